From an optimization exercise on the open Yosys and OpenROAD flow, aimed at small area; shortcuts taken in it are not production practice. Where RTL was checked, it was by simulation tests only, not by an equivalence proof against the original. The runs stand in the order in which they began. Some may have run side by side, so a run need not build on the results above it, and the first need not be the original design. The series may have gaps, and a smaller design here may also do less where the tests do not look. Only the layout flow was run in runs 3, 9 and 15 to 17; the RTL was not checked for function there. The flow treats the clock pin as an ideal source, which a real chip does not have. Power figures rest on the tool's default switching activity, not on a simulated workload.

**config.mk**
```make
export PLATFORM = sky130hd
export DESIGN_NAME = uart_top
export DESIGN_NICKNAME = uart_top
export VERILOG_FILES = /design/flow/design.v
export SDC_FILE = /design/flow/constraint.sdc
export NUM_CORES = 4
export LEC_CHECK = 0
export CAP_MARGIN = 20
export CORE_MARGIN = 2
export CORE_UTILIZATION = 40
export SLEW_MARGIN = 20
```
**constraint.sdc**
```tcl
create_clock -name core_clock -period 20.0 [get_ports {clk}]
set_input_delay 4.0000 -clock core_clock [delete_from_list [all_inputs] [get_ports {clk}]]
set_output_delay 4.0000 -clock core_clock [all_outputs]
set_load 0.01 [all_outputs]
```
**design.v**
```verilog
`timescale 1ns / 1ps
module fifo_sync #(
    parameter DATA_WIDTH = 8,
    parameter DEPTH = 8,
    parameter ADDR_WIDTH = 3
)(
    input  clk,
    input  rst,
    input  wr_en,
    input  rd_en,
    input  [DATA_WIDTH-1:0] data_in,
    output reg [DATA_WIDTH-1:0] data_out,
    output full,
    output empty
);
reg [DATA_WIDTH-1:0] mem [0:DEPTH-1];
reg [ADDR_WIDTH-1:0] wr_ptr;
reg [ADDR_WIDTH-1:0] rd_ptr;
reg [ADDR_WIDTH:0]   count;
assign empty = (count == 0);
assign full  = (count == DEPTH);
wire do_wr = wr_en && !full;
wire do_rd = rd_en && !empty;
always @(posedge clk) begin
    if (rst) begin
        wr_ptr <= 0;
        rd_ptr <= 0;
        count  <= 0;
    end
    else begin
        if (do_wr) begin
            mem[wr_ptr] <= data_in;
            wr_ptr <= wr_ptr + 1;
        end
        if (do_rd) begin
            data_out <= mem[rd_ptr];
            rd_ptr <= rd_ptr + 1;
        end
        if (do_wr && !do_rd)
            count <= count + 1;
        else if (do_rd && !do_wr)
            count <= count - 1;
    end
end
endmodule
`timescale 1ns / 1ps
module uart_baud_gen
 # (parameter integer  clk_freq  = 50000000,
    parameter integer  baud_rate = 9600 ) 
(
input clk , rst,
output reg baud_tick 
    );
    localparam integer baud_div = clk_freq / baud_rate;
     reg [$clog2(baud_div)-1:0] baud_cnt;
always @(posedge clk)begin
if(rst)
begin 
baud_tick <= 1'b0 ;
baud_cnt <= 1'b0;
end
else
begin
if(baud_cnt == baud_div -1)
begin
baud_cnt <= 1'b0;
baud_tick <= 1'b1;
end
else
begin
baud_cnt <= baud_cnt + 1;
baud_tick <= 1'b0;
 end
 end  
  end
endmodule
`timescale 1ns / 1ps
module uart_tx (
    input  wire clk,
    input  wire rst,
    input  wire baud_tick,
    input  wire tx_start,
    input  wire [7:0] tx_data,
    output reg  tx,
    output reg  tx_busy
);
    localparam [1:0]
        IDLE  = 2'b00,
        START = 2'b01,
        DATA  = 2'b10,
        STOP  = 2'b11;
    reg [1:0] state;
    reg [7:0] shift_reg;
    reg [2:0] bit_cnt;
    always @(posedge clk) begin
        if (rst) begin
            state     <= IDLE;
            tx        <= 1'b1;
            tx_busy  <= 1'b0;
            bit_cnt  <= 3'd0;
            shift_reg<= 8'd0;
        end else begin
            case (state)
                IDLE: begin
                    tx <= 1'b1;
                    tx_busy <= 1'b0;
                    if (tx_start) begin
                        bit_cnt   <= 3'd0;
                        state     <= START;
                        tx_busy   <= 1'b1;
                    end
                end
                START: begin
                    tx <= 1'b0;
                    shift_reg <= tx_data;
                    if (baud_tick)
                        state <= DATA;
                end
                DATA: begin
                    tx <= shift_reg[0];
                    if (baud_tick) begin
                        shift_reg <= shift_reg >> 1;
                        bit_cnt   <= bit_cnt + 1;
                        if (bit_cnt == 3'd7)
                            state <= STOP;
                    end
                end
                STOP: begin
                    tx <= 1'b1;
                    if (baud_tick) begin
                        state    <= IDLE;
                        tx_busy  <= 1'b0;
                    end
                end
            endcase
        end
    end
endmodule
`timescale 1ns / 1ps
module uart_rx (
    input  wire clk,
    input  wire rst,
    input  wire baud_tick,
    input  wire rx,
    output reg  [7:0] rx_data,
    output reg  rx_done
);
    localparam [1:0]
        IDLE  = 2'b00,
        START = 2'b01,
        DATA  = 2'b10,
        STOP  = 2'b11;
    reg [1:0] state;
    reg [7:0] shift_reg;
    reg [2:0] bit_cnt;
    reg       rx_prev;
    always @(posedge clk) begin
        if (rst) begin
            state     <= IDLE;
            shift_reg <= 8'd0;
            bit_cnt   <= 3'd0;
            rx_data   <= 8'd0;
            rx_done   <= 1'b0;
            rx_prev   <= 1'b1;   
        end else begin
            rx_done <= 1'b0;
            rx_prev <= rx;
            case (state)
                IDLE: begin
                    bit_cnt <= 3'd0;
                    if (rx_prev == 1'b1 && rx == 1'b0) begin
                        state <= START;
                    end
                end
                START: begin
                    if (baud_tick) begin
                        if (rx == 1'b0) begin
                            state <= DATA;
                        end else begin
                            state <= IDLE;
                        end
                    end
                end
                DATA: begin
                    if (baud_tick) begin
                        shift_reg <= {rx, shift_reg[7:1]};
                        bit_cnt   <= bit_cnt + 1'b1;
                        if (bit_cnt == 3'd7) begin
                            state <= STOP;
                        end
                    end
                end
                STOP: begin
                    if (baud_tick) begin
                        if (rx == 1'b1) begin
                            rx_data <= shift_reg;
                            rx_done <= 1'b1;   
                        end
                        state <= IDLE;
                    end
                end
            endcase
        end
    end
endmodule
`timescale 1ns / 1ps
module uart_top (
    input  clk,
    input  rst,
    input  rx,
    output tx,
    input  tx_wr_en,
    input  [7:0] tx_wr_data,
    input  rx_rd_en,
    output [7:0] rx_rd_data,
    output tx_full,
    output rx_empty
);
wire baud_tick;
wire tx_busy;
wire tx_start;
wire [7:0] tx_data;
wire rx_done;
wire [7:0] rx_data;
wire tx_fifo_empty;
wire rx_fifo_full;
uart_baud_gen baud_gen (
    .clk(clk),
    .rst(rst),
    .baud_tick(baud_tick)
);
uart_tx tx_inst (
    .clk(clk),
    .rst(rst),
    .baud_tick(baud_tick),
    .tx_start(tx_start),
    .tx_data(tx_data),
    .tx(tx),
    .tx_busy(tx_busy)
);
uart_rx rx_inst (
    .clk(clk),
    .rst(rst),
    .baud_tick(baud_tick),
    .rx(rx),
    .rx_data(rx_data),
    .rx_done(rx_done)
);
fifo_sync tx_fifo (
    .clk(clk),
    .rst(rst),
    .wr_en(tx_wr_en),
    .rd_en(tx_start),
    .data_in(tx_wr_data),
    .data_out(tx_data),
    .full(tx_full),
    .empty(tx_fifo_empty)
);
fifo_sync rx_fifo (
    .clk(clk),
    .rst(rst),
    .wr_en(rx_done),
    .rd_en(rx_rd_en),
    .data_in(rx_data),
    .data_out(rx_rd_data),
    .full(rx_fifo_full),
    .empty(rx_empty)
);
assign tx_start = !tx_busy && !tx_fifo_empty && baud_tick;
endmodule
```
**run.sh**
```bash
#!/bin/bash
# synth_recipe.tcl (not shown) runs the flow's synth.tcl, then flattens the netlist and writes it again
# the make line also repeats each setting of config.mk as NAME=value (left out here)
make -C /OpenROAD-flow-scripts/flow DESIGN_CONFIG=/design/flow/config.mk WORK_HOME=/design/flow/orfs CLKGATE_MAP_FILE= SYNTH_SCRIPT=/design/flow/synth_recipe.tcl finish
```
==> results of run 1 <==
## cells by family (layout without fill, tap and decap cells)
logic type | count (synthesis) | after routing | synth area share (%)
compound gates | 62 | 62 | 5.10
mux | 61 | 61 | 11.9
fa+ha+maj | 21 | 21 | 3.20
flops | 216 | 216 | 66.3
simple gates | 173 | 173 | 9.16
buf+inv | 41 | 88 | 2.07
xor+xnor | 22 | 22 | 2.22
## report_power, final
part / internal (mW) / switching [mW]
combinational: 0.0637 / 0.0634
clock: 0.241 / 0.164
sequential: 0.495 / 0.0199
## cells in the mapped netlist, types with 3 or more instances
library cell	count	area [µm²]
nor3_1	10	50.1
nand4_1	5	31.3
nor4b_1	3	26.3
buf_2	5	25.0
mux4_2	32	721
ha_1	19	238
nand2b_1	3	18.8
buf_1	6	22.5
a211oi_1	9	67.6
dfxtp_1	72	1440
o21ai_0	6	30.0
mux2i_1	10	100
nor2b_1	5	31.3
xor2_1	12	105
nor4_1	3	18.8
a21oi_1	29	145
or3_1	3	18.8
nor2_1	67	251
nand3_1	21	105
inv_1	14	52.6
xnor2_1	10	87.6
mux2_2	19	214
edfxtp_1	144	4320
buf_4	5	37.5
clkbuf_1	10	37.5
nand2_1	43	161
a22o_1	4	35.0
## tightest hold or removal path, stage by stage (launching register included)
cell	delay [ns]
dfxtp_1	0.31
nand2_1	0.05
a21oi_1	0.05
## worst max path at each step
stage,from,endpoint,slack [ns]
2_1_floorplan,rst,rx_fifo.mem[4][0]$_DFFE_PP_,14.38
3_3_place_gp,rst,tx_fifo.mem[1][0]$_DFFE_PP_,13.66
3_5_place_dp,tx_wr_en,tx_fifo.mem[0][6]$_DFFE_PP_,13.57
4_1_cts,tx_fifo.count[0]$_SDFFE_PP0P_,tx_full,13.73
5_1_grt,tx_fifo.count[0]$_SDFFE_PP0P_,tx_full,13.66
6_report,tx_fifo.count[0]$_SDFFE_PP0P_,tx_full,13.77
## metrics by stage
stage	total power [mW]	hold WS (ns)	setup WS, ns
global placement	0.646	0.445	13.66
floorplan	0.615	0.432	14.38
global route	1.10	0.489	13.66
detailed placement	0.652	0.448	13.57
finish	1.05	0.452	13.77
CTS	1.06	0.456	13.73
## cell type report
class	count	area [µm²]
Clock buffer	31	648
Clock inverter	13	91.3
Fill cell	1786	11200
Inverter	14	52.6
Multi-Input combinational cell	339	2760
Sequential cell	216	5770
Tap cell	275	344
Timing Repair Buffer	30	278
## per-layer routing
| layer | global-route usage [%] | vias up | share of wire, % |
|---|---|---|---|
| li1 | - | 2294 | - |
| met1 | 19.2 | 2393 | 46 |
| met2 | 24.0 | 83 | 49 |
| met3 | 2.23 | 24 | 3.4 |
| met4 | 3.74 | 0 | 1.5 |
| met5 | 0 | - | 0 |
==> results.txt, run 1 <==
* CTS Buf Count at 24
* CTS clock-pin slew for the worst setup and hold paths at 0.06 ns
* Worst Max-Slew Pin Slew at 0.969 ns
* Largest net degree at the start of global routing at 66
* CTS tree: built
* Tmin final at 6.23 ns
* Run status: complete, no violations
* Max H-tree Level at 1
* Critical path depth at 3
* Worst vdd ir at 65.2 µV
* Cell Area, Placed at 0.00919 mm²
* Post-synth EDFFs at 144
* Global-route wire length before repair at 25700 µm
* Cells on worst reg2reg path at 10
* Antenna Cells at 0
* Async SR Flop Fraction at 0%
* Hold Crit Class: flop to flop
* Routed wire length at 15500 µm
* YS warnings at 4
* Final setup fails at 0
* Num rows at 53
* Grt total ovfl at 0
* Most common flop cell mapped by yosys: edfxtp_1
* Largest regs: rx_fifo.mem: 64 flops, tx_fifo.mem: 64 flops, baud_gen.baud_cnt: 13 flops
* Pwr/cell area at 105 mW/mm²
* CP Cell Sequence: or4b_1 -> inv_1 -> clkdlybuf4s50_1
* Pins Over Slew Limit at 0
* Hold EP: rx_inst.shift_reg[0]$_SDFFE_PP0P_
* IO Count at 24
* Area Growth Syn to Fin at 14.4%
* Synthesized net count at 630
* Total track usage at 14.2%
* RSZ-0062 raised after global routing: no
* Most frequent cells in the layout: 144 x edfxtp_1, 72 x dfxtp_1, 67 x nor2_1, 43 x nand2_1, 32 x mux4_2
* Starting Density at 41.1%
* Initial antenna violation count at 0
* Post-CTS setup buffer count at 0
* R2R Path End: rx_fifo.count[3]$_SDFFE_PP0P_
* Cells after Synth at 596
* Quantity of gates resized following cts at 0
* WP buf/inv at 2
* Seq cells post-synth at 216
* Arrival time worst endpoint at 2.23 ns
* Peak Freq at 0.161 GHz
* Final period utilization at 31.1%
* Min-delay src: rx_inst.shift_reg[0]$_SDFFE_PP0P_
* Clock sinks at 216
* DRC violations left at 0
* PortBufs at 23
* WHS Path Cells at 2
* Final ANT Viol Nets at 0
* Final Cell Area at 0.00994 mm²
* Worst setup EP type: primary output
* Delay-heaviest family, CP: simple AND/OR/NAND/NOR gates
* Max Clock Skew at 0.0121 ns
* FF-to-FF setup slack at 17.07 ns
* Number of global-route vias before repair at 4938
* Die area at 0.0229 mm²
* Gpl congestion at 0.769
* Yosys cell types at 47
* Clk root buf: clkbuf_16
* Register area share after synthesis at 66.3%
* Hold buffers post-CTS at 0
* Crit-path max cell delay at 0.69 ns
* Relative slew margins at 35.2%
* Setup TNS at 0 ns
* Leak at 3.37 nW
* Crit-path max FO at 5
* Synthesized area at 0.00869 mm²
* WS Path Type: flop to primary output
* Drt initial violations at 366
* Avg Cell Area, Syn at 14.6 µm²
* Vias/cell at 5.22
* WL/cell at 16.9 µm
* Layout Utilization at 47.0%
* Die height at 151 µm
* CP Launch Type: flop
* Post-DP HPWL at 10100 µm
* Worst skew pair latency at 0.50 ns
* Most frequent standard cell in the layout excluding fill and tap cells: edfxtp_1
* Fin nets at 659
* Placed insts at 874
* Final Non-Filler Cells at 918
* First-pass detailed-route iteration total at 5
* Die Wd at 151 µm
* Vias at 4794
* Slowest cell on the critical path: or4b_1
* Hold Fails Final Rpt at 0
* Worst reg2reg startpoint: rx_fifo.count[3]$_SDFFE_PP0P_
* CTS max path bufs at 3
* Share of cells above drive strength 1 at 15.9%
* WP data required at 16.00 ns
* Max-Cap Viols at 0
* Core footprint at 0.0212 mm²
==> run 2: changes to the inputs <==
==> design.v (replaced) <==
`timescale 1ns / 1ps
module fifo_sync (
    input  clk,
    input  rst,
    input  wr_en,
    input  rd_en,
    input  [7:0] data_in,
    output [7:0] data_out,
    output full,
    output empty
);
reg [7:0] mem [0:7];
reg [2:0] wr_ptr;
reg [2:0] rd_ptr;
reg       last_wr;     
wire same = (wr_ptr == rd_ptr);
assign full  = same &  last_wr;
assign empty = same & ~last_wr;
assign data_out = mem[rd_ptr];
wire do_wr = wr_en & ~full;
wire do_rd = rd_en & ~empty;
always @(posedge clk) begin
    if (do_wr)
        mem[wr_ptr] <= data_in;
end
always @(posedge clk) begin
    if (rst) begin
        wr_ptr  <= 3'd0;
        rd_ptr  <= 3'd0;
        last_wr <= 1'b0;
    end else begin
        if (do_wr)
            wr_ptr <= wr_ptr + 3'd1;
        if (do_rd)
            rd_ptr <= rd_ptr + 3'd1;
        last_wr <= do_wr | (last_wr & ~do_rd);
    end
end
endmodule
`timescale 1ns / 1ps
module uart_baud_gen (
    input  clk,
    input  rst,
    output baud_tick
);
reg [2:0] c8;
reg [1:0] c3;
reg [2:0] c7;
reg [4:0] c31;
always @(posedge clk) begin
    if (rst) begin
        c8  <= 3'd0;
        c3  <= 2'd3;
        c7  <= 3'b001;
        c31 <= 5'b00001;
    end else begin
        c8  <= c8 + 3'd1;
        c3  <= {~c3[1] & c3[0], ~(c3[1] ^ c3[0])};    
        c7  <= {c7[1:0], c7[2] ^ c7[1]};
        c31 <= {c31[3:0], c31[4] ^ c31[2]};
    end
end
assign baud_tick = (c8 == 3'd0) && (c3 == 2'd0) && (c7 == 3'b001) && (c31 == 5'b00001);
endmodule
`timescale 1ns / 1ps
module uart_tx (
    input  wire clk,
    input  wire rst,
    input  wire baud_tick,
    input  wire fifo_empty,
    input  wire [7:0] fifo_data,
    output wire tx_start,
    output reg  tx
);
reg [3:0] state;
reg [7:0] data;
wire idle = (state == 4'd0);
assign tx_start = idle & ~fifo_empty & baud_tick;
always @(posedge clk) begin
    if (idle)
        data <= fifo_data;
end
always @(posedge clk) begin
    if (rst) begin
        state <= 4'd0;
        tx    <= 1'b1;
    end else begin
        tx <= state[3] ? data[state[2:0]] : (state != 4'd1);
        if (idle) begin
            if (tx_start)
                state <= 4'd1;
        end else if (baud_tick) begin
            case (state)
                4'd1:    state <= 4'd8;
                4'd15:   state <= 4'd2;
                4'd2:    state <= 4'd0;
                default: state <= state + 4'd1;
            endcase
        end
    end
end
endmodule
`timescale 1ns / 1ps
module uart_rx (
    input  wire clk,
    input  wire rst,
    input  wire baud_tick,
    input  wire rx,
    output reg  [7:0] rx_data,
    output wire rx_done
);
reg [3:0] state;
reg       rx_prev;
assign rx_done = (state == 4'd3) & rx_prev;
always @(posedge clk) begin
    if (state[3] & baud_tick)
        rx_data <= {rx, rx_data[7:1]};
end
always @(posedge clk) begin
    if (rst) begin
        state   <= 4'd0;
        rx_prev <= 1'b1;
    end else begin
        rx_prev <= rx;
        case (state)
            4'd0, 4'd3: state <= (rx_prev & ~rx) ? 4'd1 : 4'd0;
            4'd1:  if (baud_tick) state <= rx ? 4'd0 : 4'd8;
            4'd2:  if (baud_tick) state <= 4'd3;
            4'd15: if (baud_tick) state <= 4'd2;
            default: if (baud_tick) state <= state + 4'd1;
        endcase
    end
end
endmodule
`timescale 1ns / 1ps
module uart_top (
    input  clk,
    input  rst,
    input  rx,
    output tx,
    input  tx_wr_en,
    input  [7:0] tx_wr_data,
    input  rx_rd_en,
    output reg [7:0] rx_rd_data,
    output tx_full,
    output rx_empty
);
wire baud_tick;
wire tx_start;
wire tx_fifo_empty;
wire [7:0] tx_head;
wire rx_done;
wire [7:0] rx_data;
wire [7:0] rx_head;
wire rx_fifo_full;
uart_baud_gen baud_gen (
    .clk(clk),
    .rst(rst),
    .baud_tick(baud_tick)
);
uart_tx tx_inst (
    .clk(clk),
    .rst(rst),
    .baud_tick(baud_tick),
    .fifo_empty(tx_fifo_empty),
    .fifo_data(tx_head),
    .tx_start(tx_start),
    .tx(tx)
);
uart_rx rx_inst (
    .clk(clk),
    .rst(rst),
    .baud_tick(baud_tick),
    .rx(rx),
    .rx_data(rx_data),
    .rx_done(rx_done)
);
fifo_sync tx_fifo (
    .clk(clk),
    .rst(rst),
    .wr_en(tx_wr_en),
    .rd_en(tx_start),
    .data_in(tx_wr_data),
    .data_out(tx_head),
    .full(tx_full),
    .empty(tx_fifo_empty)
);
fifo_sync rx_fifo (
    .clk(clk),
    .rst(rst),
    .wr_en(rx_done),
    .rd_en(rx_rd_en),
    .data_in(rx_data),
    .data_out(rx_head),
    .full(rx_fifo_full),
    .empty(rx_empty)
);
always @(posedge clk) begin
    if (rx_rd_en & ~rx_empty)
        rx_rd_data <= rx_head;
end
endmodule
==> run 2 against run 1 <==
  * Sequential cell count shrank 27
  * Worst hold slack lost 0.0039 ns
  * Clock power shrank 14%
  * Power shrank 17%
  * Still clean on timing, DRC and antenna
  * Largest cell class unchanged
  * Critical path depth is the same
  * Core utilization shrank 0.33 points
  * Non-clock buffer count shrank 3
==> results.txt, run 2 <==
* Routed wire length at 13400 µm
* Psw at 0.203 mW
* Fin nets at 506
* WP data required at 16.00 ns
* Die Wd at 142 µm
* Cells after Synth at 451
* Antenna Cells at 0
* Largest net degree at the start of global routing at 39
* Post-CTS setup buffer count at 0
* Setup TNS at 0 ns
* First-pass detailed-route iteration total at 4
* Dpl ws at 13.68 ns
* Worst hold slack at 0.448 ns
* Pins Over Slew Limit at 0
* CTS Buf Count at 17
* Post-synth top area share at 59.7%
* Total track usage at 14.2%
* Sw Share at 23.4%
* Leak at 2.90 nW
* Max-Cap Viols at 0
* Clk root buf: clkbuf_16
* Worst vdd ir at 56.0 µV
* Logic gate share of total power at 8.6%
* Biggest area consumer among synthesized cells: edfxtp_1
* Total power at 0.866 mW
* Largest regs: rx_fifo.mem: 64 flops, tx_fifo.mem: 64 flops
* Most frequent cells in the layout: 152 x edfxtp_1, 37 x dfxtp_1, 35 x nor2_1, 34 x mux4_2, 23 x clkdlybuf4s50_1
* Avg Cell Area, Syn at 16.9 µm²
* Number of global-route vias before repair at 3868
* Post-DP HPWL at 8730 µm
* Vias/cell at 5.30
* Register area share after synthesis at 69.4%
* Tmin final at 6.70 ns
* Fillers at 1535
* Final period utilization at 33.5%
* Drt initial violations at 262
* CP Launch Type: flop
* Clock sinks at 189
* Final ANT Viol Nets at 0
* Layout Utilization at 46.6%
* Peak Freq at 0.149 GHz
* Seq pwr share at 51.4%
* Clk pwr share at 40.1%
* Most common cell in the netlist: edfxtp_1
* Internal at 0.663 mW
* Final setup fails at 0
* Most frequent standard cell in the layout excluding fill and tap cells: edfxtp_1
* Arrival time worst endpoint at 2.70 ns
* YS warnings at 5
* Worst skew pair latency at 0.43 ns
* Die height at 142 µm
* Most common library cells after synthesis: 152 x edfxtp_1, 37 x dfxtp_1, 35 x nor2_1
* Post-synth EDFFs at 152
* Hold Crit Class: flop to flop
* CTS clock-pin slew for the worst setup and hold paths at 0.07 ns
* Seq cells post-synth at 189
* CTS tree: built
* Run status: complete, no violations
* WL/cell at 18.5 µm
* Gpl congestion at 0.800
* Top cells by area, synth: edfxtp_1 60%, mux4_2 10%, dfxtp_1 9.7%
* Synthesized area at 0.00764 mm²
* Initial antenna violation count at 0
* Pwr/cell area at 99.3 mW/mm²
* Area Growth Syn to Fin at 14.2%
* Max H-tree Level at 4
* Global-route wire length before repair at 21400 µm
* Final Worst Setup Slack at 13.30 ns
* RSZ-0062 raised after global routing: no
* Max Clock Skew at 0.0173 ns
* WS Path Type: flop to primary output
* Quantity of gates resized following cts at 0
* Share of cells above drive strength 1 at 20.6%
* Worst Max-Slew Pin Slew at 0.928 ns
* CTS max path bufs at 2
* Synthesized net count at 480
* Die area at 0.0202 mm²
* Worst setup EP type: primary output
* Grt total ovfl at 0
* Crit-path max FO at 19
* Hold buffers post-CTS at 0
* Yosys cell types at 60
* PortBufs at 23
* DRC violations left at 0
* Starting Density at 40.9%
* Num rows at 50
* Most common flop cell mapped by yosys: edfxtp_1
* Vias at 3838
* Hold Fails Final Rpt at 0
* Async SR Flop Fraction at 0%
* Core footprint at 0.0187 mm²
* Relative slew margins at 37.9%
* IO Count at 24
[run 2: changes by cell type in the layout (fill, tap and decap cells not counted), moves of 6 or more]
cell	delta
nand2b_1	+6
clkbuf_1	-6
clkbuf_16	-8
dfxtp_1	-35
nand2_1	-31
nand3_1	-18
a211oi_1	-8
edfxtp_1	+8
xnor2_1	-6
a21oi_1	-13
nor2_1	-32
mux2i_1	-6
[run 2: critical path, cell delays in order (launching register included)]
cell and delay [ns]:
dfxtp_1 0.90, xor2_1 0.27, nor4_1 0.48, clkdlybuf4s50_1 0.62
[run 2: final cells by class]
cell class                 instances  area (µm²)  area share [%]
timing repair buffer              27         260            2.98
multi-input combinational        226        2180            25.0
inverter                          16        60.1           0.688
sequential                       189        5310            60.8
tap                              234         293            3.36
clock buffer                      17         425            4.88
clock inverter                    15         198            2.27
[run 2: path summary, 6_finish.rpt]
check        slack, ns  depth (start not counted)                          end                            from
max              13.30                          3                     rx_empty  rx_fifo.rd_ptr[1]$_SDFFE_PP0P_
min               0.45                          1    baud_gen.c8[0]$_SDFF_PP0_       baud_gen.c8[0]$_SDFF_PP0_
min reg2reg       0.45                          1    baud_gen.c8[0]$_SDFF_PP0_       baud_gen.c8[0]$_SDFF_PP0_
max reg2reg      17.12                          4  tx_fifo.mem[0][0]$_DFFE_PP_  tx_fifo.rd_ptr[1]$_SDFFE_PP0P_
[run 2: cells by family (layout without fill, tap and decap cells)]
family	Yosys count	after routing	synth area share [%]
flip-flops	189	189	69.4
AND/OR/NAND/NOR	99	99	7.24
multiplexers	54	54	12.9
AO/OA/AOI/OAI	46	46	4.44
buffers and inverters	36	75	2.13
adder cells (fa/ha/maj)	16	16	2.62
XOR/XNOR	11	11	1.26
[run 2: layer usage]
layer  up-vias  part of all wire, %  track usage, %  wire length, µm
met4         0                  1.1            5.37              141
met1      1934                   47            20.3             6350
met2        95                   46            21.5             6210
met3         9                  5.1            2.96              677
li1       1800                    -               -                -
met5         -                    0               0                0
[run 2: metrics by stage]
| step | instances | instance area, µm² |
|---|---|---|
| 2_1_floorplan | 451 | 7640 |
| 3_3_place_gp | 692 | 8100 |
| 3_5_place_dp | 692 | 8100 |
| 4_1_cts | 724 | 8720 |
| 5_1_grt | 724 | 8730 |
| 6_report | 724 | 8730 |
[run 2: power groups by stage]
stage	registers, mW	clock network, mW	logic (mW)
after CTS	0.445	0.352	0.0747
after detailed placement	0.454	0	0.0743
after global placement	0.453	0	0.0722
after floorplan	0.451	0	0.0548
final	0.445	0.347	0.0741
after global routing	0.447	0.369	0.0828
==> run 3: changes to the inputs <==
--- a/design.v
+++ b/design.v
@@ -11,29 +11,31 @@
 );
 reg [7:0] mem [0:7];
-reg [2:0] wr_ptr;
-reg [2:0] rd_ptr;
-reg       last_wr;     
-wire same = (wr_ptr == rd_ptr);
-assign full  = same &  last_wr;
-assign empty = same & ~last_wr;
-assign data_out = mem[rd_ptr];
+reg [3:0] count;
+assign full  = count[3];
+assign empty = (count == 4'd0);
+wire [7:0] m0 = count[0] ? mem[0] : mem[7];
+wire [7:0] m1 = count[0] ? mem[2] : mem[1];
+wire [7:0] m2 = count[0] ? mem[4] : mem[3];
+wire [7:0] m3 = count[0] ? mem[6] : mem[5];
+wire [7:0] n0 = count[1] ? m1 : m0;
+wire [7:0] n1 = count[1] ? m3 : m2;
+assign data_out = count[2] ? n1 : n0;
 wire do_wr = wr_en & ~full;
 wire do_rd = rd_en & ~empty;
-always @(posedge clk) begin
-    if (do_wr)
-        mem[wr_ptr] <= data_in;
-end
-always @(posedge clk) begin
-    if (rst) begin
-        wr_ptr  <= 3'd0;
-        rd_ptr  <= 3'd0;
-        last_wr <= 1'b0;
-    end else begin
-        if (do_wr)
-            wr_ptr <= wr_ptr + 3'd1;
-        if (do_rd)
-            rd_ptr <= rd_ptr + 3'd1;
-        last_wr <= do_wr | (last_wr & ~do_rd);
-    end
+integer i;
+always @(posedge clk) begin
+    if (do_wr) begin
+        mem[0] <= data_in;
+        for (i = 1; i < 8; i = i + 1)
+            mem[i] <= mem[i-1];
+    end
+end
+always @(posedge clk) begin
+    if (rst)
+        count <= 4'd0;
+    else if (do_wr & ~do_rd)
+        count <= count + 4'd1;
+    else if (do_rd & ~do_wr)
+        count <= count - 4'd1;
 end
 endmodule
@@ -55,5 +57,5 @@
         c31 <= 5'b00001;
     end else begin
-        c8  <= c8 + 3'd1;
+        c8  <= {c8[1:0], c8[2] ^ (c8[1] | ~c8[0])};    
         c3  <= {~c3[1] & c3[0], ~(c3[1] ^ c3[0])};    
         c7  <= {c7[1:0], c7[2] ^ c7[1]};
@@ -79,5 +81,6 @@
 always @(posedge clk) begin
     if (idle)
-        data <= fifo_data;
+        data <= {fifo_data[5], fifo_data[6], fifo_data[3], fifo_data[7],
+                 fifo_data[4], fifo_data[2], fifo_data[1], fifo_data[0]};
 end
 always @(posedge clk) begin
@@ -92,8 +95,8 @@
         end else if (baud_tick) begin
             case (state)
-                4'd1:    state <= 4'd8;
-                4'd15:   state <= 4'd2;
+                4'd1:    state <= 4'b1000;
+                4'b1100: state <= 4'd2;
                 4'd2:    state <= 4'd0;
-                default: state <= state + 4'd1;
+                default: state <= {1'b1, state[1:0], state[2] ^ (state[1] | ~state[0])};
             endcase
         end
@@ -127,6 +130,6 @@
             4'd1:  if (baud_tick) state <= rx ? 4'd0 : 4'd8;
             4'd2:  if (baud_tick) state <= 4'd3;
-            4'd15: if (baud_tick) state <= 4'd2;
-            default: if (baud_tick) state <= state + 4'd1;
+            4'b1100: if (baud_tick) state <= 4'd2;
+            default: if (baud_tick) state <= {1'b1, state[1:0], state[2] ^ (state[1] | ~state[0])};
         endcase
     end
==> flow/run.sh (new file) <==
#!/bin/bash
# Standard layout, with the smallest buffer on each port.
set -euo pipefail
cd "$(dirname "$0")/.."
export BUFFER_PORTS_ARGS="-buffer_cell sky130_fd_sc_hd__buf_1"
bash standard.sh > standard.log 2>&1
==> standard.sh (new file) <==
#!/bin/bash
# synth_recipe.tcl (not shown) runs the flow's synth.tcl, then flattens the netlist and writes it again
# the make line also repeats each setting of config.mk as NAME=value (left out here)
make -C /OpenROAD-flow-scripts/flow DESIGN_CONFIG=/design/flow/config.mk WORK_HOME=/design/flow/orfs CLKGATE_MAP_FILE= SYNTH_SCRIPT=/design/flow/synth_recipe.tcl "${@:-finish}"
removed: run.sh
==> run 3 against run 2 <==
  * Area after synthesis fell by 5.6%
  * Final cell count fell by 9.8%
  * Core utilization fell by 1.4 points
  * Combinational power rose by 110%
  * Synthesized cell count fell by 16%
  * Worst setup slack improved by 1.0 ns
  * Clock-buffer cell count rose by 1
  * Critical endpoint unchanged
  * Clock power fell by about 10%
  * Register-to-register slack got worse by 0.55 ns
  * Highest routed layer unchanged
==> results.txt, run 3 <==
* Die height at 138 µm
* Final setup fails at 0
* Clk pwr share at 31.6%
* Largest net degree at the start of global routing at 66
* Slowest cell on the critical path: dfxtp_1
* PortBufs at 23
* Peak Freq at 0.176 GHz
* Cells after Synth at 381
* Worst vdd ir at 62.6 µV
* Most common cell in the netlist: edfxtp_1
* RSZ-0062 raised after global routing: no
* Share of cells above drive strength 1 at 15.6%
* WL/cell at 16.9 µm
* CP Cell Sequence: nor4_1 -> buf_1
* Crit-path max FO at 20
* Max-Cap Viols at 0
* IO Count at 24
* Starting Density at 40.4%
* Psw at 0.248 mW
* DRC violations left at 0
* Gpl congestion at 0.726
* Top cells by area, synth: edfxtp_1 63%, mux4_1 11%, dfxtp_1 8.6%
* Arrival time worst endpoint at 1.69 ns
* XOR/XNOR share of the synthesized area at 1.09%
* Delay-heaviest family, CP: flip-flops
* CP Launch Type: flop
* Max Clock Skew at 0.00868 ns
* Seq pwr share at 52.6%
* Seq cells post-synth at 183
* Core footprint at 0.0178 mm²
* Grt total ovfl at 0
* Total track usage at 12.2%
* Internal at 0.737 mW
* Drt initial violations at 217
* Hold buffers post-CTS at 0
* Worst setup EP type: primary output
* Synthesized net count at 404
* Routed wire length at 11000 µm
* Final ANT Viol Nets at 0
* Adder-cell area share of the yosys netlist at 1.94%
* Post-DP HPWL at 6510 µm
* Yosys cell types at 45
* Initial antenna violation count at 0
* Area Growth Syn to Fin at 11.9%
* Avg Cell Area, Syn at 18.9 µm²
* Synthesized area at 0.00722 mm²
* WP data required at 16.00 ns
* Fillers at 1519
* Clock sinks at 183
* Most common library cells after synthesis: 152 x edfxtp_1, 31 x dfxtp_1, 29 x mux4_1
* Synth Area in Simple Gates at 4.65%
* Synth Area in Compound Gates at 3.05%
* CTS max path bufs at 2
* Num rows at 49
* Most frequent cells in the layout: 152 x edfxtp_1, 30 x dfxtp_1, 29 x mux4_1, 23 x buf_1
* CTS Buf Count at 17
* Crit-path max cell delay at 0.62 ns
* Die area at 0.0191 mm²
* CTS tree: built
* Setup TNS at 0 ns
* Final period utilization at 28.4%
* Largest regs: rx_fifo.mem: 64 flops, tx_fifo.mem: 64 flops
* Tmin final at 5.69 ns
* Register area share after synthesis at 71.9%
* Relative slew margins at 37.2%
* YS warnings at 6
* Sw Share at 25.2%
* Global-route wire length before repair at 18300 µm
* Main combinational cell family by area after synthesis: multiplexers
* Worst Max-Slew Pin Slew at 0.940 ns
* Post-synth EDFFs at 152
* Most frequent standard cell in the layout excluding fill and tap cells: edfxtp_1
* Pins Over Slew Limit at 0
* Vias/cell at 5.26
* Leak at 2.68 nW
* WS Path Type: flop to primary output
* Clk root buf: clkbuf_16
* Worst skew pair latency at 0.42 ns
* Biggest area consumer among synthesized cells: edfxtp_1
* Post-synth top area share at 63.3%
* Pwr/cell area at 122 mW/mm²
* Die Wd at 138 µm
* WP buf/inv at 1
* Run status: complete, no violations
* First-pass detailed-route iteration total at 4
* Most common flop cell mapped by yosys: edfxtp_1
* Mux cell area share after synthesis at 15.2%
* Number of global-route vias before repair at 3460
* Max H-tree Level at 4
* Antenna Cells at 0
* Vias at 3432
* Total power at 0.985 mW
* Fin nets at 434
* Quantity of gates resized following cts at 0
* CTS clock-pin slew for the worst setup and hold paths at 0.06 ns
* Async SR Flop Fraction at 0%
* Hold Crit Class: flop to flop
* Hold Fails Final Rpt at 0
* Logic gate share of total power at 15.8%
* Post-CTS setup buffer count at 0
## run 3: changes by cell type in the layout (fill, tap and decap cells not counted), sizes merged, moves of 3 or more
cell,change
nor2,-18
clkinvlp,+4
dfxtp,-6
ha,-8
clkdlybuf4s50,-23
xnor2,+3
inv,-10
nor2b,+3
nor3,-6
buf,+24
nand2b,-6
xor2,-5
## run 3: kinds of logic after synthesis
group / after synthesis
adders and majority gates: 10
DFF: 183
xor gates and xnor gates: 9
muxes: 54
buffers and inverters: 28
and+or+nand+nor: 63
AOI/OAI and AO/OA: 34
## run 3: worst paths after layout
check                                                endpoint  slack (ns)                          start  cells past startpoint
worst max-delay path                                 rx_empty       14.31  rx_fifo.count[1]$_SDFFE_PP0P_                      2
worst min-delay path              rx_fifo.mem[0][0]$_DFFE_PP_        0.42   rx_inst.rx_data[0]$_DFFE_PP_                      0
worst max register to register  rx_fifo.count[3]$_SDFFE_PP0P_       16.57  rx_inst.state[2]$_SDFFE_PP0P_                     12
worst min register to register    rx_fifo.mem[0][0]$_DFFE_PP_        0.42   rx_inst.rx_data[0]$_DFFE_PP_                      0
## run 3: cell type report
class / instances / area [µm²] / share of cell area (%)
multi-input combinational: 170 / 1880 / 23.3
clock buffer: 18 / 429 / 5.31
tap: 229 / 287 / 3.55
timing repair buffer: 28 / 124 / 1.53
inverter: 11 / 41.3 / 0.511
sequential: 183 / 5190 / 64.2
clock inverter: 14 / 126 / 1.56
## run 3: power groups by stage
stage / combinational [mW] / clock, mW / sequential [mW]
final: 0.156 / 0.312 / 0.518
after global routing: 0.171 / 0.337 / 0.526
after CTS: 0.159 / 0.321 / 0.520
after detailed placement: 0.157 / 0 / 0.527
after global placement: 0.153 / 0 / 0.524
after floorplan: 0.144 / 0 / 0.502
## run 3: metal layers
layer | part of all wire, % | global-route usage (%) | routed length, µm
met2 | 48 | 18.6 | 5320
met1 | 47 | 16.5 | 5130
met3 | 3.4 | 3.53 | 379
met5 | 0 | 0 | 0
met4 | 1.6 | 5.42 | 176
## run 3: metrics by stage
step	util (%)	hold WS (ns)	setup slack [ns]	cells	instance area [µm²]
2_1_floorplan	-	0.400	11.32	381	7220
3_3_place_gp	42.1	0.402	14.34	621	7520
3_5_place_dp	42.1	0.407	14.24	621	7520
4_1_cts	45.3	0.417	14.26	653	8080
5_1_grt	45.3	0.428	14.21	653	8080
6_report	45.3	0.418	14.31	653	8080
==> run 4: changes to the inputs <==
--- a/design.v
+++ b/design.v
@@ -14,11 +14,12 @@
 assign full  = count[3];
 assign empty = (count == 4'd0);
-wire [7:0] m0 = count[0] ? mem[0] : mem[7];
-wire [7:0] m1 = count[0] ? mem[2] : mem[1];
-wire [7:0] m2 = count[0] ? mem[4] : mem[3];
-wire [7:0] m3 = count[0] ? mem[6] : mem[5];
-wire [7:0] n0 = count[1] ? m1 : m0;
-wire [7:0] n1 = count[1] ? m3 : m2;
-assign data_out = count[2] ? n1 : n0;
+reg [7:0] head;
+integer j;
+always @* begin
+    head = 8'd0;
+    for (j = 0; j < 8; j = j + 1)
+        head = head | ({8{count[2:0] == ((j + 1) % 8)}} & mem[j]);
+end
+assign data_out = head;
 wire do_wr = wr_en & ~full;
 wire do_rd = rd_en & ~empty;
==> flow/run.sh (replaced) <==
#!/bin/bash
# The standard layout with three changes:
#  - synthesis maps logic with an area-oriented ABC script (abc_area.script)
#    instead of ORFS's speed script; everything else in synthesis is the standard flow's
#  - each port gets the smallest buffer, sky130_fd_sc_hd__buf_1
#  - clock tree synthesis uses small clock buffers and no dummy loads
set -euo pipefail
W="$(cd "$(dirname "$0")/.." && pwd)"
cd "$W"
{
  echo "proc abc {args} {"
  echo "  set i [lsearch \$args -script]"
  echo "  if {\$i >= 0} { lset args [expr {\$i + 1}] $W/flow/abc_area.script }"
  echo "  yosys abc {*}\$args"
  echo "}"
  cat synth_recipe.tcl
} > flow_synth.tcl
sed "s#SYNTH_SCRIPT=[^ ]*#SYNTH_SCRIPT=$W/flow_synth.tcl#" standard.sh > flow_standard.sh
grep -q "SYNTH_SCRIPT=$W/flow_synth.tcl" flow_standard.sh
export BUFFER_PORTS_ARGS="-buffer_cell sky130_fd_sc_hd__buf_1"
export CTS_ARGS="-sink_clustering_enable -repair_clock_nets -dont_use_dummy_load -buf_list sky130_fd_sc_hd__clkbuf_8 -sink_clustering_size 12"
bash flow_standard.sh > flow_standard.log 2>&1
==> flow/abc_area.script (new file) <==
strash
&get -n
&st
&dch
&nf -a
&put
==> run 4 against run 3 <==
  * Global-route usage grew 0.36 points
  * Area after synthesis is 6.7% lower
  * Via count is 6.2% higher
  * Die area down 6.5%
  * Final cell count up 3.1%
  * Worst setup slack got worse by 0.32 ns
  * Still clean on timing, DRC and antenna
  * Power shrank 13%
  * Routed wire length down 3.7%
  * Critical path depth rose by 8
  * Sequential cell count unchanged
  * First-iteration DRC count up 88%
==> results.txt, run 4 <==
* PortBufs at 23
* Final ANT Viol Nets at 0
* RSZ-0062 raised after global routing: no
* CTS max path bufs at 2
* Number of global-route vias before repair at 3543
* Largest net degree at the start of global routing at 66
* Yosys cell types at 41
* Most frequent standard cell in the layout excluding fill and tap cells: edfxtp_1
* Most common cell in the netlist: edfxtp_1
* Register area share after synthesis at 77.0%
* Top cells by area, synth: edfxtp_1 68%, dfxtp_1 9.2%, a222oi_1 3.1%
* Dpl ws at 13.50 ns
* Quantity of gates resized following cts at 0
* FF-to-FF setup slack at 16.84 ns
* WL/cell at 15.7 µm
* Most frequent CP cell: ha_1
* Vias/cell at 5.41
* Final Cell Area at 0.00738 mm²
* Hold buffers post-CTS at 0
* Largest regs: rx_fifo.mem: 64 flops, tx_fifo.mem: 64 flops
* Crit-path max FO at 65
* Starting Density at 40.7%
* Multi-input logic area at 0.00153 mm²
* Setup TNS at 0 ns
* WS Path Type: primary input to flop
* Post-DP HPWL at 6630 µm
* Cells after Synth at 409
* Share of cells above drive strength 1 at 5.96%
* Pins Over Slew Limit at 0
* R2R Path End: tx_fifo.count[3]$_SDFFE_PP0P_
* Slowest cell on the critical path: buf_4
* Tmin final at 6.01 ns
* Hold Crit Class: flop to flop
* CTS clock-pin slew for the worst setup and hold paths at 0.08 ns
* Seq cells post-synth at 183
* Total track usage at 12.6%
* Die Wd at 134 µm
* Vias at 3644
* Crit-path max cell delay at 0.61 ns
* IO Count at 24
* WP buf/inv at 3
* Antenna Cells at 0
* Area Growth Syn to Fin at 9.67%
* Synthesized area at 0.00673 mm²
* Pwr/cell area at 117 mW/mm²
* Register area at 0.00518 mm²
* Async SR Flop Fraction at 0%
* YS warnings at 6
* Critical path depth at 10
* Post-CTS setup buffer count at 0
* Most common library cells after synthesis: 152 x edfxtp_1, 31 x dfxtp_1, 29 x nand2_1
* Max H-tree Level at 4
* Layout Utilization at 44.7%
* Worst skew pair latency at 0.45 ns
* WP data required at 20.36 ns
* Core footprint at 0.0165 mm²
* Global-route wire length before repair at 17700 µm
* DRC violations left at 0
* CP Cell Sequence: buf_1 -> nor2b_4 -> buf_4 -> ha_1 -> clkinv_1 -> ha_1 -> a21oi_1 -> a31oi_1 -> and3_1 -> nor3_1
* Worst reg2reg startpoint: tx_fifo.count[0]$_SDFFE_PP0P_
* Worst Max-Slew Pin Slew at 1.05 ns
* First-pass detailed-route iteration total at 6
* Initial antenna violation count at 0
* Total power at 0.861 mW
* Worst vdd ir at 58.8 µV
* Fin nets at 478
* Cells on worst reg2reg path at 10
* Synthesized net count at 432
* Run status: complete, no violations
* Peak Freq at 0.166 GHz
* Relative slew margins at 29.7%
* Delay-heaviest family, CP: buffers and inverters
* Clk root buf: clkbuf_8
* CTS tree: built
* Most frequent cells in the layout: 152 x edfxtp_1, 31 x dfxtp_1, 29 x nand2_1, 23 x buf_1, 21 x a222oi_1
* CTS Buf Count at 17
* Gpl congestion at 0.740
* Post-synth EDFFs at 152
* Most common flop cell mapped by yosys: edfxtp_1
* Final period utilization at 30.0%
* Drt initial violations at 408
* Max Clock Skew at 0.0285 ns
* Post-synth top area share at 67.8%
* Avg Cell Area, Syn at 16.5 µm²
* Die height at 134 µm
* Grt total ovfl at 0
* Die area at 0.0179 mm²
* Critical Path Start: tx_wr_en
* Fillers at 1444
* Final Worst Setup Slack at 13.99 ns
* Final setup fails at 0
* CP Launch Type: primary input
* Arrival time worst endpoint at 6.37 ns
* Num rows at 47
* Leak at 2.39 nW
* Worst Setup EP: tx_fifo.count[3]$_SDFFE_PP0P_
* Max-Cap Viols at 0
* Hold Fails Final Rpt at 0
* Cell Area, Placed at 0.00714 mm²
* Routed wire length at 10600 µm
* Worst setup EP type: flop
* Clock sinks at 183
* Biggest area consumer among synthesized cells: edfxtp_1
-- run 4: cell types whose count changed in the layout (fill, tap and decap cells not counted), moves of 15 or more --
cell	before	now
a222oi_1	0	21
mux2_2	16	0
nand2_1	12	29
clkbuf_8	0	17
mux4_1	29	0
clkbuf_16	17	0
nand3_1	4	19
-- run 4: worst min path at each step --
stage,start,to,depth (start not counted)
3_5_place_dp,rx_inst.rx_data[0]$_DFFE_PP_,rx_fifo.mem[0][0]$_DFFE_PP_,0
2_1_floorplan,rx_inst.rx_data[0]$_DFFE_PP_,rx_fifo.mem[0][0]$_DFFE_PP_,0
5_1_grt,tx_fifo.mem[6][0]$_DFFE_PP_,tx_fifo.mem[7][0]$_DFFE_PP_,0
6_report,rx_inst.rx_data[0]$_DFFE_PP_,rx_fifo.mem[0][0]$_DFFE_PP_,0
4_1_cts,rx_inst.rx_data[0]$_DFFE_PP_,rx_fifo.mem[0][0]$_DFFE_PP_,0
3_3_place_gp,rx_inst.rx_data[0]$_DFFE_PP_,rx_fifo.mem[0][0]$_DFFE_PP_,0
-- run 4: metal layers --
metal / vias to the layer above / global-route usage [%] / wire [µm]
met5: - / 0 / 0
met4: 0 / 4.43 / 156
met3: 14 / 3.88 / 490
met2: 85 / 19.4 / 4950
met1: 1809 / 16.9 / 5000
li1: 1736 / - / -
-- run 4: logic make-up (layout without fill, tap and decap cells) --
| logic type | Yosys count | count (layout) | synth area share, % |
|---|---|---|---|
| multiplexers | 5 | 5 | 1.12 |
| flip-flops | 183 | 183 | 77.0 |
| AND/OR/NAND/NOR | 118 | 118 | 9.16 |
| XOR/XNOR | 7 | 7 | 0.911 |
| adder cells (fa/ha/maj) | 10 | 10 | 2.08 |
| buffers and inverters | 10 | 54 | 0.558 |
| AO/OA/AOI/OAI | 76 | 76 | 9.15 |
-- run 4: metrics by stage --
stage / instances / hold slack, ns
2_1_floorplan: 409 / 0.400
3_3_place_gp: 656 / 0.409
3_5_place_dp: 656 / 0.412
4_1_cts: 673 / 0.431
5_1_grt: 673 / 0.446
6_report: 673 / 0.432
-- run 4: worst reg2reg max path: stages, from the launching register on --
cell      delay, ns
dfxtp_1        0.44
nor3_1         0.90
nand2b_1       0.17
nand3_1        0.15
ha_1           0.22
clkinv_1       0.17
ha_1           0.38
a21oi_1        0.21
a31oi_1        0.15
and3_1         0.19
nor3_1         0.11
-- run 4: cell type report --
type                       instances  area share (%)
sequential                       183            70.2
multi-input combinational        216            20.8
tap                              220            3.73
clock buffer                      17            3.17
timing repair buffer              27            1.58
inverter                          10           0.508
-- run 4: report_power, final --
group	switching [mW]	internal (mW)
Sequential	0.0337	0.481
Combinational	0.0942	0.0691
Clock	0.107	0.0752
==> run 5: changes to the inputs <==
==> flow/run.sh (replaced) <==
#!/bin/bash
# The standard layout (standard.sh) with these changes:
#  - synthesis maps logic with an area-oriented ABC script (abc_area.script)
#    in place of ORFS's speed script; the rest of synthesis is the standard flow's own
#    script, so registers keep their names and cell types
#  - each port gets the smallest buffer, sky130_fd_sc_hd__buf_1
#  - clock tree synthesis uses clkbuf_8 and no dummy loads; after it,
#    clk_resize.tcl swaps each clock buffer for clkbuf_2 or clkbuf_4 where
#    the estimated slew at its loads stays under CLK_SLEW_LIMIT_PS
# Each step's output goes to a log of its own in this folder.
set -euo pipefail
W="$(cd "$(dirname "$0")/.." && pwd)"
cd "$W"
{
  echo "proc abc {args} {"
  echo "  set i [lsearch \$args -script]"
  echo "  if {\$i >= 0} { lset args [expr {\$i + 1}] $W/flow/abc_area.script }"
  echo "  yosys abc {*}\$args"
  echo "}"
  cat synth_recipe.tcl
} > flow_synth.tcl
sed "s#SYNTH_SCRIPT=[^ ]*#SYNTH_SCRIPT=$W/flow_synth.tcl#" standard.sh > flow_standard.sh
grep -q "SYNTH_SCRIPT=$W/flow_synth.tcl" flow_standard.sh
export BUFFER_PORTS_ARGS="-buffer_cell sky130_fd_sc_hd__buf_1"
export CTS_ARGS="-sink_clustering_enable -repair_clock_nets -dont_use_dummy_load -buf_list sky130_fd_sc_hd__clkbuf_8"
bash flow_standard.sh cts > flow_1_to_cts.log 2>&1
CLK_RESULTS="$W/orfs/results/$FLOW_PLATFORM/uart_top/base" CLK_SLEW_LIMIT_PS=115 \
  openroad -no_init -exit flow/clk_resize.tcl > flow_clk_resize.log 2>&1
bash flow_standard.sh > flow_2_to_finish.log 2>&1
==> flow/abc_area.script (replaced) <==
strash
dc2
dch -f
amap -F 50 -A 100
==> flow/clk_resize.tcl (new file) <==
# Downsize each clock buffer that drives flip-flops to the smallest clock
# buffer whose estimated slew at its loads stays under a limit.
set P $::env(FLOW_HOME)/platforms/sky130hd
set R $::env(CLK_RESULTS)
read_liberty $P/lib/sky130_fd_sc_hd__tt_025C_1v80.lib
read_db $R/4_cts.odb
read_sdc $R/4_cts.sdc
source $P/setRC.tcl
estimate_parasitics -placement
set limit $::env(CLK_SLEW_LIMIT_PS)
proc load_slew {inst} {
  set worst 0
  foreach pin [get_pins -of_objects [get_nets -of_objects [get_pins $inst/X]]] {
    if {[get_property $pin direction] ne "input"} continue
    foreach a {max min} { foreach e {rise fall} {
      set s [get_property $pin slew_${a}_${e}]
      if {[string is double -strict $s]} { set worst [expr {max($worst, [sta::time_ui_sta $s] * 1e12)}] }
    } }
  }
  return $worst
}
foreach inst [get_cells -quiet clkbuf_*] {
  set name [get_name $inst]
  set orig [get_property $inst ref_name]
  puts "$name $orig start [format %.1f [load_slew $name]]"
  foreach cand {sky130_fd_sc_hd__clkbuf_2 sky130_fd_sc_hd__clkbuf_4} {
    if {$cand eq $orig} break
    replace_cell $inst $cand
    estimate_parasitics -placement
    set s [load_slew $name]
    if {$s <= $limit} { puts "  -> $cand [format %.1f $s]"; set orig $cand; break }
    replace_cell $inst $orig
    estimate_parasitics -placement
  }
}
detailed_placement
check_placement
write_db $R/4_cts.odb
==> run 5 against run 4 <==
  * Critical path type unchanged
  * Core utilization up 0.13 points
  * Synthesized cell count up 2.2%
  * Power down 5.9%
  * Global-route usage up 1.6 points
  * Die area down 1.1%
  * Routed wire length up 12%
  * Non-clock buffer count up 10
==> results.txt, run 5 <==
* Run status: complete, no violations
* First-pass detailed-route iteration total at 5
* Relative slew margins at 47.4%
* Avg Cell Area, Syn at 15.9 µm²
* Arrival time worst endpoint at 6.47 ns
* Leak at 2.34 nW
* Most frequent cells in the layout: 152 x edfxtp_1, 39 x clkinv_1, 31 x dfxtp_1, 30 x nor2_1, 29 x a222oi_1
* WS Path Type: primary input to flop
* Final Worst Setup Slack at 13.86 ns
* Routed wire length at 11900 µm
* Cells after Synth at 418
* Global-route wire length before repair at 19400 µm
* CTS max path bufs at 2
* Final setup fails at 0
* Vias at 3824
* Worst vdd ir at 53.1 µV
* Slowest cell on the critical path: buf_4
* Synthesized net count at 441
* Clk root buf: clkbuf_8
* Worst setup EP type: flop
* Core footprint at 0.0164 mm²
* Post-synth top area share at 68.6%
* RSZ-0062 raised after global routing: no
* Most frequent standard cell in the layout excluding fill and tap cells: edfxtp_1
* Post-CTS setup buffer count at 0
* Post-DP HPWL at 7500 µm
* CP Launch Type: primary input
* Max-Cap Viols at 0
* Hold Crit Class: flop to flop
* Hold Fails Final Rpt at 0
* Synthesized area at 0.00665 mm²
* WHS Path Cells at 0
* Post-synth EDFFs at 152
* Worst skew pair latency at 0.44 ns
* Die height at 133 µm
* Die Wd at 133 µm
* IO Count at 24
* Max H-tree Level at 4
* Setup TNS at 0 ns
* Vias/cell at 5.53
* Worst hold slack at 0.421 ns
* Cell Area, Placed at 0.00716 mm²
* DRC violations left at 0
* Quantity of gates resized following cts at 0
* CTS clock-pin slew for the worst setup and hold paths at 0.10 ns
* Total power at 0.810 mW
* WP data required at 20.33 ns
* Fillers at 1432
* Layout Utilization at 44.8%
* Starting Density at 40.6%
* Final ANT Viol Nets at 0
* Share of cells above drive strength 1 at 8.26%
* CP Cell Sequence: buf_1 -> nor2b_4 -> buf_4 -> ha_1 -> clkinv_1 -> ha_1 -> a21o_1 -> a21oi_1 -> nor2_1 -> a211oi_1 -> nor2_1 -> a211oi_1
* Cells on worst reg2reg path at 13
* Grt total ovfl at 0
* Biggest area consumer among synthesized cells: edfxtp_1
* CTS tree: built
* Gpl congestion at 0.849
* Peak Freq at 0.163 GHz
* Final period utilization at 30.7%
* Seq cells post-synth at 183
* Most common cell in the netlist: edfxtp_1
* Placed insts at 675
* Tmin final at 6.14 ns
* CTS Buf Count at 17
* Async SR Flop Fraction at 0%
* Register area share after synthesis at 77.9%
* Crit-path max cell delay at 0.60 ns
* Worst Max-Slew Pin Slew at 0.789 ns
* Number of global-route vias before repair at 3755
* Antenna Cells at 0
* Drt initial violations at 558
* Max Clock Skew at 0.0332 ns
* Largest net degree at the start of global routing at 66
* YS warnings at 6
* PortBufs at 23
* Initial antenna violation count at 0
* Fin nets at 497
* Pins Over Slew Limit at 0
* Dpl ws at 13.40 ns
* Num rows at 47
* Largest regs: rx_fifo.mem: 64 flops, tx_fifo.mem: 64 flops
* WL/cell at 17.1 µm
* Hold buffers post-CTS at 0
* Crit-path max FO at 65
* Final Non-Filler Cells at 692
* Final Cell Area at 0.00735 mm²
* Yosys cell types at 33
* Die area at 0.0177 mm²
* Top cells by area, synth: edfxtp_1 69%, dfxtp_1 9.3%, a222oi_1 4.4%
* Area Growth Syn to Fin at 10.5%
* Pwr/cell area at 110 mW/mm²
* Most common library cells after synthesis: 152 x edfxtp_1, 39 x clkinv_1, 31 x dfxtp_1
* Most common flop cell mapped by yosys: edfxtp_1
* Clock sinks at 183
* Total track usage at 14.2%
==> run 5: cell type report <==
class | count | area (µm²) | share of cell area (%)
Sequential cell | 183 | 5180 | 70.5
Multi-Input combinational cell | 196 | 1370 | 18.6
Tap cell | 220 | 275 | 3.74
Clock buffer | 17 | 190 | 2.59
Timing Repair Buffer | 37 | 189 | 2.57
Inverter | 39 | 146 | 1.99
==> run 5: worst paths after layout <==
kind / to / start / slack [ns]
hold / removal: tx_fifo.mem[7][0]$_DFFE_PP_ / tx_fifo.mem[6][0]$_DFFE_PP_ / 0.42
setup reg to reg: rx_fifo.count[3]$_SDFFE_PP0P_ / rx_inst.state[1]$_SDFFE_PP0P_ / 16.54
hold reg to reg: tx_fifo.mem[7][0]$_DFFE_PP_ / tx_fifo.mem[6][0]$_DFFE_PP_ / 0.42
setup / recovery: tx_fifo.count[3]$_SDFFE_PP0P_ / tx_wr_en / 13.86
==> run 5: kinds of logic (layout without fill, tap and decap cells) <==
group	Yosys count	in the layout	share of synthesized area, %
compound gates	92	92	11.2
buf+inv	39	93	2.20
flops	183	183	77.9
fa+ha+maj	10	10	2.11
simple gates	94	94	6.60
==> run 5: per-layer routing <==
layer / track usage [%] / part of all wire (%) / vias to the layer above
li1: - / - / 1792
met1: 19.2 / 44 / 1865
met2: 22.1 / 48 / 155
met3: 3.95 / 7.1 / 12
met4: 5.26 / 1.4 / 0
met5: 0 / 0 / -
==> run 5: where the power goes <==
part | internal (mW) | total (mW) | switching [mW]
logic | 0.0520 | 0.142 | 0.0895
clock network | 0.0608 | 0.165 | 0.104
registers | 0.475 | 0.503 | 0.0281
total | 0.588 | 0.810 | 0.222
==> run 5: worst max-delay path: cells and delay by family <==
| family | cells | cell delay [ns] |
|---|---|---|
| compound gates | 4 | 0.75 |
| fa+ha+maj | 2 | 0.64 |
| buf+inv | 3 | 0.82 |
| simple gates | 3 | 0.27 |
==> run 6: changes to the inputs <==
--- a/config.mk
+++ b/config.mk
@@ -9,3 +9,4 @@
 export CORE_MARGIN = 2
 export CORE_UTILIZATION = 40
+export GPL_TIMING_DRIVEN = 0
 export SLEW_MARGIN = 20
==> run 6 against run 5 <==
  * Still clean
  * Synthesized cell count did not move
  * Worst setup slack improved by 0.12 ns
  * Power barely moved
  * Clock power barely moved
  * Final cell count fell by 0.58%
  * First-iteration DRC count fell by 28%
  * Cell area rose by 0.66%
  * Non-clock buffer count fell by 4
  * Routed wire length rose by 1.7%
  * Critical path type is now flop to primary output
  * Largest power group unchanged
  * Highest routed layer unchanged
==> results.txt, run 6 <==
* Layout Utilization at 45.1%
* Leak at 2.34 nW
* CTS clock-pin slew for the worst setup and hold paths at 0.09 ns
* Largest net degree at the start of global routing at 32
* PortBufs at 23
* CP Cell Sequence: nor3_2 -> clkinv_1 -> nor2_1 -> buf_1
* Setup TNS at 0 ns
* Num rows at 47
* Pwr/cell area at 109 mW/mm²
* Post-synth top area share at 68.6%
* Largest regs: rx_fifo.mem: 64 flops, tx_fifo.mem: 64 flops
* Met2 Wirelength at 5870 µm
* Core footprint at 0.0164 mm²
* Clk root buf: clkbuf_8
* Main combinational cell family by area after synthesis: compound AO/OA/AOI/OAI gates
* Final period utilization at 30.1%
* Worst hold slack at 0.414 ns
* Crit-path max cell delay at 0.71 ns
* Cells on worst reg2reg path at 12
* Hold Crit Class: flop to flop
* Worst Setup EP: rx_empty
* Worst skew pair latency at 0.44 ns
* WP data required at 16.00 ns
* Clock sinks at 183
* Number of global-route vias before repair at 3794
* Antenna Cells at 0
* Final setup fails at 0
* Most frequent standard cell in the layout excluding fill and tap cells: edfxtp_1
* FF-to-FF setup slack at 16.68 ns
* Register area share after synthesis at 77.9%
* Most frequent cells in the layout: 152 x edfxtp_1, 39 x clkinv_1, 31 x dfxtp_1, 30 x nor2_1, 29 x a222oi_1
* Most common library cells after synthesis: 152 x edfxtp_1, 39 x clkinv_1, 31 x dfxtp_1
* Relative slew margins at 30.6%
* Synth Area in Compound Gates at 11.2%
* Gpl congestion at 0.851
* R2R Path End: rx_fifo.count[3]$_SDFFE_PP0P_
* Most common cell in the netlist: edfxtp_1
* Post-DP HPWL at 7770 µm
* Async SR Flop Fraction at 0%
* Yosys cell types at 33
* YS warnings at 6
* Die height at 133 µm
* Most common flop cell mapped by yosys: edfxtp_1
* Initial antenna violation count at 0
* Critical Path Start: rx_fifo.count[0]$_SDFFE_PP0P_
* Final ANT Viol Nets at 0
* Starting Density at 40.6%
* Pins Over Slew Limit at 0
* Avg Cell Area, Syn at 15.9 µm²
* Total track usage at 14.6%
* WL/cell at 17.5 µm
* Synthesized net count at 441
* DRT met1 WL at 5280 µm
* Vias at 3814
* Share of cells above drive strength 1 at 9.83%
* Post-synth EDFFs at 152
* Top cells by area, synth: edfxtp_1 69%, dfxtp_1 9.3%, a222oi_1 4.4%
* Biggest area consumer among synthesized cells: edfxtp_1
* Peak Freq at 0.166 GHz
* Tmin final at 6.02 ns
* Fin nets at 493
* IO Count at 24
* Max-Cap Viols at 0
* DRC violations left at 0
* Worst Max-Slew Pin Slew at 1.04 ns
* Adder-cell area share of the yosys netlist at 2.11%
* Hold buffers post-CTS at 0
* Die Wd at 133 µm
* Run status: complete, no violations
* Die area at 0.0177 mm²
* WS Path Type: flop to primary output
* CP Launch Type: flop
* Drt initial violations at 399
* Crit-path max FO at 9
* Cells after Synth at 418
* Seq cells post-synth at 183
* CTS Buf Count at 17
* CTS tree: built
* Synthesized area at 0.00665 mm²
* Mux cell area share after synthesis at 0%
* Hold Fails Final Rpt at 0
* CTS max path bufs at 2
* Routed wire length at 12100 µm
* Worst reg2reg startpoint: rx_fifo.count[0]$_SDFFE_PP0P_
* Max Used Layer: met4
* Slowest cell on the critical path: nor3_2
* Grt total ovfl at 0
* Area Growth Syn to Fin at 11.2%
* Min-delay src: baud_gen.c31[1]$_SDFF_PP0_
* Arrival time worst endpoint at 2.02 ns
* Quantity of gates resized following cts at 0
* Max Clock Skew at 0.0359 ns
* Routed wl met3 at 758 µm
* Worst setup EP type: primary output
* Post-CTS setup buffer count at 0
* First-pass detailed-route iteration total at 6
* RSZ-0062 raised after global routing: no
* Synth Area in Simple Gates at 6.60%
* Worst vdd ir at 58.1 µV
* XOR/XNOR share of the synthesized area at 0%
* Global-route wire length before repair at 20000 µm
* Max H-tree Level at 4
* Vias/cell at 5.54
## run 6: cell count changes in the layout (fill, tap and decap cells not counted), sizes merged
| cell | previous run | this run |
|---|---|---|
| buf | 37 | 33 |
## run 6: cells by family after synthesis
kind of cell | after synthesis
simple gates | 94
compound gates | 92
fa+ha+maj | 10
buf+inv | 39
flops | 183
## run 6: final cells by class
cell class                 count  area (µm²)
fill                        1414        9010
tap                          220         275
clock buffer                  17         184
multi-input combinational    196        1420
sequential                   183        5180
timing repair buffer          33         188
inverter                      39         146
## run 6: metal layers
metal,vias up,GRT usage (%)
met1,1890,19.7
li1,1779,-
met4,0,4.06
met5,-,0
met2,132,23.3
met3,13,4.29
## run 6: critical path, delay by kind of cell, from the launching register on
family / cells / cell delay (ns)
buffers and inverters: 2 / 0.35
and+or+nand+nor: 2 / 0.83
DFF: 1 / 0.43
## run 6: worst min path at each step
stage,end,cells past startpoint
after global routing,baud_gen.c7[1]$_SDFF_PP0_,2
final,baud_gen.c31[2]$_SDFF_PP0_,2
after global placement,rx_fifo.mem[0][0]$_DFFE_PP_,0
after floorplan,baud_gen.c7[1]$_SDFF_PP0_,2
after CTS,rx_fifo.mem[7][0]$_DFFE_PP_,0
after detailed placement,rx_fifo.mem[0][0]$_DFFE_PP_,0
## run 6: per-stage QoR
| step | setup WS (ns) | area [µm²] | power (mW) | instances |
|---|---|---|---|---|
| floorplan | 11.25 | 6650 | 0.599 | 418 |
| global placement | 10.13 | 7020 | 0.641 | 661 |
| detailed placement | 13.94 | 7210 | 0.654 | 671 |
| CTS | 13.93 | 7440 | 0.836 | 688 |
| global route | 13.83 | 7400 | 0.854 | 688 |
| finish | 13.98 | 7400 | 0.809 | 688 |
## run 6: where the power goes
part / total, mW / leakage (nW) / internal (mW) / switching (mW)
logic: 0.142 / 0.556 / 0.0515 / 0.0900
clock network: 0.164 / 0.102 / 0.0587 / 0.105
registers: 0.503 / 1.68 / 0.474 / 0.0290
==> run 7: changes to the inputs <==
--- a/config.mk
+++ b/config.mk
@@ -6,7 +6,7 @@
 export NUM_CORES = 4
 export LEC_CHECK = 0
-export CAP_MARGIN = 20
+export CAP_MARGIN = 5
 export CORE_MARGIN = 2
 export CORE_UTILIZATION = 40
 export GPL_TIMING_DRIVEN = 0
-export SLEW_MARGIN = 20
+export SLEW_MARGIN = 5
==> run 7 against run 6 <==
  * Highest routed layer unchanged
  * Critical path type is now primary input to flop
  * Routed wire length down 1.3%
  * Power down 0.38%
  * Critical path depth up 7
  * Sequential share of layout area up 0.67 points
  * Largest power group unchanged
  * First-iteration DRC count down 11%
  * Maximum frequency down 1.5%
==> results.txt, run 7 <==
* Tmin final at 6.12 ns
* Most common flop cell mapped by yosys: edfxtp_1
* Number of global-route vias before repair at 3803
* Fillers at 1441
* Clock sinks at 183
* Async SR Flop Fraction at 0%
* Grt total ovfl at 0
* Leak at 2.32 nW
* Pins Over Slew Limit at 0
* Final period utilization at 30.6%
* YS warnings at 6
* Starting Density at 40.6%
* Max H-tree Level at 4
* Worst vdd ir at 66.0 µV
* Seq cells post-synth at 183
* Top cells by area, synth: edfxtp_1 69%, dfxtp_1 9.3%, a222oi_1 4.4%
* Die height at 133 µm
* Num rows at 47
* Total power at 0.806 mW
* Share of cells above drive strength 1 at 6.42%
* Worst hold slack at 0.423 ns
* Max-Cap Viols at 0
* Routed wire length at 11900 µm
* Internal at 0.585 mW
* Psw at 0.221 mW
* RSZ-0062 raised after global routing: no
* DRC violations left at 0
* CTS clock-pin slew for the worst setup and hold paths at 0.09 ns
* Logic gate share of total power at 17.2%
* Worst setup EP type: flop
* Most common cell in the netlist: edfxtp_1
* WL/cell at 17.3 µm
* Post-CTS setup buffer count at 0
* Gpl congestion at 0.851
* Setup TNS at 0 ns
* Hold buffers post-CTS at 0
* Final setup fails at 0
* Drt initial violations at 356
* PortBufs at 23
* Most frequent standard cell in the layout excluding fill and tap cells: edfxtp_1
* Register area share after synthesis at 77.9%
* Avg Cell Area, Syn at 15.9 µm²
* Post-DP HPWL at 7720 µm
* Yosys cell types at 33
* WP data required at 20.33 ns
* Die Wd at 133 µm
* Peak Freq at 0.163 GHz
* Worst Max-Slew Pin Slew at 1.32 ns
* Arrival time worst endpoint at 6.45 ns
* Hold Fails Final Rpt at 0
* Final ANT Viol Nets at 0
* Global-route wire length before repair at 19900 µm
* Pwr/cell area at 110 mW/mm²
* Run status: complete, no violations
* WS Path Type: primary input to flop
* Clk root buf: clkbuf_8
* CP Launch Type: primary input
* CTS max path bufs at 2
* Biggest area consumer among synthesized cells: edfxtp_1
* Fin nets at 492
* Most frequent cells in the layout: 152 x edfxtp_1, 39 x clkinv_1, 31 x dfxtp_1, 30 x nor2_1, 29 x a222oi_1
* Most common library cells after synthesis: 152 x edfxtp_1, 39 x clkinv_1, 31 x dfxtp_1
* Largest regs: rx_fifo.mem: 64 flops, tx_fifo.mem: 64 flops
* Total track usage at 14.6%
* Synthesized area at 0.00665 mm²
* Hold Crit Class: flop to flop
* Synthesized net count at 441
* Vias at 3825
* Sw Share at 27.4%
* Quantity of gates resized following cts at 0
* Initial antenna violation count at 0
* Crit-path max FO at 29
* Cells after Synth at 418
* Die area at 0.0177 mm²
* IO Count at 24
* Antenna Cells at 0
* Core footprint at 0.0164 mm²
* CTS tree: built
* Final Worst Setup Slack at 13.88 ns
* Dpl ws at 13.40 ns
* Worst skew pair latency at 0.44 ns
* Post-synth EDFFs at 152
* First-pass detailed-route iteration total at 8
* Vias/cell at 5.57
* Seq pwr share at 62.3%
* Clk pwr share at 20.5%
* Relative slew margins at 11.2%
* Area Growth Syn to Fin at 10.2%
* CTS Buf Count at 17
* Post-synth top area share at 68.6%
* Largest net degree at the start of global routing at 38
* Max Clock Skew at 0.0299 ns
[run 7: cell counts after synthesis]
Identical to the previous run, type by type.
[run 7: metal layers]
layer  vias up  GRT usage (%)  part of all wire (%)
met5         -              0                     0
met2       157           22.4                    47
met3        18           3.68                   6.3
li1       1776              -                     -
met1      1874           19.8                    45
met4         0           6.27                   1.8
[run 7: stage by stage]
stage | instance area [µm²] | utilization (%) | cells
2_1_floorplan | 6650 | - | 418
3_3_place_gp | 7020 | 42.8 | 661
3_5_place_dp | 7140 | 43.5 | 670
4_1_cts | 7370 | 44.9 | 687
5_1_grt | 7330 | 44.7 | 687
6_report | 7330 | 44.7 | 687
[run 7: cell type report]
class                           instances  area (µm²)  share of cell area [%]
Multi-Input combinational cell        196        1350                    18.4
Tap cell                              220         275                    3.76
Inverter                               39         146                    2.00
Clock buffer                           17         190                    2.59
Timing Repair Buffer                   32         186                    2.54
Sequential cell                       183        5180                    70.7
[run 7: worst paths after layout]
| kind | cells after the start | slack, ns | to | startpoint |
|---|---|---|---|---|
| worst min register to register | 0 | 0.42 | rx_fifo.mem[0][0]$_DFFE_PP_ | rx_inst.rx_data[0]$_DFFE_PP_ |
| worst min-delay path | 0 | 0.42 | rx_fifo.mem[0][0]$_DFFE_PP_ | rx_inst.rx_data[0]$_DFFE_PP_ |
| worst max register to register | 12 | 16.66 | rx_fifo.count[3]$_SDFFE_PP0P_ | rx_fifo.count[0]$_SDFFE_PP0P_ |
| worst max-delay path | 11 | 13.88 | tx_fifo.count[3]$_SDFFE_PP0P_ | tx_wr_en |
[run 7: critical path, cell delays in order]
cell      delay (ns)
buf_1           0.07
nor2b_4         0.68
ha_1            0.34
clkinv_1        0.15
ha_1            0.31
a21o_1          0.17
a21oi_1         0.18
nor2_1          0.06
a211oi_1        0.25
nor2_1          0.07
a211oi_1        0.17
[run 7: power by group through the flow]
stage	Clock [mW]	Combinational [mW]	Sequential [mW]
detailed placement	0	0.140	0.510
global route	0.187	0.157	0.508
CTS	0.189	0.140	0.502
finish	0.165	0.139	0.502
global placement	0	0.130	0.511
floorplan	0	0.0897	0.509
[run 7: cells by family after synthesis]
| kind of cell | share of synthesized area (%) |
|---|---|
| fa+ha+maj | 2.11 |
| flops | 77.9 |
| buf+inv | 2.20 |
| simple gates | 6.60 |
| compound gates | 11.2 |
==> run 8: changes to the inputs <==
--- a/flow/run.sh
+++ b/flow/run.sh
@@ -23,5 +23,5 @@
 grep -q "SYNTH_SCRIPT=$W/flow_synth.tcl" flow_standard.sh
 export BUFFER_PORTS_ARGS="-buffer_cell sky130_fd_sc_hd__buf_1"
-export CTS_ARGS="-sink_clustering_enable -repair_clock_nets -dont_use_dummy_load -buf_list sky130_fd_sc_hd__clkbuf_8"
+export CTS_ARGS="-sink_clustering_enable -repair_clock_nets -dont_use_dummy_load -buf_list sky130_fd_sc_hd__clkbuf_16"
 bash flow_standard.sh cts > flow_1_to_cts.log 2>&1
 CLK_RESULTS="$W/orfs/results/$FLOW_PLATFORM/uart_top/base" CLK_SLEW_LIMIT_PS=115 \
==> run 8 against run 7 <==
  * Highest routed layer unchanged
  * Core utilization grew 0.69 points
  * Sequential cell count unchanged
  * Global-route usage fell by 0.051 points
  * Clock skew increased by 0.021 ns
  * Cell area is 1.5% higher
  * Clock-buffer cell count unchanged
  * Final cell count is the same
  * Combinational power hardly changed
  * Die area did not move
==> results.txt, run 8 <==
* Final period utilization at 30.8%
* Avg Cell Area, Syn at 15.9 µm²
* Adder-cell area share of the yosys netlist at 2.11%
* Total power at 0.856 mW
* Starting Density at 40.6%
* Hold buffers post-CTS at 0
* Max-Cap Viols at 0
* Die height at 133 µm
* Setup TNS at 0 ns
* Crit-path max cell delay at 0.68 ns
* Post-DP HPWL at 7720 µm
* Die area at 0.0177 mm²
* Register area share after synthesis at 77.9%
* Synthesized net count at 441
* XOR/XNOR share of the synthesized area at 0%
* Most common library cells after synthesis: 152 x edfxtp_1, 39 x clkinv_1, 31 x dfxtp_1
* Delay-heaviest family, CP: simple AND/OR/NAND/NOR gates
* Crit-path max FO at 29
* Area Growth Syn to Fin at 11.8%
* Worst Setup EP: tx_fifo.count[3]$_SDFFE_PP0P_
* Largest regs: rx_fifo.mem: 64 flops, tx_fifo.mem: 64 flops
* Number of global-route vias before repair at 3813
* Max Clock Skew at 0.0506 ns
* Core footprint at 0.0164 mm²
* Final Non-Filler Cells at 687
* Clk root buf: clkbuf_16
* Worst reg2reg startpoint: rx_fifo.count[0]$_SDFFE_PP0P_
* WP data required at 20.29 ns
* Top cells by area, synth: edfxtp_1 69%, dfxtp_1 9.3%, a222oi_1 4.4%
* Antenna Cells at 0
* Fin nets at 492
* Internal at 0.629 mW
* Synthesized area at 0.00665 mm²
* Worst Max-Slew Pin Slew at 1.32 ns
* Cells after Synth at 418
* WL/cell at 17.4 µm
* WS Path Type: primary input to flop
* CTS max path bufs at 2
* Yosys cell types at 33
* Synth Area in Compound Gates at 11.2%
* Psw at 0.227 mW
* Drt initial violations at 384
* Most frequent standard cell in the layout excluding fill and tap cells: edfxtp_1
* Mux cell area share after synthesis at 0%
* Most common flop cell mapped by yosys: edfxtp_1
* Most frequent cells in the layout: 152 x edfxtp_1, 39 x clkinv_1, 31 x dfxtp_1, 30 x nor2_1, 29 x a222oi_1
* Cells on worst reg2reg path at 12
* Final setup fails at 0
* Synth Area in Simple Gates at 6.60%
* CTS tree: built
* CTS clock-pin slew for the worst setup and hold paths at 0.11 ns
* Seq cells post-synth at 183
* Critical Path Start: tx_wr_en
* DRC violations left at 0
* Pwr/cell area at 115 mW/mm²
* Worst setup EP type: flop
* Hold Fails Final Rpt at 0
* First-pass detailed-route iteration total at 8
* Biggest area consumer among synthesized cells: edfxtp_1
* Worst skew pair latency at 0.42 ns
* Quantity of gates resized following cts at 0
* Critical path depth at 11
* Async SR Flop Fraction at 0%
* Grt total ovfl at 0
* CP Launch Type: primary input
* Pins Over Slew Limit at 0
* Global-route wire length before repair at 19900 µm
* Arrival time worst endpoint at 6.45 ns
* Largest net degree at the start of global routing at 38
* Tmin final at 6.16 ns
* Placed insts at 670
* Logic gate share of total power at 16.3%
* Post-synth EDFFs at 152
* Fillers at 1413
* Routed wire length at 12000 µm
* Main combinational cell family by area after synthesis: compound AO/OA/AOI/OAI gates
* Peak Freq at 0.162 GHz
* Gpl congestion at 0.851
* IO Count at 24
* Total track usage at 14.5%
* Clk pwr share at 25.0%
* Leak at 2.38 nW
* CTS Buf Count at 17
* FF-to-FF setup slack at 16.66 ns
* Worst vdd ir at 73.6 µV
* Clock sinks at 183
* CP Cell Sequence: buf_1 -> nor2b_4 -> ha_1 -> clkinv_1 -> ha_1 -> a21o_1 -> a21oi_1 -> nor2_1 -> a211oi_1 -> nor2_1 -> a211oi_1
* Run status: complete, no violations
* Final ANT Viol Nets at 0
* Die Wd at 133 µm
* Relative slew margins at 11.1%
* R2R Path End: rx_fifo.count[3]$_SDFFE_PP0P_
* Max H-tree Level at 4
* Most common cell in the netlist: edfxtp_1
* Worst hold slack at 0.401 ns
* YS warnings at 6
* Num rows at 47
* Vias at 3830
* Slowest cell on the critical path: nor2b_4
* Vias/cell at 5.57
* Hold Crit Class: flop to flop
* Seq pwr share at 58.7%
* Initial antenna violation count at 0
* Sw Share at 26.5%
* Share of cells above drive strength 1 at 6.42%
* WP buf/inv at 2
* Post-CTS setup buffer count at 0
* RSZ-0062 raised after global routing: no
* PortBufs at 23
* Post-synth top area share at 68.6%
[run 8: worst register-to-register path: stages (launching register included)]
cell      delay, ns
dfxtp_1        0.42
nor3_2         0.72
clkinv_1       0.19
o21ai_0        0.31
ha_1           0.26
clkinv_1       0.15
ha_1           0.32
a21o_1         0.18
a21oi_1        0.19
nor2_1         0.06
a211oi_1       0.24
nor2_1         0.07
a211oi_1       0.16
[run 8: kinds of logic after synthesis]
group	after synthesis
buffers and inverters	39
AOI/OAI and AO/OA	92
DFF	183
and+or+nand+nor	94
adders and majority gates	10
[run 8: area by class of cell]
cell class	count	area, µm²	share of cell area (%)
clock buffer	17	303	4.07
multi-input combinational	196	1350	18.1
inverter	39	146	1.97
tap	220	275	3.70
sequential	183	5180	69.7
timing repair buffer	32	186	2.51
[run 8: through the flow]
step                util [%]  area, µm²  setup WS, ns
detailed placement      43.5       7140         13.40
global route            45.4       7440         13.57
global placement        42.8       7020         10.13
CTS                     46.1       7560         13.86
floorplan                  -       6650         11.25
finish                  45.4       7440         13.84
[run 8: how the worst min path moves through the flow]
stage | startpoint | end | slack [ns] | depth (start not counted)
final | rx_fifo.mem[0][0]$_DFFE_PP_ | rx_fifo.mem[1][0]$_DFFE_PP_ | 0.40 | 0
after global routing | rx_fifo.mem[0][0]$_DFFE_PP_ | rx_fifo.mem[1][0]$_DFFE_PP_ | 0.41 | 0
after CTS | rx_inst.rx_data[0]$_DFFE_PP_ | rx_fifo.mem[0][0]$_DFFE_PP_ | 0.42 | 0
after detailed placement | rx_inst.rx_data[0]$_DFFE_PP_ | rx_fifo.mem[0][0]$_DFFE_PP_ | 0.40 | 0
after global placement | rx_inst.rx_data[0]$_DFFE_PP_ | rx_fifo.mem[0][0]$_DFFE_PP_ | 0.41 | 0
after floorplan | baud_gen.c7[0]$_SDFF_PP1_ | baud_gen.c7[1]$_SDFF_PP0_ | 0.40 | 2
[run 8: power by group through the flow]
stage / clock network [mW] / registers (mW) / logic, mW
floorplan: 0 / 0.509 / 0.0897
global placement: 0 / 0.511 / 0.130
detailed placement: 0 / 0.510 / 0.140
CTS: 0.272 / 0.503 / 0.140
global route: 0.237 / 0.508 / 0.157
finish: 0.214 / 0.502 / 0.139
[run 8: layer usage]
| metal | track usage (%) | up-vias | part of all wire (%) |
|---|---|---|---|
| li1 | - | 1778 | - |
| met1 | 19.6 | 1894 | 44 |
| met2 | 22.6 | 140 | 48 |
| met3 | 4.71 | 18 | 6.6 |
| met4 | 4.36 | 0 | 1.2 |
| met5 | 0 | - | 0 |
==> run 9: changes to the inputs <==
--- a/design.v
+++ b/design.v
@@ -24,9 +24,14 @@
 wire do_wr = wr_en & ~full;
 wire do_rd = rd_en & ~empty;
+wire do_wr_hi = do_wr & count[2];
 integer i;
 always @(posedge clk) begin
     if (do_wr) begin
         mem[0] <= data_in;
-        for (i = 1; i < 8; i = i + 1)
+        for (i = 1; i < 4; i = i + 1)
+            mem[i] <= mem[i-1];
+    end
+    if (do_wr_hi) begin
+        for (i = 4; i < 8; i = i + 1)
             mem[i] <= mem[i-1];
     end
--- a/flow/run.sh
+++ b/flow/run.sh
@@ -6,5 +6,5 @@
 #  - each port gets the smallest buffer, sky130_fd_sc_hd__buf_1
 #  - clock tree synthesis uses clkbuf_8 and no dummy loads; after it,
-#    clk_resize.tcl swaps each clock buffer for clkbuf_2 or clkbuf_4 where
+#    clk_resize.tcl swaps each clock buffer for a smaller clock buffer where
 #    the estimated slew at its loads stays under CLK_SLEW_LIMIT_PS
 # Each step's output goes to a log of its own in this folder.
@@ -23,7 +23,7 @@
 grep -q "SYNTH_SCRIPT=$W/flow_synth.tcl" flow_standard.sh
 export BUFFER_PORTS_ARGS="-buffer_cell sky130_fd_sc_hd__buf_1"
-export CTS_ARGS="-sink_clustering_enable -repair_clock_nets -dont_use_dummy_load -buf_list sky130_fd_sc_hd__clkbuf_16"
+export CTS_ARGS="-sink_clustering_enable -repair_clock_nets -dont_use_dummy_load -buf_list sky130_fd_sc_hd__clkbuf_8"
 bash flow_standard.sh cts > flow_1_to_cts.log 2>&1
-CLK_RESULTS="$W/orfs/results/$FLOW_PLATFORM/uart_top/base" CLK_SLEW_LIMIT_PS=115 \
+CLK_RESULTS="$W/orfs/results/$FLOW_PLATFORM/uart_top/base" CLK_SLEW_LIMIT_PS=122 \
   openroad -no_init -exit flow/clk_resize.tcl > flow_clk_resize.log 2>&1
 bash flow_standard.sh > flow_2_to_finish.log 2>&1
==> flow/clk_resize.tcl (replaced) <==
# Downsize each clock buffer to the smallest clock buffer whose estimated
# slew at its loads stays under CLK_SLEW_LIMIT_PS (placement parasitics).
# Only buffers whose slew already meets the limit are touched, so the root
# buffer, which drives the other buffers, keeps its size. At the end the
# slew at every flip-flop clock pin is checked, and all changes are undone
# if any is over the limit.
set P $::env(FLOW_HOME)/platforms/sky130hd
set R $::env(CLK_RESULTS)
read_liberty $P/lib/sky130_fd_sc_hd__tt_025C_1v80.lib
read_db $R/4_cts.odb
read_sdc $R/4_cts.sdc
source $P/setRC.tcl
estimate_parasitics -placement
set limit $::env(CLK_SLEW_LIMIT_PS)
proc pin_slew {pin} {
  set worst 0
  foreach a {max min} { foreach e {rise fall} {
    set s [get_property $pin slew_${a}_${e}]
    if {[string is double -strict $s]} { set worst [expr {max($worst, [sta::time_ui_sta $s] * 1e12)}] }
  } }
  return $worst
}
proc load_slew {inst} {
  set worst 0
  foreach pin [get_pins -of_objects [get_nets -of_objects [get_pins $inst/X]]] {
    if {[get_property $pin direction] ne "input"} continue
    set worst [expr {max($worst, [pin_slew $pin])}]
  }
  return $worst
}
proc clock_pin_slew {} {
  set worst 0
  foreach pin [all_registers -clock_pins -edge_triggered] { set worst [expr {max($worst, [pin_slew $pin])}] }
  return $worst
}
set sizes {sky130_fd_sc_hd__clkbuf_1 sky130_fd_sc_hd__clkbuf_2 sky130_fd_sc_hd__clkbuf_4 sky130_fd_sc_hd__clkbuf_8 sky130_fd_sc_hd__clkbuf_16}
set changed {}
puts "clock pin slew before: [format %.1f [clock_pin_slew]] ps"
foreach inst [get_cells -quiet clkbuf_*] {
  set name [get_name $inst]
  set orig [get_property $inst ref_name]
  set s0 [load_slew $name]
  puts "$name $orig [format %.1f $s0]"
  if {$s0 > $limit} continue
  foreach cand $sizes {
    if {$cand eq $orig} break
    replace_cell $inst $cand
    estimate_parasitics -placement
    set s [load_slew $name]
    if {$s <= $limit} { puts "  -> $cand [format %.1f $s]"; lappend changed [list $inst $orig]; break }
    replace_cell $inst $orig
    estimate_parasitics -placement
  }
}
set after [clock_pin_slew]
puts "clock pin slew after: [format %.1f $after] ps"
if {$after > $limit} {
  puts "over the limit: undoing all changes"
  foreach c [lreverse $changed] { replace_cell [lindex $c 0] [lindex $c 1] }
  estimate_parasitics -placement
  puts "clock pin slew restored: [format %.1f [clock_pin_slew]] ps"
}
detailed_placement
check_placement
write_db $R/4_cts.odb
==> run 9 against run 8 <==
  * Still clean on timing, DRC and antenna
  * Die area increased by 0.64%
  * Critical path depth decreased by 7
  * Non-clock buffer count increased by 1
  * Via count increased by 2.9%
  * First-iteration DRC count increased by 36%
  * Synthesized cell count increased by 2.4%
  * Routed wire length increased by 4.5%
  * Critical endpoint is now rx_empty
  * Largest power group unchanged
  * Highest routed layer unchanged
==> results.txt, run 9 <==
* Most frequent cells in the layout: 152 x edfxtp_1, 36 x clkinv_1, 31 x dfxtp_1, 30 x nor2_1, 27 x a222oi_1
* Crit-path max FO at 9
* Peak Freq at 0.155 GHz
* Die Wd at 133 µm
* Pins Over Slew Limit at 0
* Core footprint at 0.0165 mm²
* WL/cell at 17.9 µm
* Drt initial violations at 521
* Seq cells post-synth at 183
* First-pass detailed-route iteration total at 5
* Setup TNS at 0 ns
* Die height at 133 µm
* Dpl ws at 13.98 ns
* CTS Buf Count at 17
* Cell Area, Placed at 0.00719 mm²
* Starting Density at 40.7%
* Relative slew margins at 13.6%
* Async SR Flop Fraction at 0%
* Post-synth EDFFs at 152
* Layout Utilization at 44.7%
* Yosys cell types at 35
* Register area share after synthesis at 77.4%
* Total power at 0.794 mW
* DRC violations left at 0
* Clk root buf: clkbuf_8
* CTS tree: built
* Post-synth top area share at 68.1%
* Post-DP HPWL at 8000 µm
* Synthesized net count at 451
* Gpl congestion at 0.804
* Largest regs: rx_fifo.mem: 64 flops, tx_fifo.mem: 64 flops
* Max Clock Skew at 0.0351 ns
* Vias at 3940
* Share of cells above drive strength 1 at 6.49%
* Most common library cells after synthesis: 152 x edfxtp_1, 36 x clkinv_1, 31 x dfxtp_1, 31 x nor2_1, 27 x a222oi_1
* Vias/cell at 5.64
* Biggest area consumer among synthesized cells: edfxtp_1
* Largest net degree at the start of global routing at 33
* Synthesized area at 0.00670 mm²
* Num rows at 47
* Worst hold slack at 0.427 ns
* Die area at 0.0178 mm²
* Arrival time worst endpoint at 2.44 ns
* Post-CTS setup buffer count at 0
* CTS clock-pin slew for the worst setup and hold paths at 0.11 ns
* Tmin final at 6.44 ns
* Max H-tree Level at 4
* IO Count at 24
* Antenna Cells at 0
* Most common flop cell mapped by yosys: edfxtp_1
* PortBufs at 23
* Final ANT Viol Nets at 0
* Worst vdd ir at 59.8 µV
* Run status: complete, no violations
* Final Worst Setup Slack at 13.56 ns
* Avg Cell Area, Syn at 15.6 µm²
* Worst setup EP type: primary output
* Clock sinks at 183
* Most frequent standard cell in the layout excluding fill and tap cells: edfxtp_1
* CTS max path bufs at 2
* YS warnings at 6
* Final Non-Filler Cells at 698
* Area Growth Syn to Fin at 9.99%
* Top cells by area, synth: edfxtp_1 68%, dfxtp_1 9.3%, a222oi_1 4.0%
* Fin nets at 503
* Final period utilization at 32.2%
* Number of global-route vias before repair at 3868
* Worst Max-Slew Pin Slew at 1.29 ns
* WS Path Type: flop to primary output
* Worst skew pair latency at 0.44 ns
* RSZ-0062 raised after global routing: no
* WP data required at 16.00 ns
* Max-Cap Viols at 0
* Final setup fails at 0
* Hold Crit Class: flop to flop
* Hold Fails Final Rpt at 0
* Initial antenna violation count at 0
* Leak at 2.33 nW
* Quantity of gates resized following cts at 0
* Placed insts at 681
* Global-route wire length before repair at 20200 µm
* Hold buffers post-CTS at 0
* Routed wire length at 12500 µm
* CP Launch Type: flop
* Pwr/cell area at 108 mW/mm²
* Cells after Synth at 428
* Grt total ovfl at 0
* Final Cell Area at 0.00737 mm²
* Most common cell in the netlist: edfxtp_1
* Total track usage at 14.8%
==> run 9: cell count changes after synthesis, moves of 3 or more <==
cell and delta:
clkinv_1 -3, nand2_1 +6, nand4_1 +6, nor3_1 +5, nand3_1 -4
==> run 9: final cells by class <==
cell class / instances / area [µm²]
Tap cell: 220 / 275
Sequential cell: 183 / 5180
Fill cell: 1489 / 9100
Multi-Input combinational cell: 209 / 1400
Clock buffer: 17 / 181
Timing Repair Buffer: 33 / 189
Inverter: 36 / 135
==> run 9: path summary, 6_finish.rpt <==
check                                                   start                            end  slack (ns)  cells after the start
worst max register to register  rx_fifo.count[0]$_SDFFE_PP0P_  rx_fifo.count[3]$_SDFFE_PP0P_       16.29                     12
worst min register to register    tx_fifo.mem[2][0]$_DFFE_PP_    tx_fifo.mem[3][0]$_DFFE_PP_        0.43                      0
worst min-delay path              tx_fifo.mem[2][0]$_DFFE_PP_    tx_fifo.mem[3][0]$_DFFE_PP_        0.43                      0
worst max-delay path            rx_fifo.count[0]$_SDFFE_PP0P_                       rx_empty       13.56                      4
==> run 9: critical path, cell delays in order, from the launching register on <==
cell	delay (ns)
dfxtp_1	0.42
nor3_1	1.06
clkinv_1	0.22
nor2_1	0.14
buf_1	0.16
==> run 9: metal layers <==
metal | vias to the layer above | global-route usage, % | wire [µm]
met1 | 1956 | 19.7 | 5520
li1 | 1829 | - | -
met5 | - | 0 | 0
met2 | 139 | 23.7 | 6060
met4 | 0 | 6.03 | 195
met3 | 16 | 3.54 | 738
==> run 9: report_power, final <==
part / leakage (nW) / switching (mW) / internal (mW) / total [mW]
clock: 0.101 / 0.105 / 0.0578 / 0.163
combinational: 0.559 / 0.0930 / 0.0529 / 0.146
sequential: 1.67 / 0.0253 / 0.460 / 0.486
total: 2.33 / 0.223 / 0.571 / 0.794
==> run 9: logic make-up after synthesis <==
logic type | share of synthesized area [%]
and+or+nand+nor | 7.83
DFF | 77.4
buffers and inverters | 2.02
AOI/OAI and AO/OA | 10.6
adders and majority gates | 2.09
==> run 10: changes to the inputs <==
--- a/design.v
+++ b/design.v
@@ -24,14 +24,9 @@
 wire do_wr = wr_en & ~full;
 wire do_rd = rd_en & ~empty;
-wire do_wr_hi = do_wr & count[2];
 integer i;
 always @(posedge clk) begin
     if (do_wr) begin
         mem[0] <= data_in;
-        for (i = 1; i < 4; i = i + 1)
-            mem[i] <= mem[i-1];
-    end
-    if (do_wr_hi) begin
-        for (i = 4; i < 8; i = i + 1)
+        for (i = 1; i < 8; i = i + 1)
             mem[i] <= mem[i-1];
     end
==> run 10 against run 9 <==
  * Still clean on timing, DRC and antenna
  * Routed wire length decreased by 4.7%
  * First-iteration DRC count decreased by 31%
  * Power increased by 0.55%
  * Cell area decreased by 0.76%
  * Die area decreased by 0.64%
  * Final cell count decreased by 1.6%
  * Worst setup slack improved by 0.31 ns
  * Combinational power decreased by 5%
  * Synthesized cell count decreased by 2.3%
  * Largest cell class unchanged
==> results.txt, run 10 <==
* FF-to-FF setup slack at 16.67 ns
* CTS clock-pin slew for the worst setup and hold paths at 0.09 ns
* Worst vdd ir at 60.1 µV
* YS warnings at 6
* Min-delay src: rx_inst.rx_data[0]$_DFFE_PP_
* Global-route wire length before repair at 19900 µm
* Max-Cap Viols at 0
* Register area share after synthesis at 77.9%
* Die Wd at 133 µm
* Final period utilization at 30.6%
* Hold buffers post-CTS at 0
* Final setup fails at 0
* Die height at 133 µm
* Most common library cells after synthesis: 152 x edfxtp_1, 39 x clkinv_1, 31 x dfxtp_1
* CTS tree: built
* Worst Setup EP: tx_fifo.count[3]$_SDFFE_PP0P_
* CP Launch Type: primary input
* Seq cells post-synth at 183
* PortBufs at 23
* WS Path Type: primary input to flop
* Clk root buf: clkbuf_8
* Die area at 0.0177 mm²
* Avg Cell Area, Syn at 15.9 µm²
* Pwr/cell area at 109 mW/mm²
* Routed wire length at 11900 µm
* Largest net degree at the start of global routing at 38
* Max H-tree Level at 4
* Biggest area consumer among synthesized cells: edfxtp_1
* Most common flop cell mapped by yosys: edfxtp_1
* Arrival time worst endpoint at 6.45 ns
* WP data required at 20.32 ns
* Final Non-Filler Cells at 687
* Post-DP HPWL at 7720 µm
* Number of global-route vias before repair at 3809
* Largest regs: rx_fifo.mem: 64 flops, tx_fifo.mem: 64 flops
* Area Growth Syn to Fin at 9.87%
* Pins Over Slew Limit at 0
* DRC violations left at 0
* Worst skew pair latency at 0.44 ns
* Quantity of gates resized following cts at 0
* Final ANT Viol Nets at 0
* Fin nets at 492
* Antenna Cells at 0
* Final Worst Setup Slack at 13.87 ns
* Synthesized net count at 441
* Placed insts at 670
* Worst setup EP type: flop
* Clock sinks at 183
* IO Count at 24
* CTS max path bufs at 2
* Vias at 3779
* Hold Crit Class: flop to flop
* Post-CTS setup buffer count at 0
* Initial antenna violation count at 0
* Synthesized area at 0.00665 mm²
* Num rows at 47
* Post-synth top area share at 68.6%
* Starting Density at 40.6%
* Cells after Synth at 418
* CTS Buf Count at 17
* Worst hold slack at 0.423 ns
* Total track usage at 14.6%
* Dpl ws at 13.40 ns
* Core footprint at 0.0164 mm²
* Peak Freq at 0.163 GHz
* Most frequent standard cell in the layout excluding fill and tap cells: edfxtp_1
* Worst reg2reg startpoint: rx_fifo.count[0]$_SDFFE_PP0P_
* Critical Path Start: tx_wr_en
* Tmin final at 6.13 ns
* Hold Fails Final Rpt at 0
* RSZ-0062 raised after global routing: no
* Vias/cell at 5.50
* First-pass detailed-route iteration total at 7
* Run status: complete, no violations
* Crit-path max FO at 29
* Gpl congestion at 0.851
* Top cells by area, synth: edfxtp_1 69%, dfxtp_1 9.3%, a222oi_1 4.4%
* WL/cell at 17.4 µm
* Relative slew margins at 11.2%
* Async SR Flop Fraction at 0%
* Max Clock Skew at 0.0312 ns
* Share of cells above drive strength 1 at 6.42%
* Worst Max-Slew Pin Slew at 1.32 ns
* Total power at 0.799 mW
* Grt total ovfl at 0
* Leak at 2.32 nW
* Most frequent cells in the layout: 152 x edfxtp_1, 39 x clkinv_1, 31 x dfxtp_1, 30 x nor2_1, 29 x a222oi_1
* Drt initial violations at 361
* Cells on worst reg2reg path at 12
* Post-synth EDFFs at 152
* Setup TNS at 0 ns
* Yosys cell types at 33
* Fillers at 1445
* R2R Path End: rx_fifo.count[3]$_SDFFE_PP0P_
* Most common cell in the netlist: edfxtp_1
## run 10: cell count changes after synthesis, moves of 3 or more
cell	change
nand2_1	-6
nand4_1	-6
nor3_1	-5
nand3_1	+4
clkinv_1	+3
## run 10: worst max-delay path, cell delays in order
cell and delay (ns):
buf_1 0.07, nor2b_4 0.68, ha_1 0.34, clkinv_1 0.15, ha_1 0.31, a21o_1 0.17
a21oi_1 0.18, nor2_1 0.06, a211oi_1 0.25, nor2_1 0.07, a211oi_1 0.17
## run 10: where the power goes
| group | total (mW) | internal, mW | switching, mW |
|---|---|---|---|
| sequential | 0.502 | 0.474 | 0.0274 |
| combinational | 0.138 | 0.0501 | 0.0884 |
| clock | 0.158 | 0.0546 | 0.104 |
## run 10: per-layer routing
metal / track usage [%] / vias up / wire length [µm]
met2: 22.4 / 137 / 5640
li1: - / 1775 / -
met4: 6.27 / 0 / 211
met3: 3.68 / 18 / 756
met5: 0 / - / 0
met1: 19.8 / 1849 / 5320
## run 10: worst min path at each step
| stage | endpoint | slack (ns) | depth (start not counted) |
|---|---|---|---|
| after floorplan | baud_gen.c7[1]$_SDFF_PP0_ | 0.40 | 2 |
| after global placement | rx_fifo.mem[0][0]$_DFFE_PP_ | 0.41 | 0 |
| after detailed placement | rx_fifo.mem[0][0]$_DFFE_PP_ | 0.40 | 0 |
| after CTS | tx_fifo.mem[2][6]$_DFFE_PP_ | 0.43 | 0 |
| after global routing | baud_gen.c7[1]$_SDFF_PP0_ | 0.44 | 2 |
| final | rx_fifo.mem[0][0]$_DFFE_PP_ | 0.42 | 0 |
## run 10: cell families (layout without fill, tap and decap cells)
| kind of cell | after synthesis | count (layout) | synth area share, % |
|---|---|---|---|
| DFF | 183 | 183 | 77.9 |
| and+or+nand+nor | 94 | 94 | 6.60 |
| adders and majority gates | 10 | 10 | 2.11 |
| buffers and inverters | 39 | 88 | 2.20 |
| AOI/OAI and AO/OA | 92 | 92 | 11.2 |
## run 10: stage by stage
stage                     utilization (%)  area, µm²
final                                44.6       7310
after global routing                 44.6       7310
after CTS                            44.9       7370
after detailed placement             43.5       7140
after global placement               42.8       7020
after floorplan                         -       6650
## run 10: final cells by class
cell class	instances	area [µm²]	area share [%]
timing repair buffer	32	186	2.55
sequential	183	5180	70.9
tap	220	275	3.77
multi-input combinational	196	1350	18.4
inverter	39	146	2.00
clock buffer	17	171	2.34
==> run 11: changes to the inputs <==
--- a/config.mk
+++ b/config.mk
@@ -8,5 +8,6 @@
 export CAP_MARGIN = 5
 export CORE_MARGIN = 2
-export CORE_UTILIZATION = 40
+export CORE_UTILIZATION = 55
 export GPL_TIMING_DRIVEN = 0
+export PLACE_DENSITY = 0.75
 export SLEW_MARGIN = 5
==> run 11 against run 10 <==
  * Still clean
  * Register-to-register slack about the same
  * Clock power about the same
  * Cell area down 1.7%
==> results.txt, run 11 <==
* Number of global-route vias before repair at 3728
* Starting Density at 55.9%
* XOR/XNOR share of the synthesized area at 0%
* Worst skew pair latency at 0.45 ns
* Setup TNS at 0 ns
* CTS tree: built
* Arrival time worst endpoint at 6.48 ns
* RSZ-0062 raised after global routing: no
* Worst reg2reg startpoint: rx_fifo.count[0]$_SDFFE_PP0P_
* DRC violations left at 0
* Run status: complete, no violations
* Main combinational cell family by area after synthesis: compound AO/OA/AOI/OAI gates
* Fillers at 876
* Hold Crit Class: flop to flop
* Post-synth EDFFs at 152
* Synthesized area at 0.00665 mm²
* Initial antenna violation count at 0
* Synth Area in Compound Gates at 11.2%
* Grt total ovfl at 0
* Quantity of gates resized following cts at 0
* YS warnings at 6
* Post-DP HPWL at 7510 µm
* Share of cells above drive strength 1 at 6.22%
* CTS clock-pin slew for the worst setup and hold paths at 0.11 ns
* PortBufs at 23
* IO Count at 24
* Hold Fails Final Rpt at 0
* Area Growth Syn to Fin at 8.05%
* Hold EP: baud_gen.c7[1]$_SDFF_PP0_
* CTS Buf Count at 17
* Final setup fails at 0
* CP Launch Type: primary input
* Total power at 0.797 mW
* Worst Max-Slew Pin Slew at 1.32 ns
* Vias/cell at 6.32
* Biggest area consumer among synthesized cells: edfxtp_1
* Die area at 0.0130 mm²
* Synth Area in Simple Gates at 6.60%
* Worst hold slack at 0.419 ns
* Final Cell Area at 0.00719 mm²
* Min-delay src: baud_gen.c7[0]$_SDFF_PP1_
* Num rows at 40
* Drt initial violations at 576
* CTS max path bufs at 2
* Most common cell in the netlist: edfxtp_1
* Hold buffers post-CTS at 0
* WS Path Type: primary input to flop
* Max-Cap Viols at 0
* Critical Path Start: tx_wr_en
* Worst vdd ir at 51.7 µV
* Largest net degree at the start of global routing at 37
* Total track usage at 19.3%
* Register area at 0.00518 mm²
* Die height at 114 µm
* Most common library cells after synthesis: 152 x edfxtp_1, 39 x clkinv_1, 31 x dfxtp_1
* Gpl congestion at 0.796
* WHS Path Cells at 2
* Most frequent standard cell in the layout excluding fill and tap cells: edfxtp_1
* Vias at 3873
* Seq cells post-synth at 183
* Avg Cell Area, Syn at 15.9 µm²
* Cells after Synth at 418
* Yosys cell types at 33
* Largest regs: rx_fifo.mem: 64 flops, tx_fifo.mem: 64 flops
* Tmin final at 6.12 ns
* Antenna Cells at 0
* Max Clock Skew at 0.0366 ns
* WP data required at 20.36 ns
* Register area share after synthesis at 77.9%
* Global-route wire length before repair at 18800 µm
* Synthesized net count at 441
* Pins Over Slew Limit at 0
* WL/cell at 19.0 µm
* R2R Path End: rx_fifo.count[3]$_SDFFE_PP0P_
* Routed wire length at 11600 µm
* Max H-tree Level at 4
* Cell Area, Placed at 0.00702 mm²
* Die Wd at 114 µm
* Mux cell area share after synthesis at 0%
* Most frequent cells in the layout: 152 x edfxtp_1, 39 x clkinv_1, 31 x dfxtp_1, 30 x nor2_1, 29 x a222oi_1
* Post-CTS setup buffer count at 0
* Clk root buf: clkbuf_8
* Leak at 2.31 nW
* Worst setup EP type: flop
* Async SR Flop Fraction at 0%
* Peak Freq at 0.163 GHz
* Fin nets at 491
* Core footprint at 0.0119 mm²
* Relative slew margins at 11.4%
* Cells on worst reg2reg path at 12
* Clock sinks at 183
* Final period utilization at 30.6%
* Top cells by area, synth: edfxtp_1 69%, dfxtp_1 9.3%, a222oi_1 4.4%
* Final ANT Viol Nets at 0
* Crit-path max FO at 30
* Pwr/cell area at 111 mW/mm²
* FF-to-FF setup slack at 16.66 ns
* Adder-cell area share of the yosys netlist at 2.11%
* Most common flop cell mapped by yosys: edfxtp_1
* Multi-input logic area at 0.00135 mm²
* Post-synth top area share at 68.6%
* First-pass detailed-route iteration total at 6
[run 11: worst max-delay path: stages]
cell and delay (ns):
buf_1 0.07, nor2b_4 0.67, ha_1 0.35, clkinv_1 0.16, ha_1 0.32, a21o_1 0.18
a21oi_1 0.18, nor2_1 0.06, a211oi_1 0.26, nor2_1 0.07, a211oi_1 0.15
[run 11: kinds of logic after synthesis]
group,after synthesis
AO/OA/AOI/OAI,92
AND/OR/NAND/NOR,94
adder cells (fa/ha/maj),10
flip-flops,183
buffers and inverters,39
[run 11: final cells by class]
| cell class | instances | share of cell area, % |
|---|---|---|
| flip-flops and latches | 183 | 72.1 |
| multi-input cells | 196 | 18.7 |
| well taps | 147 | 2.56 |
| clock buffers | 17 | 2.30 |
| repair buffers | 31 | 2.26 |
| inverters | 39 | 2.04 |
[run 11: worst max-delay path by stage]
stage	to
final	tx_fifo.count[3]$_SDFFE_PP0P_
after global routing	tx_fifo.count[3]$_SDFFE_PP0P_
after CTS	tx_fifo.count[3]$_SDFFE_PP0P_
after detailed placement	tx_fifo.count[3]$_SDFFE_PP0P_
after global placement	tx_fifo.count[3]$_SDFFE_PP0P_
after floorplan	tx_fifo.count[3]$_SDFFE_PP0P_
[run 11: power breakdown]
group | total [mW] | switching [mW] | leakage [nW] | internal [mW]
logic | 0.138 | 0.0885 | 0.528 | 0.0497
clock network | 0.156 | 0.103 | 0.0937 | 0.0524
registers | 0.503 | 0.0283 | 1.68 | 0.475
total | 0.797 | 0.220 | 2.31 | 0.577
[run 11: per-stage QoR]
step	cells	setup slack (ns)	utilization, %
2_1_floorplan	418	11.25	-
3_3_place_gp	588	10.23	58.1
3_5_place_dp	595	13.38	58.9
4_1_cts	612	13.87	60.9
5_1_grt	613	13.65	60.4
6_report	613	13.88	60.4
[run 11: layer usage]
| layer | vias up | global-route usage, % | routed length, µm | share of wire (%) |
|---|---|---|---|---|
| met4 | 0 | 9.67 | 250 | 2.1 |
| met5 | - | 0 | 0 | 0 |
| li1 | 1794 | - | - | - |
| met3 | 25 | 5.26 | 935 | 8.0 |
| met2 | 186 | 28.6 | 5430 | 47 |
| met1 | 1868 | 26.5 | 5030 | 43 |
==> run 12: changes to the inputs <==
--- a/flow/run.sh
+++ b/flow/run.sh
@@ -5,4 +5,6 @@
 #    script, so registers keep their names and cell types
 #  - each port gets the smallest buffer, sky130_fd_sc_hd__buf_1
+#  - after global placement, prebuffer.tcl gives each net with 20 or more
+#    loads one buffer at the centre of its loads, before repair_design
 #  - clock tree synthesis uses clkbuf_8 and no dummy loads; after it,
 #    clk_resize.tcl swaps each clock buffer for a smaller clock buffer where
@@ -24,6 +26,9 @@
 export BUFFER_PORTS_ARGS="-buffer_cell sky130_fd_sc_hd__buf_1"
 export CTS_ARGS="-sink_clustering_enable -repair_clock_nets -dont_use_dummy_load -buf_list sky130_fd_sc_hd__clkbuf_8"
-bash flow_standard.sh cts > flow_1_to_cts.log 2>&1
-CLK_RESULTS="$W/orfs/results/$FLOW_PLATFORM/uart_top/base" CLK_SLEW_LIMIT_PS=122 \
+R="$W/orfs/results/$FLOW_PLATFORM/uart_top/base"
+bash flow_standard.sh "$R/3_3_place_gp.odb" > flow_1_to_global_place.log 2>&1
+PB_RESULTS="$R" PB_MIN_FANOUT=20 openroad -no_init -exit flow/prebuffer.tcl > flow_prebuffer.log 2>&1
+bash flow_standard.sh cts > flow_2_to_cts.log 2>&1
+CLK_RESULTS="$R" CLK_SLEW_LIMIT_PS=112 \
   openroad -no_init -exit flow/clk_resize.tcl > flow_clk_resize.log 2>&1
-bash flow_standard.sh > flow_2_to_finish.log 2>&1
+bash flow_standard.sh > flow_3_to_finish.log 2>&1
==> flow/prebuffer.tcl (new file) <==
# Give each high-fanout signal net one buffer, placed at the centre of its
# loads, before the resizer's repair_design runs; repair_design otherwise
# builds chains of large buffers on these nets. Clock nets are left alone.
set P $::env(FLOW_HOME)/platforms/sky130hd
set R $::env(PB_RESULTS)
read_liberty $P/lib/sky130_fd_sc_hd__tt_025C_1v80.lib
read_db $R/3_3_place_gp.odb
read_sdc $R/2_floorplan.sdc
source $P/setRC.tcl
set block [ord::get_db_block]
set n 0
foreach net [$block getNets] {
  if {[$net getSigType] ne "SIGNAL"} continue
  set name [$net getName]
  if {[string match "*clk*" $name]} continue
  set loads {}
  set driver ""
  foreach it [$net getITerms] {
    if {[$it isOutputSignal]} { set driver $it } elseif {[$it isInputSignal]} { lappend loads $it }
  }
  if {$driver eq "" || [llength $loads] < $::env(PB_MIN_FANOUT)} continue
  set sx 0; set sy 0
  foreach it $loads {
    set inst [$it getInst]
    set b [$inst getBBox]
    set sx [expr {$sx + ([$b xMin] + [$b xMax]) / 2.0}]
    set sy [expr {$sy + ([$b yMin] + [$b yMax]) / 2.0}]
  }
  set dbu [$block getDbUnitsPerMicron]
  set x [expr {$sx / [llength $loads] / $dbu}]
  set y [expr {$sy / [llength $loads] / $dbu}]
  set cell [expr {[llength $loads] > 40 ? "sky130_fd_sc_hd__buf_4" : "sky130_fd_sc_hd__buf_2"}]
  puts "net $name: [llength $loads] loads, $cell at ([format %.1f $x], [format %.1f $y])"
  insert_buffer -buffer_cell $cell -net $name -location [list $x $y] -buffer_name prebuf_$n -net_name prebuf_net_$n
  incr n
}
puts "inserted $n buffers"
write_db $R/3_3_place_gp.odb
==> run 12 against run 11 <==
  * Core utilization is 0.24 points lower
  * Combinational power about the same
  * Register-to-register slack lost 0.42 ns
  * Clock skew about the same
  * Die area did not move
  * Routed wire length grew 2.2%
  * Sequential power about the same
  * Area after synthesis unchanged
  * Highest routed layer unchanged
==> results.txt, run 12 <==
* CP Launch Type: primary input
* Run status: complete, no violations
* DRC violations left at 0
* Cells on worst reg2reg path at 13
* Max Clock Skew at 0.0362 ns
* Core footprint at 0.0119 mm²
* Biggest area consumer among synthesized cells: edfxtp_1
* Die area at 0.0130 mm²
* Fin nets at 488
* Worst hold slack at 0.387 ns
* WP buf/inv at 3
* Largest net degree at the start of global routing at 66
* Final ANT Viol Nets at 0
* Seq cells post-synth at 183
* Global-route wire length before repair at 19000 µm
* Setup TNS at 0 ns
* Slowest cell on the critical path: buf_4
* CTS Buf Count at 17
* RSZ-0062 raised after global routing: no
* Hold buffers post-CTS at 0
* Grt total ovfl at 0
* Synthesized area at 0.00665 mm²
* Area Growth Syn to Fin at 7.62%
* Placed insts at 592
* Vias/cell at 6.37
* Fillers at 859
* Number of global-route vias before repair at 3779
* Die Wd at 114 µm
* Crit-path max FO at 65
* Crit-path max cell delay at 0.69 ns
* Register area share after synthesis at 77.9%
* Pins Over Slew Limit at 0
* Cells after Synth at 418
* Max-Cap Viols at 0
* Worst Max-Slew Pin Slew at 1.28 ns
* Critical path depth at 12
* Most common cell in the netlist: edfxtp_1
* FF-to-FF setup slack at 16.24 ns
* Avg Cell Area, Syn at 15.9 µm²
* Yosys cell types at 33
* Arrival time worst endpoint at 6.77 ns
* Most common flop cell mapped by yosys: edfxtp_1
* Delay-heaviest family, CP: buffers and inverters
* Starting Density at 55.9%
* Synthesized net count at 441
* Hold Crit Class: flop to flop
* Final setup fails at 0
* Relative slew margins at 13.9%
* Routed wire length at 11900 µm
* Post-CTS setup buffer count at 0
* Clk root buf: clkbuf_8
* IO Count at 24
* Top cells by area, synth: edfxtp_1 69%, dfxtp_1 9.3%, a222oi_1 4.4%
* Worst setup EP type: flop
* Drt initial violations at 611
* Max H-tree Level at 4
* Most frequent standard cell in the layout excluding fill and tap cells: edfxtp_1
* Critical Path Start: tx_wr_en
* Tmin final at 6.44 ns
* Leak at 2.29 nW
* Final Non-Filler Cells at 610
* Hold Fails Final Rpt at 0
* WL/cell at 19.5 µm
* Most common library cells after synthesis: 152 x edfxtp_1, 39 x clkinv_1, 31 x dfxtp_1
* Post-synth top area share at 68.6%
* Die height at 114 µm
* CTS clock-pin slew for the worst setup and hold paths at 0.10 ns
* Initial antenna violation count at 0
* Share of cells above drive strength 1 at 5.18%
* PortBufs at 23
* Largest regs: rx_fifo.mem: 64 flops, tx_fifo.mem: 64 flops
* WP data required at 20.33 ns
* Pwr/cell area at 112 mW/mm²
* Worst skew pair latency at 0.44 ns
* CTS max path bufs at 2
* Worst vdd ir at 63.3 µV
* Vias at 3883
* Register area at 0.00518 mm²
* Clock sinks at 183
* Post-synth EDFFs at 152
* YS warnings at 6
* Worst reg2reg startpoint: rx_inst.state[1]$_SDFFE_PP0P_
* CTS tree: built
* Final period utilization at 32.2%
* Min-delay src: baud_gen.c7[0]$_SDFF_PP1_
* Quantity of gates resized following cts at 0
* Most frequent cells in the layout: 152 x edfxtp_1, 39 x clkinv_1, 31 x dfxtp_1, 30 x nor2_1, 29 x a222oi_1
* Total track usage at 19.3%
* WHS Path Cells at 2
* First-pass detailed-route iteration total at 6
* WS Path Type: primary input to flop
* Multi-input logic area at 0.00133 mm²
* Post-DP HPWL at 7350 µm
* Num rows at 40
* Peak Freq at 0.155 GHz
* Antenna Cells at 0
* CP Cell Sequence: buf_1 -> nor2b_1 -> buf_4 -> ha_1 -> clkinv_1 -> ha_1 -> a21o_1 -> a21oi_1 -> nor2_1 -> a211oi_1 -> nor2_1 -> a211oi_1
* Gpl congestion at 0.796
* Async SR Flop Fraction at 0%
## run 12: worst reg2reg max path, stage by stage, from the launching register on
cell      delay [ns]
dfxtp_1         0.43
clkinv_1        0.15
or3_1           0.38
nor3_1          0.25
buf_4           0.70
ha_1            0.37
clkinv_1        0.16
ha_1            0.33
a21o_1          0.17
a21oi_1         0.18
nor2_1          0.06
a211oi_1        0.25
nor2_1          0.07
a211oi_1        0.15
## run 12: cells by family after synthesis
group	share of synthesized area [%]
and+or+nand+nor	6.60
DFF	77.9
buffers and inverters	2.20
AOI/OAI and AO/OA	11.2
adders and majority gates	2.11
## run 12: per-layer routing
metal  global-route usage, %  vias up  wire (µm)
li1                        -     1774          -
met1                    26.1     1892       5020
met2                    29.8      196       5710
met3                    5.26       21        975
met4                    8.05        0        190
met5                       0        -          0
## run 12: power by group
part / total [mW] / switching [mW] / internal, mW
registers: 0.503 / 0.0280 / 0.475
clock network: 0.166 / 0.105 / 0.0608
logic: 0.136 / 0.0877 / 0.0480
## run 12: cell type report
type | count | share of cell area, %
repair buffers | 28 | 1.69
clock buffers | 17 | 2.66
multi-input cells | 196 | 18.6
well taps | 147 | 2.57
inverters | 39 | 2.04
flip-flops and latches | 183 | 72.4
## run 12: final timing paths
kind | end
worst max-delay path | tx_fifo.count[3]$_SDFFE_PP0P_
worst min-delay path | baud_gen.c7[1]$_SDFF_PP0_
worst max register to register | rx_fifo.count[3]$_SDFFE_PP0P_
worst min register to register | baud_gen.c7[1]$_SDFF_PP0_
## run 12: metrics by stage
stage               utilization (%)  cell area, µm²  total power, mW  setup WS (ns)
floorplan                         -            6650            0.599          11.25
global placement               58.1            6920            0.637          10.23
detailed placement             58.5            6960            0.644          13.16
CTS                            60.4            7200            0.824          13.61
global route                   60.1            7160            0.843          13.29
finish                         60.1            7160            0.804          13.56
==> run 13: changes to the inputs <==
--- a/flow/run.sh
+++ b/flow/run.sh
@@ -30,5 +30,5 @@
 PB_RESULTS="$R" PB_MIN_FANOUT=20 openroad -no_init -exit flow/prebuffer.tcl > flow_prebuffer.log 2>&1
 bash flow_standard.sh cts > flow_2_to_cts.log 2>&1
-CLK_RESULTS="$R" CLK_SLEW_LIMIT_PS=112 \
+CLK_RESULTS="$R" CLK_SLEW_LIMIT_PS=118 \
   openroad -no_init -exit flow/clk_resize.tcl > flow_clk_resize.log 2>&1
 bash flow_standard.sh > flow_3_to_finish.log 2>&1
--- a/config.mk
+++ b/config.mk
@@ -8,6 +8,5 @@
 export CAP_MARGIN = 5
 export CORE_MARGIN = 2
-export CORE_UTILIZATION = 55
+export CORE_UTILIZATION = 40
 export GPL_TIMING_DRIVEN = 0
-export PLACE_DENSITY = 0.75
 export SLEW_MARGIN = 5
==> run 13 against run 12 <==
  * Cell area is 1.3% higher
  * Clock skew decreased by 0.0069 ns
  * Maximum frequency rose by 1.7%
  * Critical path type unchanged
  * Sequential cell count unchanged
  * Largest power group unchanged
  * Non-clock buffer count grew 1
  * Synthesized cell count is the same
  * Power down 0.33%
  * Area after synthesis did not move
  * Sequential share of layout area shrank 0.92 points
  * Sequential power hardly changed
  * Worst hold slack improved by 0.040 ns
  * Die area grew 36%
==> results.txt, run 13 <==
* Initial antenna violation count at 0
* Logic gate share of total power at 16.9%
* CTS max path bufs at 2
* Async SR Flop Fraction at 0%
* Num rows at 47
* Crit-path max FO at 65
* Max Clock Skew at 0.0293 ns
* Max-Cap Viols at 0
* WP data required at 20.35 ns
* DRC violations left at 0
* Final setup fails at 0
* Final period utilization at 31.6%
* WL/cell at 17.6 µm
* PortBufs at 23
* Hold Fails Final Rpt at 0
* Most frequent cells in the layout: 152 x edfxtp_1, 39 x clkinv_1, 31 x dfxtp_1, 30 x nor2_1, 29 x a222oi_1
* Max H-tree Level at 4
* IO Count at 24
* Seq pwr share at 62.6%
* Final ANT Viol Nets at 0
* Vias at 3753
* Tmin final at 6.33 ns
* Biggest area consumer among synthesized cells: edfxtp_1
* Layout Utilization at 44.2%
* Arrival time worst endpoint at 6.68 ns
* Most frequent standard cell in the layout excluding fill and tap cells: edfxtp_1
* Routed wire length at 12000 µm
* Worst skew pair latency at 0.44 ns
* Worst Max-Slew Pin Slew at 1.30 ns
* WS Path Type: primary input to flop
* Synthesized area at 0.00665 mm²
* Antenna Cells at 0
* Register area share after synthesis at 77.9%
* Pins Over Slew Limit at 0
* Clk root buf: clkbuf_8
* Clock sinks at 183
* Placed insts at 666
* Die area at 0.0177 mm²
* Core footprint at 0.0164 mm²
* CTS Buf Count at 17
* Share of cells above drive strength 1 at 5.60%
* Sw Share at 27.5%
* Number of global-route vias before repair at 3692
* Avg Cell Area, Syn at 15.9 µm²
* Hold buffers post-CTS at 0
* Dpl ws at 13.15 ns
* Cell Area, Placed at 0.00706 mm²
* Fin nets at 489
* Peak Freq at 0.158 GHz
* DRT met1 WL at 5480 µm
* Drt initial violations at 502
* Global-route wire length before repair at 19700 µm
* Total track usage at 14.4%
* Yosys cell types at 33
* Leak at 2.29 nW
* Worst vdd ir at 51.0 µV
* Relative slew margins at 12.4%
* Total power at 0.802 mW
* Max Used Layer: met4
* Die Wd at 133 µm
* Pwr/cell area at 111 mW/mm²
* Most common cell in the netlist: edfxtp_1
* Final Worst Setup Slack at 13.67 ns
* Grt total ovfl at 0
* Most common library cells after synthesis: 152 x edfxtp_1, 39 x clkinv_1, 31 x dfxtp_1
* RSZ-0062 raised after global routing: no
* First-pass detailed-route iteration total at 5
* Most common flop cell mapped by yosys: edfxtp_1
* Largest net degree at the start of global routing at 66
* Vias/cell at 5.49
* Hold Crit Class: flop to flop
* Gpl congestion at 0.851
* Synthesized net count at 441
* Quantity of gates resized following cts at 0
* Post-DP HPWL at 7440 µm
* Starting Density at 40.6%
* Seq cells post-synth at 183
* Worst hold slack at 0.428 ns
* Post-CTS setup buffer count at 0
* Psw at 0.220 mW
* Cells after Synth at 418
* Post-synth top area share at 68.6%
* Internal at 0.581 mW
* YS warnings at 6
* Met2 Wirelength at 5620 µm
* Final Cell Area at 0.00725 mm²
* Top cells by area, synth: edfxtp_1 69%, dfxtp_1 9.3%, a222oi_1 4.4%
* Final Non-Filler Cells at 684
* CTS tree: built
* CTS clock-pin slew for the worst setup and hold paths at 0.10 ns
* Worst setup EP type: flop
* Post-synth EDFFs at 152
* Area Growth Syn to Fin at 9.01%
* Setup TNS at 0 ns
* Routed wl met3 at 746 µm
* Largest regs: rx_fifo.mem: 64 flops, tx_fifo.mem: 64 flops
* Run status: complete, no violations
* Clk pwr share at 20.5%
* Die height at 133 µm
* CP Launch Type: primary input
==> run 13: cell count changes in the layout (fill, tap and decap cells not counted), sizes merged <==
| cell | before | now |
|---|---|---|
| clkbuf | 18 | 17 |
| buf | 27 | 29 |
==> run 13: final timing paths <==
path / startpoint / end / slack, ns / cells past startpoint
hold reg to reg: rx_inst.rx_data[0]$_DFFE_PP_ / rx_fifo.mem[0][0]$_DFFE_PP_ / 0.43 / 0
hold / removal: rx_inst.rx_data[0]$_DFFE_PP_ / rx_fifo.mem[0][0]$_DFFE_PP_ / 0.43 / 0
setup reg to reg: rx_inst.state[1]$_SDFFE_PP0P_ / rx_fifo.count[3]$_SDFFE_PP0P_ / 16.33 / 13
setup / recovery: tx_wr_en / tx_fifo.count[3]$_SDFFE_PP0P_ / 13.67 / 12
==> run 13: cell type report <==
cell class	instances	area, µm²
sequential	183	5180
inverter	39	146
fill	1466	9150
tap	220	275
timing repair buffer	29	124
clock buffer	17	184
multi-input combinational	196	1340
==> run 13: routing by layer <==
metal	global-route usage [%]	vias up
met2	21.8	138
met3	4.02	16
met5	0	-
li1	-	1768
met4	5.79	0
met1	19.8	1831
==> run 13: power groups by stage <==
stage                     logic [mW]  registers (mW)  clock network (mW)
final                          0.135           0.502               0.164
after CTS                      0.136           0.502               0.190
after global routing           0.153           0.509               0.185
after detailed placement       0.135           0.511                   0
after floorplan               0.0897           0.509                   0
after global placement         0.130           0.511                   0
==> run 13: critical path, cell delays in order <==
cell and delay (ns):
buf_1 0.06, nor2b_1 0.22, buf_4 0.66, ha_1 0.34
clkinv_1 0.15, ha_1 0.32, a21o_1 0.17, a21oi_1 0.18
nor2_1 0.06, a211oi_1 0.25, nor2_1 0.07, a211oi_1 0.17
==> run 13: cell families after synthesis <==
| group | Yosys count | share of synthesized area (%) |
|---|---|---|
| flops | 183 | 77.9 |
| simple gates | 94 | 6.60 |
| compound gates | 92 | 11.2 |
| buf+inv | 39 | 2.20 |
| fa+ha+maj | 10 | 2.11 |
==> run 14: changes to the inputs <==
--- a/flow/run.sh
+++ b/flow/run.sh
@@ -25,5 +25,5 @@
 grep -q "SYNTH_SCRIPT=$W/flow_synth.tcl" flow_standard.sh
 export BUFFER_PORTS_ARGS="-buffer_cell sky130_fd_sc_hd__buf_1"
-export CTS_ARGS="-sink_clustering_enable -repair_clock_nets -dont_use_dummy_load -buf_list sky130_fd_sc_hd__clkbuf_8"
+export CTS_ARGS="-sink_clustering_enable -repair_clock_nets -dont_use_dummy_load -buf_list sky130_fd_sc_hd__clkbuf_8 -sink_clustering_levels 1 -sink_clustering_size 24 -sink_clustering_max_diameter 100"
 R="$W/orfs/results/$FLOW_PLATFORM/uart_top/base"
 bash flow_standard.sh "$R/3_3_place_gp.odb" > flow_1_to_global_place.log 2>&1
==> run 14 against run 13 <==
  * Still clean on timing, DRC and antenna
  * Maximum frequency stayed put
  * Sequential power about the same
  * Core utilization is the same
  * Worst setup slack unchanged
  * Highest routed layer unchanged
==> results.txt, run 14 <==
* Run status: complete, no violations
* WP data required at 20.35 ns
* Area Growth Syn to Fin at 9.01%
* Synthesized net count at 441
* Most common library cells after synthesis: 152 x edfxtp_1, 39 x clkinv_1, 31 x dfxtp_1
* Post-synth EDFFs at 152
* Final setup fails at 0
* YS warnings at 6
* Global-route wire length before repair at 19700 µm
* CTS tree: built
* Post-CTS setup buffer count at 0
* Seq cells post-synth at 183
* Max H-tree Level at 4
* Most common flop cell mapped by yosys: edfxtp_1
* Vias at 3753
* Die area at 0.0177 mm²
* Leak at 2.29 nW
* Routed wire length at 12000 µm
* Clock sinks at 183
* Core footprint at 0.0164 mm²
* CTS Buf Count at 17
* Final period utilization at 31.6%
* Register area share after synthesis at 77.9%
* Initial antenna violation count at 0
* Largest regs: rx_fifo.mem: 64 flops, tx_fifo.mem: 64 flops
* Quantity of gates resized following cts at 0
* Worst hold slack at 0.428 ns
* PortBufs at 23
* Fin nets at 489
* Hold Crit Class: flop to flop
* WL/cell at 17.6 µm
* Worst Max-Slew Pin Slew at 1.30 ns
* Biggest area consumer among synthesized cells: edfxtp_1
* First-pass detailed-route iteration total at 5
* Share of cells above drive strength 1 at 5.60%
* Relative slew margins at 12.4%
* Yosys cell types at 33
* Max Clock Skew at 0.0293 ns
* Dpl ws at 13.15 ns
* Final Worst Setup Slack at 13.67 ns
* Most common cell in the netlist: edfxtp_1
* IO Count at 24
* Setup TNS at 0 ns
* Hold Fails Final Rpt at 0
* Pins Over Slew Limit at 0
* Peak Freq at 0.158 GHz
* Worst vdd ir at 51.0 µV
* RSZ-0062 raised after global routing: no
* Die height at 133 µm
* Post-synth top area share at 68.6%
* Die Wd at 133 µm
* WS Path Type: primary input to flop
* DRC violations left at 0
* Vias/cell at 5.49
* CTS max path bufs at 2
* CTS clock-pin slew for the worst setup and hold paths at 0.10 ns
* Synthesized area at 0.00665 mm²
* Final ANT Viol Nets at 0
* Gpl congestion at 0.851
* Pwr/cell area at 111 mW/mm²
* Antenna Cells at 0
* Worst setup EP type: flop
* Number of global-route vias before repair at 3692
* Grt total ovfl at 0
* Arrival time worst endpoint at 6.68 ns
* Clk root buf: clkbuf_8
* Worst skew pair latency at 0.44 ns
* Crit-path max FO at 65
* FF-to-FF setup slack at 16.33 ns
* CP Launch Type: primary input
* Hold buffers post-CTS at 0
* Largest net degree at the start of global routing at 66
* Most frequent standard cell in the layout excluding fill and tap cells: edfxtp_1
* Avg Cell Area, Syn at 15.9 µm²
* Async SR Flop Fraction at 0%
* Max-Cap Viols at 0
* Drt initial violations at 502
* Top cells by area, synth: edfxtp_1 69%, dfxtp_1 9.3%, a222oi_1 4.4%
* Total track usage at 14.4%
* Most frequent cells in the layout: 152 x edfxtp_1, 39 x clkinv_1, 31 x dfxtp_1, 30 x nor2_1, 29 x a222oi_1
* Num rows at 47
* Cells after Synth at 418
* Post-DP HPWL at 7440 µm
* Starting Density at 40.6%
* Tmin final at 6.33 ns
[run 14: cell counts after synthesis]
Identical to the previous run, type by type.
[run 14: layout make-up]
type | instances | area, µm²
Fill cell | 1466 | 9150
Tap cell | 220 | 275
Clock buffer | 17 | 184
Inverter | 39 | 146
Multi-Input combinational cell | 196 | 1340
Sequential cell | 183 | 5180
Timing Repair Buffer | 29 | 124
[run 14: final timing paths]
check,from,end,cells past startpoint
min reg2reg,rx_inst.rx_data[0]$_DFFE_PP_,rx_fifo.mem[0][0]$_DFFE_PP_,0
max,tx_wr_en,tx_fifo.count[3]$_SDFFE_PP0P_,12
min,rx_inst.rx_data[0]$_DFFE_PP_,rx_fifo.mem[0][0]$_DFFE_PP_,0
max reg2reg,rx_inst.state[1]$_SDFFE_PP0P_,rx_fifo.count[3]$_SDFFE_PP0P_,13
[run 14: critical path: stages]
cell,delay [ns]
buf_1,0.06
nor2b_1,0.22
buf_4,0.66
ha_1,0.34
clkinv_1,0.15
ha_1,0.32
a21o_1,0.17
a21oi_1,0.18
nor2_1,0.06
a211oi_1,0.25
nor2_1,0.07
a211oi_1,0.17
[run 14: cells by family (layout without fill, tap and decap cells)]
logic type,after synthesis,in the layout,share of synthesized area (%)
flip-flops,183,183,77.9
AND/OR/NAND/NOR,94,94,6.60
buffers and inverters,39,85,2.20
AO/OA/AOI/OAI,92,92,11.2
adder cells (fa/ha/maj),10,10,2.11
[run 14: metal layers]
layer  GRT usage (%)  part of all wire, %
met5               0                    0
met4            5.79                  1.4
met3            4.02                  6.2
met2            21.8                   47
met1            19.8                   46
[run 14: metrics by stage]
step                area [µm²]  instances  power [mW]  utilization [%]
detailed placement        7060        666       0.646             43.0
finish                    7250        684       0.802             44.2
global placement          7020        661       0.641             42.8
CTS                       7290        683       0.829             44.5
floorplan                 6650        418       0.599                -
global route              7250        684       0.847             44.2
[run 14: report_power, final]
part,total [mW],switching [mW],internal (mW)
clock,0.164,0.105,0.0587
sequential,0.502,0.0270,0.475
combinational,0.135,0.0879,0.0476
==> run 15: changes to the inputs <==
--- a/design.v
+++ b/design.v
@@ -45,5 +45,6 @@
     input  clk,
     input  rst,
-    output baud_tick
+    output baud_tick,
+    output baud_tick_d      
 );
 reg [2:0] c8;
@@ -65,4 +66,5 @@
 end
 assign baud_tick = (c8 == 3'd0) && (c3 == 2'd0) && (c7 == 3'b001) && (c31 == 5'b00001);
+assign baud_tick_d = (c8 == 3'b001) && (c3 == 2'd1) && (c7 == 3'b010) && (c31 == 5'b00010);
 endmodule
 `timescale 1ns / 1ps
@@ -71,8 +73,9 @@
     input  wire rst,
     input  wire baud_tick,
+    input  wire baud_tick_d,
     input  wire fifo_empty,
     input  wire [7:0] fifo_data,
     output wire tx_start,
-    output reg  tx
+    output wire tx
 );
 reg [3:0] state;
@@ -80,4 +83,5 @@
 wire idle = (state == 4'd0);
 assign tx_start = idle & ~fifo_empty & baud_tick;
+assign tx = state[3] ? data[state[2:0]] : (state != 4'd3);
 always @(posedge clk) begin
     if (idle)
@@ -88,18 +92,13 @@
     if (rst) begin
         state <= 4'd0;
-        tx    <= 1'b1;
     end else begin
-        tx <= state[3] ? data[state[2:0]] : (state != 4'd1);
-        if (idle) begin
-            if (tx_start)
-                state <= 4'd1;
-        end else if (baud_tick) begin
-            case (state)
-                4'd1:    state <= 4'b1000;
-                4'b1100: state <= 4'd2;
-                4'd2:    state <= 4'd0;
-                default: state <= {1'b1, state[1:0], state[2] ^ (state[1] | ~state[0])};
-            endcase
-        end
+        case (state)
+            4'd0:    if (tx_start) state <= 4'd1;
+            4'd1:    state <= 4'd3;
+            4'd3:    if (baud_tick_d) state <= 4'b1000;
+            4'b1100: if (baud_tick_d) state <= 4'd2;
+            4'd2:    if (baud_tick_d) state <= 4'd0;
+            default: if (baud_tick_d) state <= {1'b1, state[1:0], state[2] ^ (state[1] | ~state[0])};
+        endcase
     end
 end
@@ -115,6 +114,5 @@
 );
 reg [3:0] state;
-reg       rx_prev;
-assign rx_done = (state == 4'd3) & rx_prev;
+assign rx_done = (state == 4'd3);
 always @(posedge clk) begin
     if (state[3] & baud_tick)
@@ -123,12 +121,11 @@
 always @(posedge clk) begin
     if (rst) begin
-        state   <= 4'd0;
-        rx_prev <= 1'b1;
+        state <= 4'd0;
     end else begin
-        rx_prev <= rx;
         case (state)
-            4'd0, 4'd3: state <= (rx_prev & ~rx) ? 4'd1 : 4'd0;
+            4'd0, 4'd3: state <= rx ? 4'd0 : 4'd1;
+            4'd4, 4'd5: state <= rx ? 4'd0 : 4'd4;
             4'd1:  if (baud_tick) state <= rx ? 4'd0 : 4'd8;
-            4'd2:  if (baud_tick) state <= 4'd3;
+            4'd2:  if (baud_tick) state <= rx ? 4'd3 : 4'd5;
             4'b1100: if (baud_tick) state <= 4'd2;
             default: if (baud_tick) state <= {1'b1, state[1:0], state[2] ^ (state[1] | ~state[0])};
@@ -151,4 +148,5 @@
 );
 wire baud_tick;
+wire baud_tick_d;
 wire tx_start;
 wire tx_fifo_empty;
@@ -161,5 +159,6 @@
     .clk(clk),
     .rst(rst),
-    .baud_tick(baud_tick)
+    .baud_tick(baud_tick),
+    .baud_tick_d(baud_tick_d)
 );
 uart_tx tx_inst (
@@ -167,4 +166,5 @@
     .rst(rst),
     .baud_tick(baud_tick),
+    .baud_tick_d(baud_tick_d),
     .fifo_empty(tx_fifo_empty),
     .fifo_data(tx_head),
--- a/flow/run.sh
+++ b/flow/run.sh
@@ -25,5 +25,5 @@
 grep -q "SYNTH_SCRIPT=$W/flow_synth.tcl" flow_standard.sh
 export BUFFER_PORTS_ARGS="-buffer_cell sky130_fd_sc_hd__buf_1"
-export CTS_ARGS="-sink_clustering_enable -repair_clock_nets -dont_use_dummy_load -buf_list sky130_fd_sc_hd__clkbuf_8 -sink_clustering_levels 1 -sink_clustering_size 24 -sink_clustering_max_diameter 100"
+export CTS_ARGS="-sink_clustering_enable -repair_clock_nets -dont_use_dummy_load -buf_list sky130_fd_sc_hd__clkbuf_8"
 R="$W/orfs/results/$FLOW_PLATFORM/uart_top/base"
 bash flow_standard.sh "$R/3_3_place_gp.odb" > flow_1_to_global_place.log 2>&1
==> run 15 against run 14 <==
  * Sequential cell count down 2
  * Highest routed layer unchanged
  * Critical path depth down 8
  * Clock-buffer cell count unchanged
  * Area after synthesis up 0.43%
  * Still clean on timing, DRC and antenna
  * Critical path type is now flop to primary output
  * Global-route usage down 0.35 points
  * Clock skew up 0.0078 ns
  * Via count up 5.1%
==> results.txt, run 15 <==
* Fillers at 1477
* Placed insts at 677
* Hold Crit Class: flop to flop
* CP Launch Type: flop
* WL/cell at 17.6 µm
* Post-DP HPWL at 7550 µm
* CTS Buf Count at 17
* IO Count at 24
* PortBufs at 23
* Leak at 2.28 nW
* Register area share after synthesis at 77.0%
* Num rows at 47
* Core footprint at 0.0165 mm²
* Die Wd at 133 µm
* Share of cells above drive strength 1 at 4.43%
* Largest net degree at the start of global routing at 66
* Post-CTS setup buffer count at 0
* Min-delay src: tx_fifo.mem[2][2]$_DFFE_PP_
* Largest regs: rx_fifo.mem: 64 flops, tx_fifo.mem: 64 flops
* Clock sinks at 181
* Initial antenna violation count at 0
* Clk root buf: clkbuf_8
* Peak Freq at 0.156 GHz
* Biggest area consumer among synthesized cells: edfxtp_1
* Register area at 0.00514 mm²
* DRC violations left at 0
* Gpl congestion at 0.878
* CTS clock-pin slew for the worst setup and hold paths at 0.12 ns
* Final period utilization at 32.0%
* Pwr/cell area at 117 mW/mm²
* Routed wire length at 12200 µm
* Most common flop cell mapped by yosys: edfxtp_1
* Async SR Flop Fraction at 0%
* Quantity of gates resized following cts at 0
* Die height at 133 µm
* Post-synth EDFFs at 152
* YS warnings at 6
* Pins Over Slew Limit at 0
* Antenna Cells at 0
* Yosys cell types at 29
* Worst setup EP type: primary output
* Final ANT Viol Nets at 0
* Synthesized net count at 455
* CTS tree: built
* Setup TNS at 0 ns
* Worst skew pair latency at 0.44 ns
* Final setup fails at 0
* Crit-path max FO at 9
* Most common cell in the netlist: edfxtp_1
* Total track usage at 14.1%
* WP data required at 16.00 ns
* Seq cells post-synth at 181
* Number of global-route vias before repair at 3574
* Run status: complete, no violations
* Cells after Synth at 431
* Hold Fails Final Rpt at 0
* Starting Density at 40.6%
* Vias at 3945
* Grt total ovfl at 0
* Worst Max-Slew Pin Slew at 1.36 ns
* Global-route wire length before repair at 19200 µm
* Max H-tree Level at 4
* Fin nets at 500
* Relative slew margins at 8.50%
* Top cells by area, synth: edfxtp_1 68%, dfxtp_1 8.7%, a222oi_1 3.7%
* Critical Path Start: rx_fifo.count[0]$_SDFFE_PP0P_
* Arrival time worst endpoint at 2.40 ns
* Area Growth Syn to Fin at 8.63%
* Max-Cap Viols at 0
* Avg Cell Area, Syn at 15.5 µm²
* Vias/cell at 5.68
* RSZ-0062 raised after global routing: no
* WS Path Type: flop to primary output
* Post-synth top area share at 68.3%
* Hold buffers post-CTS at 0
* Max Clock Skew at 0.0371 ns
* Worst vdd ir at 51.5 µV
* Multi-input logic area at 0.00139 mm²
* CTS max path bufs at 2
* Final Non-Filler Cells at 694
* Most common library cells after synthesis: 152 x edfxtp_1, 41 x clkinv_1, 34 x nor2_1
* First-pass detailed-route iteration total at 7
* Worst reg2reg startpoint: rx_inst.state[3]$_SDFFE_PP0P_
* Drt initial violations at 460
* Most frequent cells in the layout: 152 x edfxtp_1, 41 x clkinv_1, 34 x nor2_1, 29 x dfxtp_1, 28 x a22oi_1
* Die area at 0.0178 mm²
* Most frequent standard cell in the layout excluding fill and tap cells: edfxtp_1
* Tmin final at 6.40 ns
* Synthesized area at 0.00668 mm²
==> run 15: cell count changes after synthesis, moves of 3 or more <==
| cell | delta |
|---|---|
| nand4_1 | +9 |
| nand3_1 | -7 |
| a222oi_1 | -4 |
| a22oi_1 | +7 |
| nand2_1 | +5 |
| o31ai_1 | +3 |
| nor2_1 | +4 |
==> run 15: logic make-up (layout without fill, tap and decap cells) <==
family / count (synthesis) / count (layout) / share of synthesized area (%)
simple gates: 102 / 102 / 7.08
fa+ha+maj: 11 / 11 / 2.28
buf+inv: 41 / 84 / 2.30
flops: 181 / 181 / 77.0
compound gates: 96 / 96 / 11.3
==> run 15: layer usage <==
metal / wire [µm] / global-route usage (%) / part of all wire, %
met2: 5560 / 20.7 / 46
met1: 5770 / 20.1 / 47
met4: 195 / 5.73 / 1.6
met3: 691 / 3.50 / 5.7
met5: 0 / 0 / 0
==> run 15: report_power, final <==
group / total [mW] / internal, mW / switching, mW
Sequential: 0.513 / 0.481 / 0.0323
Combinational: 0.169 / 0.0565 / 0.113
Clock: 0.168 / 0.0609 / 0.107
Total: 0.851 / 0.599 / 0.252
==> run 15: cell type report <==
| class | instances | share of cell area (%) |
|---|---|---|
| multi-input combinational | 209 | 19.1 |
| timing repair buffer | 26 | 1.47 |
| inverter | 41 | 2.12 |
| tap | 220 | 3.79 |
| clock buffer | 17 | 2.62 |
| sequential | 181 | 70.9 |
==> run 15: stage by stage <==
stage | util (%) | power [mW] | cell area (µm²) | hold WS [ns] | worst slack [ns]
after floorplan | - | 0.637 | 6680 | 0.400 | 10.82
after global placement | 42.8 | 0.685 | 7040 | 0.409 | 8.60
after detailed placement | 42.9 | 0.689 | 7060 | 0.405 | 13.16
after CTS | 44.3 | 0.873 | 7300 | 0.423 | 13.56
after global routing | 44.1 | 0.897 | 7260 | 0.419 | 13.32
final | 44.1 | 0.851 | 7260 | 0.415 | 13.60
==> run 15: final timing paths <==
path / end / slack [ns] / cells past startpoint
max: rx_empty / 13.60 / 4
min: tx_fifo.mem[3][2]$_DFFE_PP_ / 0.42 / 0
max reg2reg: rx_fifo.count[3]$_SDFFE_PP0P_ / 16.36 / 13
min reg2reg: tx_fifo.mem[3][2]$_DFFE_PP_ / 0.42 / 0
==> run 15: worst max-delay path: stages (launching register included) <==
cell      delay (ns)
dfxtp_1         0.41
nor3_1          1.03
clkinv_1        0.24
nor2_1          0.14
buf_1           0.16
==> run 16: changes to the inputs <==
--- a/design.v
+++ b/design.v
@@ -45,6 +45,5 @@
     input  clk,
     input  rst,
-    output baud_tick,
-    output baud_tick_d      
+    output baud_tick
 );
 reg [2:0] c8;
@@ -66,5 +65,4 @@
 end
 assign baud_tick = (c8 == 3'd0) && (c3 == 2'd0) && (c7 == 3'b001) && (c31 == 5'b00001);
-assign baud_tick_d = (c8 == 3'b001) && (c3 == 2'd1) && (c7 == 3'b010) && (c31 == 5'b00010);
 endmodule
 `timescale 1ns / 1ps
@@ -73,9 +71,8 @@
     input  wire rst,
     input  wire baud_tick,
-    input  wire baud_tick_d,
     input  wire fifo_empty,
     input  wire [7:0] fifo_data,
     output wire tx_start,
-    output wire tx
+    output reg  tx
 );
 reg [3:0] state;
@@ -83,5 +80,4 @@
 wire idle = (state == 4'd0);
 assign tx_start = idle & ~fifo_empty & baud_tick;
-assign tx = state[3] ? data[state[2:0]] : (state != 4'd3);
 always @(posedge clk) begin
     if (idle)
@@ -92,13 +88,18 @@
     if (rst) begin
         state <= 4'd0;
+        tx    <= 1'b1;
     end else begin
-        case (state)
-            4'd0:    if (tx_start) state <= 4'd1;
-            4'd1:    state <= 4'd3;
-            4'd3:    if (baud_tick_d) state <= 4'b1000;
-            4'b1100: if (baud_tick_d) state <= 4'd2;
-            4'd2:    if (baud_tick_d) state <= 4'd0;
-            default: if (baud_tick_d) state <= {1'b1, state[1:0], state[2] ^ (state[1] | ~state[0])};
-        endcase
+        tx <= state[3] ? data[state[2:0]] : (state != 4'd1);
+        if (idle) begin
+            if (tx_start)
+                state <= 4'd1;
+        end else if (baud_tick) begin
+            case (state)
+                4'd1:    state <= 4'b1000;
+                4'b1100: state <= 4'd2;
+                4'd2:    state <= 4'd0;
+                default: state <= {1'b1, state[1:0], state[2] ^ (state[1] | ~state[0])};
+            endcase
+        end
     end
 end
@@ -148,5 +149,4 @@
 );
 wire baud_tick;
-wire baud_tick_d;
 wire tx_start;
 wire tx_fifo_empty;
@@ -159,12 +159,10 @@
     .clk(clk),
     .rst(rst),
+    .baud_tick(baud_tick)
+);
+uart_tx tx_inst (
+    .clk(clk),
+    .rst(rst),
     .baud_tick(baud_tick),
-    .baud_tick_d(baud_tick_d)
-);
-uart_tx tx_inst (
-    .clk(clk),
-    .rst(rst),
-    .baud_tick(baud_tick),
-    .baud_tick_d(baud_tick_d),
     .fifo_empty(tx_fifo_empty),
     .fifo_data(tx_head),
==> run 16 against run 15 <==
  * Still clean
  * Sequential share of layout area grew 0.21 points
  * Final cell count decreased by 0.43%
  * Sequential power fell by 2%
  * Via count shrank 3.2%
  * Core utilization barely moved
  * Critical endpoint is now tx_fifo.count[3]$_SDFFE_PP0P_
  * Largest cell class unchanged
  * Highest routed layer unchanged
==> results.txt, run 16 <==
* Share of cells above drive strength 1 at 5.10%
* Worst vdd ir at 53.8 µV
* CP Cell Sequence: buf_1 -> nor2b_1 -> buf_4 -> ha_1 -> clkinv_1 -> ha_1 -> a21o_1 -> a21oi_1 -> nor2_1 -> a211oi_1 -> nor2_1 -> a211oi_1
* Worst setup EP type: flop
* WS Path Type: primary input to flop
* Hold Fails Final Rpt at 0
* Seq cells post-synth at 182
* Routed wire length at 11900 µm
* Synthesized area at 0.00667 mm²
* Most frequent cells in the layout: 152 x edfxtp_1, 37 x clkinv_1, 33 x nor2_1, 30 x dfxtp_1
* WL/cell at 17.2 µm
* Biggest area consumer among synthesized cells: edfxtp_1
* Internal at 0.589 mW
* Multi-input logic area at 0.00138 mm²
* CTS Buf Count at 17
* Area Growth Syn to Fin at 8.97%
* Drt initial violations at 481
* Starting Density at 40.5%
* Gpl congestion at 0.800
* Dpl ws at 13.20 ns
* Relative slew margins at 13.3%
* Arrival time worst endpoint at 6.74 ns
* Worst reg2reg startpoint: rx_inst.state[3]$_SDFFE_PP0P_
* Max Clock Skew at 0.0300 ns
* Core footprint at 0.0165 mm²
* Post-synth EDFFs at 152
* Fillers at 1490
* Hold buffers post-CTS at 0
* Most frequent standard cell in the layout excluding fill and tap cells: edfxtp_1
* Largest net degree at the start of global routing at 66
* Yosys cell types at 31
* Logic gate share of total power at 19.0%
* Total track usage at 14.2%
* Final period utilization at 32.0%
* Grt total ovfl at 0
* Cells after Synth at 426
* Run status: complete, no violations
* Peak Freq at 0.156 GHz
* Register area at 0.00516 mm²
* Min-delay src: rx_inst.rx_data[0]$_DFFE_PP_
* WP buf/inv at 3
* Crit-path max FO at 65
* Fin nets at 496
* WP data required at 20.34 ns
* Quantity of gates resized following cts at 0
* Final ANT Viol Nets at 0
* Sw Share at 28.4%
* Post-synth top area share at 68.5%
* CTS tree: built
* Tmin final at 6.40 ns
* CP Launch Type: primary input
* Avg Cell Area, Syn at 15.7 µm²
* YS warnings at 6
* PortBufs at 23
* Max H-tree Level at 4
* Final Worst Setup Slack at 13.60 ns
* Psw at 0.234 mW
* Initial antenna violation count at 0
* Register area share after synthesis at 77.5%
* First-pass detailed-route iteration total at 5
* Most common library cells after synthesis: 152 x edfxtp_1, 37 x clkinv_1, 33 x nor2_1
* Worst skew pair latency at 0.44 ns
* Clk root buf: clkbuf_8
* Setup TNS at 0 ns
* Hold Crit Class: flop to flop
* Clock sinks at 182
* Slowest cell on the critical path: buf_4
* Async SR Flop Fraction at 0%
* Synthesized net count at 449
* Vias/cell at 5.53
* Top cells by area, synth: edfxtp_1 68%, dfxtp_1 9.0%, a222oi_1 3.6%
* Seq pwr share at 60.9%
* Vias at 3818
* Largest regs: rx_fifo.mem: 64 flops, tx_fifo.mem: 64 flops
* Final setup fails at 0
* IO Count at 24
* DRC violations left at 0
* Die Wd at 133 µm
* Delay-heaviest family, CP: buffers and inverters
* Worst hold slack at 0.431 ns
* Number of global-route vias before repair at 3695
* RSZ-0062 raised after global routing: no
* Most common cell in the netlist: edfxtp_1
* Post-CTS setup buffer count at 0
* CTS clock-pin slew for the worst setup and hold paths at 0.08 ns
* Num rows at 47
* Max-Cap Viols at 0
* Clk pwr share at 20.0%
* Die area at 0.0177 mm²
* Global-route wire length before repair at 19600 µm
* Die height at 133 µm
* Post-DP HPWL at 7350 µm
* Most common flop cell mapped by yosys: edfxtp_1
* Crit-path max cell delay at 0.68 ns
* Antenna Cells at 0
* CTS max path bufs at 2
* Leak at 2.30 nW
* Pwr/cell area at 113 mW/mm²
* Worst Max-Slew Pin Slew at 1.29 ns
* Pins Over Slew Limit at 0
* Critical Path Start: tx_wr_en
[run 16: changes by cell type in the layout (fill, tap and decap cells not counted), sizes merged, moves of 2 or more]
cell    before  now
clkinv      41   37
a22oi       28   24
a211oi       7    5
a221oi       3    5
o221a        0    3
nand4       18   16
nand2       20   23
[run 16: power groups by stage]
| stage | clock network, mW | logic (mW) | registers, mW |
|---|---|---|---|
| final | 0.165 | 0.157 | 0.501 |
| after global routing | 0.186 | 0.178 | 0.508 |
| after CTS | 0.189 | 0.156 | 0.501 |
| after detailed placement | 0 | 0.156 | 0.510 |
| after global placement | 0 | 0.150 | 0.512 |
| after floorplan | 0 | 0.108 | 0.508 |
[run 16: logic make-up (layout without fill, tap and decap cells)]
group	count (synthesis)	after routing	synth area share [%]
simple gates	106	106	7.43
flops	182	182	77.5
buf+inv	37	82	2.08
compound gates	91	91	10.9
fa+ha+maj	10	10	2.10
[run 16: cell type report]
cell class	count	share of cell area (%)
Clock buffer	17	2.62
Inverter	37	1.91
Multi-Input combinational cell	207	18.9
Sequential cell	182	71.1
Tap cell	220	3.79
Timing Repair Buffer	28	1.67
[run 16: final timing paths]
check	endpoint	slack [ns]	depth (start not counted)
max	tx_fifo.count[3]$_SDFFE_PP0P_	13.60	12
min reg2reg	rx_fifo.mem[0][0]$_DFFE_PP_	0.43	0
max reg2reg	rx_fifo.count[3]$_SDFFE_PP0P_	16.34	13
min	rx_fifo.mem[0][0]$_DFFE_PP_	0.43	0
[run 16: routing by layer]
| layer | vias to the layer above | GRT usage [%] | part of all wire [%] |
|---|---|---|---|
| li1 | 1800 | - | - |
| met1 | 1887 | 19.6 | 46 |
| met2 | 119 | 21.9 | 47 |
| met3 | 12 | 4.03 | 5.8 |
| met4 | 0 | 4.91 | 1.2 |
| met5 | - | 0 | 0 |
[run 16: through the flow]
stage | utilization [%] | cells | instance area [µm²] | power [mW]
after floorplan | - | 426 | 6670 | 0.616
after global placement | 42.7 | 669 | 7030 | 0.663
after detailed placement | 42.9 | 673 | 7060 | 0.665
after CTS | 44.3 | 690 | 7300 | 0.847
after global routing | 44.1 | 691 | 7270 | 0.872
final | 44.1 | 691 | 7270 | 0.823
==> run 17: changes to the inputs <==
--- a/design.v
+++ b/design.v
@@ -45,5 +45,6 @@
     input  clk,
     input  rst,
-    output baud_tick
+    output baud_tick,
+    output baud_tick_d      
 );
 reg [2:0] c8;
@@ -65,4 +66,5 @@
 end
 assign baud_tick = (c8 == 3'd0) && (c3 == 2'd0) && (c7 == 3'b001) && (c31 == 5'b00001);
+assign baud_tick_d = (c8 == 3'b001) && (c3 == 2'd1) && (c7 == 3'b010) && (c31 == 5'b00010);
 endmodule
 `timescale 1ns / 1ps
@@ -71,8 +73,9 @@
     input  wire rst,
     input  wire baud_tick,
+    input  wire baud_tick_d,
     input  wire fifo_empty,
     input  wire [7:0] fifo_data,
     output wire tx_start,
-    output reg  tx
+    output wire tx
 );
 reg [3:0] state;
@@ -80,4 +83,5 @@
 wire idle = (state == 4'd0);
 assign tx_start = idle & ~fifo_empty & baud_tick;
+assign tx = state[3] ? data[state[2:0]] : (state != 4'd3);
 always @(posedge clk) begin
     if (idle)
@@ -88,18 +92,13 @@
     if (rst) begin
         state <= 4'd0;
-        tx    <= 1'b1;
     end else begin
-        tx <= state[3] ? data[state[2:0]] : (state != 4'd1);
-        if (idle) begin
-            if (tx_start)
-                state <= 4'd1;
-        end else if (baud_tick) begin
-            case (state)
-                4'd1:    state <= 4'b1000;
-                4'b1100: state <= 4'd2;
-                4'd2:    state <= 4'd0;
-                default: state <= {1'b1, state[1:0], state[2] ^ (state[1] | ~state[0])};
-            endcase
-        end
+        case (state)
+            4'd0:    if (tx_start) state <= 4'd1;
+            4'd1:    state <= 4'd3;
+            4'd3:    if (baud_tick_d) state <= 4'b1000;
+            4'b1100: if (baud_tick_d) state <= 4'd2;
+            4'd2:    if (baud_tick_d) state <= 4'd0;
+            default: if (baud_tick_d) state <= {1'b1, state[1:0], state[2] ^ (state[1] | ~state[0])};
+        endcase
     end
 end
@@ -115,5 +114,6 @@
 );
 reg [3:0] state;
-assign rx_done = (state == 4'd3);
+reg       rx_prev;
+assign rx_done = (state == 4'd3) & rx_prev;
 always @(posedge clk) begin
     if (state[3] & baud_tick)
@@ -122,11 +122,12 @@
 always @(posedge clk) begin
     if (rst) begin
-        state <= 4'd0;
+        state   <= 4'd0;
+        rx_prev <= 1'b1;
     end else begin
+        rx_prev <= rx;
         case (state)
-            4'd0, 4'd3: state <= rx ? 4'd0 : 4'd1;
-            4'd4, 4'd5: state <= rx ? 4'd0 : 4'd4;
+            4'd0, 4'd3: state <= (rx_prev & ~rx) ? 4'd1 : 4'd0;
             4'd1:  if (baud_tick) state <= rx ? 4'd0 : 4'd8;
-            4'd2:  if (baud_tick) state <= rx ? 4'd3 : 4'd5;
+            4'd2:  if (baud_tick) state <= 4'd3;
             4'b1100: if (baud_tick) state <= 4'd2;
             default: if (baud_tick) state <= {1'b1, state[1:0], state[2] ^ (state[1] | ~state[0])};
@@ -149,4 +150,5 @@
 );
 wire baud_tick;
+wire baud_tick_d;
 wire tx_start;
 wire tx_fifo_empty;
@@ -159,5 +161,6 @@
     .clk(clk),
     .rst(rst),
-    .baud_tick(baud_tick)
+    .baud_tick(baud_tick),
+    .baud_tick_d(baud_tick_d)
 );
 uart_tx tx_inst (
@@ -165,4 +168,5 @@
     .rst(rst),
     .baud_tick(baud_tick),
+    .baud_tick_d(baud_tick_d),
     .fifo_empty(tx_fifo_empty),
     .fifo_data(tx_head),
==> run 17 against run 16 <==
  * Final cell count grew 0.72%
  * Clock skew grew 0.0056 ns
  * Register-to-register slack gained 0.05 ns
  * Clock power is essentially flat
  * Global-route usage grew 0.11 points
  * Worst setup slack gained 0.19 ns
  * Critical endpoint unchanged
  * First-iteration DRC count shrank 7.7%
  * Core utilization is essentially flat
  * Cell area is essentially flat
  * Power grew 2.7%
  * Via count grew 0.47%
==> results.txt, run 17 <==
* Run status: complete, no violations
* Most frequent cells in the layout: 152 x edfxtp_1, 41 x clkinv_1, 34 x nor2_1, 30 x dfxtp_1, 27 x a222oi_1
* Internal at 0.597 mW
* Final ANT Viol Nets at 0
* Seq cells post-synth at 182
* Initial antenna violation count at 0
* Logic gate share of total power at 20.0%
* Worst setup EP type: flop
* CP Cell Sequence: buf_1 -> nor2b_1 -> buf_4 -> ha_1 -> clkinv_1 -> ha_1 -> a21o_1 -> a21oi_1 -> nor2_1 -> a211oi_1 -> nor2_1 -> a211oi_1
* Area Growth Syn to Fin at 8.85%
* Max H-tree Level at 4
* Avg Cell Area, Syn at 15.5 µm²
* Hold EP: baud_gen.c31[2]$_SDFF_PP0_
* Vias/cell at 5.51
* CTS max path bufs at 2
* R2R Path End: rx_fifo.count[3]$_SDFFE_PP0P_
* Die area at 0.0177 mm²
* Share of cells above drive strength 1 at 5.25%
* CP Launch Type: primary input
* Cells after Synth at 430
* Hold Fails Final Rpt at 0
* Most common flop cell mapped by yosys: edfxtp_1
* Max Clock Skew at 0.0356 ns
* Hold Crit Class: flop to flop
* Tmin final at 6.20 ns
* WL/cell at 17.1 µm
* Pins Over Slew Limit at 0
* Most common cell in the netlist: edfxtp_1
* Die Wd at 133 µm
* Sw Share at 29.4%
* IO Count at 24
* Hold buffers post-CTS at 0
* Post-synth top area share at 68.4%
* Synthesized net count at 454
* Gpl congestion at 0.822
* WHS Path Cells at 2
* Psw at 0.248 mW
* Layout Utilization at 44.1%
* Fillers at 1492
* Max-Cap Viols at 0
* Worst Max-Slew Pin Slew at 1.30 ns
* Drt initial violations at 444
* YS warnings at 6
* Quantity of gates resized following cts at 0
* Antenna Cells at 0
* Clk root buf: clkbuf_8
* Most frequent standard cell in the layout excluding fill and tap cells: edfxtp_1
* Grt total ovfl at 0
* Largest net degree at the start of global routing at 66
* Cells on worst reg2reg path at 13
* CTS tree: built
* Final period utilization at 31.0%
* CTS Buf Count at 17
* Worst skew pair latency at 0.46 ns
* Min-delay src: baud_gen.c31[1]$_SDFF_PP0_
* Number of global-route vias before repair at 3739
* Worst reg2reg startpoint: rx_inst.state[3]$_SDFFE_PP0P_
* Crit-path max cell delay at 0.64 ns
* Post-CTS setup buffer count at 0
* Async SR Flop Fraction at 0%
* Arrival time worst endpoint at 6.57 ns
* Yosys cell types at 29
* Post-synth EDFFs at 152
* Worst vdd ir at 45.1 µV
* Vias at 3836
* Clock sinks at 182
* WP data required at 20.37 ns
* Crit-path max FO at 65
* Most common library cells after synthesis: 152 x edfxtp_1, 41 x clkinv_1, 34 x nor2_1
* Num rows at 47
* PortBufs at 23
* Relative slew margins at 12.8%
* Leak at 2.29 nW
* Total track usage at 14.3%
* Core footprint at 0.0165 mm²
* Final setup fails at 0
* Pwr/cell area at 116 mW/mm²
* Die height at 133 µm
* Biggest area consumer among synthesized cells: edfxtp_1
* Fin nets at 502
* Starting Density at 40.5%
* WS Path Type: primary input to flop
* Register area share after synthesis at 77.4%
* CTS clock-pin slew for the worst setup and hold paths at 0.11 ns
* Top cells by area, synth: edfxtp_1 68%, dfxtp_1 9.0%, a222oi_1 4.1%
* Setup TNS at 0 ns
* Synthesized area at 0.00667 mm²
* Critical Path Start: tx_wr_en
* Routed wire length at 11900 µm
* Largest regs: rx_fifo.mem: 64 flops, tx_fifo.mem: 64 flops
* Seq pwr share at 60.4%
* FF-to-FF setup slack at 16.39 ns
* DRC violations left at 0
* RSZ-0062 raised after global routing: no
* Slowest cell on the critical path: buf_4
* Peak Freq at 0.161 GHz
* Post-DP HPWL at 7520 µm
* First-pass detailed-route iteration total at 5
* Clk pwr share at 19.6%
* Global-route wire length before repair at 19500 µm
## run 17: cell types whose count changed in the layout (fill, tap and decap cells not counted), sizes merged, moves of 3 or more
cell | previous run | this run
o221a | 3 | 0
a22oi | 24 | 21
clkinv | 37 | 41
a221oi | 5 | 2
a222oi | 24 | 27
## run 17: cell families (layout without fill, tap and decap cells)
kind of cell               count (synthesis)  after routing  share of synthesized area (%)
AOI/OAI and AO/OA                         90             90                           10.7
and+or+nand+nor                          106            106                           7.30
adders and majority gates                 11             11                           2.29
buffers and inverters                     41             87                           2.31
DFF                                      182            182                           77.4
## run 17: worst max-delay path: cells and delay by family
family	cells	cell delay [ns]
compound gates	4	0.78
simple gates	3	0.27
buf+inv	3	0.87
fa+ha+maj	2	0.65
## run 17: layout make-up
type / count / area (µm²) / share of cell area, %
flip-flops and latches: 182 / 5160 / 71.1
clock buffers: 17 / 184 / 2.53
well taps: 220 / 275 / 3.79
inverters: 41 / 154 / 2.12
multi-input cells: 207 / 1360 / 18.8
repair buffers: 29 / 121 / 1.67
## run 17: worst max path at each step
stage / to / slack (ns) / cells after the start
6_report: tx_fifo.count[3]$_SDFFE_PP0P_ / 13.80 / 12
5_1_grt: tx_fifo.count[3]$_SDFFE_PP0P_ / 13.47 / 12
3_5_place_dp: tx_fifo.count[3]$_SDFFE_PP0P_ / 13.30 / 12
3_3_place_gp: rx_fifo.count[3]$_SDFFE_PP0P_ / 8.69 / 12
4_1_cts: tx_fifo.count[3]$_SDFFE_PP0P_ / 13.77 / 12
2_1_floorplan: rx_fifo.count[3]$_SDFFE_PP0P_ / 10.95 / 12
## run 17: per-layer routing
metal,up-vias,part of all wire (%),GRT usage (%)
met5,-,0,0
li1,1808,-,-
met4,0,1.6,5.67
met2,118,48,22.9
met3,16,5.3,3.88
met1,1894,45,18.9
## run 17: per-stage QoR
step / cells / power (mW) / hold WS (ns) / setup slack, ns / area [µm²]
finish: 696 / 0.845 / 0.413 / 13.80 / 7260
CTS: 695 / 0.870 / 0.429 / 13.77 / 7300
global route: 696 / 0.896 / 0.421 / 13.47 / 7260
detailed placement: 678 / 0.688 / 0.413 / 13.30 / 7060
floorplan: 430 / 0.634 / 0.400 / 10.95 / 6670
global placement: 673 / 0.682 / 0.411 / 8.69 / 7030
## run 17: power by group through the flow
stage	registers [mW]	logic (mW)	clock network [mW]
finish	0.511	0.169	0.165
detailed placement	0.519	0.169	0
CTS	0.511	0.170	0.190
floorplan	0.517	0.117	0
global placement	0.521	0.161	0
global route	0.517	0.194	0.185
==> run 18: changes to the inputs <==
--- a/design.v
+++ b/design.v
@@ -45,6 +45,5 @@
     input  clk,
     input  rst,
-    output baud_tick,
-    output baud_tick_d      
+    output baud_tick
 );
 reg [2:0] c8;
@@ -66,5 +65,4 @@
 end
 assign baud_tick = (c8 == 3'd0) && (c3 == 2'd0) && (c7 == 3'b001) && (c31 == 5'b00001);
-assign baud_tick_d = (c8 == 3'b001) && (c3 == 2'd1) && (c7 == 3'b010) && (c31 == 5'b00010);
 endmodule
 `timescale 1ns / 1ps
@@ -73,9 +71,8 @@
     input  wire rst,
     input  wire baud_tick,
-    input  wire baud_tick_d,
     input  wire fifo_empty,
     input  wire [7:0] fifo_data,
     output wire tx_start,
-    output wire tx
+    output reg  tx
 );
 reg [3:0] state;
@@ -83,5 +80,4 @@
 wire idle = (state == 4'd0);
 assign tx_start = idle & ~fifo_empty & baud_tick;
-assign tx = state[3] ? data[state[2:0]] : (state != 4'd3);
 always @(posedge clk) begin
     if (idle)
@@ -92,13 +88,18 @@
     if (rst) begin
         state <= 4'd0;
+        tx    <= 1'b1;
     end else begin
-        case (state)
-            4'd0:    if (tx_start) state <= 4'd1;
-            4'd1:    state <= 4'd3;
-            4'd3:    if (baud_tick_d) state <= 4'b1000;
-            4'b1100: if (baud_tick_d) state <= 4'd2;
-            4'd2:    if (baud_tick_d) state <= 4'd0;
-            default: if (baud_tick_d) state <= {1'b1, state[1:0], state[2] ^ (state[1] | ~state[0])};
-        endcase
+        tx <= state[3] ? data[state[2:0]] : (state != 4'd1);
+        if (idle) begin
+            if (tx_start)
+                state <= 4'd1;
+        end else if (baud_tick) begin
+            case (state)
+                4'd1:    state <= 4'b1000;
+                4'b1100: state <= 4'd2;
+                4'd2:    state <= 4'd0;
+                default: state <= {1'b1, state[1:0], state[2] ^ (state[1] | ~state[0])};
+            endcase
+        end
     end
 end
@@ -150,5 +151,4 @@
 );
 wire baud_tick;
-wire baud_tick_d;
 wire tx_start;
 wire tx_fifo_empty;
@@ -161,12 +161,10 @@
     .clk(clk),
     .rst(rst),
+    .baud_tick(baud_tick)
+);
+uart_tx tx_inst (
+    .clk(clk),
+    .rst(rst),
     .baud_tick(baud_tick),
-    .baud_tick_d(baud_tick_d)
-);
-uart_tx tx_inst (
-    .clk(clk),
-    .rst(rst),
-    .baud_tick(baud_tick),
-    .baud_tick_d(baud_tick_d),
     .fifo_empty(tx_fifo_empty),
     .fifo_data(tx_head),
--- a/flow/run.sh
+++ b/flow/run.sh
@@ -30,5 +30,5 @@
 PB_RESULTS="$R" PB_MIN_FANOUT=20 openroad -no_init -exit flow/prebuffer.tcl > flow_prebuffer.log 2>&1
 bash flow_standard.sh cts > flow_2_to_cts.log 2>&1
-CLK_RESULTS="$R" CLK_SLEW_LIMIT_PS=118 \
+CLK_RESULTS="$R" CLK_SLEW_LIMIT_PS=115 \
   openroad -no_init -exit flow/clk_resize.tcl > flow_clk_resize.log 2>&1
 bash flow_standard.sh > flow_3_to_finish.log 2>&1
--- a/config.mk
+++ b/config.mk
@@ -10,3 +10,4 @@
 export CORE_UTILIZATION = 40
 export GPL_TIMING_DRIVEN = 0
+export PLACE_DENSITY = 0.7
 export SLEW_MARGIN = 5
==> run 18 against run 17 <==
  * Clock power hardly changed
  * Final cell count decreased by 1.9%
  * Cell area barely moved
  * Largest power group unchanged
  * Highest routed layer unchanged
  * Power fell by 4.8%
  * Non-clock buffer count fell by 1
==> results.txt, run 18 <==
* Sw Share at 27.2%
* Die height at 133 µm
* Critical Path Start: tx_wr_en
* Post-synth EDFFs at 152
* Cell Area, Placed at 0.00705 mm²
* Post-synth top area share at 68.6%
* Setup TNS at 0 ns
* Global-route wire length before repair at 19400 µm
* PortBufs at 23
* Grt total ovfl at 0
* Largest regs: rx_fifo.mem: 64 flops, tx_fifo.mem: 64 flops
* Relative slew margins at 14.4%
* Clk pwr share at 20.8%
* RSZ-0062 raised after global routing: no
* CTS clock-pin slew for the worst setup and hold paths at 0.10 ns
* Max H-tree Level at 4
* CTS tree: built
* Fin nets at 488
* Leak at 2.29 nW
* Worst vdd ir at 63.8 µV
* Psw at 0.219 mW
* Most common flop cell mapped by yosys: edfxtp_1
* Crit-path max FO at 65
* Cells after Synth at 418
* WL/cell at 17.3 µm
* Share of cells above drive strength 1 at 5.18%
* CTS Buf Count at 17
* Most common cell in the netlist: edfxtp_1
* Hold Crit Class: flop to flop
* Post-DP HPWL at 7460 µm
* Seq pwr share at 62.4%
* Cells on worst reg2reg path at 13
* Synthesized net count at 441
* FF-to-FF setup slack at 16.28 ns
* Run status: complete, no violations
* Drt initial violations at 468
* Area Growth Syn to Fin at 9.04%
* Final ANT Viol Nets at 0
* Hold Fails Final Rpt at 0
* Most common library cells after synthesis: 152 x edfxtp_1, 39 x clkinv_1, 31 x dfxtp_1
* Async SR Flop Fraction at 0%
* Hold buffers post-CTS at 0
* First-pass detailed-route iteration total at 6
* Most frequent cells in the layout: 152 x edfxtp_1, 39 x clkinv_1, 31 x dfxtp_1, 30 x nor2_1, 29 x a222oi_1
* Worst setup EP type: flop
* Max Clock Skew at 0.0399 ns
* Worst reg2reg startpoint: rx_inst.state[1]$_SDFFE_PP0P_
* Worst hold slack at 0.399 ns
* Internal at 0.586 mW
* Vias/cell at 5.55
* Clk root buf: clkbuf_8
* Worst Max-Slew Pin Slew at 1.27 ns
* Post-CTS setup buffer count at 0
* Seq cells post-synth at 183
* Synthesized area at 0.00665 mm²
* Final period utilization at 31.8%
* Pins Over Slew Limit at 0
* Vias at 3793
* Worst Setup EP: tx_fifo.count[3]$_SDFFE_PP0P_
* YS warnings at 6
* Gpl congestion at 0.830
* Top cells by area, synth: edfxtp_1 69%, dfxtp_1 9.3%, a222oi_1 4.4%
* Yosys cell types at 33
* Peak Freq at 0.157 GHz
* WP data required at 20.34 ns
* Die area at 0.0177 mm²
* Tmin final at 6.35 ns
* WS Path Type: primary input to flop
* Final setup fails at 0
* DRC violations left at 0
* Min-delay src: rx_inst.rx_data[0]$_DFFE_PP_
* Routed wire length at 11800 µm
* Die Wd at 133 µm
* Quantity of gates resized following cts at 0
* Largest net degree at the start of global routing at 66
* Antenna Cells at 0
* Pwr/cell area at 111 mW/mm²
* Starting Density at 40.6%
* Most frequent standard cell in the layout excluding fill and tap cells: edfxtp_1
* Logic gate share of total power at 16.8%
* Biggest area consumer among synthesized cells: edfxtp_1
* IO Count at 24
* CTS max path bufs at 2
* Register area share after synthesis at 77.9%
* Core footprint at 0.0164 mm²
* Num rows at 47
* R2R Path End: rx_fifo.count[3]$_SDFFE_PP0P_
* Total track usage at 14.3%
* Initial antenna violation count at 0
* Max-Cap Viols at 0
* CP Launch Type: primary input
* Worst skew pair latency at 0.46 ns
* Clock sinks at 183
* Number of global-route vias before repair at 3820
* Final Cell Area at 0.00726 mm²
* Arrival time worst endpoint at 6.70 ns
* Avg Cell Area, Syn at 15.9 µm²
-- run 18: changes by cell type after synthesis, moves of 3 or more --
cell | previous run | this run
nor2_1 | 34 | 30
nand3_1 | 5 | 11
nand4_1 | 17 | 9
nand2_1 | 25 | 15
a31oi_1 | 4 | 1
-- run 18: cell type report --
type,count,area [µm²]
Clock buffer,17,196
Multi-Input combinational cell,196,1330
Inverter,39,146
Tap cell,220,275
Sequential cell,183,5180
Timing Repair Buffer,28,119
Fill cell,1451,9150
-- run 18: per-stage QoR --
stage | power [mW] | util (%) | setup slack (ns) | std cells
3_5_place_dp | 0.644 | 43.0 | 13.19 | 665
5_1_grt | 0.849 | 44.2 | 13.45 | 683
2_1_floorplan | 0.599 | - | 11.25 | 418
3_3_place_gp | 0.637 | 42.8 | 10.24 | 661
6_report | 0.804 | 44.2 | 13.65 | 683
4_1_cts | 0.824 | 44.4 | 13.49 | 682
-- run 18: worst min-delay path by stage --
stage | to | slack [ns] | cells after the start
final | rx_fifo.mem[0][0]$_DFFE_PP_ | 0.40 | 0
after detailed placement | rx_fifo.mem[0][0]$_DFFE_PP_ | 0.41 | 0
after CTS | baud_gen.c7[1]$_SDFF_PP0_ | 0.42 | 2
after global placement | rx_fifo.mem[0][0]$_DFFE_PP_ | 0.41 | 0
after global routing | rx_fifo.mem[0][0]$_DFFE_PP_ | 0.42 | 0
after floorplan | baud_gen.c7[1]$_SDFF_PP0_ | 0.40 | 2
-- run 18: cell families after synthesis --
group                      share of synthesized area [%]
and+or+nand+nor                                     6.60
AOI/OAI and AO/OA                                   11.2
buffers and inverters                               2.20
adders and majority gates                           2.11
DFF                                                 77.9
-- run 18: metal layers --
layer | share of wire, % | global-route usage, %
met1 | 43 | 18.4
met2 | 49 | 23.0
met3 | 6.7 | 4.06
met4 | 1.0 | 5.38
met5 | 0 | 0
-- run 18: worst max-delay path, cell delays in order --
cell and delay [ns]:
buf_1 0.08, nor2b_1 0.24, buf_4 0.68, ha_1 0.33
clkinv_1 0.15, ha_1 0.32, a21o_1 0.17, a21oi_1 0.19
nor2_1 0.06, a211oi_1 0.24, nor2_1 0.07, a211oi_1 0.16
-- run 18: power by group through the flow --
stage | Sequential, mW | Combinational (mW) | Clock [mW]
3_5_place_dp | 0.510 | 0.134 | 0
5_1_grt | 0.508 | 0.152 | 0.190
3_3_place_gp | 0.510 | 0.127 | 0
6_report | 0.502 | 0.135 | 0.167
4_1_cts | 0.502 | 0.134 | 0.188
2_1_floorplan | 0.509 | 0.0897 | 0
==> run 19: changes to the inputs <==
--- a/flow/run.sh
+++ b/flow/run.sh
@@ -5,5 +5,5 @@
 #    script, so registers keep their names and cell types
 #  - each port gets the smallest buffer, sky130_fd_sc_hd__buf_1
-#  - after global placement, prebuffer.tcl gives each net with 20 or more
+#  - after global placement, prebuffer.tcl gives each net with 12 or more
 #    loads one buffer at the centre of its loads, before repair_design
 #  - clock tree synthesis uses clkbuf_8 and no dummy loads; after it,
@@ -28,7 +28,7 @@
 R="$W/orfs/results/$FLOW_PLATFORM/uart_top/base"
 bash flow_standard.sh "$R/3_3_place_gp.odb" > flow_1_to_global_place.log 2>&1
-PB_RESULTS="$R" PB_MIN_FANOUT=20 openroad -no_init -exit flow/prebuffer.tcl > flow_prebuffer.log 2>&1
+PB_RESULTS="$R" PB_MIN_FANOUT=12 openroad -no_init -exit flow/prebuffer.tcl > flow_prebuffer.log 2>&1
 bash flow_standard.sh cts > flow_2_to_cts.log 2>&1
-CLK_RESULTS="$R" CLK_SLEW_LIMIT_PS=115 \
+CLK_RESULTS="$R" CLK_SLEW_LIMIT_PS=118 \
   openroad -no_init -exit flow/clk_resize.tcl > flow_clk_resize.log 2>&1
 bash flow_standard.sh > flow_3_to_finish.log 2>&1
--- a/config.mk
+++ b/config.mk
@@ -10,4 +10,3 @@
 export CORE_UTILIZATION = 40
 export GPL_TIMING_DRIVEN = 0
-export PLACE_DENSITY = 0.7
 export SLEW_MARGIN = 5
==> run 19 against run 18 <==
  * Cell area about the same
  * Sequential share of layout area about the same
  * Clock-buffer cell count unchanged
  * Largest power group unchanged
  * Largest cell class unchanged
  * Worst setup slack better by 0.025 ns
  * Die area unchanged
  * Clock power about the same
  * Non-clock buffer count up 1
  * Via count down 1.1%
==> results.txt, run 19 <==
* Run status: complete, no violations
* Worst skew pair latency at 0.44 ns
* WL/cell at 17.6 µm
* Adder-cell area share of the yosys netlist at 2.11%
* Total track usage at 14.4%
* Drt initial violations at 502
* XOR/XNOR share of the synthesized area at 0%
* Main combinational cell family by area after synthesis: compound AO/OA/AOI/OAI gates
* Mux cell area share after synthesis at 0%
* CP Launch Type: primary input
* Vias at 3753
* Peak Freq at 0.158 GHz
* Post-synth EDFFs at 152
* Leak at 2.29 nW
* CTS tree: built
* Synthesized net count at 441
* Internal at 0.581 mW
* Register area share after synthesis at 77.9%
* Biggest area consumer among synthesized cells: edfxtp_1
* Layout Utilization at 44.2%
* Crit-path max FO at 65
* Vias/cell at 5.49
* Global-route wire length before repair at 19700 µm
* Hold buffers post-CTS at 0
* Synth Area in Simple Gates at 6.60%
* Post-CTS setup buffer count at 0
* CTS Buf Count at 17
* Sw Share at 27.5%
* Starting Density at 40.6%
* Core footprint at 0.0164 mm²
* Largest regs: rx_fifo.mem: 64 flops, tx_fifo.mem: 64 flops
* Post-synth top area share at 68.6%
* First-pass detailed-route iteration total at 5
* Routed wire length at 12000 µm
* Tmin final at 6.33 ns
* Area Growth Syn to Fin at 9.01%
* Grt total ovfl at 0
* Avg Cell Area, Syn at 15.9 µm²
* Antenna Cells at 0
* Crit-path max cell delay at 0.66 ns
* WS Path Type: primary input to flop
* Dpl ws at 13.15 ns
* Yosys cell types at 33
* Quantity of gates resized following cts at 0
* Relative slew margins at 12.4%
* Seq cells post-synth at 183
* Number of global-route vias before repair at 3692
* Hold Crit Class: flop to flop
* Fin nets at 489
* Synthesized area at 0.00665 mm²
* Logic gate share of total power at 16.9%
* Setup TNS at 0 ns
* Initial antenna violation count at 0
* Die area at 0.0177 mm²
* CTS max path bufs at 2
* Seq pwr share at 62.6%
* Async SR Flop Fraction at 0%
* PortBufs at 23
* Slowest cell on the critical path: buf_4
* CTS clock-pin slew for the worst setup and hold paths at 0.10 ns
* WP data required at 20.35 ns
* Clock sinks at 183
* Max-Cap Viols at 0
* Most frequent standard cell in the layout excluding fill and tap cells: edfxtp_1
* Post-DP HPWL at 7440 µm
* RSZ-0062 raised after global routing: no
* Top cells by area, synth: edfxtp_1 69%, dfxtp_1 9.3%, a222oi_1 4.4%
* Max Clock Skew at 0.0293 ns
* Worst vdd ir at 51.0 µV
* Final period utilization at 31.6%
* Most frequent cells in the layout: 152 x edfxtp_1, 39 x clkinv_1, 31 x dfxtp_1, 30 x nor2_1, 29 x a222oi_1
* Largest net degree at the start of global routing at 66
* Pwr/cell area at 111 mW/mm²
* Worst Max-Slew Pin Slew at 1.30 ns
* Final setup fails at 0
* Most common cell in the netlist: edfxtp_1
* Most common library cells after synthesis: 152 x edfxtp_1, 39 x clkinv_1, 31 x dfxtp_1
* Most common flop cell mapped by yosys: edfxtp_1
* Worst hold slack at 0.428 ns
* Arrival time worst endpoint at 6.68 ns
* Num rows at 47
* Final Worst Setup Slack at 13.67 ns
* Max H-tree Level at 4
* Worst setup EP type: flop
* Cells after Synth at 418
* Synth Area in Compound Gates at 11.2%
* Pins Over Slew Limit at 0
* Die height at 133 µm
* Final ANT Viol Nets at 0
* YS warnings at 6
* Hold Fails Final Rpt at 0
* Die Wd at 133 µm
* DRC violations left at 0
* IO Count at 24
* Clk pwr share at 20.5%
* Gpl congestion at 0.851
* CP Cell Sequence: buf_1 -> nor2b_1 -> buf_4 -> ha_1 -> clkinv_1 -> ha_1 -> a21o_1 -> a21oi_1 -> nor2_1 -> a211oi_1 -> nor2_1 -> a211oi_1
* Clk root buf: clkbuf_8
* Share of cells above drive strength 1 at 5.60%
* Psw at 0.220 mW
## run 19: cell types whose count changed in the layout (fill, tap and decap cells not counted)
cell and delta:
buf_2 +1, clkbuf_4 +2, clkbuf_8 -2, nor3_1 -1
nor3_2 +1
## run 19: worst max-delay path: cells and delay by family
family	cells	cell delay, ns
AOI/OAI and AO/OA	4	0.77
adders and majority gates	2	0.66
buffers and inverters	3	0.87
and+or+nand+nor	3	0.35
## run 19: logic make-up after synthesis
group | count (synthesis)
AO/OA/AOI/OAI | 92
flip-flops | 183
buffers and inverters | 39
adder cells (fa/ha/maj) | 10
AND/OR/NAND/NOR | 94
## run 19: path summary, 6_finish.rpt
check	startpoint	endpoint	slack, ns	cells past startpoint
hold reg to reg	rx_inst.rx_data[0]$_DFFE_PP_	rx_fifo.mem[0][0]$_DFFE_PP_	0.43	0
setup reg to reg	rx_inst.state[1]$_SDFFE_PP0P_	rx_fifo.count[3]$_SDFFE_PP0P_	16.33	13
setup / recovery	tx_wr_en	tx_fifo.count[3]$_SDFFE_PP0P_	13.67	12
hold / removal	rx_inst.rx_data[0]$_DFFE_PP_	rx_fifo.mem[0][0]$_DFFE_PP_	0.43	0
## run 19: power by group through the flow
stage / logic [mW] / registers, mW / clock network, mW
final: 0.135 / 0.502 / 0.164
after CTS: 0.136 / 0.502 / 0.190
after detailed placement: 0.135 / 0.511 / 0
after global routing: 0.153 / 0.509 / 0.185
after global placement: 0.130 / 0.511 / 0
after floorplan: 0.0897 / 0.509 / 0
## run 19: layout make-up
type / instances / area [µm²]
clock buffer: 17 / 184
fill: 1466 / 9150
inverter: 39 / 146
multi-input combinational: 196 / 1340
sequential: 183 / 5180
tap: 220 / 275
timing repair buffer: 29 / 124
## run 19: metal layers
layer	global-route usage (%)	wire, µm
met5	0	0
met4	5.79	163
met3	4.02	746
met2	21.8	5620
met1	19.8	5480
## run 19: through the flow
| step | std cells | power (mW) | instance area [µm²] |
|---|---|---|---|
| after floorplan | 418 | 0.599 | 6650 |
| after global placement | 661 | 0.641 | 7020 |
| after detailed placement | 666 | 0.646 | 7060 |
| after CTS | 683 | 0.829 | 7290 |
| after global routing | 684 | 0.847 | 7250 |
| final | 684 | 0.802 | 7250 |

==> separate check: timing with driven ports <==
The flow's constraints put no driver on any port. The routed layouts listed below were extracted and timed again, unchanged, in two steps.
Step 1 (the two cells are an assumption about what drives the block):
set clk [get_ports {clk}]
set_driving_cell -lib_cell sky130_fd_sc_hd__clkbuf_16 $clk
set_driving_cell -lib_cell sky130_fd_sc_hd__buf_2 [delete_from_list [all_inputs] $clk]
Step 2 times the ports against the registers' clock, not the clock port: input delays grow and output delays shrink by t, the midpoint of the rising clock arrivals with the driver on.
Slacks: ideal ports / drivers / drivers and shift; pairs: ideal ports / drivers.
run	shift t [ns]	slack for setup (ns)	latest minus earliest clock arrival (ns)	worst data-port slew with drivers (ns)	pins driven straight from the clock port
run 1	0.538	13.775 / 13.730 / 13.685	0.014 / 0.015	0.03	1
run 2	0.468	13.299 / 13.251 / 13.719	0.017 / 0.018	0.03	1
run 3	0.461	14.313 / 14.273 / 14.229	0.009 / 0.009	0.03	1
run 4	0.476	13.991 / 14.005 / 13.530	0.029 / 0.029	0.03	1
run 5	0.458	13.858 / 13.868 / 13.410	0.037 / 0.036	0.04	1
run 6	0.460	13.977 / 13.941 / 13.933	0.037 / 0.037	0.03	1
run 7	0.462	13.882 / 13.894 / 13.432	0.032 / 0.032	0.03	1
run 8	0.431	13.839 / 13.853 / 13.422	0.052 / 0.051	0.03	1
run 9	0.467	13.559 / 13.520 / 13.977	0.035 / 0.035	0.03	1
run 10	0.457	13.871 / 13.883 / 13.426	0.040 / 0.040	0.03	1
run 11	0.465	13.880 / 13.889 / 13.424	0.040 / 0.040	0.03	1
run 12	0.460	13.560 / 13.574 / 13.114	0.036 / 0.036	0.03	1
run 13	0.465	13.670 / 13.679 / 13.214	0.034 / 0.034	0.03	1
run 14	0.465	13.670 / 13.679 / 13.214	0.034 / 0.034	0.03	1
run 15	0.463	13.596 / 13.556 / 13.182	0.037 / 0.038	0.05	1
run 16	0.463	13.604 / 13.620 / 13.157	0.030 / 0.030	0.04	1
run 17	0.478	13.796 / 13.811 / 13.334	0.038 / 0.037	0.04	1
run 18	0.470	13.645 / 13.651 / 13.182	0.042 / 0.043	0.03	1
run 19	0.465	13.670 / 13.679 / 13.214	0.034 / 0.034	0.03	1
After both steps setup and hold are still met in every run listed. The setup slack of run 18, which loses most, moves by +0.006 ns with the drivers and by -0.463 ns with both steps.
